From an optimization exercise on the open Yosys and OpenROAD flow, aimed at small area; shortcuts taken in it are not production practice.
Function was checked by simulation only, so behaviour that the tests miss may differ from the original.
Runs are listed by start time; runs that overlapped did not see each other's results, and the first one shown may already differ from the original design.
The series may have gaps, and a smaller design here may also do less where the tests do not look.
Power is estimated from default activity; no workload was simulated.

`design/flow/config.mk`:
```
export PLATFORM = sky130hd
export DESIGN_NAME = guitar_cpu
export DESIGN_NICKNAME = guitar_cpu
export VERILOG_FILES = /design/flow/design.v
export SDC_FILE = /design/flow/constraint.sdc
export NUM_CORES = 4
export LEC_CHECK = 0
export CAP_MARGIN = 20
export CORE_MARGIN = 2
export CORE_UTILIZATION = 40
export SLEW_MARGIN = 20
```
`design/flow/constraint.sdc`:
```
create_clock -name core_clock -period 12.0 [get_ports {clock}]
set_input_delay 2.4000 -clock core_clock [delete_from_list [all_inputs] [get_ports {clock}]]
set_output_delay 2.4000 -clock core_clock [all_outputs]
set_load 0.01 [all_outputs]
```
`design/flow/design.v`:
```
module dffe_ref (q, d, clk, en, clr);
   input d, clk, en, clr;
   wire clr;
   output q;
   reg q;
   always @(posedge clk or posedge clr) begin
       if (clr) begin
           q <= 1'b0;
       end else if (en) begin
           q <= d;
       end
   end
endmodule
module dffe_neg (q, d, clk, en, clr);
   input d, clk, en, clr;
   wire clr;
   output q;
   reg q;
   always @(negedge clk or posedge clr) begin
       if (clr) begin
           q <= 1'b0;
       end else if (en) begin
           q <= d;
       end
   end
endmodule
module register (clock, input_enable, output_enable, clear, data, data_out);
	input clock, input_enable, output_enable, clear;
	input [31:0] data;
	output [31:0] data_out;
	genvar i;
	generate
		for (i = 0; i <= 31; i = i + 1) begin: loop1
			dffe_ref dff(.q(data_out[i]), .d(data[i]), .clk(clock), .en(input_enable), .clr(clear));
		end
	endgenerate
endmodule
module register_neg (clock, input_enable, output_enable, clear, data, data_out);
	input clock, input_enable, output_enable, clear;
	input [31:0] data;
	output [31:0] data_out;
	genvar i;
	generate
		for (i = 0; i <= 31; i = i + 1) begin: loop1
			dffe_neg dff(.q(data_out[i]), .d(data[i]), .clk(clock), .en(input_enable), .clr(clear));
		end
	endgenerate
endmodule
module decoder(select, enable, out);
	input [4:0] select;
    input enable;
    output [31:0] out;
	assign out = enable << select;
endmodule
module regfile (
	clock,
	ctrl_writeEnable, ctrl_reset, ctrl_writeReg,
	ctrl_readRegA, ctrl_readRegB, data_writeReg,
	data_readRegA, data_readRegB
);
	input clock, ctrl_writeEnable, ctrl_reset;
	input [4:0] ctrl_writeReg, ctrl_readRegA, ctrl_readRegB;
	input [31:0] data_writeReg;
	output [31:0] data_readRegA, data_readRegB;
	wire [31:0] ie;
	decoder write_decoder(.select(ctrl_writeReg), .enable(1'b1), .out(ie));
	wire [1023:0] r;
	assign r[31:0] = 32'b0;
	genvar i;
	generate
		for (i = 1; i <= 31; i = i + 1) begin: loop1
			wire [31:0] out;
			wire write_enable;
			and we(write_enable, ie[i], ctrl_writeEnable);
			register a_reg(.clock(clock), .input_enable(write_enable), .output_enable(1'b1),
				.clear(ctrl_reset), .data(data_writeReg), .data_out(out));
			assign r[32*i +: 32] = out;
		end
	endgenerate
	assign data_readRegA = r[32*ctrl_readRegA +: 32];
	assign data_readRegB = r[32*ctrl_readRegB +: 32];
endmodule
module mux_2(out, select, in0, in1);
	input select;
	input[31:0] in0, in1;
	output[31:0] out;
	assign out = select ? in1 : in0;
endmodule
module mux_4(out, select, in0, in1, in2, in3);
	input [1:0] select;
	input [31:0] in0, in1, in2, in3;
	output [31:0] out;
	wire [31:0] w1, w2;
	mux_2 top(w1, select[0], in0, in1);
	mux_2 bottom(w2, select[0], in2, in3);
	mux_2 final_mux(out, select[1], w1, w2);
endmodule
module mux_8(out, select, in0, in1, in2, in3, in4, in5, in6, in7);
	input [2:0] select;
	input [31:0] in0, in1, in2, in3, in4, in5, in6, in7;
	output [31:0] out;
	wire [31:0] w1, w2;
	mux_4 top(w1, select[1:0], in0, in1, in2, in3);
	mux_4 bottom(w2, select[1:0], in4, in5, in6, in7);
	mux_2 final_mux(out, select[2], w1, w2);
endmodule
module not_2(result, in);
	input[1:0] in;
	output[1:0] result;
	not(result[0], in[0]);
	not(result[1], in[1]);
endmodule
module not_4(result, in);
	input[3:0] in;
	output[3:0] result;
	not_2 first(result[1:0], in[1:0]);
	not_2 second(result[3:2], in[3:2]);
endmodule
module not_8(result, in);
	input[7:0] in;
	output[7:0] result;
	not_4 first(result[3:0], in[3:0]);
	not_4 second(result[7:4], in[7:4]);
endmodule
module not_32(result, in);
	input[31:0] in;
	output[31:0] result;
	not_8 first(result[7:0], in[7:0]);
	not_8 second(result[15:8], in[15:8]);
	not_8 third(result[23:16], in[23:16]);
	not_8 fourth(result[31:24], in[31:24]);
endmodule
module or_2(result, in);
	input[1:0] in;
	output result;
	or(result, in[0], in[1]);
endmodule
module or_4(result, in);
	input[3:0] in;
	output result;
	wire w1, w2;
	or_2 first(w1, in[1:0]);
	or_2 second(w2, in[3:2]);
	or(result, w1, w2);
endmodule
module or_8(result, in);
	input[7:0] in;
	output result;
	wire w1, w2;
	or_4 first(w1, in[3:0]);
	or_4 second(w2, in[7:4]);
	or(result, w1, w2);
endmodule
module or_32(result, in);
	input[31:0] in;
	output result;
	wire w1, w2, w3, w4;
	or_8 first(w1, in[7:0]);
	or_8 second(w2, in[15:8]);
	or_8 third(w3, in[23:16]);
	or_8 fourth(w4, in[31:24]);
	or(result, w1, w2, w3, w4);
endmodule
module sll_1(out, in);
	input[31:0] in;
	output[31:0] out;
	assign out[0] = 0;
	assign out[31:1] = in[30:0];
endmodule
module sll_2(out, in);
	input[31:0] in;
	output[31:0] out;
	assign out[1:0] = 0;
	assign out[31:2] = in[29:0];
endmodule
module sll_4(out, in);
	input[31:0] in;
	output[31:0] out;
	assign out[3:0] = 0;
	assign out[31:4] = in[27:0];
endmodule
module sll_8(out, in);
	input[31:0] in;
	output[31:0] out;
	assign out[7:0] = 0;
	assign out[31:8] = in[23:0];
endmodule
module sll_16(out, in);
	input[31:0] in;
	output[31:0] out;
	assign out[15:0] = 0;
	assign out[31:16] = in[15:0];
endmodule
module sra_1(out, in);
	input[31:0] in;
	output[31:0] out;
	assign out[31] = in[31];
	assign out[30:0] = in[31:1];
endmodule
module sra_2(out, in);
	input[31:0] in;
	output[31:0] out;
	assign out[31] = in[31];
	assign out[30] = in[31];
	assign out[29:0] = in[31:2];
endmodule
module sra_4(out, in);
	input[31:0] in;
	output[31:0] out;
	assign out[31] = in[31];
	assign out[30] = in[31];
	assign out[29] = in[31];
	assign out[28] = in[31];
	assign out[27:0] = in[31:4];
endmodule
module sra_8(out, in);
	input[31:0] in;
	output[31:0] out;
	assign out[31] = in[31];
	assign out[30] = in[31];
	assign out[29] = in[31];
	assign out[28] = in[31];
	assign out[27] = in[31];
	assign out[26] = in[31];
	assign out[25] = in[31];
	assign out[24] = in[31];
	assign out[23:0] = in[31:8];
endmodule
module sra_16(out, in);
	input[31:0] in;
	output[31:0] out;
	assign out[31] = in[31];
	assign out[30] = in[31];
	assign out[29] = in[31];
	assign out[28] = in[31];
	assign out[27] = in[31];
	assign out[26] = in[31];
	assign out[25] = in[31];
	assign out[24] = in[31];
	assign out[23] = in[31];
	assign out[22] = in[31];
	assign out[21] = in[31];
	assign out[20] = in[31];
	assign out[19] = in[31];
	assign out[18] = in[31];
	assign out[17] = in[31];
	assign out[16] = in[31];
	assign out[15:0] = in[31:16];
endmodule
module cla_8(A, B, Cin, S, G, P, Gout, Pout);
    input [7:0] A, B;
    input Cin;
    output [7:0] S, G, P;
    output Gout, Pout;
    wire [7:0] C;
    and g0(G[0], A[0], B[0]);
    and g1(G[1], A[1], B[1]);
    and g2(G[2], A[2], B[2]);
    and g3(G[3], A[3], B[3]);
    and g4(G[4], A[4], B[4]);
    and g5(G[5], A[5], B[5]);
    and g6(G[6], A[6], B[6]);
    and g7(G[7], A[7], B[7]);
    or p0(P[0], A[0], B[0]);
    or p1(P[1], A[1], B[1]);
    or p2(P[2], A[2], B[2]);
    or p3(P[3], A[3], B[3]);
    or p4(P[4], A[4], B[4]);
    or p5(P[5], A[5], B[5]);
    or p6(P[6], A[6], B[6]);
    or p7(P[7], A[7], B[7]);
    assign C[0] = Cin;
    xor s0(S[0], A[0], B[0], C[0]);
    wire w1;
    and w_1(w1, P[0], C[0]);
    or c1(C[1], w1, G[0]);
    xor s1(S[1], A[1], B[1], C[1]);
    wire w2, w3;
    and w_2(w2, P[1], G[0]);
    and w_3(w3, P[1], P[0], C[0]);
    or c2(C[2], w2, w3, G[1]);
    xor s2(S[2], A[2], B[2], C[2]);
    wire w4, w5, w6;
    and w_4(w4, P[2], G[1]);
    and w_5(w5, P[2], P[1], G[0]);
    and w_6(w6, P[2], P[1], P[0], C[0]);
    or c3(C[3], w4, w5, w6, G[2]);
    xor s3(S[3], A[3], B[3], C[3]);
    wire w7, w8, w9, w10;
    and w_7(w7, P[3], G[2]);
    and w_8(w8, P[3], P[2], G[1]);
    and w_9(w9, P[3], P[2], P[1], G[0]);
    and w_10(w10, P[3], P[2], P[1], P[0], C[0]);
    or c4(C[4], w7, w8, w9, w10, G[3]);
    xor s4(S[4], A[4], B[4], C[4]);
    wire w11, w12, w13, w14, w15;
    and w_11(w11, P[4], G[3]);
    and w_12(w12, P[4], P[3], G[2]);
    and w_13(w13, P[4], P[3], P[2], G[1]);
    and w_14(w14, P[4], P[3], P[2], P[1], G[0]);
    and w_15(w15, P[4], P[3], P[2], P[1], P[0], C[0]);
    or c5(C[5], w11, w12, w13, w14, w15, G[4]);
    xor s5(S[5], A[5], B[5], C[5]);
    wire w16, w17, w18, w19, w20, w21;
    and w_16(w16, P[5], G[4]);
    and w_17(w17, P[5], P[4], G[3]);
    and w_18(w18, P[5], P[4], P[3], G[2]);
    and w_19(w19, P[5], P[4], P[3], P[2], G[1]);
    and w_20(w20, P[5], P[4], P[3], P[2], P[1], G[0]);
    and w_21(w21, P[5], P[4], P[3], P[2], P[1], P[0], C[0]);
    or c6(C[6], w16, w17, w18, w19, w20, w21, G[5]);
    xor s6(S[6], A[6], B[6], C[6]);
    wire w22, w23, w24, w25, w26, w27, w28;
    and w_22(w22, P[6], G[5]);
    and w_23(w23, P[6], P[5], G[4]);
    and w_24(w24, P[6], P[5], P[4], G[3]);
    and w_25(w25, P[6], P[5], P[4], P[3], G[2]);
    and w_26(w26, P[6], P[5], P[4], P[3], P[2], G[1]);
    and w_27(w27, P[6], P[5], P[4], P[3], P[2], P[1], G[0]);
    and w_28(w28, P[6], P[5], P[4], P[3], P[2], P[1], P[0], C[0]);
    or c7(C[7], w22, w23, w24, w25, w26, w27, w28, G[6]);
    xor s7(S[7], A[7], B[7], C[7]);
    wire w29, w30, w31, w32, w33, w34, w35;
    and w_29(w29, P[7], G[6]);
    and w_30(w30, P[7], P[6], G[5]);
    and w_31(w31, P[7], P[6], P[5], G[4]);
    and w_32(w32, P[7], P[6], P[5], P[4], G[3]);
    and w_33(w33, P[7], P[6], P[5], P[4], P[3], G[2]);
    and w_34(w34, P[7], P[6], P[5], P[4], P[3], P[2], G[1]);
    and w_35(w35, P[7], P[6], P[5], P[4], P[3], P[2], P[1], G[0]);
    or g_out(Gout, w29, w30, w31, w32, w33, w34, w35, G[7]);
    and p_out(Pout, P[7], P[6], P[5], P[4], P[3], P[2], P[1], P[0]);
endmodule
module cla_32(A, B, Cin, S, Cout, And, Or);
    input [31:0] A, B;
    input Cin;
    output [31:0] S, And, Or;
    output Cout;
    wire [31:0] test;
    wire P0, P1, P2, P3, G0, G1, G2, G3, C8, C16, C24, C32;
    cla_8 block0(.A(A[7:0]), .B(B[7:0]), .Cin(Cin),
                 .S(S[7:0]), .G(And[7:0]), .P(Or[7:0]), .Gout(G0), .Pout(P0));
    wire w1;
    and w_1(w1, P0, Cin);
    or c8(C8, w1, G0);
    cla_8 block1(.A(A[15:8]), .B(B[15:8]), .Cin(C8),
                 .S(S[15:8]), .G(And[15:8]), .P(Or[15:8]), .Gout(G1), .Pout(P1));
    wire w2, w3;
    and w_2(w2, P1, G0);
    and w_3(w3, P1, P0, Cin);
    or c16(C16, w2, w3, G1);
    cla_8 block2(.A(A[23:16]), .B(B[23:16]), .Cin(C16),
                 .S(S[23:16]), .G(And[23:16]), .P(Or[23:16]), .Gout(G2), .Pout(P2));
    wire w4, w5, w6;
    and w_4(w4, P2, G1);
    and w_5(w5, P2, P1, G0);
    and w_6(w6, P2, P1, P0, Cin);
    or c24(C24, w4, w5, w6, G2);
    cla_8 block3(.A(A[31:24]), .B(B[31:24]), .Cin(C24),
                 .S(S[31:24]), .G(And[31:24]), .P(Or[31:24]), .Gout(G3), .Pout(P3));
    wire w7, w8, w9, w10;
    and w_7(w7, P3, G2);
    and w_8(w8, P3, P2, G1);
    and w_9(w9, P3, P2, P1, G0);
    and w_10(w10, P3, P2, P1, P0, Cin);
    or c32(C32, w7, w8, w9, w10, G3);
    assign Cout = C32;
endmodule
module barrel_shifter_sll(A, shift, res);
	input [31:0] A;
    input [4:0] shift;
    output [31:0] res;
    wire [31:0] sli2, sli3, sli4, sli5;
    wire [31:0] slo1, slo2, slo3, slo4, slo5;
    sll_16 block1(.in(A), .out(slo1));
    mux_2 mux1(sli2, shift[4], A, slo1);
    sll_8 block2(.in(sli2), .out(slo2));
    mux_2 mux2(sli3, shift[3], sli2, slo2);
    sll_4 block3(.in(sli3), .out(slo3));
    mux_2 mux3(sli4, shift[2], sli3, slo3);
    sll_2 block4(.in(sli4), .out(slo4));
    mux_2 mux4(sli5, shift[1], sli4, slo4);
    sll_1 block5(.in(sli5), .out(slo5));
    mux_2 mux5(res, shift[0], sli5, slo5);
endmodule
module barrel_shifter_sra(A, shift, res);
	input [31:0] A;
    input [4:0] shift;
    output [31:0] res;
    wire [31:0] sri2, sri3, sri4, sri5;
    wire [31:0] sro1, sro2, sro3, sro4, sro5;
    sra_16 block1(.in(A), .out(sro1));
    mux_2 mux1(sri2, shift[4], A, sro1);
    sra_8 block2(.in(sri2), .out(sro2));
    mux_2 mux2(sri3, shift[3], sri2, sro2);
    sra_4 block3(.in(sri3), .out(sro3));
    mux_2 mux3(sri4, shift[2], sri3, sro3);
    sra_2 block4(.in(sri4), .out(sro4));
    mux_2 mux4(sri5, shift[1], sri4, sro4);
    sra_1 block5(.in(sri5), .out(sro5));
    mux_2 mux5(res, shift[0], sri5, sro5);
endmodule
module alu(data_operandA, data_operandB, ctrl_ALUopcode, ctrl_shiftamt, data_result, isNotEqual, isLessThan, overflow);
    input [31:0] data_operandA, data_operandB;
    input [4:0] ctrl_ALUopcode, ctrl_shiftamt;
    output [31:0] data_result;
    output isNotEqual, isLessThan, overflow;
    wire [31:0] cla_result, and_result, or_result, sll_result, sra_result, cla_b, not_b;
    wire cout, notA31, notB31, notResult31, subtract, w1;
    wire pos_over, neg_over, nnn, np, ppn, eq;
    not_32 negate_b(.result(not_b), .in(data_operandB));
    not temp(w1, ctrl_ALUopcode[1]);
    and sub(subtract, ctrl_ALUopcode[0], w1);
    mux_2 arithmetic(.out(cla_b), .select(subtract), .in0(data_operandB), .in1(not_b));
    cla_32 cla(.A(data_operandA), .B(cla_b), .Cin(ctrl_ALUopcode[0]),
    		   .S(cla_result), .Cout(cout), .And(and_result), .Or(or_result));
    not(notA31, data_operandA[31]);
    not(notB31, cla_b[31]);
    not(notResult31, cla_result[31]);
    and add_overflow_pos(pos_over, notA31, notB31, cla_result[31]);
    and add_overflow_neg(neg_over, data_operandA[31], cla_b[31], notResult31);
    or add_overflow_result(overflow, pos_over, neg_over);
    and(nnn, data_operandA[31], notB31, cla_result[31]);
    and(np, data_operandA[31], cla_b[31]);
    and(ppn, notA31, cla_b[31], cla_result[31]);
    or(isLessThan, nnn, np, ppn);
    or_32 neq(isNotEqual, cla_result);
    barrel_shifter_sll sll(.A(data_operandA), .shift(ctrl_shiftamt), .res(sll_result));
    barrel_shifter_sra sra(.A(data_operandA), .shift(ctrl_shiftamt), .res(sra_result));
    mux_8 mux(data_result, ctrl_ALUopcode[2:0], cla_result, cla_result, and_result, or_result, sll_result, sra_result, 0, 0);
endmodule
module bypass(dx_ir, xm_ir, mw_ir, alu_in_a, alu_in_b, dmem_in);
	input [31:0] dx_ir, xm_ir, mw_ir;
	output [1:0] alu_in_a, alu_in_b;  
	output dmem_in;
	wire [4:0] dx_rs, dx_rt, xm_rd, mw_rd;
	wire [4:0] dx_op = dx_ir[31:27];
	wire [4:0] xm_op = xm_ir[31:27];
	wire [4:0] mw_op = mw_ir[31:27];
	wire dx_rtype = (~dx_op[4] & ~dx_op[3] & ~dx_op[2] & ~dx_op[1] & ~dx_op[0]);
	wire dx_addi = (~dx_op[4] & ~dx_op[3] & dx_op[2] & ~dx_op[1] & dx_op[0]);
	wire dx_lw = (~dx_op[4] & dx_op[3] & ~dx_op[2] & ~dx_op[1] & ~dx_op[0]);
	wire dx_sw = (~dx_op[4] & ~dx_op[3] & dx_op[2] & dx_op[1] & dx_op[0]);
	wire dx_bne = (~dx_op[4] & ~dx_op[3] & ~dx_op[2] & dx_op[1] & ~dx_op[0]);
	wire dx_blt = (~dx_op[4] & ~dx_op[3] & dx_op[2] & dx_op[1] & ~dx_op[0]);
	wire dx_itype_nonbranch = dx_addi | dx_lw | dx_sw;
	wire dx_itype_branch = dx_bne | dx_blt;
	wire dx_jr = (~dx_op[4] & ~dx_op[3] & dx_op[2] & ~dx_op[1] & ~dx_op[0]);
	wire dx_bex = (dx_op[4] & ~dx_op[3] & dx_op[2] & dx_op[1] & ~dx_op[0]);
	wire xm_sw = (~xm_op[4] & ~xm_op[3] & xm_op[2] & xm_op[1] & xm_op[0]);
	wire xm_bne = (~xm_op[4] & ~xm_op[3] & ~xm_op[2] & xm_op[1] & ~xm_op[0]);
	wire xm_blt = (~xm_op[4] & ~xm_op[3] & xm_op[2] & xm_op[1] & ~xm_op[0]);
	wire mw_sw = (~mw_op[4] & ~mw_op[3] & mw_op[2] & mw_op[1] & mw_op[0]);
	wire mw_lw = (~mw_op[4] & mw_op[3] & ~mw_op[2] & ~mw_op[1] & ~mw_op[0]);
	wire mw_bne = (~mw_op[4] & ~mw_op[3] & ~mw_op[2] & mw_op[1] & ~mw_op[0]);
	wire mw_blt = (~mw_op[4] & ~mw_op[3] & mw_op[2] & mw_op[1] & ~mw_op[0]);
	assign mw_rd = mw_ir[26:22];
	assign xm_rd = xm_ir[26:22];
	assign dx_rs = (dx_rtype | dx_itype_nonbranch) ? dx_ir[21:17] :
	               (dx_itype_branch) ? dx_ir[26:22] :
	               dx_jr ? dx_ir[26:22] :
	               dx_bex ? 5'b11110 : 5'b0;
	assign alu_in_a[0] = (xm_rd == dx_rs & ~(xm_sw | xm_bne | xm_blt) & (xm_rd != 5'b0));
	assign alu_in_a[1] = mw_rd == dx_rs & ~(mw_sw | mw_bne | mw_blt) & (mw_rd != 5'b0) & ~alu_in_a[0];
	assign dx_rt = (dx_rtype) ? dx_ir[16:12] :
	               (dx_itype_nonbranch) ? dx_ir[26:22] :
	               (dx_itype_branch) ? dx_ir[21:17] : 5'b0;
	assign alu_in_b[0] = (xm_rd == dx_rt & ~(xm_sw | xm_bne | xm_blt) & (xm_rd != 5'b0));
	assign alu_in_b[1] = mw_rd == dx_rt & ~(mw_sw | mw_bne | mw_blt) & (mw_rd != 5'b0) & ~alu_in_b[0];
	assign dmem_in = (xm_sw & mw_lw & (mw_rd == xm_rd)) ? 1'b1 : 1'b0;
endmodule
module datapath(fd_ir, dx_ir, xm_ir, mw_ir, mul_ir, ne, lt, reg_we, reg_a, reg_b, 
	wreg, im, im_en, alu_op, mwren, wb, branch, mul_rdy, jbranch, jr_im, setx, bex);
	input [31:0] fd_ir, dx_ir, xm_ir, mw_ir, mul_ir;
	input ne, lt, mul_rdy;
	output reg_we, im_en, mwren, branch, jbranch, jr_im, setx, bex;
	output [1:0] wb;
	output [4:0] reg_a, reg_b, wreg, alu_op;
	output [31:0] im;
	wire [4:0] fd_op = fd_ir[31:27];
	wire [4:0] dx_op = dx_ir[31:27];
	wire [4:0] xm_op = xm_ir[31:27];
	wire [4:0] mw_op = mw_ir[31:27];
	wire [4:0] mul_op = mul_ir[31:27];
	wire [4:0] mul_alu_op = mul_ir[6:2];
	wire fd_rtype = (~fd_op[4] & ~fd_op[3] & ~fd_op[2] & ~fd_op[1] & ~fd_op[0]);
	wire fd_addi = (~fd_op[4] & ~fd_op[3] & fd_op[2] & ~fd_op[1] & fd_op[0]);
	wire fd_lw = (~fd_op[4] & fd_op[3] & ~fd_op[2] & ~fd_op[1] & ~fd_op[0]);
	wire fd_sw = (~fd_op[4] & ~fd_op[3] & fd_op[2] & fd_op[1] & fd_op[0]);
	wire fd_bne = (~fd_op[4] & ~fd_op[3] & ~fd_op[2] & fd_op[1] & ~fd_op[0]);
	wire fd_blt = (~fd_op[4] & ~fd_op[3] & fd_op[2] & fd_op[1] & ~fd_op[0]);
	wire fd_jr = (~fd_op[4] & ~fd_op[3] & fd_op[2] & ~fd_op[1] & ~fd_op[0]);
	wire fd_setx = (fd_op[4] & ~fd_op[3] & fd_op[2] & ~fd_op[1] & fd_op[0]);
	wire fd_bex = (fd_op[4] & ~fd_op[3] & fd_op[2] & fd_op[1] & ~fd_op[0]);
	wire dx_rtype = (~dx_op[4] & ~dx_op[3] & ~dx_op[2] & ~dx_op[1] & ~dx_op[0]);
	wire dx_addi = (~dx_op[4] & ~dx_op[3] & dx_op[2] & ~dx_op[1] & dx_op[0]);
	wire dx_lw = (~dx_op[4] & dx_op[3] & ~dx_op[2] & ~dx_op[1] & ~dx_op[0]);
	wire dx_sw = (~dx_op[4] & ~dx_op[3] & dx_op[2] & dx_op[1] & dx_op[0]);
	wire dx_bne = (~dx_op[4] & ~dx_op[3] & ~dx_op[2] & dx_op[1] & ~dx_op[0]);
	wire dx_blt = (~dx_op[4] & ~dx_op[3] & dx_op[2] & dx_op[1] & ~dx_op[0]);
	wire dx_jal = (~dx_op[4] & ~dx_op[3] & ~dx_op[2] & dx_op[1] & dx_op[0]);
	wire dx_j = (~dx_op[4] & ~dx_op[3] & ~dx_op[2] & ~dx_op[1] & dx_op[0]);
	wire dx_jr = (~dx_op[4] & ~dx_op[3] & dx_op[2] & ~dx_op[1] & ~dx_op[0]);
	wire dx_setx = (dx_op[4] & ~dx_op[3] & dx_op[2] & ~dx_op[1] & dx_op[0]);
	wire dx_bex = (dx_op[4] & ~dx_op[3] & dx_op[2] & dx_op[1] & ~dx_op[0]);
	wire xm_sw = (~xm_op[4] & ~xm_op[3] & xm_op[2] & xm_op[1] & xm_op[0]);
	wire mw_rtype = (~mw_op[4] & ~mw_op[3] & ~mw_op[2] & ~mw_op[1] & ~mw_op[0]);
	wire mw_addi = (~mw_op[4] & ~mw_op[3] & mw_op[2] & ~mw_op[1] & mw_op[0]);
	wire mw_lw = (~mw_op[4] & mw_op[3] & ~mw_op[2] & ~mw_op[1] & ~mw_op[0]);
	wire mw_jal = (~mw_op[4] & ~mw_op[3] & ~mw_op[2] & mw_op[1] & mw_op[0]);
	wire mw_setx = (mw_op[4] & ~mw_op[3] & mw_op[2] & ~mw_op[1] & mw_op[0]);
	wire mul_rtype = (~mul_op[4] & ~mul_op[3] & ~mul_op[2] & ~mul_op[1] & ~mul_op[0]);
	wire mul_mul = mul_rtype & (~mul_alu_op[4] & ~mul_alu_op[3] & mul_alu_op[2] & mul_alu_op[1] & ~mul_alu_op[0]);
	wire mul_div = mul_rtype & (~mul_alu_op[4] & ~mul_alu_op[3] & mul_alu_op[2] & mul_alu_op[1] & mul_alu_op[0]);
	wire mul_div_wb = mul_rdy & (mul_mul | mul_div);
	assign reg_we = mul_div_wb | mw_rtype | mw_addi | mw_lw | mw_jal;
	assign wreg = mul_div_wb ? mul_ir[26:22] :
	              (mw_rtype | mw_addi | mw_lw) ? mw_ir[26:22] :
	              mw_jal ? 5'b11111 : 5'b0;
	assign reg_a = (fd_rtype | fd_addi) ? fd_ir[21:17] :
	               (fd_bne | fd_blt | fd_jr) ? fd_ir[26:22] :
	               (fd_sw | fd_lw) ? fd_ir[21:17] :
	               (fd_bex) ? 5'b11110 : 5'b0;
	assign reg_b = (fd_rtype | fd_addi) ? fd_ir[16:12] :
	               (fd_bne | fd_blt) ? fd_ir[21:17] :
	               (fd_sw | fd_lw) ? fd_ir[26:22] : 5'b0;
	assign im = (dx_addi | dx_lw | dx_sw | dx_bne | dx_blt) ? {{15{dx_ir[16]}}, dx_ir[16:0]} :
	            (dx_j | dx_jal | dx_bex | dx_setx) ? {5'b0, dx_ir[26:0]} : 32'b0;
	assign im_en = dx_addi | dx_sw | dx_lw | dx_setx |dx_bex;
	assign jr_im = dx_jr;
	assign setx = dx_setx;
	assign bex = dx_bex;
	assign alu_op = dx_rtype ? dx_ir[6:2] :
	                (dx_bne | dx_blt | dx_bex) ? {4'b0, 1'b1} : 5'b0;
	assign branch = (dx_blt & lt) | (dx_bne & ne) | dx_jal | dx_j | dx_jr | (dx_bex & ne);
	assign jbranch = dx_jal | dx_j | dx_jr;
	assign mwren = xm_sw;
	assign wb[0] = mw_lw | mw_jal;
	assign wb[1] = mul_div_wb | mw_jal;
endmodule
module stall(fd_ir, dx_ir, xm_ir, stall, mul_stall);
	input [31:0] fd_ir, dx_ir, xm_ir;
	input mul_stall;
	output stall;
	wire [4:0] fd_op = fd_ir[31:27];
	wire [4:0] dx_op = dx_ir[31:27];
	wire [4:0] xm_op = xm_ir[31:27];
	wire fd_sw = (~fd_op[4] & ~fd_op[3] & fd_op[2] & fd_op[1] & fd_op[0]);
	wire dx_lw = (~dx_op[4] & dx_op[3] & ~dx_op[2] & ~dx_op[1] & ~dx_op[0]);
	wire [4:0] fd_rs = fd_ir[21:17];
	wire [4:0] fd_rt = fd_ir[16:12];
	wire [4:0] dx_rd = dx_ir[26:22];
	assign stall = mul_stall | (dx_lw & ((fd_rs == dx_rd) | (fd_rt == dx_rd & ~fd_sw)));
endmodule
module guitar(mw_ir, old_strum, new_strum, buttons, intersections, update, inc, score_out);
	input [31:0] mw_ir;
	input old_strum, new_strum;
	input [3:0] buttons, intersections;
	output update;
	output inc;
	output score_out;
	assign c0 = (buttons[0] ~^ intersections[0]);
	assign c1 = (buttons[1] ~^ intersections[1]);
	assign c2 = (buttons[2] ~^ intersections[2]);
	assign c3 = (buttons[3] ~^ intersections[3]);
	assign inc = c0 & c1 & c2 & c3;  
	assign update = new_strum & (~old_strum);  
	assign score_out = mw_ir[26] & mw_ir[25] & mw_ir[24] & ~mw_ir[23] & ~mw_ir[22];
endmodule
module processor(
    clock,                           
    reset,                           
    address_imem,                    
    q_imem,                          
    address_dmem,                    
    data,                            
    wren,                            
    q_dmem,                          
    ctrl_writeEnable,                
    ctrl_writeReg,                   
    ctrl_readRegA,                   
    ctrl_readRegB,                   
    data_writeReg,                   
    data_readRegA,                   
    data_readRegB,                   
    buttons,
    intersections,
    strum,
    score
    );
    input clock, reset;
    output [31:0] address_imem;
    input [31:0] q_imem;
    output [31:0] address_dmem, data;
    output wren;
    input [31:0] q_dmem;
    output ctrl_writeEnable;
    output [4:0] ctrl_writeReg, ctrl_readRegA, ctrl_readRegB;
    output [31:0] data_writeReg;
    input [31:0] data_readRegA, data_readRegB;
    input [3:0] buttons;
    input [3:0] intersections;
    input strum;
    output [31:0] score;
    wire [31:0] pci, pco;  
    wire [31:0] fd_pci, fd_pco, fd_ir, fd_ir_in;  
    wire [31:0] dx_pco, dx_ir_in, dx_ir, dx_a, dx_b;  
    wire [31:0] xm_ir_i, overflow_ir, xm_ir, xm_o, xm_b, mul_ir, mul_p, xm_pco, xm_o_i;  
    wire [31:0] mw_ir, mw_o, mw_d, mw_pco;  
    wire [31:0] pc_inc;  
    wire [31:0] alu_a, alu_b, bypass_a, bypass_b, pcx_res, alu_result, mult_res, im_in_alu_b;  
    wire ne, lt, overflow;  
    wire mul_ctrl_div, mul_ctrl_mul, mul_stall, mul_ready;  
    wire [31:0] wb_data;  
    wire dp_branch;  
    wire dp_reg_we;  
    wire [4:0] dp_reg_a, dp_reg_b, dp_wreg;  
    wire [31:0] dp_immediate, cla_in_a, cla_in_b;  
    wire dp_im_en, dp_jbranch, dp_jr_im, dp_setx, dp_bex;  
    wire [4:0] dp_alu_op;  
    wire dp_mwren;  
    wire [1:0] dp_wb;  
    wire [1:0] bypass_alu_a, bypass_alu_b;
    wire bypass_dmem_in;
    wire stall_ctrl;
    wire [1:0] guitar_sel;
    datapath dp_ctrl(.fd_ir(fd_ir), .dx_ir(dx_ir), .xm_ir(xm_ir), .mw_ir(mw_ir), .mul_ir(mul_ir), 
        .reg_we(dp_reg_we), .ne(ne), .lt(lt),
        .reg_a(dp_reg_a), .reg_b(dp_reg_b), .wreg(dp_wreg), .im(dp_immediate),
        .im_en(dp_im_en), .alu_op(dp_alu_op), .mwren(dp_mwren), .wb(dp_wb), .branch(dp_branch),
        .mul_rdy(mul_ready), .jbranch(dp_jbranch), .jr_im(dp_jr_im), .setx(dp_setx), .bex(dp_bex));
    bypass bp_ctrl(.dx_ir(dx_ir), .xm_ir(xm_ir), .mw_ir(mw_ir), 
        .alu_in_a(bypass_alu_a), .alu_in_b(bypass_alu_b), .dmem_in(bypass_dmem_in));
    stall s_ctrl(.fd_ir(fd_ir), .dx_ir(dx_ir), .xm_ir(xm_ir), .stall(stall_ctrl), .mul_stall(mul_stall));
    register_neg pc_reg(.clock(clock), .input_enable(~stall_ctrl & ~guitar_sel[0] & ~guitar_sel[1]), .output_enable(1'b1), 
        .clear(reset), .data(fd_pci), .data_out(pco));
    wire old_strum, new_strum, guitar_update, guitar_inc, guitar_score;
    guitar guitar_ctrl(.mw_ir(mw_ir), .old_strum(old_strum), .new_strum(new_strum), 
        .buttons(buttons), .intersections(intersections), 
        .update(guitar_update), .inc(guitar_inc), .score_out(guitar_score));
    dffe_neg new_s(.q(new_strum), .d(strum), .clk(clock), .en(1'b1), .clr(reset));
    dffe_neg old_s(.q(old_strum), .d(new_strum), .clk(clock), .en(1'b1), .clr(reset));
    wire inc;
    wire [31:0] guitar_fd_ir, inc_or_dec_ir;
    assign inc_or_dec_ir = inc ? 32'b00101000100000000000000000000010 : 32'b00101000100000000000000000000000;
    mux_4 guitar_inst(.out(guitar_fd_ir), .select(guitar_sel), 
        .in0(fd_ir_in),  
        .in1(inc_or_dec_ir),  
        .in2(32'b00101000010000000000000000000001),  
        .in3(32'b0));
    wire out2, out1, out0;
    wire in0 = (~out2 & ~out1 & ~out0 & guitar_update) | (~out2 & out1 & ~out0) | (out2 & ~out1 & ~out0);
    wire in1 = (~out2 & ~out1 & out0) | (~out2 & out1 & ~out0);
    wire in2 = (out2 & ~out1 & ~out0) | (~out2 & out1 & out0);
    assign guitar_sel[1] = out2 | out1;
    assign guitar_sel[0] = (~out2 & out0) | out2;
    dffe_neg y0(.q(out0), .d(in0), .clk(clock), .en(1'b1), .clr(reset));
    dffe_neg y1(.q(out1), .d(in1), .clk(clock), .en(1'b1), .clr(reset));
    dffe_neg y2(.q(out2), .d(in2), .clk(clock), .en(1'b1), .clr(reset));
    dffe_neg iord(.q(inc), .d(guitar_inc), .clk(clock), .en(1'b1), .clr(reset));
    assign address_imem = pco;
    cla_32 pc_incrementor(.A(pco), .B({31'b0, 1'b1}), .Cin(1'b0),
               .S(pc_inc), .Cout(), .And(), .Or());
    assign fd_pci = dp_branch ? pcx_res : pc_inc;
    assign fd_ir_in = dp_branch ? 32'b0 : q_imem;
    register_neg fd_pc_reg(.clock(clock), .input_enable(~stall_ctrl & ~guitar_sel[0] & ~guitar_sel[1]), .output_enable(1'b1), 
        .clear(reset), .data(fd_pci), .data_out(fd_pco));
    register_neg fd_ir_reg(.clock(clock), .input_enable(~stall_ctrl), .output_enable(1'b1), 
        .clear(reset), .data(guitar_fd_ir), .data_out(fd_ir));
    assign ctrl_writeReg = dp_wreg;
    assign ctrl_writeEnable = dp_reg_we;
    assign ctrl_readRegA = dp_reg_a;
    assign ctrl_readRegB = dp_reg_b;
    assign data_writeReg = wb_data;
    assign dx_ir_in = stall_ctrl | dp_branch ? 32'b0 : fd_ir; 
    register_neg dx_pc_reg(.clock(clock), .input_enable(1'b1), .output_enable(1'b1), 
        .clear(reset), .data(fd_pco), .data_out(dx_pco));
    register_neg dx_ir_reg(.clock(clock), .input_enable(1'b1), .output_enable(1'b1), 
        .clear(reset), .data(dx_ir_in), .data_out(dx_ir));
    register_neg dx_a_reg(.clock(clock), .input_enable(1'b1), .output_enable(1'b1), 
        .clear(reset), .data(data_readRegA), .data_out(dx_a));
    register_neg dx_b_reg(.clock(clock), .input_enable(1'b1), .output_enable(1'b1), 
        .clear(reset), .data(data_readRegB), .data_out(dx_b));
    mux_4 alu_a_bypass(.out(bypass_a), .select(bypass_alu_a), .in0(dx_a), .in1(xm_o), .in2(wb_data), .in3());
    mux_4 alu_b_bypass(.out(bypass_b), .select(bypass_alu_b), .in0(dx_b), .in1(xm_o), .in2(wb_data), .in3());
    assign im_in_alu_b = dp_bex ? 32'b0 : dp_immediate;
    assign alu_a = dp_setx ? 32'b0 : bypass_a;
    assign alu_b = dp_im_en ? im_in_alu_b : bypass_b;
    assign cla_in_a = dp_jbranch | dp_bex ? 32'b0 : dx_pco;
    assign cla_in_b = dp_jr_im ? bypass_a : dp_immediate;
    cla_32 pcx_cla(.A(cla_in_a), .B(cla_in_b), .Cin(1'b0),
               .S(pcx_res), .Cout(), .And(), .Or());
    alu x_alu(.data_operandA(alu_a), .data_operandB(alu_b), 
        .ctrl_ALUopcode(dp_alu_op), .ctrl_shiftamt(dx_ir[11:7]),
        .data_result(alu_result), .isNotEqual(ne), .isLessThan(lt), .overflow(overflow));
    assign mult_res = 32'b0;
    assign mul_ready = 1'b0;
    assign mul_ctrl_mul = 1'b0;
    assign mul_ctrl_div = 1'b0;
    assign mul_stall = 1'b0;
    assign overflow_ir[31:27] = 5'b0;
    assign overflow_ir[26:22] = 5'b11110;
    assign overflow_ir[21:0] = 22'b0;
    assign xm_ir_i = (overflow | dp_setx) ? overflow_ir : dx_ir;
    assign xm_o_i = overflow ? 32'b1 : alu_result;
    register_neg xm_pc_reg(.clock(clock), .input_enable(1'b1), .output_enable(1'b1), 
        .clear(reset), .data(dx_pco), .data_out(xm_pco));
    register_neg xm_ir_reg(.clock(clock), .input_enable(1'b1), .output_enable(1'b1), 
        .clear(reset), .data(xm_ir_i), .data_out(xm_ir));
    register_neg xm_o_reg(.clock(clock), .input_enable(1'b1), .output_enable(1'b1), 
        .clear(reset), .data(xm_o_i), .data_out(xm_o));
    register_neg xm_b_reg(.clock(clock), .input_enable(1'b1), .output_enable(1'b1), 
        .clear(reset), .data(bypass_b), .data_out(xm_b));
    assign mul_ir = 32'b0;
    assign address_dmem = xm_o;
    assign data = bypass_dmem_in ? wb_data : xm_b;
    assign wren = dp_mwren;
    register_neg mw_pc_reg(.clock(clock), .input_enable(1'b1), .output_enable(1'b1), 
        .clear(reset), .data(xm_pco), .data_out(mw_pco));
    register_neg mw_ir_reg(.clock(clock), .input_enable(1'b1), .output_enable(1'b1), 
        .clear(reset), .data(xm_ir), .data_out(mw_ir));
    register_neg mw_o_reg(.clock(clock), .input_enable(1'b1), .output_enable(1'b1), 
        .clear(reset), .data(xm_o), .data_out(mw_o));
    register_neg mw_d_reg(.clock(clock), .input_enable(1'b1), .output_enable(1'b1), 
        .clear(reset), .data(q_dmem), .data_out(mw_d));
    mux_4 writeback(.out(wb_data), .select(dp_wb), .in0(mw_o), .in1(mw_d), .in2(mult_res), .in3(mw_pco));
    assign score = guitar_score ? wb_data : 32'b1;
endmodule
module guitar_cpu (clock, reset, strum, buttons, intersections,
	imem_addr, imem_data, dmem_addr, dmem_wdata, dmem_we, dmem_rdata, score);
	input clock, reset, strum;
	input [3:0] buttons, intersections;
	output [11:0] imem_addr;
	input [31:0] imem_data;
	output [11:0] dmem_addr;
	output [31:0] dmem_wdata;
	output dmem_we;
	input [31:0] dmem_rdata;
	output reg [31:0] score;
	wire rwe, mwe;
	wire[4:0] rd, rs1, rs2;
	wire[31:0] instAddr, instData, 
		rData, regA, regB,
		memAddr, memDataIn, memDataOut, procscore;
	assign imem_addr = instAddr[11:0];
	assign instData = imem_data;
	assign dmem_addr = memAddr[11:0];
	assign dmem_wdata = memDataIn;
	assign dmem_we = mwe;
	assign memDataOut = dmem_rdata;
	processor CPU(.clock(clock), .reset(reset), 
		.address_imem(instAddr), .q_imem(instData),
		.ctrl_writeEnable(rwe),     .ctrl_writeReg(rd),
		.ctrl_readRegA(rs1),     .ctrl_readRegB(rs2), 
		.data_writeReg(rData), .data_readRegA(regA), .data_readRegB(regB),
		.wren(mwe), .address_dmem(memAddr), 
		.data(memDataIn), .q_dmem(memDataOut),
		.buttons(buttons),
		.intersections(intersections),
		.strum(strum),
		.score(procscore)); 
	regfile RegisterFile(.clock(clock), 
		.ctrl_writeEnable(rwe), .ctrl_reset(reset), 
		.ctrl_writeReg(rd),
		.ctrl_readRegA(rs1), .ctrl_readRegB(rs2), 
		.data_writeReg(rData), .data_readRegA(regA), .data_readRegB(regB));
	always @(posedge clock or posedge reset) begin
		if (reset)
		  score <= 32'b0;
		else if(procscore != 32'b1)
		  score <= procscore;
	end
endmodule
```
`design/flow/run.sh`:
```
#!/bin/bash
# synth_recipe.tcl (not shown) runs the flow's synth.tcl, then flattens the netlist and writes it again
# the make line also repeats each setting of config.mk as NAME=value (left out here)
make -C /OpenROAD-flow-scripts/flow DESIGN_CONFIG=/design/flow/config.mk WORK_HOME=/design/flow/orfs CLKGATE_MAP_FILE= SYNTH_SCRIPT=/design/flow/synth_recipe.tcl finish
```
==> run notes, run 1 <==
Routing:
- The routed wire length is 376,000 um.
- The post-detailed-route via-to-cell ratio is 6.23.
- The number of detailed-routing iterations run before antenna repair is 8.
- The detailed router finished its first iteration with 9,857 violations.
- The via count is 79,400.
- In this run the remaining antenna-violating nets after routing total 0.
- In the routed design, unresolved DRC markers number 0.
- In the final routed layout, each cell accounts on average for around 29 um.

Clock network:
- The CTS sink count is 1,434.
- At the later pin of the worst-skew pair, clock insertion delay measures 0.86 ns.
- Clock tree synthesis inserted a total of 165 buffers.
- For this design, the CTS-stage hold fixing added 0 buffers.
- The H-tree was split into 4 levels.
- The largest buffer count on any clock path is 3.
- The clock tree from TritonCTS is built.
- The buffer cell driving the clock tree root is clkbuf_16.
- Clock-pin slew was measured on the worst setup and hold paths at 0.05 ns.

Die:
- After floorplanning, the core was sized to cover ~200,000 um2.
- The vertical die dimension is 455 um.
- The floorplan has roughly 170 rows.
- The number of ports placed on the die boundary is 164.
- The floorplan step defined a die boundary enclosing 207,000 um2.
- The starting density of the core is 0.402.
- The die span in x is 455 um.

Synthesis:
- The distinct cell type count of the synthesized netlist is just over 100.
- Synthesis handed over a netlist of roughly 10,000 instances.
- The area of the mapped netlist is 81,300 um2.
- The post-synthesis async set-or-reset flop share is 1.00.
- The prevailing post-synth register cell is dfrtp_1.
- The most common cell in the synthesized netlist is nand2_1.
- The largest area contributor in the netlist is dfrtp_1.
- By area the synthesized netlist is led by dfrtp_1 32%, nand2_1 13%, dfrtn_1 13%.
- Counting instances in the post-synthesis netlist gives the leading cell types as 2,896 x nand2_1, 1,384 x o21ai_0, 1,024 x dfrtp_1, 811 x clkbuf_1, 415 x a21oi_1.
- The synthesized area per cell is 7.96 um2.
- The share of synthesized area in the top cell type comes to 0.315.
- In this run, synthesis inferred 0 flip-flops with an integrated enable.
- Counting flops and latches in the post-synthesis netlist gives ~1,400.
- The sequential element share of the synthesized area is 0.441.
- The Yosys warning count is 71.

Final layout:
- The number of nets in the layout is 10,100.
- For this run, the share of the core covered by cells in the final layout is 0.454.
- Counting the fill cells in the layout gives ~20,000.
- The signed area change from the synthesized netlist to the final layout is 12.8%.
- The share of cells above drive strength 1 is 0.0791.

Min path:
- The number of cells on the worst hold path is 0.
- The class of the most critical hold timing path is reg2reg.

Worst setup path:
- STA puts the critical path data required time at around 9.6 ns.
- Measured in cells, the most critical reg-to-reg path has a length of 38.
- The critical path contains buffers and inverters numbering 2 combined.
- The delay of the slowest cell on the worst path is between 0.6 and 0.7 ns.
- Along the worst path, the maximum fanout reaches 64.
- The critical path depth is 6.
- STA classifies the critical path endpoint as a primary output.
- The cell family contributing the most delay on the critical path is buffers and inverters.
- STA puts the critical path data arrival time at 9.56 ns.
- The kind of critical path is reg2out.
- The worst setup path is launched from a flop.
- The signal on the critical path passes through xor2_1, nor3_2, nand4_1, buf_4, o21ai_0, clkdlybuf4s50_1.
- The cell with the largest stage delay on the worst path is clkdlybuf4s50_1.

Timing:
- The largest clock skew in the final design is 0.120 ns.
- The final number of hold-violating endpoints is 0.
- The number of pins with negative max-slew slack in the final report is 0.
- Setup repair after global routing could not meet its margin everywhere.
- At the pin with the least slew margin, the transition time is 1.27 ns.
- The count of final setup violators is 0.
- The remaining max-slew budget at the tightest pin is 0.153.

Global routing:
- Summed over all layers, the global routing overflow is 0.
- The first global-routing pass estimated 539,000 um of wire.
- The total routing usage reported by global routing is 0.357.
- Entering global routing, the biggest net connects 156 pins.
- The via count of the first global-routing pass is 74,200.
- The number of antenna violations at the first check in global routing is 28.

Status:
- The flow ran to the end and the layout has no timing, DRC or antenna violations.

Place:
- The routability congestion estimate from global placement is 1.09.
- Buffers placed on the I/O ports in this run total about 160.
- Detailed placement ended at an HPWL of 245,000 um.

Job:
- The number of maximum-capacitance constraint violations is 0.
-- area by class of cell --
cell class | count | area (um2) | share of cell area
clock buffer | 236 | 4830 | 0.0527
clock inverter | 74 | 923 | 0.0101
inverter | 212 | 800 | 0.00872
multi-input combinational | 7642 | 41600 | 0.454
sequential | 1434 | 35900 | 0.391
tap | 2672 | 3340 | 0.0365
antenna | 24 | 60.1 | 0.000655
timing repair buffer | 456 | 4230 | 0.0461
-- path summary, 6_finish.rpt --
kind,start,end,slack [ns]
min,CPU.xm_pc_reg.loop1[16].dff.q$_DFF_NP0_,CPU.mw_pc_reg.loop1[16].dff.q$_DFF_NP0_,0.29
max in group asynchronous,reset,CPU.xm_pc_reg.loop1[3].dff.q$_DFF_NP0_,2.68
min in group asynchronous,reset,RegisterFile.loop1[14].a_reg.loop1[8].dff.q$_DFFE_PP0P_,2.66
max,CPU.mw_ir_reg.loop1[25].dff.q$_DFF_NP0_,dmem_wdata[19],0.04
min reg2reg,CPU.xm_pc_reg.loop1[16].dff.q$_DFF_NP0_,CPU.mw_pc_reg.loop1[16].dff.q$_DFF_NP0_,0.29
max reg2reg,CPU.dx_ir_reg.loop1[30].dff.q$_DFF_NP0_,CPU.pc_reg.loop1[23].dff.q$_DFFE_NP0P_,0.77
-- per-layer routing --
| metal | up-vias | GRT usage | share of wire |
|---|---|---|---|
| met4 | 8 | 0.204 | 0.064 |
| met5 | - | 0 | 0.00014 |
| met1 | 38800 | 0.486 | 0.41 |
| met2 | 4765 | 0.514 | 0.42 |
| met3 | 972 | 0.0908 | 0.11 |
| li1 | 34800 | - | - |
-- flip-flops by register name (all words and copies together) (netlist names) --
signal,cells
CPU.xm_b_reg.loop1.dff.q,32
CPU.mw_o_reg.loop1.dff.q,32
CPU.pc_reg.loop1.dff.q,32
RegisterFile.loop1.a_reg.loop1.dff.q,992
CPU.dx_b_reg.loop1.dff.q,32
CPU.dx_a_reg.loop1.dff.q,32
CPU.old_s.q,1
CPU.y2.q,1
score,32
CPU.xm_ir_reg.loop1.dff.q,10
CPU.mw_pc_reg.loop1.dff.q,32
CPU.dx_ir_reg.loop1.dff.q,32
CPU.mw_d_reg.loop1.dff.q,32
CPU.new_s.q,1
CPU.y1.q,1
CPU.fd_ir_reg.loop1.dff.q,32
CPU.mw_ir_reg.loop1.dff.q,10
CPU.iord.q,1
CPU.xm_pc_reg.loop1.dff.q,32
CPU.y0.q,1
CPU.dx_pc_reg.loop1.dff.q,32
CPU.xm_o_reg.loop1.dff.q,32
-- what timing repair did --
| item | in CTS | in global routing |
|---|---|---|
| pin swaps | 0 | 2 |
| setup buffers | 0 | 4 |
| endpoints found under the setup margin | 28 | 20 |
| gates resized for setup | 7 | 13 |
| gates cloned | 0 | 0 |
-- metrics by stage --
step	TNS, ns	area [um2]	hold slack (ns)	worst slack, ns	std cells
final	0	91700	0.291	0.0446	12800
after global routing	-0.162	91700	0.298	-0.0460	12700
after CTS	0	91500	0.295	0.0147	12700
after detailed placement	0	85800	0.295	0.553	12400
after global placement	0	85800	0.293	0.567	12400
after floorplan	-	81300	0.292	-15.75	10200
-- layout by cell type (no fill, tap or decap), types with 45 or more instances in the layout --
cell             netlist  routed
clkbuf_16              0     169
a211oi_1             232     232
o21ai_0             1384    1364
dfrtn_1              410     410
xnor2_1               68      68
a221oi_1              45      45
a311oi_1             241     241
mux2i_1               87      87
clkdlybuf4s50_1        0     163
buf_4                 28     262
inv_1                200     199
a22oi_1               53      53
a31oi_1              160     156
and2_1               251     249
xor2_1                49      49
nor3_1                84      83
nand2_1             2896    2863
o311ai_0              70      69
mux2_2                55      55
a21oi_1              415     399
nor2_1               330     324
ha_1                 129     129
and3_1               146     146
o21ai_1               40      58
dfrtp_1             1024    1024
nand3_1              393     391
-- kinds of logic (layout without fill, tap and decap cells) --
group,Yosys count,in the layout,synth area share
DFF,1434,1434,0.441
adders and majority gates,138,138,0.0221
other,0,24,0
xor gates and xnor gates,117,117,0.0126
AOI/OAI and AO/OA,2955,2955,0.225
muxes,148,148,0.0199
and+or+nand+nor,4284,4284,0.224
buffers and inverters,1142,978,0.0548
Power of run 1 is not shown: the default activity estimate is doubtful for this run.
==> run 2, diff against run 1 <==
==> design/flow/design.v (replaced) <==
module guitar_cpu (clock, reset, strum, buttons, intersections,
	imem_addr, imem_data, dmem_addr, dmem_wdata, dmem_we, dmem_rdata, score);
	input clock, reset, strum;
	input [3:0] buttons, intersections;
	output [11:0] imem_addr;
	input [31:0] imem_data;
	output [11:0] dmem_addr;
	output [31:0] dmem_wdata;
	output dmem_we;
	input [31:0] dmem_rdata;
	output reg [31:0] score;
	reg [31:0] pc;
	reg [31:0] fd_ir;
	reg [31:0] dx_ir, dx_pc, dx_a, dx_b;
	reg [31:0] xm_o, xm_b;
	reg [4:0]  xm_rd;
	reg        xm_w, xm_lw, xm_jal, xm_nb, xm_sw;
	reg [31:0] mw_o;
	reg [4:0]  mw_rd;
	reg        mw_w, mw_lw, mw_jal;
	reg        new_s, old_s, g0, g1, g2, inc;
	wire [4:0] fo = fd_ir[31:27];
	wire f_rtype = fo == 5'b00000;
	wire f_addi  = fo == 5'b00101;
	wire f_lw    = fo == 5'b01000;
	wire f_sw    = fo == 5'b00111;
	wire f_bne   = fo == 5'b00010;
	wire f_blt   = fo == 5'b00110;
	wire f_jr    = fo == 5'b00100;
	wire f_bex   = fo == 5'b10110;
	wire [4:0] reg_a = (f_rtype | f_addi | f_sw | f_lw) ? fd_ir[21:17] :
	                   (f_bne | f_blt | f_jr) ? fd_ir[26:22] :
	                   f_bex ? 5'd30 : 5'd0;
	wire [4:0] reg_b = (f_rtype | f_addi) ? fd_ir[16:12] :
	                   (f_bne | f_blt) ? fd_ir[21:17] :
	                   (f_sw | f_lw) ? fd_ir[26:22] : 5'd0;
	wire [4:0] f_rt  = f_rtype ? fd_ir[16:12] :
	                   (f_addi | f_lw | f_sw) ? fd_ir[26:22] :
	                   (f_bne | f_blt) ? fd_ir[21:17] : 5'd0;
	wire [4:0] xo = dx_ir[31:27];
	wire x_rtype = xo == 5'b00000;
	wire x_addi  = xo == 5'b00101;
	wire x_lw    = xo == 5'b01000;
	wire x_sw    = xo == 5'b00111;
	wire x_bne   = xo == 5'b00010;
	wire x_blt   = xo == 5'b00110;
	wire x_jal   = xo == 5'b00011;
	wire x_j     = xo == 5'b00001;
	wire x_jr    = xo == 5'b00100;
	wire x_setx  = xo == 5'b10101;
	wire x_bex   = xo == 5'b10110;
	wire [4:0] x_rs = (x_rtype | x_addi | x_sw | x_lw) ? dx_ir[21:17] :
	                  (x_bne | x_blt | x_jr) ? dx_ir[26:22] :
	                  x_bex ? 5'd30 : 5'd0;
	wire [4:0] x_rt = x_rtype ? dx_ir[16:12] :
	                  (x_addi | x_lw | x_sw) ? dx_ir[26:22] :
	                  (x_bne | x_blt) ? dx_ir[21:17] : 5'd0;
	wire stall = x_lw & ((fd_ir[21:17] == dx_ir[26:22]) |
	                     ((fd_ir[16:12] == dx_ir[26:22]) & ~f_sw));
	wire gsel1 = g2 | g1;
	wire gsel0 = (~g2 & g0) | g2;
	wire inject = gsel1 | gsel0;
	wire [31:0] xm_oe = xm_jal ? 32'b0 : xm_o;    
	wire mx_a = (xm_rd == x_rs) & ~xm_nb & (xm_rd != 5'd0);
	wire mx_b = (xm_rd == x_rt) & ~xm_nb & (xm_rd != 5'd0);
	wire [31:0] byp_a = mx_a ? xm_oe : dx_a;
	wire [31:0] byp_b = mx_b ? xm_oe : dx_b;
	wire [31:0] imm_s = {{15{dx_ir[16]}}, dx_ir[16:0]};
	wire [31:0] imm_t = {5'b0, dx_ir[26:0]};
	wire [31:0] alu_a = x_setx ? 32'b0 : byp_a;
	wire [31:0] alu_b = (x_addi | x_sw | x_lw) ? imm_s :
	                    x_setx ? imm_t :
	                    x_bex ? 32'b0 : byp_b;
	wire [2:0] aop = x_rtype ? dx_ir[4:2] : {2'b0, x_bne | x_blt | x_bex};
	wire [4:0] shamt = dx_ir[11:7];
	wire sub = aop[0] & ~aop[1];
	wire [31:0] cb = sub ? ~alu_b : alu_b;
	wire [31:0] sum = alu_a + cb + {31'b0, aop[0]};
	wire ovf = (~alu_a[31] & ~cb[31] & sum[31]) | (alu_a[31] & cb[31] & ~sum[31]);
	wire lt = (alu_a[31] & ~cb[31] & sum[31]) | (alu_a[31] & cb[31]) |
	          (~alu_a[31] & cb[31] & sum[31]);
	wire ne = |sum;
	function [31:0] rev(input [31:0] x);
		integer j;
		begin
			for (j = 0; j < 32; j = j + 1) rev[j] = x[31-j];
		end
	endfunction
	wire sh_left = ~aop[0];
	wire [31:0] sh_in = sh_left ? rev(alu_a) : alu_a;
	wire sh_fill = ~sh_left & alu_a[31];
	wire [63:0] sh_ext = {{32{sh_fill}}, sh_in};
	wire [63:0] sh_out = sh_ext >> shamt;
	wire [31:0] shr = sh_out[31:0];
	wire [31:0] shl = rev(shr);
	reg [31:0] res;
	always @* begin
		case (aop)
			3'd0, 3'd1: res = sum;
			3'd2: res = alu_a & alu_b;
			3'd3: res = alu_a | alu_b;
			3'd4: res = shl;
			3'd5: res = shr;
			default: res = 32'b0;
		endcase
	end
	wire branch = (x_blt & lt) | (x_bne & ne) | x_jal | x_j | x_jr | (x_bex & ne);
	wire [31:0] target = x_jr ? byp_a :
	                     (x_j | x_jal | x_bex) ? imm_t :
	                     dx_pc + imm_s;
	wire to_r30 = ovf | x_setx;
	assign imem_addr = pc[11:0];
	wire [31:0] pc_next = branch ? target : pc + 32'd1;
	wire [31:0] fetched = branch ? 32'b0 : imem_data;
	wire [31:0] fd_in = ~inject ? fetched :
	                    ~gsel1 ? (inc ? 32'h28800002 : 32'h28800000) :
	                    ~gsel0 ? 32'h28400001 : 32'b0;
	wire flush = stall | branch;
	wire [31:0] wb_data = mw_lw ? dmem_rdata : mw_o;
	wire rf_we = mw_w | mw_jal;
	wire [4:0] rf_wa = mw_w ? mw_rd : 5'd31;
	reg [31:0] rf [1:31];
	reg [31:1] valid;
	reg [31:0] rb_hold;
	reg ph_p, ph_n;
	wire ph = ph_p ^ ph_n;
	always @(posedge clock)
		if (rf_we && rf_wa != 5'd0) rf[rf_wa] <= wb_data;
	always @(posedge clock or posedge reset)
		if (reset) valid <= 31'b0;
		else if (rf_we && rf_wa != 5'd0) valid[rf_wa] <= 1'b1;
	always @(posedge clock or posedge reset)
		if (reset) ph_p <= 1'b1;
		else ph_p <= ~ph_p;
	wire [4:0] rp_addr = ph ? reg_a : reg_b;
	wire [31:0] rp_sel = {valid, 1'b0} & (32'd1 << rp_addr);
	reg [31:0] rp;
	integer k;
	always @* begin
		rp = 32'b0;
		for (k = 1; k < 32; k = k + 1)
			rp = rp | ({32{rp_sel[k]}} & rf[k]);
	end
	wire wt_b = rf_we & (rf_wa == reg_b) & (rf_wa != 5'd0);
	always @(posedge clock)
		rb_hold <= wt_b ? wb_data : rp;
	wire [31:0] rd_a = rp;
	wire [31:0] rd_b = rb_hold;
	wire [31:0] xm_wb = xm_lw ? dmem_rdata : xm_o;
	wire wx_a = (xm_rd == reg_a) & ~xm_nb & (xm_rd != 5'd0) & ~flush;
	wire wx_b = (xm_rd == f_rt) & ~xm_nb & (xm_rd != 5'd0) & ~flush;
	assign dmem_addr = xm_oe[11:0];
	assign dmem_we = xm_sw;
	assign dmem_wdata = (mw_lw & (mw_rd == xm_rd)) ? dmem_rdata : xm_b;
	always @(negedge clock or posedge reset) begin
		if (reset) begin
			pc <= 32'b0; fd_ir <= 32'b0;
			dx_ir <= 32'b0; dx_pc <= 32'b0; dx_a <= 32'b0; dx_b <= 32'b0;
			xm_o <= 32'b0; xm_b <= 32'b0; xm_rd <= 5'b0;
			xm_w <= 1'b0; xm_lw <= 1'b0; xm_jal <= 1'b0; xm_nb <= 1'b0; xm_sw <= 1'b0;
			mw_o <= 32'b0; mw_rd <= 5'b0; mw_w <= 1'b0; mw_lw <= 1'b0; mw_jal <= 1'b0;
			ph_n <= 1'b0; new_s <= 1'b0; old_s <= 1'b0; g0 <= 1'b0; g1 <= 1'b0; g2 <= 1'b0; inc <= 1'b0;
		end else begin
			if (~stall & ~inject) pc <= pc_next;
			if (~stall) fd_ir <= fd_in;
			dx_ir <= flush ? 32'b0 : fd_ir;
			dx_pc <= pc;
			dx_a <= wx_a ? xm_wb : rd_a;
			dx_b <= wx_b ? xm_wb : rd_b;
			xm_o <= x_jal ? dx_pc : (ovf ? 32'd1 : res);
			xm_b <= byp_b;
			xm_rd <= to_r30 ? 5'd30 : dx_ir[26:22];
			xm_w <= to_r30 | x_rtype | x_addi | x_lw;
			xm_lw <= ~to_r30 & x_lw;
			xm_jal <= ~to_r30 & x_jal;
			xm_nb <= ~to_r30 & (x_sw | x_bne | x_blt);
			xm_sw <= ~to_r30 & x_sw;
			mw_o <= xm_o; mw_rd <= xm_rd;
			mw_w <= xm_w; mw_lw <= xm_lw; mw_jal <= xm_jal;
			new_s <= strum; old_s <= new_s;
			ph_n <= ph_p;
			inc <= buttons == intersections;
			g0 <= (~g2 & ~g1 & ~g0 & new_s & ~old_s) | (~g2 & g1 & ~g0) | (g2 & ~g1 & ~g0);
			g1 <= (~g2 & ~g1 & g0) | (~g2 & g1 & ~g0);
			g2 <= (g2 & ~g1 & ~g0) | (~g2 & g1 & g0);
		end
	end
	always @(posedge clock or posedge reset)
		if (reset) score <= 32'b0;
		else if (mw_rd == 5'd28 && wb_data != 32'd1) score <= wb_data;
endmodule
==> run 2 against run 1 <==
- still clean on timing, DRC and antenna
- global-route usage decreased by 4.9 points
- synthesized cell count is 54% lower
- routed wire length decreased by 32%
- non-clock buffer count down 49
- sequential cell count shrank 33
- setup slack better by 0.18 ns
- via count down 41%
- count of clock-buffer cells in the layout down 34
- die area is 22% lower
- core utilization rose by 1.3 points
- clock skew is 0.012 ns higher
- hold slack improved by 0.032 ns
- critical path type unchanged
==> run notes, run 2 <==
Pwr:
- The total leakage power is 26.8 nW.
- Power spread over the standard cell area amounts to 297 nW/um2.
- Across the VDD grid, the largest voltage drop is 187 uV.
- The combinational power share is 0.469.
- The fraction of power consumed by sequential logic is 0.326.
- The internal power is 12.2 mW.
- The power spent charging and discharging nets is 9.44 mW.
- The share of total power dissipated in the clock network is 0.205.
- Of the total power, the share spent switching nets is 0.437.
- The overall power consumption is 21.6 mW.

Min path:
- The worst hold path belongs to the class reg2reg.

Final layout:
- The number of flip-flops under the largest register name is 992 (unchanged).
- The top cell types in the final layout, fill and taps aside, are 992 x edfxtp_1, 313 x dfrtn_1, 312 x a22oi_1.
- The number of nets in the layout came to 5,131 (-49%).
- The library cell used most frequently in the layout, excluding fill and tap cells, is edfxtp_1.
- The number of non-filler instances in the completed layout is 7,163 (-44%).
- More flip-flops sit in one register than any other, and that register is rf.
- The signed area change from the synthesized netlist to the final layout is 15.6%.
- The share of cells above drive strength 1 is 0.159 (+0.0797).

Status:
- The flow ran to the end and the layout has no timing, DRC or antenna violations.

Global routing:
- The global-route wire length before repair was 351,000 um (-35%).
- The number of antenna violations at the first check in global routing is 15 (-46%).
- The largest net degree at the start of global routing came to 94 (-40%).
- The via count of the first global-routing pass is 44,100 (-41%).
- The total routing usage reported by global routing was 0.309 (-0.0486).
- The total grt overflow was 0 (unchanged).

Clock network:
- The number of levels in the clock H-tree is 4 (unchanged).
- CTS placed an instance of clkbuf_16 at the clock tree root.
- The number of CTS-inserted buffers is 144 (-13%).
- The later-pin clock latency in the skew report came to 0.82 ns (-0.04 ns).
- TritonCTS built the clock tree.
- The clock-pin slew on the worst setup and hold paths is 0.05 ns (about the same).
- The largest buffer count on any clock path is 3 (unchanged).
- The CTS sink count came to 1,401 (-2.3%).

Routing:
- The number of detailed-routing iterations run before antenna repair is 9 (+1).
- The post-detailed-route count of antenna-violating nets is 0 (unchanged).
- The via count came to 46,800 (-41%).
- The final routed DRC violation total is 0 (unchanged).
- The routed wire length was 254,000 um (-32%).
- The number of DRC markers after the initial detailed-route iteration is 8,148 (-17%).
- The average wire length per cell after detail routing is 35.5 um (+20%).
- The post-detailed-route via-to-cell ratio is 6.54 (+5.0%).

Synthesis:
- The most used flip-flop cell after synthesis is edfxtp_1.
- The sequential element share of the synthesized area came to 0.632 (+0.191).
- The register bit count reported by yosys came to 1,401 (-2.3%).
- The synthesized area per cell was 13.3 um2 (+67%).
- The post-synthesis async set-or-reset flop share is 0.269 (-0.731).
- The number of standard cells after synthesis is 4,750 (-54%).
- The share of the synthesized area in the top cell type is 0.472 (+0.157).
- The area of the mapped netlist is 63,100 um2 (-22%).
- The most instantiated library cell after synthesis is edfxtp_1.
- The largest area contributor in the netlist is edfxtp_1.
- The commonest cells after synthesis are 992 x edfxtp_1, 313 x dfrtn_1, 312 x a22oi_1, 232 x nand2_1, 222 x clkbuf_1.
- The Yosys warning count is 1 (-99%).
- The number of synthesized flops with an enable pin was 992 (+992).
- The distinct cell type count of the synthesized netlist is 113 (+11%).
- By area the synthesized netlist is led by edfxtp_1 47%, dfrtn_1 12%, mux2_2 3.8%.

Timing:
- The count of final setup violators was 0 (unchanged).
- The remaining max-slew budget at the tightest pin came to 0.214 (+0.0615).
- The final sum of negative setup slack is 0 ns (unchanged).
- The setup slack after layout is 0.229 ns (+0.184 ns).
- Setup repair after global routing left no endpoint under its margin.
- The slew at the pin with the worst max-slew slack is 1.18 ns (-0.0875 ns).
- The largest clock skew in the final design is 0.133 ns (+0.0123 ns).
- The minimum hold slack is 0.323 ns (+0.0316 ns).
- The final number of hold-violating endpoints came to 0 (unchanged).
- The number of pins with negative max-slew slack in the final report came to 0 (unchanged).

Place:
- The placed cell count came to 6,886 (-45%).
- The routability congestion estimate from global placement is 1.03 (-5.9%).
- The estimated wirelength of the detail-placed design is 170,000 um (-31%).
- The placement-stage worst setup slack came to 0.832 ns (+0.279 ns).
- The total of buffers placed on input and output ports is 163 (unchanged).

Die:
- The core outline area came to 156,000 um2 (-23%).
- The vertical die dimension was 401 um (-12%).
- The total die area came to 161,000 um2 (-22%).
- The row count is 145 (-12%).
- The die span in x is 401 um (-12%).
- The number of ports placed on the die boundary came to 164 (unchanged).
- The starting density of the core is 0.403 (+0.00108).

Job:
- The number of maximum-capacitance constraint violations is 0 (unchanged).

Worst setup path:
- The data arrival time of the worst path is 9.37 ns (-0.19 ns).
- The worst setup path is launched from a flop.
- The largest fanout on the critical path is 32 (-50%).
- The kind of critical path is reg2out.
- STA classifies the critical path endpoint as a primary output.
- The worst path required time was 9.60 ns (about the same).
-- run 2: through the flow --
step,util,area [um2]
5_1_grt,0.466,72900
2_1_floorplan,-,63100
3_3_place_gp,0.436,68200
4_1_cts,0.466,72900
6_report,0.466,72900
3_5_place_dp,0.436,68200
-- run 2: critical path: stages, from the launching register on --
cell and delay (ns):
dfrtn_1 0.65, xor2_1 0.12, nor4_1 0.40, and3_2 0.26
buf_6 0.33, mux2_2 0.39, clkdlybuf4s50_1 0.48
-- run 2: power by group through the flow --
stage          combinational, mW  sequential, mW  clock, mW
2_1_floorplan               5.87            6.80          0
3_3_place_gp                9.76            7.12          0
6_report                    10.1            7.06       4.42
4_1_cts                     9.82            7.05       4.44
3_5_place_dp                9.77            7.14          0
5_1_grt                     10.6            7.12       4.64
-- run 2: path summary, 6_finish.rpt --
kind                                      from               endpoint  slack (ns)  cells after the start
hold / removal                 new_s$_DFF_NP0_        old_s$_DFF_NP0_        0.32                      0
setup reg to reg           dx_ir[28]$_DFF_NP0_     dx_a[18]$_DFF_NP0_        0.57                     40
min in group asynchronous                reset  score[17]$_DFFE_PP0P_        2.09                      2
setup / recovery            mw_rd[2]$_DFF_NP0_         dmem_wdata[20]        0.23                      6
max in group asynchronous                reset     dx_a[11]$_DFF_NP0_        2.82                      3
hold reg to reg                new_s$_DFF_NP0_        old_s$_DFF_NP0_        0.32                      0
-- run 2: logic make-up (layout without fill, tap and decap cells) --
| logic type | Yosys count | in the layout | synth area share |
|---|---|---|---|
| other cells | 0 | 9 | 0 |
| flops | 1401 | 1401 | 0.632 |
| fa+ha+maj | 107 | 107 | 0.0207 |
| buf+inv | 402 | 748 | 0.0273 |
| xor+xnor | 135 | 135 | 0.0187 |
| compound gates | 1334 | 1334 | 0.156 |
| mux | 342 | 342 | 0.0616 |
| simple gates | 1029 | 1029 | 0.0839 |
-- run 2: final cells by class --
cell class	instances	area [um2]
tap	2058	2570
antenna	9	22.5
inverter	74	282
timing repair buffer	407	3680
sequential	1401	39900
fill	13800	83500
clock inverter	65	702
clock buffer	202	3930
multi-input combinational	2947	21900
-- run 2: what timing repair did --
item,CTS,global route
endpoints found under the setup margin,0,5
buffers inserted,0,0
hold buffers,0,0
resized for setup,0,1
-- run 2: layer usage --
layer	global-route usage	vias to the layer above	wire length, um
li1	-	19200	-
met1	0.417	23700	98400
met2	0.461	3306	111000
met3	0.0872	589	31700
met4	0.139	6	12800
met5	0	-	50
==> run 3, diff against run 2 <==
--- a/design/flow/design.v
+++ b/design/flow/design.v
@@ -18,6 +18,7 @@
 	reg [31:0] mw_o;
 	reg [4:0]  mw_rd;
 	reg        mw_w, mw_lw, mw_jal;
+	reg        wm_sel;   
 	reg        new_s, old_s, g0, g1, g2, inc;
 	wire [4:0] fo = fd_ir[31:27];
 	wire f_rtype = fo == 5'b00000;
@@ -151,14 +152,14 @@
 	wire wx_b = (xm_rd == f_rt) & ~xm_nb & (xm_rd != 5'd0) & ~flush;
 	assign dmem_addr = xm_oe[11:0];
 	assign dmem_we = xm_sw;
-	assign dmem_wdata = (mw_lw & (mw_rd == xm_rd)) ? dmem_rdata : xm_b;
+	assign dmem_wdata = wm_sel ? dmem_rdata : xm_b;
 	always @(negedge clock or posedge reset) begin
 		if (reset) begin
 			pc <= 32'b0; fd_ir <= 32'b0;
 			dx_ir <= 32'b0; dx_pc <= 32'b0; dx_a <= 32'b0; dx_b <= 32'b0;
 			xm_o <= 32'b0; xm_b <= 32'b0; xm_rd <= 5'b0;
 			xm_w <= 1'b0; xm_lw <= 1'b0; xm_jal <= 1'b0; xm_nb <= 1'b0; xm_sw <= 1'b0;
-			mw_o <= 32'b0; mw_rd <= 5'b0; mw_w <= 1'b0; mw_lw <= 1'b0; mw_jal <= 1'b0;
+			wm_sel <= 1'b0; mw_o <= 32'b0; mw_rd <= 5'b0; mw_w <= 1'b0; mw_lw <= 1'b0; mw_jal <= 1'b0;
 			ph_n <= 1'b0; new_s <= 1'b0; old_s <= 1'b0; g0 <= 1'b0; g1 <= 1'b0; g2 <= 1'b0; inc <= 1'b0;
 		end else begin
 			if (~stall & ~inject) pc <= pc_next;
@@ -175,6 +176,7 @@
 			xm_jal <= ~to_r30 & x_jal;
 			xm_nb <= ~to_r30 & (x_sw | x_bne | x_blt);
 			xm_sw <= ~to_r30 & x_sw;
+			wm_sel <= xm_lw & (xm_rd == dx_ir[26:22]);
 			mw_o <= xm_o; mw_rd <= xm_rd;
 			mw_w <= xm_w; mw_lw <= xm_lw; mw_jal <= xm_jal;
 			new_s <= strum; old_s <= new_s;
--- a/design/flow/config.mk
+++ b/design/flow/config.mk
@@ -7,5 +7,6 @@
 export LEC_CHECK = 0
 export CAP_MARGIN = 20
 export CORE_MARGIN = 2
-export CORE_UTILIZATION = 40
+export CORE_UTILIZATION = 55
+export CTS_BUF_LIST = sky130_fd_sc_hd__clkbuf_4 sky130_fd_sc_hd__clkbuf_8
 export SLEW_MARGIN = 20
==> run 3 against run 2 <==
- sequential power is 0.6% higher
- clock power is 3% lower
- count of clock-buffer cells in the layout is 135 higher
- cell area is 1.5% lower
- sequential cell count is 1 higher
- routed wire length is 2.9% lower
- final cell count is 7.0% lower
- core utilization is 17 points higher
- global-route usage is 11 points higher
- still clean
- setup slack better by 0.47 ns
==> run notes, run 3 <==
Status:
- The run finished with no timing, DRC or antenna violations.

Routing:
- The post-detailed-route via-to-cell ratio is 7.06 (+7.9%).
- The average wire length per cell after detail routing is 37.1 um (+4.4%).
- The post-detailed-route count of antenna-violating nets is 0 (unchanged).
- The via count is 47,000 (+0.33%).
- The number of DRC markers after the initial detailed-route iteration is 7,506 (-7.9%).
- The number of detailed-routing iterations run before antenna repair is 8 (-1).
- The routed wire length is 247,000 um (-2.9%).
- The final routed DRC violation total is 0 (unchanged).

Timing:
- Setup repair after global routing left no endpoint under its margin.
- The final number of hold-violating endpoints came to 0 (unchanged).
- The slew at the pin with the worst max-slew slack is 1.20 ns (+0.0175 ns).
- The count of final setup violators is 0 (unchanged).
- The largest clock skew in the final design was 0.199 ns (+0.0667 ns).
- The remaining max-slew budget at the tightest pin is 0.180 (-0.0345).
- The number of pins with negative max-slew slack in the final report came to 0 (unchanged).

Pwr:
- The total leakage power is 26.8 nW (about the same).
- The power spent charging and discharging nets is 9.36 mW (-0.89%).
- The highest ir drop seen on vdd is 174 uV (-6.8%).
- The fraction of power consumed by sequential logic is 0.333 (+0.007).
- The internal power is 12.0 mW (-1.9%).
- The combinational power share is 0.465 (-0.004).
- The power density relative to cell area is 297 nW/um2 (about the same).
- The overall power consumption came to 21.3 mW (-1.5%).
- The proportion of power drawn by the clock network was 0.201 (-0.004).
- The switching portion of total power was 0.439 (+0.00259).

Die:
- The starting density of the core is 0.557 (+0.153).
- The vertical die dimension is 342 um (-15%).
- The number of ports placed on the die boundary came to 164 (unchanged).
- The row count is 123 (-15%).
- The die span in x was 342 um (-15%).
- The core outline area is 113,000 um2 (-28%).
- The total die area is 117,000 um2 (-27%).

Global routing:
- The total routing usage reported by global routing came to 0.419 (+0.111).
- The via count of the first global-routing pass is 44,500 (+0.79%).
- The total grt overflow is 0 (unchanged).
- The global-route wire length before repair is 343,000 um (-2.5%).
- The largest net degree at the start of global routing came to 65 (-31%).
- The number of antenna violations at the first check in global routing is 13 (-2).

Final layout:
- From synthesis to final layout, the design area changed by 14.4%.
- In the layout the commonest cells are 992 x edfxtp_1, 314 x dfrtn_1, 297 x a22oi_1.
- The design area is 71,800 um2 (-1.5%).
- The number of non-filler instances in the completed layout was 6,659 (-7.0%).
- The number of flip-flops under the largest register name is 992 (unchanged).
- The most common cell after layout, fill and taps aside is edfxtp_1.
- The share of cells above drive strength 1 is 0.178 (+0.0192).
- Ranked by flip-flop count, first place goes to rf.
- The number of nets in the layout is 5,120 (-0.21%).

Synthesis:
- The prevailing post-synth register cell is edfxtp_1.
- The sequential element share of the synthesized area came to 0.635 (+0.00338).
- The most instantiated library cell after synthesis is edfxtp_1.
- The area of the mapped netlist is 62,800 um2 (-0.47%).
- The largest area contributor in the netlist is edfxtp_1.
- The number of standard cells after synthesis is 4,722 (-0.59%).
- The synthesized area per cell is 13.3 um2 (+0.12%).
- The register bit count reported by yosys is 1,402 (+0.071%).
- The post-synthesis async set-or-reset flop share came to 0.270 (+0.000521).
- Sorting the synthesized cells by how often they occur yields 992 x edfxtp_1, 314 x dfrtn_1, 297 x a22oi_1, 266 x clkbuf_1, 239 x nand2_1.
- Sorting the synthesized cells by area gives the leading types as edfxtp_1 47%, dfrtn_1 13%, mux2_2 3.6%.
- The number of synthesized flops with an enable pin was 992 (unchanged).
- The Yosys warning count is 1 (unchanged).
- The distinct cell type count of the synthesized netlist was 96 (-15%).
- The share of the synthesized area in the top cell type came to 0.474 (+0.00223).

Clock network:
- The clock tree from TritonCTS is built.
- The setup fix buffers added after clock tree synthesis is 0 (unchanged).
- The clock-pin slew on the worst setup and hold paths is 0.05 ns (about the same).
- The number of levels in the clock H-tree is 4 (unchanged).
- The largest buffer count on any clock path is 3 (unchanged).
- The CTS sink count came to 1,402 (+0.071%).
- The buffer cell driving the clock tree root is clkbuf_8.
- The number of CTS-inserted buffers was 215 (+49%).
- The hold buffer count at cts was 0 (unchanged).
- The later-pin clock latency in the skew report is 0.94 ns (+0.12 ns).
- The number of instances resized during post-cts repair was 0 (unchanged).

Worst setup path:
- The data arrival time of the worst path is 8.90 ns (-0.47 ns).
- The largest fanout on the critical path is 23 (-28%).
- The critical path launch point type is a flop.
- The worst path required time came to 9.60 ns (about the same).
- The logic depth of the worst register-to-register path is 13 (-68%).
- The critical path endpoint category is a primary output.
- The kind of critical path is reg2out.

Place:
- The total cell area at the placement stage is 67,000 um2 (-1.8%).
- The routability congestion estimate from global placement is 1.05 (+2.3%).
- The estimated wirelength of the detail-placed design was 162,000 um (-5.1%).
- The total of buffers placed on input and output ports is 163 (unchanged).
- The placed cell count is 6,246 (-9.3%).

Min path:
- In this run the worst hold path is classified as reg2reg.
- The number of cells on the worst hold path is 0 (unchanged).

Job:
- The number of maximum-capacitance constraint violations is 0 (unchanged).
[run 3: power groups by stage]
stage / Sequential, mW / Clock [mW] / Combinational, mW
floorplan: 6.77 / 0 / 5.94
global placement: 7.15 / 0 / 9.48
detailed placement: 7.16 / 0 / 9.50
CTS: 7.07 / 4.30 / 9.55
global route: 7.14 / 4.52 / 10.3
finish: 7.10 / 4.29 / 9.92
[run 3: layout make-up]
class                           instances  area, um2
Clock buffer                          337       4180
Clock inverter                         68        601
Inverter                               64        244
Antenna cell                            7       17.5
Multi-Input combinational cell       2935      21800
Fill cell                            8430      41000
Sequential cell                      1402      39900
Timing Repair Buffer                  346       3210
Tap cell                             1500       1880
[run 3: layer usage]
metal  GRT usage  vias up  share of wire
met5    0.000817        -        0.00011
met4       0.265        4          0.076
met3      0.0769      783           0.11
met2       0.653     3537           0.46
met1       0.546    23500           0.36
li1            -    19200              -
[run 3: cell families after synthesis]
group	Yosys count	share of synthesized area
flip-flops	1402	0.635
AND/OR/NAND/NOR	1052	0.0847
XOR/XNOR	132	0.0184
AO/OA/AOI/OAI	1311	0.155
adder cells (fa/ha/maj)	110	0.0212
buffers and inverters	385	0.0243
multiplexers	330	0.0611
[run 3: worst max-delay path, cell delays in order, from the launching register on]
cell             delay, ns
dfrtn_1               1.04
nand2b_1              0.49
inv_1                 0.08
clkdlybuf4s50_1       0.49
[run 3: stage by stage]
stage	worst slack, ns	utilization	hold slack (ns)	setup TNS, ns
2_1_floorplan	-1.29	-	0.292	-405.92
3_3_place_gp	1.05	0.594	0.299	0
3_5_place_dp	0.945	0.594	0.309	0
4_1_cts	0.703	0.637	0.305	0
5_1_grt	0.648	0.637	0.320	0
6_report	0.697	0.637	0.300	0
[run 3: path summary, 6_finish.rpt]
path,end,slack (ns),from
max,dmem_addr[4],0.70,xm_jal$_DFF_NP0_
min,mw_w$_DFF_NP0_,0.30,xm_w$_DFF_NP0_
max reg2reg,rb_hold[8]$_DFF_P_,0.97,fd_ir[27]$_DFFE_NP0N_
min reg2reg,mw_w$_DFF_NP0_,0.30,xm_w$_DFF_NP0_
max in group asynchronous,dx_b[4]$_DFF_NP0_,2.98,reset
min in group asynchronous,score[12]$_DFFE_PP0P_,2.49,reset
==> run 4, diff against run 3 <==
--- a/design/flow/design.v
+++ b/design/flow/design.v
@@ -176,7 +176,7 @@
 			xm_jal <= ~to_r30 & x_jal;
 			xm_nb <= ~to_r30 & (x_sw | x_bne | x_blt);
 			xm_sw <= ~to_r30 & x_sw;
-			wm_sel <= xm_lw & (xm_rd == dx_ir[26:22]);
+			wm_sel <= xm_lw & (xm_rd == dx_ir[26:22]) & x_sw & ~to_r30;
 			mw_o <= xm_o; mw_rd <= xm_rd;
 			mw_w <= xm_w; mw_lw <= xm_lw; mw_jal <= xm_jal;
 			new_s <= strum; old_s <= new_s;
==> design/flow/flow/run.sh (new file) <==
#!/bin/bash
# The standard layout (standard.sh: standard synthesis, floorplan,
# power grid, placement, CTS, routing), with two arguments changed:
#  - CTS without dummy loads, using clkbuf_4/clkbuf_8 buffers;
#  - port buffers use the smallest buffer cell (every port still gets one).
set -euo pipefail
export CTS_ARGS="-sink_clustering_enable -repair_clock_nets -dont_use_dummy_load -buf_list {sky130_fd_sc_hd__clkbuf_4 sky130_fd_sc_hd__clkbuf_8}"
export BUFFER_PORTS_ARGS="-buffer_cell sky130_fd_sc_hd__buf_1"
bash standard.sh > standard_flow.log 2>&1
==> design/flow/standard.sh (new file) <==
#!/bin/bash
# synth_recipe.tcl (not shown) runs the flow's synth.tcl, then flattens the netlist and writes it again
# the make line also repeats each setting of config.mk as NAME=value (left out here)
make -C /OpenROAD-flow-scripts/flow DESIGN_CONFIG=/design/flow/config.mk WORK_HOME=/design/flow/orfs CLKGATE_MAP_FILE= SYNTH_SCRIPT=/design/flow/synth_recipe.tcl "${@:-finish}"
removed: design/flow/run.sh
==> run 4 against run 3 <==
- register-to-register slack got worse by 0.25 ns
- critical path type is now reg2reg
- core utilization down 2.7 points
- routed wire length up 1.1%
- sequential share of layout area up 1.9 points
- via count down 0.37%
- count of clock-buffer cells in the layout decreased by 122
- final cell count down 0.90%
==> run notes, run 4 <==
Min path:
- The number of cells on the worst hold path is 0 (unchanged).
- In this run the worst hold path is classified as reg2reg.

Global routing:
- The total grt overflow is 0 (unchanged).
- The total routing usage reported by global routing is 0.425 (+0.00559).
- The global-route wire length before repair came to 346,000 um (+0.99%).
- The largest net degree at the start of global routing was 100 (+54%).
- The via count of the first global-routing pass was 44,600 (+0.33%).
- The number of antenna violations at the first check in global routing is 16 (+3).

Routing:
- The number of DRC markers after the initial detailed-route iteration was 6,995 (-6.8%).
- The final routed DRC violation total is 0 (unchanged).
- The routed metal-1 wirelength is 87,500 um (-1.7%).
- The uppermost layer routed is met5.
- The via count was 46,800 (-0.37%).
- The met3 routed wirelength was 24,800 um (-7.0%).
- The number of detailed-routing iterations run before antenna repair is 10 (+2).
- The post-detailed-route via-to-cell ratio is 7.09 (+0.53%).
- The average wire length per cell after detail routing is 37.8 um (+2.0%).
- The total length of routed met2 wires is 115,000 um (+2.4%).
- The post-detailed-route count of antenna-violating nets was 0 (unchanged).
- The routed wire length was 250,000 um (+1.1%).

Final layout:
- In the layout the commonest cells are 992 x edfxtp_1, 314 x dfrtn_1, 242 x nor2_1.
- More flip-flops sit in one register than any other, and that register is rf.
- The area growth from synthesis to layout is 10.4%.
- The number of nets in the layout came to 5,232 (+2.2%).
- The most common cell after layout, fill and taps aside is edfxtp_1.
- The number of flip-flops under the largest register name is 992 (unchanged).
- The sequential cell area came to 39,900 um2 (unchanged).
- The number of fill cells came to 9,025 (+7.1%).
- The area of the multi-input gates is 21,700 um2 (-0.56%).
- The share of cells above drive strength 1 came to 0.152 (-0.0264).

Synthesis:
- The share of synthesized cell area in full adder, half adder and majority cells is 0.0204 (-0.000838).
- The post-synthesis async set-or-reset flop share came to 0.270 (unchanged).
- After synthesis, the most frequently instantiated cells are 992 x edfxtp_1, 314 x dfrtn_1, 279 x nor2_1, 255 x clkbuf_1, 238 x a22oi_1.
- The area fraction in compound gates after synthesis is 0.163 (+0.00786).
- The Yosys warning count is 1 (unchanged).
- The XOR/XNOR share of the synthesized area is 0.0181 (-0.000315).
- By area, the combinational part of the netlist is dominated by compound AO/OA/AOI/OAI gates.
- The area of the mapped netlist is 62,900 um2 (+0.20%).
- Ranked by total cell area, the synthesized netlist is headed by edfxtp_1 47%, dfrtn_1 12%, mux2_2 3.0%.
- The largest area contributor in the netlist is edfxtp_1.
- The synthesized area per cell was 13.1 um2 (-1.5%).
- The distinct cell type count of the synthesized netlist came to 102 (+6.3%).
- The simple-gate share of the synthesized area is 0.0861 (+0.00142).
- The sequential element share of the synthesized area is 0.634 (-0.00128).
- The share of the synthesized area in the top cell type is 0.474 (-0.000953).
- The number of standard cells after synthesis is 4,804 (+1.7%).
- Among all flip-flop cells after synthesis, the most frequent one is edfxtp_1.
- The number of synthesized flops with an enable pin is 992 (unchanged).
- The register bit count reported by yosys is 1,402 (unchanged).
- The multiplexer fraction of the synthesized cell area is 0.0508 (-0.0103).
- Among all cell types in the netlist, the one instantiated most often is edfxtp_1.

Clock network:
- The number of CTS-inserted buffers is 215 (unchanged).
- The number of levels in the clock H-tree is 4 (unchanged).
- The clock-pin slew on the worst setup and hold paths is 0.06 ns (about the same).
- The largest buffer count on any clock path is 3 (unchanged).
- The number of instances resized during post-cts repair is 0 (unchanged).
- The CTS sink count came to 1,402 (unchanged).
- CTS placed an instance of clkbuf_8 at the clock tree root.
- The later-pin clock latency in the skew report was 0.91 ns (-0.03 ns).
- The hold buffer count at cts is 0 (unchanged).
- TritonCTS built the clock tree.
- The setup fix buffers added after clock tree synthesis is 0 (unchanged).

Timing:
- The count of final setup violators is 0 (unchanged).
- The remaining max-slew budget at the tightest pin is 0.147 (-0.0324).
- The largest clock skew in the final design is 0.236 ns (+0.0367 ns).
- The final sum of negative setup slack is 0 ns (unchanged).
- The final number of hold-violating endpoints is 0 (unchanged).
- The number of pins with negative max-slew slack in the final report came to 0 (unchanged).
- The slew at the pin with the worst max-slew slack is 1.24 ns (+0.0473 ns).
- Setup repair after global routing left no endpoint under its margin.

Die:
- The core outline area is 114,000 um2 (+0.95%).
- The vertical die dimension came to 342 um (about the same).
- The die span in x is 342 um (about the same).
- The starting density of the core is 0.552 (-0.00413).
- The total die area was 117,000 um2 (+0.20%).
- The row count is 124 (+0.81%).
- The number of ports placed on the die boundary was 164 (unchanged).

Job:
- The number of maximum-capacitance constraint violations is 0 (unchanged).

Worst setup path:
- The largest fanout on the critical path came to 21 (-8.7%).
- The logic depth of the worst register-to-register path is 12 (-1).
- The critical path is of the reg2reg type.
- The worst path required time is 12.71 ns (+3.11 ns).
- The data arrival time of the worst path is 11.99 ns (+3.09 ns).
- The critical path endpoint category is a flop.
- STA classifies the critical path startpoint as a flop.

Place:
- The estimated wirelength of the detail-placed design was 172,000 um (+6.8%).
- The total of buffers placed on input and output ports came to 163 (unchanged).
- The routability congestion estimate from global placement is 1.06 (+1.2%).

Status:
- The run finished with no timing, DRC or antenna violations.
==> run 4: area by class of cell <==
type                    instances  share of cell area
well taps                    1512              0.0272
diodes                         13            0.000468
clock buffers                 215              0.0426
repair buffers                390              0.0373
multi-input cells            2970               0.313
inverters                      97             0.00530
flip-flops and latches       1402               0.574
==> run 4: routing by layer <==
| metal | track usage | vias to the layer above |
|---|---|---|
| met5 | 0 | - |
| met4 | 0.313 | 12 |
| li1 | - | 19300 |
| met1 | 0.522 | 23500 |
| met2 | 0.663 | 3199 |
| met3 | 0.0951 | 813 |
==> run 4: through the flow <==
step	worst slack (ns)	hold WS [ns]	util	instance area (um2)	std cells
after floorplan	-1.29	0.292	-	62900	4804
after global placement	0.913	0.309	0.583	66300	6366
after detailed placement	0.772	0.301	0.583	66400	6368
after CTS	0.898	0.280	0.609	69300	6583
after global routing	0.524	0.295	0.610	69400	6589
final	0.715	0.286	0.610	69400	6599
==> run 4: cell families (layout without fill, tap and decap cells) <==
group                    after synthesis  after routing
XOR/XNOR                             130            130
AND/OR/NAND/NOR                     1074           1074
other                                  0             13
flip-flops                          1402           1402
AO/OA/AOI/OAI                       1389           1389
adder cells (fa/ha/maj)              105            105
multiplexers                         272            272
buffers and inverters                432            702
==> run 4: critical path, cell delays in order (launching register included) <==
cell and delay (ns):
dfrtn_1 0.56, or3_1 0.50, a21oi_1 0.33, nand2b_1 0.13, a31oi_1 0.83, a21oi_1 0.27
and3_2 0.61, a222oi_1 0.98, nand4_1 0.18, nor2_1 0.25, nand4_1 0.21, nor2_1 0.33
a21oi_1 0.09
==> run 4: worst paths after layout <==
check | startpoint | endpoint | slack [ns]
max reg2reg | fd_ir[27]$_DFFE_NP0N_ | rb_hold[10]$_DFF_P_ | 0.72
max | fd_ir[27]$_DFFE_NP0N_ | rb_hold[10]$_DFF_P_ | 0.72
min reg2reg | new_s$_DFF_NP0_ | old_s$_DFF_NP0_ | 0.29
min | new_s$_DFF_NP0_ | old_s$_DFF_NP0_ | 0.29
max in group asynchronous | reset | dx_ir[17]$_DFF_NP0_ | 3.26
min in group asynchronous | reset | score[17]$_DFFE_PP0P_ | 1.87
Power of run 4 is not shown: the default activity estimate is doubtful for this run.
==> run 5, diff against run 4 <==
--- a/design/flow/design.v
+++ b/design/flow/design.v
@@ -11,7 +11,8 @@
 	output reg [31:0] score;
 	reg [31:0] pc;
 	reg [31:0] fd_ir;
-	reg [31:0] dx_ir, dx_pc, dx_a, dx_b;
+	reg [31:0] dx_ir, dx_a, dx_b;
+	reg        adv;    
 	reg [31:0] xm_o, xm_b;
 	reg [4:0]  xm_rd;
 	reg        xm_w, xm_lw, xm_jal, xm_nb, xm_sw;
@@ -61,11 +62,10 @@
 	wire gsel1 = g2 | g1;
 	wire gsel0 = (~g2 & g0) | g2;
 	wire inject = gsel1 | gsel0;
-	wire [31:0] xm_oe = xm_jal ? 32'b0 : xm_o;    
 	wire mx_a = (xm_rd == x_rs) & ~xm_nb & (xm_rd != 5'd0);
 	wire mx_b = (xm_rd == x_rt) & ~xm_nb & (xm_rd != 5'd0);
-	wire [31:0] byp_a = mx_a ? xm_oe : dx_a;
-	wire [31:0] byp_b = mx_b ? xm_oe : dx_b;
+	wire [31:0] byp_a = mx_a ? xm_o : dx_a;
+	wire [31:0] byp_b = mx_b ? xm_o : dx_b;
 	wire [31:0] imm_s = {{15{dx_ir[16]}}, dx_ir[16:0]};
 	wire [31:0] imm_t = {5'b0, dx_ir[26:0]};
 	wire [31:0] alu_a = x_setx ? 32'b0 : byp_a;
@@ -88,8 +88,8 @@
 		end
 	endfunction
 	wire sh_left = ~aop[0];
-	wire [31:0] sh_in = sh_left ? rev(alu_a) : alu_a;
-	wire sh_fill = ~sh_left & alu_a[31];
+	wire [31:0] sh_in = sh_left ? rev(byp_a) : byp_a;
+	wire sh_fill = ~sh_left & byp_a[31];
 	wire [63:0] sh_ext = {{32{sh_fill}}, sh_in};
 	wire [63:0] sh_out = sh_ext >> shamt;
 	wire [31:0] shr = sh_out[31:0];
@@ -98,17 +98,19 @@
 	always @* begin
 		case (aop)
 			3'd0, 3'd1: res = sum;
-			3'd2: res = alu_a & alu_b;
-			3'd3: res = alu_a | alu_b;
+			3'd2: res = byp_a & byp_b;
+			3'd3: res = byp_a | byp_b;
 			3'd4: res = shl;
 			3'd5: res = shr;
 			default: res = 32'b0;
 		endcase
 	end
 	wire branch = (x_blt & lt) | (x_bne & ne) | x_jal | x_j | x_jr | (x_bex & ne);
+	wire [17:0] imm_m1 = {dx_ir[16], dx_ir[16:0]} - 18'd1;
+	wire [31:0] pcx_b = x_jal ? 32'hffffffff : {{14{imm_m1[17]}}, imm_m1};
+	wire [31:0] pcx = pc + pcx_b + {31'b0, ~adv};
 	wire [31:0] target = x_jr ? byp_a :
-	                     (x_j | x_jal | x_bex) ? imm_t :
-	                     dx_pc + imm_s;
+	                     (x_j | x_jal | x_bex) ? imm_t : pcx;
 	wire to_r30 = ovf | x_setx;
 	assign imem_addr = pc[11:0];
 	wire [31:0] pc_next = branch ? target : pc + 32'd1;
@@ -147,29 +149,29 @@
 		rb_hold <= wt_b ? wb_data : rp;
 	wire [31:0] rd_a = rp;
 	wire [31:0] rd_b = rb_hold;
-	wire [31:0] xm_wb = xm_lw ? dmem_rdata : xm_o;
+	wire [31:0] xm_wb = xm_lw ? dmem_rdata : xm_jal ? xm_b : xm_o;
 	wire wx_a = (xm_rd == reg_a) & ~xm_nb & (xm_rd != 5'd0) & ~flush;
 	wire wx_b = (xm_rd == f_rt) & ~xm_nb & (xm_rd != 5'd0) & ~flush;
-	assign dmem_addr = xm_oe[11:0];
+	assign dmem_addr = xm_o[11:0];
 	assign dmem_we = xm_sw;
 	assign dmem_wdata = wm_sel ? dmem_rdata : xm_b;
 	always @(negedge clock or posedge reset) begin
 		if (reset) begin
 			pc <= 32'b0; fd_ir <= 32'b0;
-			dx_ir <= 32'b0; dx_pc <= 32'b0; dx_a <= 32'b0; dx_b <= 32'b0;
+			dx_ir <= 32'b0; adv <= 1'b0; dx_a <= 32'b0; dx_b <= 32'b0;
 			xm_o <= 32'b0; xm_b <= 32'b0; xm_rd <= 5'b0;
 			xm_w <= 1'b0; xm_lw <= 1'b0; xm_jal <= 1'b0; xm_nb <= 1'b0; xm_sw <= 1'b0;
-			wm_sel <= 1'b0; mw_o <= 32'b0; mw_rd <= 5'b0; mw_w <= 1'b0; mw_lw <= 1'b0; mw_jal <= 1'b0;
+			wm_sel <= 1'b0;
 			ph_n <= 1'b0; new_s <= 1'b0; old_s <= 1'b0; g0 <= 1'b0; g1 <= 1'b0; g2 <= 1'b0; inc <= 1'b0;
 		end else begin
 			if (~stall & ~inject) pc <= pc_next;
 			if (~stall) fd_ir <= fd_in;
 			dx_ir <= flush ? 32'b0 : fd_ir;
-			dx_pc <= pc;
+			adv <= ~inject;
 			dx_a <= wx_a ? xm_wb : rd_a;
 			dx_b <= wx_b ? xm_wb : rd_b;
-			xm_o <= x_jal ? dx_pc : (ovf ? 32'd1 : res);
-			xm_b <= byp_b;
+			xm_o <= ovf ? 32'd1 : res;
+			xm_b <= x_jal ? pcx : byp_b;    
 			xm_rd <= to_r30 ? 5'd30 : dx_ir[26:22];
 			xm_w <= to_r30 | x_rtype | x_addi | x_lw;
 			xm_lw <= ~to_r30 & x_lw;
@@ -177,8 +179,6 @@
 			xm_nb <= ~to_r30 & (x_sw | x_bne | x_blt);
 			xm_sw <= ~to_r30 & x_sw;
 			wm_sel <= xm_lw & (xm_rd == dx_ir[26:22]) & x_sw & ~to_r30;
-			mw_o <= xm_o; mw_rd <= xm_rd;
-			mw_w <= xm_w; mw_lw <= xm_lw; mw_jal <= xm_jal;
 			new_s <= strum; old_s <= new_s;
 			ph_n <= ph_p;
 			inc <= buttons == intersections;
@@ -187,6 +187,10 @@
 			g2 <= (g2 & ~g1 & ~g0) | (~g2 & g1 & g0);
 		end
 	end
+	always @(posedge clock) begin
+		mw_o <= xm_jal ? xm_b : xm_o; mw_rd <= xm_rd;
+		mw_w <= xm_w; mw_lw <= xm_lw; mw_jal <= xm_jal;
+	end
 	always @(posedge clock or posedge reset)
 		if (reset) score <= 32'b0;
 		else if (mw_rd == 5'd28 && wb_data != 32'd1) score <= wb_data;
==> design/flow/flow/run.sh (replaced) <==
#!/bin/bash
# The standard layout (standard.sh: standard synthesis, floorplan,
# power grid, placement, CTS, routing), with two arguments changed:
#  - CTS: clkbuf_8 buffers on clusters of at most 12 sinks (50 um), and no
#    dummy loads; this keeps flip-flop clock-pin slews near 100 ps;
#  - port buffers use the smallest buffer cell (every port still gets one).
set -euo pipefail
export CTS_ARGS="-sink_clustering_enable -repair_clock_nets -dont_use_dummy_load -buf_list {sky130_fd_sc_hd__clkbuf_8} -sink_clustering_size 12 -sink_clustering_max_diameter 50"
export BUFFER_PORTS_ARGS="-buffer_cell sky130_fd_sc_hd__buf_1"
bash standard.sh > standard_flow.log 2>&1
--- a/design/flow/config.mk
+++ b/design/flow/config.mk
@@ -8,5 +8,4 @@
 export CAP_MARGIN = 20
 export CORE_MARGIN = 2
 export CORE_UTILIZATION = 55
-export CTS_BUF_LIST = sky130_fd_sc_hd__clkbuf_4 sky130_fd_sc_hd__clkbuf_8
 export SLEW_MARGIN = 20
==> run 5 against run 4 <==
- hold slack better by 0.027 ns
- via count is 2.9% lower
- non-clock buffer count decreased by 9
- setup slack better by 0.060 ns
==> run notes, run 5 <==
Status:
- The flow ran to the end and the layout has no timing, DRC or antenna violations.

Synthesis:
- The distinct cell type count of the synthesized netlist is 107 (+4.9%).
- The share of synthesized cell area in full adder, half adder and majority cells is 0.0217 (+0.00134).
- The share of the synthesized area in the top cell type came to 0.479 (+0.00498).
- Ranked by total cell area, the synthesized netlist is headed by edfxtp_1 48%, dfrtn_1 9.8%, mux2i_1 2.8%.
- In the post-synthesis netlist, the cell with the most instances is edfxtp_1.
- edfxtp_1 takes more of the synthesized area than any other cell.
- The number of synthesized flops with an enable pin is 992 (unchanged).
- The Yosys warning count came to 1 (unchanged).
- The sequential element share of the synthesized area is 0.625 (-0.00901).
- The most used flip-flop cell after synthesis is edfxtp_1.
- The post-synthesis async set-or-reset flop share is 0.224 (-0.0457).
- The multiplexer fraction of the synthesized cell area is 0.0759 (+0.0251).
- The synthesized area per cell is 13.2 um2 (+1.1%).
- The simple-gate share of the synthesized area came to 0.0830 (-0.00313).
- The register bit count reported by yosys came to 1,371 (-2.2%).
- The number of standard cells after synthesis is 4,702 (-2.1%).
- The XOR/XNOR share of the synthesized area is 0.0203 (+0.00216).
- The area fraction in compound gates after synthesis is 0.144 (-0.0187).
- By area, the combinational part of the netlist is dominated by compound AO/OA/AOI/OAI gates.
- The area of the mapped netlist came to 62,300 um2 (-1.0%).
- By count the netlist is led by 992 x edfxtp_1, 286 x nor2_1, 243 x dfrtn_1, 237 x clkbuf_1, 230 x a21oi_1.

Die:
- The core outline area is 112,000 um2 (-1.3%).
- The row count came to 123 (-0.81%).
- The die span in x came to 340 um (-0.52%).
- The number of ports placed on the die boundary is 164 (unchanged).
- The vertical die dimension was 340 um (-0.52%).
- The total die area was 116,000 um2 (-1.0%).
- The starting density of the core is 0.554 (+0.00172).

Final layout:
- The sequential cell area is 38,900 um2 (-2.4%).
- The number of fill cells came to 8,927 (-1.1%).
- Counting flops per register, the top entry is rf.
- The top cell types in the final layout, fill and taps aside, are 992 x edfxtp_1, 254 x nor2_1, 243 x dfrtn_1.
- The number of non-filler instances in the completed layout is 6,404 (-3.0%).
- The most common cell after layout, fill and taps aside is edfxtp_1.
- The area of the multi-input gates is 21,900 um2 (+0.71%).
- The share of cells above drive strength 1 came to 0.141 (-0.0109).
- The signed area change from the synthesized netlist to the final layout is 8.42%.
- The number of nets in the layout is 5,052 (-3.4%).
- The number of flip-flops under the largest register name is 992 (unchanged).

Clock network:
- The number of instances resized during post-cts repair is 0 (unchanged).
- CTS placed an instance of clkbuf_8 at the clock tree root.
- TritonCTS built the clock tree.
- The largest buffer count on any clock path came to 3 (unchanged).
- The number of levels in the clock H-tree came to 4 (unchanged).
- The number of CTS-inserted buffers was 147 (-32%).
- The hold buffer count at cts was 0 (unchanged).
- The CTS sink count is 1,371 (-2.2%).
- The setup fix buffers added after clock tree synthesis came to 0 (unchanged).
- The later-pin clock latency in the skew report is 0.89 ns (-0.02 ns).
- The clock-pin slew on the worst setup and hold paths is 0.05 ns (about the same).

Timing:
- The remaining max-slew budget at the tightest pin is 0.226 (+0.0787).
- The final number of hold-violating endpoints was 0 (unchanged).
- The number of pins with negative max-slew slack in the final report came to 0 (unchanged).
- The largest clock skew in the final design was 0.208 ns (-0.0283 ns).
- The count of final setup violators is 0 (unchanged).
- Setup repair after global routing left no endpoint under its margin.
- The slew at the pin with the worst max-slew slack is 1.13 ns (-0.115 ns).

Place:
- The total of buffers placed on input and output ports is 163 (unchanged).
- The estimated wirelength of the detail-placed design is 157,000 um (-8.9%).
- The placed cell count is 6,245 (-1.9%).
- The routability congestion estimate from global placement is 1.06 (about the same).

Global routing:
- The via count of the first global-routing pass is 43,200 (-3.1%).
- The largest net degree at the start of global routing is 100 (unchanged).
- The total routing usage reported by global routing is 0.410 (-0.0145).
- The global-route wire length before repair is 335,000 um (-3.3%).
- The number of antenna violations at the first check in global routing is 8 (-8).
- The total grt overflow came to 0 (unchanged).

Worst setup path:
- The cell with the largest stage delay on the worst path is dfrtn_1.
- The data arrival time of the worst path is 8.82 ns (-3.17 ns).
- The critical path endpoint category is a primary output.
- The critical path goes through buf_4, mux2_2, buf_1.
- The flop-to-flop setup slack is 1.00 ns (+0.28 ns).
- The kind of critical path is reg2out.
- The worst path required time was 9.60 ns (-3.11 ns).
- The delay of the slowest cell on the worst path is 1.14 ns (+0.16 ns).
- The critical path launch point type is a flop.
- The largest fanout on the critical path was 20 (-4.8%).

Routing:
- The number of detailed-routing iterations run before antenna repair is 9 (-1).
- The post-detailed-route via-to-cell ratio is 7.09 (about the same).
- The routed wire length is 240,000 um (-3.8%).
- The average wire length per cell after detail routing is 37.5 um (-0.91%).
- The via count is 45,400 (-2.9%).
- The post-detailed-route count of antenna-violating nets is 0 (unchanged).
- The final routed DRC violation total came to 0 (unchanged).
- The number of DRC markers after the initial detailed-route iteration is 7,393 (+5.7%).

Job:
- The number of maximum-capacitance constraint violations is 0 (unchanged).

Min path:
- The class of the most critical hold timing path is reg2reg.
==> run 5: cell count changes after synthesis, moves of 28 or more <==
cell and delta:
nand2_1 -36, dfrtn_1 -71, dfxtp_1 +40, mux2_2 -38, mux2_1 +28, o21ai_0 -28, nand4_1 -29, mux2i_1 +93
xnor2_1 +28, mux2_4 +30, a22oi_1 -46, or3_1 +31, nor2b_1 -28
==> run 5: kinds of logic after synthesis <==
family                   Yosys count
flip-flops                      1371
AO/OA/AOI/OAI                   1218
AND/OR/NAND/NOR                 1021
buffers and inverters            440
multiplexers                     397
XOR/XNOR                         144
adder cells (fa/ha/maj)          111
==> run 5: final timing paths <==
| path | endpoint | cells after the start | startpoint |
|---|---|---|---|
| worst max-delay path | dmem_wdata[18] | 3 | wm_sel$_DFF_NP0_ |
| worst min-delay path | old_s$_DFF_NP0_ | 0 | new_s$_DFF_NP0_ |
| worst max register to register | rb_hold[22]$_DFF_P_ | 13 | fd_ir[29]$_DFFE_NP0N_ |
| worst min register to register | old_s$_DFF_NP0_ | 0 | new_s$_DFF_NP0_ |
| max in group asynchronous | xm_o[1]$_DFF_NP0_ | 4 | reset |
| min in group asynchronous | score[26]$_DFFE_PP0P_ | 4 | reset |
==> run 5: metal layers <==
metal  GRT usage  vias up  part of all wire
met5           0        -          0.000096
met4       0.222        4             0.065
met3      0.0744      689              0.11
met2       0.646     3197              0.46
met1       0.544    22900              0.37
li1            -    18700                 -
==> run 5: worst max-delay path, delay by kind of cell (launching register included) <==
family | cells | cell delay (ns)
DFF | 1 | 1.14
buffers and inverters | 2 | 0.57
muxes | 1 | 0.41
==> run 5: area by class of cell <==
cell class                      count  area share
Clock buffer                      147      0.0300
Tap cell                         1500      0.0278
Timing Repair Buffer              381      0.0355
Antenna cell                       11    0.000408
Multi-Input combinational cell   2891       0.324
Inverter                          103     0.00578
Sequential cell                  1371       0.577
==> run 5: through the flow <==
stage	setup TNS [ns]	hold slack (ns)	instance area [um2]	util	setup slack (ns)
final	0	0.313	67500	0.601	0.775
after global placement	0	0.314	65400	0.582	1.14
after global routing	0	0.327	67500	0.601	0.771
after detailed placement	0	0.317	65400	0.582	1.11
after floorplan	-78.21	0.307	62300	-	-0.322
after CTS	0	0.317	67400	0.600	0.831
Power of run 5 is not shown: default switching activity piles up to over one toggle a cycle in this logic, so the estimate is an artifact.
==> run 6, diff against run 5 <==
==> design/flow/flow/run.sh (replaced) <==
#!/bin/bash
# The standard layout (standard.sh: standard synthesis, floorplan,
# power grid, placement, CTS, routing), with two arguments changed:
#  - CTS: clkbuf_4 buffers on clusters of at most 8 sinks (40 um), and no
#    dummy loads; this keeps flip-flop clock-pin slews near 115 ps;
#  - port buffers use the smallest buffer cell (every port still gets one).
set -euo pipefail
export CTS_ARGS="-sink_clustering_enable -repair_clock_nets -dont_use_dummy_load -buf_list {sky130_fd_sc_hd__clkbuf_4} -sink_clustering_size 8 -sink_clustering_max_diameter 40"
export BUFFER_PORTS_ARGS="-buffer_cell sky130_fd_sc_hd__buf_1"
bash standard.sh > standard_flow.log 2>&1
==> run 6 against run 5 <==
- global-route usage about the same
- highest routed layer unchanged
- still clean
- critical path depth unchanged
- first-iteration DRC count down 11%
- final cell count rose by 0.91%
- largest cell class unchanged
- count of clock-buffer cells in the layout rose by 56
- synthesized cell count unchanged
- hold slack barely moved
- cell area decreased by 0.74%
==> run notes, run 6 <==
Place:
- The routability congestion estimate from global placement is 1.06 (unchanged).
- The total of buffers placed on input and output ports is 163 (unchanged).
- The estimated wirelength of the detail-placed design is 157,000 um (unchanged).

Die:
- The number of ports placed on the die boundary is 164 (unchanged).
- The starting density of the core is 0.554 (unchanged).
- The vertical die dimension is 340 um (unchanged).
- The row count is 123 (unchanged).
- The total die area is 116,000 um2 (unchanged).
- The core outline area is 112,000 um2 (unchanged).
- The die span in x is 340 um (unchanged).

Final layout:
- In the layout the commonest cells are 992 x edfxtp_1, 254 x nor2_1, 243 x dfrtn_1.
- The register name with the most flops is rf.
- The area of the multi-input gates is 21,900 um2 (about the same).
- The number of nets in the layout is 5,108 (+1.1%).
- The share of cells above drive strength 1 is 0.150 (+0.00952).
- The sequential cell area is 38,900 um2 (unchanged).
- The number of fill cells is 9,094 (+1.9%).
- The number of flip-flops under the largest register name is 992 (unchanged).
- The library cell used most frequently in the layout, excluding fill and tap cells, is edfxtp_1.
- The signed area change from the synthesized netlist to the final layout is 7.62%.

Synthesis:
- The synthesized area per cell is 13.2 um2 (unchanged).
- The number of standard cells after synthesis was 4,702 (unchanged).
- The share of the synthesized area in the top cell type came to 0.479 (unchanged).
- The distinct cell type count of the synthesized netlist is 107 (unchanged).
- The register bit count reported by yosys came to 1,371 (unchanged).
- The post-synthesis async set-or-reset flop share is 0.224 (unchanged).
- The area of the mapped netlist was 62,300 um2 (unchanged).
- In the post-synthesis netlist, the cell with the most instances is edfxtp_1.
- The largest area contributor in the netlist is edfxtp_1.
- The prevailing post-synth register cell is edfxtp_1.
- By area the synthesized netlist is led by edfxtp_1 48%, dfrtn_1 9.8%, mux2i_1 2.8%.
- The sequential element share of the synthesized area is 0.625 (unchanged).
- The commonest cells after synthesis are 992 x edfxtp_1, 286 x nor2_1, 243 x dfrtn_1, 237 x clkbuf_1, 230 x a21oi_1.
- The Yosys warning count was 1 (unchanged).
- The number of synthesized flops with an enable pin was 992 (unchanged).

Clock network:
- The root buffer cell chosen for the clock tree is clkbuf_4.
- TritonCTS built the clock tree.
- The later-pin clock latency in the skew report was 1.18 ns (+0.29 ns).
- The CTS sink count came to 1,371 (unchanged).
- The hold buffer count at cts came to 0 (unchanged).
- The number of CTS-inserted buffers is 203 (+38%).
- The number of instances resized during post-cts repair is 0 (unchanged).
- The clock-pin slew on the worst setup and hold paths is 0.06 ns (about the same).
- The number of levels in the clock H-tree is 4 (unchanged).
- The largest buffer count on any clock path is 3 (unchanged).
- The setup fix buffers added after clock tree synthesis is 0 (unchanged).

Timing:
- The minimum hold slack was 0.313 ns (-0.0000400 ns).
- The number of pins with negative max-slew slack in the final report is 0 (unchanged).
- The remaining max-slew budget at the tightest pin is 0.181 (-0.0455).
- The final number of hold-violating endpoints was 0 (unchanged).
- The largest clock skew in the final design is 0.274 ns (+0.0664 ns).
- Setup repair after global routing left no endpoint under its margin.
- The count of final setup violators came to 0 (unchanged).
- The slew at the pin with the worst max-slew slack was 1.19 ns (+0.0663 ns).

Routing:
- The post-detailed-route count of antenna-violating nets is 0 (unchanged).
- The number of detailed-routing iterations run before antenna repair is 8 (-1).
- The routed wire length is 240,000 um (about the same).
- The number of DRC markers after the initial detailed-route iteration is 6,606 (-11%).
- The post-detailed-route via-to-cell ratio is 7.06 (-0.44%).
- The average wire length per cell after detail routing is 37.1 um (-0.92%).
- The final routed DRC violation total is 0 (unchanged).
- The via count is 45,600 (+0.46%).

Worst setup path:
- The worst path required time is 9.60 ns (about the same).
- STA classifies the critical path startpoint as a flop.
- The data arrival time of the worst path is 9.10 ns (+0.28 ns).
- The largest fanout on the critical path is 20 (unchanged).
- The critical path endpoint category is a primary output.
- The kind of critical path is reg2out.

Min path:
- In this run the worst hold path is classified as reg2reg.

Global routing:
- The largest net degree at the start of global routing is 100 (unchanged).
- The total grt overflow is 0 (unchanged).
- The global-route wire length before repair is 335,000 um (+0.14%).
- The total routing usage reported by global routing is 0.410 (about the same).
- The number of antenna violations at the first check in global routing is 14 (+6).
- The via count of the first global-routing pass came to 43,600 (+0.85%).

Status:
- The run finished with no timing, DRC or antenna violations.

Job:
- The number of maximum-capacitance constraint violations came to 0 (unchanged).
## run 6: cells by family (layout without fill, tap and decap cells)
logic type | count (synthesis) | after routing | share of synthesized area
and+or+nand+nor | 1021 | 1021 | 0.0830
buffers and inverters | 440 | 687 | 0.0299
AOI/OAI and AO/OA | 1218 | 1218 | 0.144
adders and majority gates | 111 | 111 | 0.0217
other | 0 | 13 | 0
xor gates and xnor gates | 144 | 144 | 0.0203
DFF | 1371 | 1371 | 0.625
muxes | 397 | 397 | 0.0759
## run 6: stage by stage
| step | TNS (ns) | worst slack, ns | instances | cell area (um2) | utilization |
|---|---|---|---|---|---|
| after floorplan | -78.21 | -0.322 | 4702 | 62300 | - |
| after global placement | 0 | 1.14 | 6245 | 65400 | 0.582 |
| after detailed placement | 0 | 1.11 | 6245 | 65400 | 0.582 |
| after CTS | 0 | 0.518 | 6448 | 66900 | 0.596 |
| after global routing | 0 | 0.489 | 6453 | 67000 | 0.596 |
| final | 0 | 0.501 | 6462 | 67000 | 0.596 |
## run 6: worst paths after layout
check	start	to	slack [ns]	depth (start not counted)
min in group asynchronous	reset	score[20]$_DFFE_PP0P_	1.81	4
worst max register to register	fd_ir[29]$_DFFE_NP0N_	rb_hold[22]$_DFF_P_	1.01	13
worst max-delay path	wm_sel$_DFF_NP0_	dmem_wdata[15]	0.50	3
worst min-delay path	new_s$_DFF_NP0_	old_s$_DFF_NP0_	0.31	0
worst min register to register	new_s$_DFF_NP0_	old_s$_DFF_NP0_	0.31	0
max in group asynchronous	reset	xm_o[2]$_DFF_NP0_	3.50	4
## run 6: critical path, stage by stage (launching register included)
cell and delay (ns):
dfrtn_1 1.14, buf_4 0.43, mux2_2 0.40, buf_1 0.15
## run 6: per-layer routing
| metal | GRT usage | wire (um) | part of all wire |
|---|---|---|---|
| met2 | 0.634 | 109000 | 0.45 |
| met4 | 0.246 | 17200 | 0.072 |
| met1 | 0.538 | 88300 | 0.37 |
| met3 | 0.0841 | 25700 | 0.11 |
| met5 | 0 | 33 | 0.00014 |
## run 6: cell type report
class / count / area share
antenna: 13 / 0.000486
multi-input combinational: 2891 / 0.326
sequential: 1371 / 0.581
timing repair buffer: 381 / 0.0358
inverter: 103 / 0.00583
clock buffer: 203 / 0.0227
tap: 1500 / 0.0280
Power of run 6 is left out for the same reason.
==> run 7, diff against run 6 <==
--- a/design/flow/config.mk
+++ b/design/flow/config.mk
@@ -7,5 +7,5 @@
 export LEC_CHECK = 0
 export CAP_MARGIN = 20
 export CORE_MARGIN = 2
-export CORE_UTILIZATION = 55
+export CORE_UTILIZATION = 65
 export SLEW_MARGIN = 20
==> run 7 against run 6 <==
- die area shrank 15%
- sequential share of layout area up 0.59 points
- area after synthesis unchanged
- routed wire length is 5.2% lower
- highest routed layer unchanged
==> run notes, run 7 <==
Synthesis:
- The sequential element share of the synthesized area is 0.625 (unchanged).
- The prevailing post-synth register cell is edfxtp_1.
- The biggest area contributor in the post-synthesis netlist is edfxtp_1.
- The share of the synthesized area in the top cell type is 0.479 (unchanged).
- The simple-gate share of the synthesized area was 0.0830 (unchanged).
- The dominant combinational cell family by area after synthesis is compound AO/OA/AOI/OAI gates.
- The number of standard cells after synthesis is 4,702 (unchanged).
- The Yosys warning count was 1 (unchanged).
- The distinct cell type count of the synthesized netlist is 107 (unchanged).
- The area fraction in compound gates after synthesis is 0.144 (unchanged).
- The number of synthesized flops with an enable pin came to 992 (unchanged).
- By area the synthesized netlist is led by edfxtp_1 48%, dfrtn_1 9.8%, mux2i_1 2.8%.
- By count the netlist is led by 992 x edfxtp_1, 286 x nor2_1, 243 x dfrtn_1, 237 x clkbuf_1, 230 x a21oi_1.
- The area of the mapped netlist is 62,300 um2 (unchanged).
- The post-synthesis async set-or-reset flop share is 0.224 (unchanged).
- The XOR/XNOR share of the synthesized area is 0.0203 (unchanged).
- The synthesized area per cell is 13.2 um2 (unchanged).
- The most common cell in the synthesized netlist is edfxtp_1.
- The register bit count reported by yosys is 1,371 (unchanged).
- The multiplexer fraction of the synthesized cell area was 0.0759 (unchanged).
- The share of synthesized cell area in full adder, half adder and majority cells is 0.0217 (unchanged).

Routing:
- The post-detailed-route count of antenna-violating nets came to 0 (unchanged).
- The final routed DRC violation total came to 0 (unchanged).
- The post-detailed-route via-to-cell ratio came to 7.45 (+5.5%).
- The number of DRC markers after the initial detailed-route iteration is 7,768 (+18%).
- The routed wire length is 228,000 um (-5.2%).
- The via count came to 46,100 (+1.0%).
- The number of detailed-routing iterations run before antenna repair is 8 (unchanged).
- The average wire length per cell after detail routing is 36.8 um (-0.90%).

Worst setup path:
- The kind of critical path is reg2reg.
- The worst path required time is 18.74 ns (+9.14 ns).
- The delay of the slowest cell on the worst path is 0.77 ns (-0.37 ns).
- The worst setup path is captured at a flop.
- The cell with the largest stage delay on the worst path is or4b_2.
- The largest fanout on the critical path is 32 (+60%).
- The data arrival time of the worst path is 18.10 ns (+9.00 ns).
- The logic depth of the worst register-to-register path is 36 (+23).
- The endpoint of the worst-slack reg-to-reg timing path is dx_a[11]$_DFF_NP0_.
- Counting stages on the worst path, the most repeated cell is a21oi_1.
- The flop-to-flop setup slack is 0.64 ns (-0.37 ns).
- The worst setup path is launched from a flop.
- The startpoint identified for the worst register-to-register timing path is dx_ir[28]$_DFF_NP0_.

Min path:
- The path class of the tightest hold or removal check is reg2reg.
- The capture endpoint of the worst hold path is old_s$_DFF_NP0_.
- The worst min-delay path startpoint is new_s$_DFF_NP0_.
- The number of cells on the worst hold path was 0 (unchanged).

Timing:
- The final number of hold-violating endpoints is 0 (unchanged).
- The count of final setup violators is 0 (unchanged).
- The largest clock skew in the final design is 0.292 ns (+0.0182 ns).
- For the finished layout, the period the worst path requires is about 11 ns.
- The number of pins with negative max-slew slack in the final report came to 0 (unchanged).
- The setup slack after layout is 0.641 ns (+0.140 ns).
- Timing would allow up to 88.0 MHz.
- The slew at the pin with the worst max-slew slack is 1.17 ns (-0.0300 ns).
- The final sum of negative setup slack was 0 ns (unchanged).
- Of the available clock period, the critical path in the final layout requires 0.947.
- The remaining max-slew budget at the tightest pin came to 0.201 (+0.0206).
- Setup repair after global routing left no endpoint under its margin.

Die:
- The core outline area was 95,000 um2 (-15%).
- The number of ports placed on the die boundary is 164 (unchanged).
- The die span in x is 313 um (-7.9%).
- The vertical die dimension is 313 um (-7.9%).
- The row count is 113 (-8.1%).
- The total die area is 98,300 um2 (-15%).
- The starting density of the core was 0.655 (+0.101).

Global routing:
- The total routing usage reported by global routing came to 0.460 (+0.0498).
- The via count of the first global-routing pass is 44,500 (+2.0%).
- The largest net degree at the start of global routing is 104 (+4.0%).
- The number of antenna violations at the first check in global routing is 11 (-3).
- The global-route wire length before repair was 320,000 um (-4.6%).
- The met2 demand-to-capacity share in global routing is 0.700 (+0.0658).
- The global routing's busiest layer is met2.
- The global routing usage on met1 is 0.572 (+0.0335).
- The met3 routing resource usage after global routing is 0.131 (+0.0468).
- The total grt overflow came to 0 (unchanged).

Place:
- The placement-stage worst setup slack is 1.00 ns (-0.107 ns).
- The total of buffers placed on input and output ports is 163 (unchanged).
- The routability congestion estimate from global placement came to 1.11 (+4.4%).
- The estimated wirelength of the detail-placed design is 148,000 um (-6.0%).

Final layout:
- Leaving out fill and tap cells, the most frequent cell in the layout is edfxtp_1.
- The sequential cell area is 38,900 um2 (unchanged).
- The number of nets in the layout was 5,067 (-0.80%).
- The share of cells above drive strength 1 is 0.143 (-0.00730).
- The number of flip-flops under the largest register name was 992 (unchanged).
- The signed area change from the synthesized netlist to the final layout is 6.54%.
- The core occupancy in the finished layout is 0.698 (+0.102).
- The area of the multi-input gates is 21,900 um2 (about the same).
- In the layout the commonest cells are 992 x edfxtp_1, 254 x nor2_1, 243 x dfrtn_1.
- The number of fill cells is 6,698 (-26%).
- The register name with the most flops is rf.

Clock network:
- The later-pin clock latency in the skew report is 1.20 ns (+0.02 ns).
- The number of CTS-inserted buffers came to 207 (+2.0%).
- The number of instances resized during post-cts repair came to 0 (unchanged).
- The CTS sink count is 1,371 (unchanged).
- The clock-pin slew on the worst setup and hold paths is 0.06 ns (about the same).
- The number of levels in the clock H-tree is 4 (unchanged).
- The setup fix buffers added after clock tree synthesis came to 0 (unchanged).
- The largest buffer count on any clock path is 3 (unchanged).
- The hold buffer count at cts came to 0 (unchanged).
- The clock tree from TritonCTS is built.
- The buffer cell driving the clock tree root is clkbuf_4.

Status:
- The run finished with no timing, DRC or antenna violations.

Job:
- The number of maximum-capacitance constraint violations came to 0 (unchanged).
[run 7: changes by cell type in the layout (fill, tap and decap cells not counted), moves of 2 or more]
| cell | before | now |
|---|---|---|
| buf_12 | 12 | 7 |
| buf_4 | 206 | 166 |
| clkbuf_4 | 203 | 207 |
| diode_2 | 13 | 11 |
[run 7: cell type report]
| cell class | count | area share |
|---|---|---|
| diodes | 11 | 0.000415 |
| clock buffers | 207 | 0.0234 |
| inverters | 103 | 0.00589 |
| multi-input cells | 2891 | 0.330 |
| flip-flops and latches | 1371 | 0.587 |
| well taps | 1265 | 0.0239 |
| repair buffers | 336 | 0.0301 |
[run 7: per-stage QoR]
step / instance area (um2) / hold slack [ns] / std cells
2_1_floorplan: 62300 / 0.307 / 4702
3_3_place_gp: 64700 / 0.314 / 5966
3_5_place_dp: 64700 / 0.320 / 5966
4_1_cts: 66300 / 0.321 / 6173
5_1_grt: 66300 / 0.343 / 6179
6_report: 66300 / 0.320 / 6184
[run 7: cell families (layout without fill, tap and decap cells)]
family                     count (synthesis)  in the layout
DFF                                     1371           1371
AOI/OAI and AO/OA                       1218           1218
and+or+nand+nor                         1021           1021
buffers and inverters                    440            646
muxes                                    397            397
xor gates and xnor gates                 144            144
adders and majority gates                111            111
other                                      0             11
[run 7: worst max-delay path, delay by kind of cell (launching register included)]
kind | cells | cell delay, ns
flops | 1 | 0.61
xor+xnor | 2 | 0.49
simple gates | 13 | 4.13
mux | 2 | 0.75
buf+inv | 4 | 1.27
compound gates | 13 | 2.86
fa+ha+maj | 2 | 0.97
[run 7: worst max path at each step]
stage	start	to	slack, ns	cells past startpoint
5_1_grt	dx_ir[28]$_DFF_NP0_	dx_a[9]$_DFF_NP0_	0.06	36
2_1_floorplan	reset	adv$_DFF_NP0_	-0.32	1
4_1_cts	dx_ir[28]$_DFF_NP0_	dx_a[11]$_DFF_NP0_	0.93	33
3_5_place_dp	dx_ir[28]$_DFF_NP0_	dx_a[11]$_DFF_NP0_	1.00	33
3_3_place_gp	dx_ir[30]$_DFF_NP0_	dx_a[30]$_DFF_NP0_	1.05	33
6_report	dx_ir[28]$_DFF_NP0_	dx_a[11]$_DFF_NP0_	0.64	36
[run 7: metal layers]
layer | share of wire | routed length (um)
met1 | 0.33 | 75700
met2 | 0.45 | 101000
met3 | 0.14 | 31200
met4 | 0.084 | 19100
met5 | 0.00010 | 23
Power of run 7 is left out for the same reason.
==> run 8, diff against run 7 <==
--- a/design/flow/design.v
+++ b/design/flow/design.v
@@ -137,13 +137,21 @@
 		else ph_p <= ~ph_p;
 	wire [4:0] rp_addr = ph ? reg_a : reg_b;
 	wire [31:0] rp_sel = {valid, 1'b0} & (32'd1 << rp_addr);
-	reg [31:0] rp;
-	integer k;
-	always @* begin
-		rp = 32'b0;
-		for (k = 1; k < 32; k = k + 1)
-			rp = rp | ({32{rp_sel[k]}} & rf[k]);
-	end
+	wire [31:0] rp;
+	genvar gb, gj;
+	generate
+		for (gb = 0; gb < 32; gb = gb + 1) begin: rpb
+			wire [10:0] g;
+			for (gj = 0; gj < 10; gj = gj + 1) begin: rpt
+				rf_aoi3 u_aoi(.s0(rp_sel[3*gj+1]), .d0(rf[3*gj+1][gb]),
+				              .s1(rp_sel[3*gj+2]), .d1(rf[3*gj+2][gb]),
+				              .s2(rp_sel[3*gj+3]), .d2(rf[3*gj+3][gb]),
+				              .y(g[gj]));
+			end
+			assign g[10] = ~(rp_sel[31] & rf[31][gb]);
+			rf_nand11 u_or(.g(g), .y(rp[gb]));
+		end
+	endgenerate
 	wire wt_b = rf_we & (rf_wa == reg_b) & (rf_wa != 5'd0);
 	always @(posedge clock)
 		rb_hold <= wt_b ? wb_data : rp;
@@ -195,3 +203,13 @@
 		if (reset) score <= 32'b0;
 		else if (mw_rd == 5'd28 && wb_data != 32'd1) score <= wb_data;
 endmodule
+module rf_aoi3 (s0, d0, s1, d1, s2, d2, y);
+	input s0, d0, s1, d1, s2, d2;
+	output y;
+	assign y = ~((s0 & d0) | (s1 & d1) | (s2 & d2));
+endmodule
+module rf_nand11 (g, y);
+	input [10:0] g;
+	output y;
+	assign y = ~&g;
+endmodule
--- a/design/flow/config.mk
+++ b/design/flow/config.mk
@@ -7,5 +7,6 @@
 export LEC_CHECK = 0
 export CAP_MARGIN = 20
 export CORE_MARGIN = 2
-export CORE_UTILIZATION = 65
+export CORE_UTILIZATION = 55
 export SLEW_MARGIN = 20
+export SYNTH_HIERARCHICAL = 1
==> run 8 against run 7 <==
- sequential share of layout area grew 0.38 points
- critical path type unchanged
- highest routed layer is now met4
- setup slack better by 0.46 ns
- sequential cell count unchanged
- largest cell class unchanged
- cell area shrank 0.64%
==> run notes, run 8 <==
Status:
- The run finished with no timing, DRC or antenna violations.

Final layout:
- The number of fill cells is 8,946 (+34%).
- The number of flip-flops under the largest register name is 992 (unchanged).
- The core occupancy in the finished layout was 0.597 (-0.101).
- In the layout the commonest cells are 992 x edfxtp_1, 325 x a222oi_1, 258 x nand2_1.
- The share of cells above drive strength 1 is 0.138 (-0.00511).
- rf holds more flip-flops than any other register.
- Compared with the post-synthesis result, the final layout area differs by 8.07%.
- The most common cell after layout, fill and taps aside is edfxtp_1.
- The number of nets in the layout is 4,967 (-2.0%).

Place:
- The placement-stage worst setup slack is 1.10 ns (+0.0915 ns).
- The routability congestion estimate from global placement is 1.05 (-5.8%).
- The estimated wirelength of the detail-placed design is 148,000 um (about the same).
- The total of buffers placed on input and output ports is 163 (unchanged).

Synthesis:
- The register bit count reported by yosys is 1,371 (unchanged).
- The largest area contributor in the netlist is edfxtp_1.
- The XOR/XNOR share of the synthesized area is 0.0210 (+0.000709).
- The number of standard cells after synthesis is 4,477 (-4.8%).
- The post-synthesis async set-or-reset flop share was 0.224 (unchanged).
- The share of the synthesized area in the top cell type came to 0.488 (+0.00996).
- The number of synthesized flops with an enable pin is 992 (unchanged).
- The share of synthesized cell area in full adder, half adder and majority cells came to 0.0224 (+0.000658).
- The area fraction in compound gates after synthesis is 0.131 (-0.0134).
- The Yosys warning count is 7 (+6).
- Ranked by total cell area, the synthesized netlist is headed by edfxtp_1 49%, dfrtn_1 10%, a222oi_1 5.3%.
- The dominant combinational cell family by area after synthesis is compound AO/OA/AOI/OAI gates.
- The most common cell in the synthesized netlist is edfxtp_1.
- The area of the mapped netlist came to 61,000 um2 (-2.0%).
- The sequential element share of the synthesized area is 0.638 (+0.0130).
- The prevailing post-synth register cell is edfxtp_1.
- The synthesized area per cell is 13.6 um2 (+2.9%).
- The distinct cell type count of the synthesized netlist is 92 (-14%).
- By count the netlist is led by 992 x edfxtp_1, 325 x a222oi_1, 283 x nor2_1, 258 x nand2_1, 243 x dfrtn_1.
- The simple-gate share of the synthesized area is 0.0873 (+0.00433).
- The multiplexer fraction of the synthesized cell area is 0.0786 (+0.00265).

Worst setup path:
- The launch instance of the worst register-to-register path is ph_p$_DFF_PP1_.
- Walking the worst path, the cells encountered are xnor2_1, mux2i_1, nand2b_1, nor2b_1, and3_1, buf_4, a222oi_1, nand4_1, or3_1, mux2_2.
- The flop-to-flop setup slack is 1.10 ns (+0.46 ns).
- The kind of cell with the highest combined delay along the critical path is simple AND/OR/NAND/NOR gates.
- The data arrival time of the worst path is 5.65 ns (-12.45 ns).
- The cell with the largest stage delay on the worst path is or3_1.
- The logic depth of the worst register-to-register path is 10 (-72%).
- The critical path is of the reg2reg type.
- The buffering stage count on the worst path with inverters included is 1 (-3).
- The worst path required time is 6.75 ns (-11.99 ns).
- The largest fanout on the critical path is 16 (-50%).
- The critical path launch point type is a flop.
- The endpoint of the worst-slack reg-to-reg timing path is dx_a[2]$_DFF_NP0_.
- The critical path endpoint category is a flop.
- The delay of the slowest cell on the worst path was 0.69 ns (-0.08 ns).

Timing:
- The final number of hold-violating endpoints is 0 (unchanged).
- Setup repair after global routing left no endpoint under its margin.
- The setup slack after layout is 1.10 ns (+0.456 ns).
- The largest clock skew in the final design was 0.311 ns (+0.0189 ns).
- The number of pins with negative max-slew slack in the final report was 0 (unchanged).
- The slew at the pin with the worst max-slew slack is 1.17 ns (+0.00316 ns).
- The remaining max-slew budget at the tightest pin is 0.201 (about the same).
- The count of final setup violators came to 0 (unchanged).

Die:
- The starting density of the core is 0.553 (-0.103).
- The die span in x is 337 um (+7.5%).
- The vertical die dimension is 337 um (+7.5%).
- The total die area came to 114,000 um2 (+16%).
- The row count is 122 (+8.0%).
- The number of ports placed on the die boundary is 164 (unchanged).
- The core outline area is 110,000 um2 (+16%).

Clock network:
- In this run the clock root is driven by a clkbuf_4.
- The number of instances resized during post-cts repair was 0 (unchanged).
- The number of levels in the clock H-tree was 4 (unchanged).
- The later-pin clock latency in the skew report is 1.15 ns (-0.05 ns).
- The hold buffer count at cts was 0 (unchanged).
- The CTS sink count is 1,371 (unchanged).
- The number of CTS-inserted buffers is 205 (-0.97%).
- TritonCTS built the clock tree.
- The setup fix buffers added after clock tree synthesis is 0 (unchanged).
- The clock-pin slew on the worst setup and hold paths was 0.08 ns (+0.02 ns).
- The largest buffer count on any clock path is 3 (unchanged).

Routing:
- The post-detailed-route via-to-cell ratio is 6.95 (-6.7%).
- The routed wire length is 219,000 um (-3.9%).
- The average wire length per cell after detail routing is 34.7 um (-5.8%).
- The number of detailed-routing iterations run before antenna repair is 9 (+1).
- The final routed DRC violation total was 0 (unchanged).
- The via count is 43,900 (-4.9%).
- The number of DRC markers after the initial detailed-route iteration is 7,363 (-5.2%).
- The post-detailed-route count of antenna-violating nets is 0 (unchanged).

Global routing:
- The via count of the first global-routing pass is 41,500 (-6.7%).
- The number of antenna violations at the first check in global routing is 7 (-4).
- The global-route wire length before repair is 307,000 um (-4.0%).
- The total grt overflow was 0 (unchanged).
- The largest net degree at the start of global routing was 90 (-13%).
- The total routing usage reported by global routing is 0.383 (-0.0773).

Min path:
- The class of the most critical hold timing path is reg2reg.
- The worst hold path terminates at old_s$_DFF_NP0_.
- The worst hold path begins at new_s$_DFF_NP0_.
- The number of cells on the worst hold path is 0 (unchanged).

Job:
- The number of maximum-capacitance constraint violations is 0 (unchanged).
run 8: cell types whose count changed in the layout (fill, tap and decap cells not counted), sizes merged, moves of 44 or more:
cell	change
a22o	-128
mux2i	+44
a22oi	-177
a222oi	+279
nand2	+65
a221oi	-126
run 8: worst max-delay path by stage:
| stage | from | to | slack (ns) | depth (start not counted) |
|---|---|---|---|---|
| final | ph_p$_DFF_PP1_ | dx_a[2]$_DFF_NP0_ | 1.10 | 10 |
| after global routing | fd_ir[31]$_DFFE_NP0N_ | rb_hold[29]$_DFF_P_ | 0.92 | 14 |
| after CTS | wm_sel$_DFF_NP0_ | dmem_wdata[1] | 1.21 | 3 |
| after detailed placement | fd_ir[28]$_DFFE_NP0N_ | rb_hold[18]$_DFF_P_ | 1.10 | 16 |
| after global placement | fd_ir[28]$_DFFE_NP0N_ | rb_hold[10]$_DFF_P_ | 1.20 | 16 |
| after floorplan | reset | adv$_DFF_NP0_ | -0.32 | 1 |
run 8: cell families after synthesis:
family / after synthesis
adders and majority gates: 112
AOI/OAI and AO/OA: 1043
muxes: 425
DFF: 1371
xor gates and xnor gates: 146
and+or+nand+nor: 1078
buffers and inverters: 302
run 8: stage by stage:
stage	TNS [ns]	hold slack [ns]	cells	instance area, um2
floorplan	-78.21	0.315	4477	61000
finish	0	0.343	6309	65900
detailed placement	0	0.345	6086	64200
global route	0	0.360	6305	65900
global placement	0	0.342	6082	64200
CTS	0	0.344	6291	65800
run 8: modules after synthesis, one instance, submodules excluded:
module      flops+latches  cells inside
guitar_cpu           1371          4029
rf_nand11               0             4
rf_aoi3                 0             1
run 8: layout make-up:
class                   instances  area (um2)  share of cell area
flip-flops and latches       1371       38900               0.590
multi-input cells            2804       21100               0.319
repair buffers                351        2210              0.0335
well taps                    1488        1860              0.0283
clock buffers                 205        1540              0.0234
inverters                      76         289             0.00439
diodes                         14        35.0            0.000532
run 8: metal layers:
metal | up-vias | wire [um] | global-route usage
met2 | 2842 | 98400 | 0.587
met5 | - | 0 | 0
met3 | 621 | 21400 | 0.0693
li1 | 18500 | - | -
met4 | 0 | 16100 | 0.240
met1 | 21900 | 82800 | 0.508
Power of run 8 is left out for the same reason.
==> run 9, diff against run 8 <==
--- a/design/flow/design.v
+++ b/design/flow/design.v
@@ -68,43 +68,11 @@
 	wire [31:0] byp_b = mx_b ? xm_o : dx_b;
 	wire [31:0] imm_s = {{15{dx_ir[16]}}, dx_ir[16:0]};
 	wire [31:0] imm_t = {5'b0, dx_ir[26:0]};
-	wire [31:0] alu_a = x_setx ? 32'b0 : byp_a;
-	wire [31:0] alu_b = (x_addi | x_sw | x_lw) ? imm_s :
-	                    x_setx ? imm_t :
-	                    x_bex ? 32'b0 : byp_b;
-	wire [2:0] aop = x_rtype ? dx_ir[4:2] : {2'b0, x_bne | x_blt | x_bex};
-	wire [4:0] shamt = dx_ir[11:7];
-	wire sub = aop[0] & ~aop[1];
-	wire [31:0] cb = sub ? ~alu_b : alu_b;
-	wire [31:0] sum = alu_a + cb + {31'b0, aop[0]};
-	wire ovf = (~alu_a[31] & ~cb[31] & sum[31]) | (alu_a[31] & cb[31] & ~sum[31]);
-	wire lt = (alu_a[31] & ~cb[31] & sum[31]) | (alu_a[31] & cb[31]) |
-	          (~alu_a[31] & cb[31] & sum[31]);
-	wire ne = |sum;
-	function [31:0] rev(input [31:0] x);
-		integer j;
-		begin
-			for (j = 0; j < 32; j = j + 1) rev[j] = x[31-j];
-		end
-	endfunction
-	wire sh_left = ~aop[0];
-	wire [31:0] sh_in = sh_left ? rev(byp_a) : byp_a;
-	wire sh_fill = ~sh_left & byp_a[31];
-	wire [63:0] sh_ext = {{32{sh_fill}}, sh_in};
-	wire [63:0] sh_out = sh_ext >> shamt;
-	wire [31:0] shr = sh_out[31:0];
-	wire [31:0] shl = rev(shr);
-	reg [31:0] res;
-	always @* begin
-		case (aop)
-			3'd0, 3'd1: res = sum;
-			3'd2: res = byp_a & byp_b;
-			3'd3: res = byp_a | byp_b;
-			3'd4: res = shl;
-			3'd5: res = shr;
-			default: res = 32'b0;
-		endcase
-	end
+	wire [31:0] res;
+	wire ovf, lt, ne;
+	alu_blk u_alu(.byp_a(byp_a), .byp_b(byp_b), .imm_s(imm_s), .imm_t(imm_t), .dx_ir(dx_ir),
+		.x_setx(x_setx), .x_addi(x_addi), .x_sw(x_sw), .x_lw(x_lw), .x_bex(x_bex),
+		.x_rtype(x_rtype), .x_bne(x_bne), .x_blt(x_blt), .res(res), .ovf(ovf), .lt(lt), .ne(ne));
 	wire branch = (x_blt & lt) | (x_bne & ne) | x_jal | x_j | x_jr | (x_bex & ne);
 	wire [17:0] imm_m1 = {dx_ir[16], dx_ir[16:0]} - 18'd1;
 	wire [31:0] pcx_b = x_jal ? 32'hffffffff : {{14{imm_m1[17]}}, imm_m1};
@@ -213,3 +181,45 @@
 	output y;
 	assign y = ~&g;
 endmodule
+module alu_blk(byp_a, byp_b, imm_s, imm_t, dx_ir, x_setx, x_addi, x_sw, x_lw, x_bex, x_rtype, x_bne, x_blt, res, ovf, lt, ne);
+	input [31:0] byp_a, byp_b, imm_s, imm_t, dx_ir;
+	input x_setx, x_addi, x_sw, x_lw, x_bex, x_rtype, x_bne, x_blt;
+	output reg [31:0] res;
+	output ovf, lt, ne;
+	wire [31:0] alu_a = x_setx ? 32'b0 : byp_a;
+	wire [31:0] alu_b = (x_addi | x_sw | x_lw) ? imm_s :
+	                    x_setx ? imm_t :
+	                    x_bex ? 32'b0 : byp_b;
+	wire [2:0] aop = x_rtype ? dx_ir[4:2] : {2'b0, x_bne | x_blt | x_bex};
+	wire [4:0] shamt = dx_ir[11:7];
+	wire sub = aop[0] & ~aop[1];
+	wire [31:0] cb = sub ? ~alu_b : alu_b;
+	wire [31:0] sum = alu_a + cb + {31'b0, aop[0]};
+	assign ovf = (~alu_a[31] & ~cb[31] & sum[31]) | (alu_a[31] & cb[31] & ~sum[31]);
+	assign lt = (alu_a[31] & ~cb[31] & sum[31]) | (alu_a[31] & cb[31]) |
+	          (~alu_a[31] & cb[31] & sum[31]);
+	assign ne = |sum;
+	function [31:0] rev(input [31:0] x);
+		integer j;
+		begin
+			for (j = 0; j < 32; j = j + 1) rev[j] = x[31-j];
+		end
+	endfunction
+	wire sh_left = ~aop[0];
+	wire [31:0] sh_in = sh_left ? rev(byp_a) : byp_a;
+	wire sh_fill = ~sh_left & byp_a[31];
+	wire [63:0] sh_ext = {{32{sh_fill}}, sh_in};
+	wire [63:0] sh_out = sh_ext >> shamt;
+	wire [31:0] shr = sh_out[31:0];
+	wire [31:0] shl = rev(shr);
+	always @* begin
+		case (aop)
+			3'd0, 3'd1: res = sum;
+			3'd2: res = byp_a & byp_b;
+			3'd3: res = byp_a | byp_b;
+			3'd4: res = shl;
+			3'd5: res = shr;
+			default: res = 32'b0;
+		endcase
+	end
+endmodule
==> run 9 against run 8 <==
- register-to-register slack improved by 0.28 ns
- largest cell class unchanged
- area after synthesis is 0.21% lower
- global-route usage decreased by 2.8 points
- still clean on timing, DRC and antenna
- highest routed layer is now met5
- setup slack got worse by 0.43 ns
- critical endpoint is now dmem_wdata[31]
- sequential share of layout area rose by 0.61 points
==> run notes, run 9 <==
Clock network:
- The clock-pin slew on the worst setup and hold paths is 0.06 ns (-0.02 ns).
- The number of CTS-inserted buffers is 210 (+2.4%).
- The hold buffer count at cts is 0 (unchanged).
- The setup fix buffers added after clock tree synthesis is 0 (unchanged).
- TritonCTS built the clock tree.
- The later-pin clock latency in the skew report was 1.13 ns (-0.02 ns).
- The number of levels in the clock H-tree is 4 (unchanged).
- The largest buffer count on any clock path is 3 (unchanged).
- The CTS sink count is 1,371 (unchanged).
- The cell sitting at the root of the clock tree is a clkbuf_4.
- The number of instances resized during post-cts repair is 0 (unchanged).

Final layout:
- The number of non-filler instances in the completed layout is 6,068 (-3.8%).
- The register name with the most flops is rf.
- Compared with the post-synthesis result, the final layout area differs by 7.20%.
- The sequential cell area is 38,900 um2 (unchanged).
- The area of the multi-input gates is 21,100 um2 (+0.21%).
- The number of flip-flops under the largest register name is 992 (unchanged).
- The number of fill cells is 8,904 (-0.47%).
- The most common cell after layout, fill and taps aside is edfxtp_1.
- In the layout the commonest cells are 992 x edfxtp_1, 342 x a222oi_1, 306 x mux2_2.
- The number of nets in the layout is 4,722 (-4.9%).
- The core occupancy in the finished layout is 0.592 (-0.00525).
- The share of cells above drive strength 1 came to 0.173 (+0.0352).

Timing:
- The remaining max-slew budget at the tightest pin is 0.224 (+0.0224).
- The final number of hold-violating endpoints is 0 (unchanged).
- The count of final setup violators is 0 (unchanged).
- The number of pins with negative max-slew slack in the final report is 0 (unchanged).
- The largest clock skew in the final design is 0.254 ns (-0.0573 ns).
- The slew at the pin with the worst max-slew slack was 1.16 ns (-0.00344 ns).
- Setup repair after global routing left no endpoint under its margin.

Min path:
- In this run the most critical hold path is launched from new_s$_DFF_NP0_.
- The number of cells on the worst hold path is 0 (unchanged).
- The class of the most critical hold timing path is reg2reg.
- For hold timing, the worst endpoint is old_s$_DFF_NP0_.

Routing:
- The post-detailed-route via-to-cell ratio is 6.95 (about the same).
- The final routed DRC violation total came to 0 (unchanged).
- The number of DRC markers after the initial detailed-route iteration is 6,824 (-7.3%).
- The via count is 42,200 (-3.8%).
- The routed wire length was 203,000 um (-7.4%).
- The average wire length per cell after detail routing is 33.4 um (-3.7%).
- The post-detailed-route count of antenna-violating nets came to 0 (unchanged).
- The number of detailed-routing iterations run before antenna repair is 9 (unchanged).

Worst setup path:
- The worst setup path is of the reg2out kind.
- The flop-to-flop setup slack came to 1.38 ns (+0.28 ns).
- The worst path required time came to 9.60 ns (+2.85 ns).
- For this design, the slowest cell found on the critical path is dfrtn_1.
- STA classifies the critical path endpoint as a primary output.
- The worst register-to-register path ends at rb_hold[14]$_DFF_P_.
- The dominant delay contributor by cell family on the critical path is flip-flops.
- The buffering stage count on the worst path with inverters included is 2 (+1).
- The worst setup path is launched from a flop.
- The launch instance of the worst register-to-register path is fd_ir[31]$_DFFE_NP0N_.
- The data arrival time of the worst path is 8.94 ns (+3.29 ns).
- The delay of the slowest cell on the worst path is 1.17 ns (+0.48 ns).
- The signal on the critical path passes through buf_4, mux2_2, buf_1.
- The largest fanout on the critical path is 13 (-3).
- The logic depth of the worst register-to-register path was 12 (+2).

Synthesis:
- The share of the synthesized area in the top cell type was 0.490 (+0.00103).
- The synthesized area per cell is 14.2 um2 (+4.3%).
- The Yosys warning count is 8 (+1).
- The sequential element share of the synthesized area came to 0.639 (+0.00135).
- By area the synthesized netlist is led by edfxtp_1 49%, dfrtn_1 10%, mux2_2 5.7%.
- The distinct cell type count of the synthesized netlist is 103 (+12%).
- The post-synthesis async set-or-reset flop share is 0.224 (unchanged).
- The number of synthesized flops with an enable pin came to 992 (unchanged).
- The number of standard cells after synthesis is 4,285 (-4.3%).
- The commonest cells after synthesis are 992 x edfxtp_1, 342 x a222oi_1, 306 x mux2_2, 243 x dfrtn_1, 231 x nand2_1.
- The register bit count reported by yosys is 1,371 (unchanged).
- The most instantiated library cell after synthesis is edfxtp_1.
- edfxtp_1 takes more of the synthesized area than any other cell.
- The area of the mapped netlist is 60,900 um2 (-0.21%).
- In the synthesized netlist the dominant register cell turns out to be edfxtp_1.

Status:
- The run finished with no timing, DRC or antenna violations.

Die:
- The starting density of the core was 0.552 (about the same).
- The number of ports placed on the die boundary was 164 (unchanged).
- The total die area came to 113,000 um2 (-0.21%).
- The vertical die dimension is 337 um (-0.10%).
- The row count is 122 (unchanged).
- The die span in x is 337 um (-0.10%).
- The core outline area came to 110,000 um2 (-0.14%).

Global routing:
- The total grt overflow was 0 (unchanged).
- The via count of the first global-routing pass is 39,900 (-3.7%).
- The global-route wire length before repair was 289,000 um (-5.9%).
- The number of antenna violations at the first check in global routing was 12 (+5).
- The total routing usage reported by global routing is 0.355 (-0.0278).
- The largest net degree at the start of global routing is 148 (+64%).

Place:
- The routability congestion estimate from global placement came to 1.05 (+0.51%).
- The total of buffers placed on input and output ports is 163 (unchanged).
- The placed cell count is 5,847 (-3.9%).
- The estimated wirelength of the detail-placed design came to 135,000 um (-8.4%).

Job:
- The number of maximum-capacitance constraint violations came to 0 (unchanged).
## run 9: cell types whose count changed after synthesis, sizes merged, moves of 23 or more
cell,delta
and2,+29
nand2,-27
a21oi,-74
nor2,-99
nor2b,+60
and3,-39
o21bai,-35
o22ai,-23
mux2,+170
mux2i,-153
a22oi,+28
## run 9: how the worst max path moves through the flow
| stage | slack [ns] | end | start | cells past startpoint |
|---|---|---|---|---|
| floorplan | -0.32 | adv$_DFF_NP0_ | reset | 1 |
| global placement | 1.51 | rb_hold[31]$_DFF_P_ | fd_ir[31]$_DFFE_NP0N_ | 12 |
| detailed placement | 1.49 | rb_hold[31]$_DFF_P_ | fd_ir[31]$_DFFE_NP0N_ | 12 |
| CTS | 0.54 | dmem_wdata[31] | wm_sel$_DFF_NP0_ | 3 |
| global route | 0.54 | dmem_wdata[20] | wm_sel$_DFF_NP0_ | 3 |
| finish | 0.66 | dmem_wdata[31] | wm_sel$_DFF_NP0_ | 3 |
## run 9: cell type report
| class | instances | share of cell area |
|---|---|---|
| well taps | 1488 | 0.0285 |
| repair buffers | 280 | 0.0237 |
| inverters | 55 | 0.00322 |
| flip-flops and latches | 1371 | 0.597 |
| multi-input cells | 2653 | 0.323 |
| diodes | 11 | 0.000422 |
| clock buffers | 210 | 0.0242 |
## run 9: metrics by stage
stage | setup TNS [ns] | setup WS [ns] | hold WS [ns] | cell area (um2)
after global placement | 0 | 1.51 | 0.336 | 63600
after detailed placement | 0 | 1.49 | 0.323 | 63600
after CTS | 0 | 0.537 | 0.339 | 65200
after global routing | 0 | 0.539 | 0.344 | 65200
final | 0 | 0.664 | 0.333 | 65200
after floorplan | -78.21 | -0.322 | 0.315 | 60900
## run 9: cells by family after synthesis
| family | synth area share |
|---|---|
| AOI/OAI and AO/OA | 0.127 |
| and+or+nand+nor | 0.0823 |
| DFF | 0.639 |
| xor gates and xnor gates | 0.0193 |
| other | 0.0000616 |
| buffers and inverters | 0.0198 |
| adders and majority gates | 0.0213 |
| muxes | 0.0910 |
## run 9: worst register-to-register path: cells and delay by family (launching register included)
family,cells,cell delay [ns]
simple gates,6,2.22
flops,1,0.45
buf+inv,1,0.35
mux,2,0.64
compound gates,3,0.92
## run 9: per-layer routing
metal  vias to the layer above  routed length, um  GRT usage
met4                         8              10700      0.172
met5                         -                 85    0.00298
met1                     21200              81600      0.497
li1                      17900                  -          -
met2                      2608              90800      0.536
met3                       515              19400     0.0687
## run 9: per-module statistics from Yosys, one instance, submodules excluded
| module | cells | cell area (um2) | flip-flops and latches |
|---|---|---|---|
| guitar_cpu | 3008 | 50800 | 1371 |
| rf_nand11 | 4 | 23.8 | 0 |
| rf_aoi3 | 1 | 10.0 | 0 |
| alu_blk | 829 | 6140 | 0 |
Power of run 9 is not shown: the default activity estimate is doubtful for this run.
==> run 10, diff against run 9 <==
--- a/design/flow/design.v
+++ b/design/flow/design.v
@@ -81,7 +81,9 @@
 	                     (x_j | x_jal | x_bex) ? imm_t : pcx;
 	wire to_r30 = ovf | x_setx;
 	assign imem_addr = pc[11:0];
-	wire [31:0] pc_next = branch ? target : pc + 32'd1;
+	wire [31:0] pc_inc;
+	pc_incr u_inc(.a(pc), .y(pc_inc));
+	wire [31:0] pc_next = branch ? target : pc_inc;
 	wire [31:0] fetched = branch ? 32'b0 : imem_data;
 	wire [31:0] fd_in = ~inject ? fetched :
 	                    ~gsel1 ? (inc ? 32'h28800002 : 32'h28800000) :
@@ -223,3 +225,16 @@
 		endcase
 	end
 endmodule
+module pc_incr(a, y);
+	input [31:0] a;
+	output [31:0] y;
+	wire [32:0] c;
+	assign c[0] = 1'b1;
+	genvar i;
+	generate
+		for (i = 0; i < 32; i = i + 1) begin: ha
+			assign y[i] = a[i] ^ c[i];
+			assign c[i+1] = a[i] & c[i];
+		end
+	endgenerate
+endmodule
--- a/design/flow/config.mk
+++ b/design/flow/config.mk
@@ -7,6 +7,6 @@
 export LEC_CHECK = 0
 export CAP_MARGIN = 20
 export CORE_MARGIN = 2
-export CORE_UTILIZATION = 55
+export CORE_UTILIZATION = 65
 export SLEW_MARGIN = 20
 export SYNTH_HIERARCHICAL = 1
==> run 10 against run 9 <==
- setup slack improved by 0.27 ns
- global-route usage rose by 5.9 points
- sequential share of layout area rose by 0.62 points
- routed wire length fell by 2.5%
- non-clock buffer count fell by 2
- first-iteration DRC count rose by 21%
- clock skew rose by 0.019 ns
- still clean on timing, DRC and antenna
- sequential cell count did not move
==> run notes, run 10 <==
Synthesis:
- The register bit count reported by yosys is 1,371 (unchanged).
- The most instantiated library cell after synthesis is edfxtp_1.
- The synthesized area per cell is 14.2 um2 (+0.31%).
- The post-synthesis async set-or-reset flop share came to 0.224 (unchanged).
- The number of standard cells after synthesis is 4,253 (-0.75%).
- By count the netlist is led by 992 x edfxtp_1, 335 x a222oi_1, 324 x mux2_2, 243 x dfrtn_1, 240 x nor2_1.
- The sequential element share of the synthesized area is 0.642 (+0.00283).
- The largest area contributor in the netlist is edfxtp_1.
- The share of the synthesized area in the top cell type is 0.492 (+0.00216).
- The most used flip-flop cell after synthesis is edfxtp_1.
- The number of synthesized flops with an enable pin is 992 (unchanged).
- The distinct cell type count of the synthesized netlist was 94 (-8.7%).
- The Yosys warning count is 8 (unchanged).
- The area of the mapped netlist was 60,600 um2 (-0.44%).
- Yosys attributes the largest share of cell area to edfxtp_1 49%, dfrtn_1 10%, mux2_2 6.0%.

Routing:
- The final routed DRC violation total is 0 (unchanged).
- The average wire length per cell after detail routing is 34.2 um (+2.4%).
- The number of DRC markers after the initial detailed-route iteration is 8,267 (+21%).
- The post-detailed-route count of antenna-violating nets came to 0 (unchanged).
- The number of detailed-routing iterations run before antenna repair is 12 (+3).
- The via count is 42,600 (+0.93%).
- The routed wire length is 198,000 um (-2.5%).
- The post-detailed-route via-to-cell ratio came to 7.37 (+6.0%).

Die:
- The total die area is 95,700 um2 (-16%).
- The vertical die dimension is 309 um (-8.1%).
- The starting density of the core is 0.658 (+0.106).
- The number of ports placed on the die boundary came to 164 (unchanged).
- The die span in x is 309 um (-8.1%).
- The row count is 111 (-9.0%).
- The core outline area came to 92,100 um2 (-16%).

Clock network:
- The number of CTS-inserted buffers was 199 (-5.2%).
- The number of levels in the clock H-tree was 4 (unchanged).
- The clock-pin slew on the worst setup and hold paths is 0.06 ns (about the same).
- TritonCTS built the clock tree.
- The setup fix buffers added after clock tree synthesis is 0 (unchanged).
- The number of instances resized during post-cts repair is 0 (unchanged).
- The hold buffer count at cts is 0 (unchanged).
- The later-pin clock latency in the skew report is 1.18 ns (+0.05 ns).
- The CTS sink count is 1,371 (unchanged).
- The largest buffer count on any clock path came to 3 (unchanged).
- The buffer cell driving the clock tree root is clkbuf_4.

Timing:
- The minimum hold slack is 0.324 ns (-0.00962 ns).
- Setup repair after global routing left no endpoint under its margin.
- The largest clock skew in the final design was 0.273 ns (+0.0189 ns).
- The slew at the pin with the worst max-slew slack is 1.29 ns (+0.126 ns).
- The remaining max-slew budget at the tightest pin is 0.139 (-0.0843).
- The number of pins with negative max-slew slack in the final report was 0 (unchanged).
- The final number of hold-violating endpoints came to 0 (unchanged).
- The count of final setup violators came to 0 (unchanged).

Global routing:
- The total grt overflow is 0 (unchanged).
- The largest net degree at the start of global routing is 109 (-26%).
- The via count of the first global-routing pass was 40,300 (+1.0%).
- The number of antenna violations at the first check in global routing is 27 (+15).
- The global-route wire length before repair was 280,000 um (-2.9%).
- The total routing usage reported by global routing is 0.414 (+0.0587).

Worst setup path:
- The logic depth of the worst register-to-register path is 13 (+1).
- STA classifies the critical path endpoint as a primary output.
- The flop-to-flop setup slack came to 1.31 ns (-0.07 ns).
- The worst setup path startpoint is wm_sel$_DFF_NP0_.
- The kind of critical path is reg2out.
- The startpoint identified for the worst register-to-register timing path is fd_ir[31]$_DFFE_NP0N_.
- STA classifies the critical path startpoint as a flop.
- In this run the critical register-to-register path is captured at rb_hold[12]$_DFF_P_.
- The largest fanout on the critical path is 28 (+15).
- The data arrival time of the worst path is 8.67 ns (-0.27 ns).
- The worst path required time is 9.60 ns (about the same).

Min path:
- The worst min-delay path startpoint is new_s$_DFF_NP0_.
- The capture endpoint of the worst hold path is old_s$_DFF_NP0_.
- The class of the most critical hold timing path is reg2reg.
- The number of cells on the worst hold path is 0 (unchanged).

Job:
- The number of maximum-capacitance constraint violations is 0 (unchanged).

Final layout:
- The number of fill cells is 6,420 (-28%).
- The share of cells above drive strength 1 is 0.167 (-0.00624).
- The top cell types in the final layout, fill and taps aside, are 992 x edfxtp_1, 335 x a222oi_1, 324 x mux2_2.
- The library cell used most frequently in the layout, excluding fill and tap cells, is edfxtp_1.
- The number of nets in the layout is 4,706 (-0.34%).
- rf holds more flip-flops than any other register.
- The area of the multi-input gates came to 20,900 um2 (-1.1%).
- The sequential cell area is 38,900 um2 (unchanged).
- The number of flip-flops under the largest register name came to 992 (unchanged).
- The signed area change from the synthesized netlist to the final layout is 6.57%.

Place:
- The total of buffers placed on input and output ports is 163 (unchanged).
- The routability congestion estimate from global placement was 1.05 (-0.35%).
- The estimated wirelength of the detail-placed design is 130,000 um (-3.7%).

Status:
- The run finished with no timing, DRC or antenna violations.
## run 10: Yosys stat by module, one instance, submodules excluded
| module | cell area, um2 | cells |
|---|---|---|
| rf_nand11 | 23.8 | 4 |
| alu_blk | 6070 | 808 |
| pc_incr | 388 | 32 |
| rf_aoi3 | 10.0 | 1 |
| guitar_cpu | 50200 | 2965 |
## run 10: per-stage QoR
step / instance area (um2) / util / worst slack (ns) / cells / TNS (ns)
floorplan: 60600 / - / -0.322 / 4257 / -78.21
global placement: 63100 / 0.685 / 1.53 / 5568 / 0
detailed placement: 63100 / 0.685 / 1.33 / 5568 / 0
CTS: 64500 / 0.701 / 0.892 / 5767 / 0
global route: 64600 / 0.701 / 0.878 / 5771 / 0
finish: 64600 / 0.701 / 0.932 / 5775 / 0
## run 10: cell type report
| cell class | count | share of cell area |
|---|---|---|
| Antenna cell | 8 | 0.000310 |
| Sequential cell | 1371 | 0.603 |
| Inverter | 39 | 0.00240 |
| Clock buffer | 199 | 0.0231 |
| Multi-Input combinational cell | 2637 | 0.323 |
| Timing Repair Buffer | 278 | 0.0242 |
| Tap cell | 1243 | 0.0241 |
## run 10: worst max path at each step
stage / endpoint / cells after the start
CTS: dmem_wdata[27] / 3
global route: dx_a[0]$_DFF_NP0_ / 37
global placement: rb_hold[12]$_DFF_P_ / 13
detailed placement: rb_hold[12]$_DFF_P_ / 13
finish: dmem_wdata[27] / 3
floorplan: adv$_DFF_NP0_ / 1
## run 10: logic make-up (layout without fill, tap and decap cells)
kind of cell,Yosys count,count (layout),synth area share
xor gates and xnor gates,132,132,0.0191
muxes,427,427,0.0856
buffers and inverters,249,516,0.0186
adders and majority gates,137,137,0.0276
and+or+nand+nor,973,973,0.0820
other,1,13,0.0000619
AOI/OAI and AO/OA,963,963,0.125
DFF,1371,1371,0.642
## run 10: per-layer routing
layer / vias up / track usage / wire, um
li1: 17700 / - / -
met2: 3354 / 0.602 / 85100
met5: - / 0.00506 / 227
met1: 20900 / 0.569 / 72600
met3: 628 / 0.126 / 28300
met4: 26 / 0.209 / 11300
## run 10: worst max-delay path, stage by stage (launching register included)
cell and delay, ns:
dfrtn_1 0.59, buf_4 0.47, mux2_2 0.47, buf_1 0.17
Power of run 10 is left out: the tool's default activity adds up to more than one toggle a clock period on the data nets, which glitch-free logic cannot reach.
==> run 11, diff against run 10 <==
--- a/design/flow/design.v
+++ b/design/flow/design.v
@@ -214,16 +214,14 @@
 	wire [63:0] sh_out = sh_ext >> shamt;
 	wire [31:0] shr = sh_out[31:0];
 	wire [31:0] shl = rev(shr);
-	always @* begin
-		case (aop)
-			3'd0, 3'd1: res = sum;
-			3'd2: res = byp_a & byp_b;
-			3'd3: res = byp_a | byp_b;
-			3'd4: res = shl;
-			3'd5: res = shr;
-			default: res = 32'b0;
-		endcase
-	end
+	wire r_sum = ~aop[2] & ~aop[1];
+	wire r_and = ~aop[2] & aop[1] & ~aop[0];
+	wire r_or  = ~aop[2] & aop[1] & aop[0];
+	wire r_shl = aop[2] & ~aop[1] & ~aop[0];
+	wire r_shr = aop[2] & ~aop[1] & aop[0];
+	always @*
+		res = ({32{r_sum}} & sum) | ({32{r_and}} & byp_a & byp_b) | ({32{r_or}} & (byp_a | byp_b)) |
+		      ({32{r_shl}} & shl) | ({32{r_shr}} & shr);
 endmodule
 module pc_incr(a, y);
 	input [31:0] a;
==> run 11 against run 10 <==
- core utilization fell by 0.062 points
- count of clock-buffer cells in the layout rose by 1
- routed wire length rose by 4.9%
- hold slack got worse by 0.0071 ns
- setup slack got worse by 0.24 ns
- via count rose by 3.3%
- non-clock buffer count rose by 5
- clock skew fell by 0.016 ns
- area after synthesis fell by 0.18%
- critical endpoint is now dmem_wdata[24]
- highest routed layer unchanged
==> run notes, run 11 <==
Status:
- The flow ran to the end and the layout has no timing, DRC or antenna violations.

Global routing:
- The total routing usage reported by global routing was 0.435 (+0.0213).
- The via count of the first global-routing pass is 41,800 (+3.7%).
- The total grt overflow is 0 (unchanged).
- The global-route wire length before repair is 294,000 um (+4.8%).
- The largest net degree at the start of global routing was 105 (-3.7%).
- The number of antenna violations at the first check in global routing was 9 (-67%).

Synthesis:
- The share of the synthesized area in the top cell type is 0.493 (+0.000895).
- The area of the mapped netlist came to 60,500 um2 (-0.18%).
- The number of synthesized flops with an enable pin is 992 (unchanged).
- The number of standard cells after synthesis was 4,423 (+4.0%).
- The Yosys warning count is 8 (unchanged).
- The synthesized area per cell is 13.7 um2 (-4.0%).
- By count the netlist is led by 992 x edfxtp_1, 341 x a222oi_1, 311 x nand2_1, 243 x dfrtn_1, 217 x o21ai_0.
- The prevailing post-synth register cell is edfxtp_1.
- After synthesis, the cell types taking the most area are edfxtp_1 49%, dfrtn_1 10%, a222oi_1 5.6%.
- The post-synthesis async set-or-reset flop share came to 0.224 (unchanged).
- The sequential element share of the synthesized area was 0.643 (+0.00117).
- The register bit count reported by yosys was 1,371 (unchanged).
- Among all cell types in the netlist, the one instantiated most often is edfxtp_1.
- The largest area contributor in the netlist is edfxtp_1.
- The distinct cell type count of the synthesized netlist is 97 (+3.2%).

Clock network:
- TritonCTS built the clock tree.
- The hold buffer count at cts came to 0 (unchanged).
- The setup fix buffers added after clock tree synthesis is 0 (unchanged).
- The largest buffer count on any clock path is 3 (unchanged).
- The CTS sink count was 1,371 (unchanged).
- The later-pin clock latency in the skew report is 1.13 ns (-0.05 ns).
- The clock-pin slew on the worst setup and hold paths is 0.06 ns (about the same).
- The number of instances resized during post-cts repair is 0 (unchanged).
- The number of levels in the clock H-tree was 4 (unchanged).
- The number of CTS-inserted buffers was 200 (+0.50%).
- The tree is rooted in a clkbuf_4.

Routing:
- The routed wire length was 207,000 um (+4.9%).
- The number of detailed-routing iterations run before antenna repair is 13 (+1).
- The final routed DRC violation total is 0 (unchanged).
- The number of DRC markers after the initial detailed-route iteration was 8,833 (+6.8%).
- The post-detailed-route via-to-cell ratio was 7.40 (+0.40%).
- The via count was 44,000 (+3.3%).
- The average wire length per cell after detail routing was 34.9 um (+2.0%).
- The post-detailed-route count of antenna-violating nets came to 0 (unchanged).

Final layout:
- The number of fill cells is 6,420 (unchanged).
- The design area is 64,400 um2 (-0.24%).
- The share of cells above drive strength 1 is 0.128 (-0.0384).
- The number of nets in the layout is 4,869 (+3.5%).
- The sequential cell area is 38,900 um2 (unchanged).
- The area of the multi-input gates is 20,600 um2 (-1.4%).
- In the layout the commonest cells are 992 x edfxtp_1, 341 x a222oi_1, 310 x nand2_1.
- The signed area change from the synthesized netlist to the final layout is 6.51% (about the same).
- The number of non-filler instances in the completed layout is 5,940 (+2.9%).
- The number of flip-flops under the largest register name came to 992 (unchanged).
- Leaving out fill and tap cells, the most frequent cell in the layout is edfxtp_1.
- rf holds more flip-flops than any other register.

Die:
- The core outline area was 91,900 um2 (-0.15%).
- The starting density of the core is 0.658 (about the same).
- The total die area is 95,500 um2 (-0.18%).
- The row count was 111 (unchanged).
- The vertical die dimension is 309 um (about the same).
- The die span in x is 309 um (about the same).
- The number of ports placed on the die boundary is 164 (unchanged).

Place:
- The estimated wirelength of the detail-placed design is 134,000 um (+3.1%).
- The routability congestion estimate from global placement is 1.08 (+2.8%).
- The total cell area at the placement stage is 62,900 um2 (-0.26%).
- The total of buffers placed on input and output ports is 163 (unchanged).
- The placement-stage worst setup slack is 1.28 ns (-0.0495 ns).
- The placed cell count was 5,730 (+2.9%).

Timing:
- The number of pins with negative max-slew slack in the final report was 0 (unchanged).
- The largest clock skew in the final design is 0.257 ns (-0.0159 ns).
- Setup repair after global routing left no endpoint under its margin.
- The remaining max-slew budget at the tightest pin is 0.145 (+0.00580).
- The final number of hold-violating endpoints came to 0 (unchanged).
- The minimum hold slack came to 0.317 ns (-0.00712 ns).
- The setup slack after layout is 0.696 ns (-0.235 ns).
- The count of final setup violators was 0 (unchanged).
- The slew at the pin with the worst max-slew slack came to 1.28 ns (-0.00869 ns).

Worst setup path:
- The data arrival time of the worst path is 8.90 ns (+0.23 ns).
- STA classifies the critical path startpoint as a flop.
- The critical path endpoint category is a primary output.
- The worst path required time is 9.60 ns (about the same).
- The setup path with the least slack is of type reg2out.
- The largest fanout on the critical path is 17 (-39%).

Job:
- The number of maximum-capacitance constraint violations was 0 (unchanged).

Min path:
- The worst hold path belongs to the class reg2reg.
==> run 11: changes by cell type after synthesis, moves of 26 or more <==
| cell | delta |
|---|---|
| o21ai_0 | +102 |
| mux2_2 | -167 |
| inv_1 | +45 |
| mux2i_1 | +71 |
| nor2_1 | -26 |
| clkbuf_1 | +28 |
| nand2_1 | +119 |
==> run 11: modules after synthesis (local to each module, per instance) <==
module / copies in the design / flops+latches / cell area [um2]
guitar_cpu: 1 / 1371 / 49800
alu_blk: 1 / 0 / 6270
pc_incr: 1 / 0 / 388
rf_nand11: 32 / 0 / 23.8
rf_aoi3: 320 / 0 / 10.0
==> run 11: final timing paths <==
kind | startpoint | to | slack (ns) | cells after the start
worst max-delay path | wm_sel$_DFF_NP0_ | dmem_wdata[24] | 0.70 | 3
worst min-delay path | new_s$_DFF_NP0_ | old_s$_DFF_NP0_ | 0.32 | 0
worst max register to register | fd_ir[27]$_DFFE_NP0N_ | rb_hold[14]$_DFF_P_ | 1.18 | 13
worst min register to register | new_s$_DFF_NP0_ | old_s$_DFF_NP0_ | 0.32 | 0
max in group asynchronous | reset | ph_n$_DFF_NP0_ | 3.44 | 3
min in group asynchronous | reset | score[25]$_DFFE_PP0P_ | 1.84 | 3
==> run 11: metal layers <==
layer	GRT usage	share of wire	vias up	wire length, um
met5	0.00455	0.00067	-	139
met2	0.645	0.44	3776	92100
met3	0.121	0.14	737	28900
met4	0.279	0.071	12	14700
li1	-	-	18100	-
met1	0.570	0.34	21300	71300
==> run 11: worst max-delay path, stage by stage, from the launching register on <==
cell and delay, ns:
dfrtn_1 1.01, buf_4 0.43, mux2_2 0.41, buf_1 0.14
==> run 11: cells by family after synthesis <==
| kind of cell | share of synthesized area |
|---|---|
| other | 0.0000620 |
| buffers and inverters | 0.0215 |
| adders and majority gates | 0.0276 |
| AOI/OAI and AO/OA | 0.136 |
| and+or+nand+nor | 0.0892 |
| DFF | 0.643 |
| muxes | 0.0627 |
| xor gates and xnor gates | 0.0193 |
==> run 11: metrics by stage <==
stage | setup TNS, ns | util
after floorplan | -78.21 | -
after global placement | 0 | 0.684
after detailed placement | 0 | 0.684
after CTS | 0 | 0.700
after global routing | 0 | 0.700
final | 0 | 0.701
==> run 11: layout make-up <==
type	instances	share of cell area
Clock buffer	200	0.0233
Inverter	81	0.00486
Multi-Input combinational cell	2752	0.319
Tap cell	1243	0.0241
Sequential cell	1371	0.604
Antenna cell	10	0.000388
Timing Repair Buffer	283	0.0239
Power of run 11 is left out for the same reason.
==> run 12, diff against run 11 <==
--- a/design/flow/config.mk
+++ b/design/flow/config.mk
@@ -7,6 +7,6 @@
 export LEC_CHECK = 0
 export CAP_MARGIN = 20
 export CORE_MARGIN = 2
-export CORE_UTILIZATION = 65
+export CORE_UTILIZATION = 75
 export SLEW_MARGIN = 20
 export SYNTH_HIERARCHICAL = 1
==> run 12 against run 11 <==
- sequential share of layout area up 0.31 points
- core utilization is 9.9 points higher
- routed wire length is 1.6% higher
- die area decreased by 13%
- count of clock-buffer cells in the layout decreased by 1
- area after synthesis did not move
- largest cell class unchanged
==> run notes, run 12 <==
Final layout:
- Counting flops per register, the top entry is rf.
- The number of fill cells is 4,437 (-31%).
- The number of flip-flops under the largest register name is 992 (unchanged).
- The library cell used most frequently in the layout, excluding fill and tap cells, is edfxtp_1.
- The share of cells above drive strength 1 is 0.126 (-0.00240).
- The number of nets in the layout is 4,855 (-0.29%).
- The signed area change from the synthesized netlist to the final layout is 5.96%.
- The design area is 64,100 um2 (-0.51%).
- The library cells used most frequently in the layout, excluding fill and tap cells, are 992 x edfxtp_1, 341 x a222oi_1, 310 x nand2_1.

Worst setup path:
- The delay of the slowest cell on the worst path was 1.07 ns (+0.06 ns).
- The critical path launch point type is a flop.
- The largest fanout on the critical path was 18 (+1).
- The buffering stage count on the worst path with inverters included is 2 (unchanged).
- The dominant delay contributor by cell family on the critical path is flip-flops.
- The worst path required time came to 9.60 ns (about the same).
- STA classifies the critical path endpoint as a primary output.
- The data arrival time of the worst path is 8.89 ns (about the same).
- Walking the worst path, the cells encountered are buf_4, mux2_2, buf_1.
- Among all stages on the critical path, the largest delay is contributed by dfrtn_1.
- The kind of critical path is reg2out.

Synthesis:
- The XOR/XNOR share of the synthesized area is 0.0193 (unchanged).
- The register bit count reported by yosys is 1,371 (unchanged).
- By area the synthesized netlist is led by edfxtp_1 49%, dfrtn_1 10%, a222oi_1 5.6%.
- By count the netlist is led by 992 x edfxtp_1, 341 x a222oi_1, 311 x nand2_1, 243 x dfrtn_1, 217 x o21ai_0.
- The distinct cell type count of the synthesized netlist was 97 (unchanged).
- The most instantiated library cell after synthesis is edfxtp_1.
- The sequential element share of the synthesized area came to 0.643 (unchanged).
- The number of standard cells after synthesis is 4,423 (unchanged).
- After synthesis, the largest family of logic cells by area is compound AO/OA/AOI/OAI gates.
- The multiplexer fraction of the synthesized cell area is 0.0627 (unchanged).
- The area fraction in compound gates after synthesis is 0.136 (unchanged).
- The area of the mapped netlist is 60,500 um2 (unchanged).
- The prevailing post-synth register cell is edfxtp_1.
- The largest total area in the synthesized netlist belongs to edfxtp_1.
- The share of synthesized cell area in full adder, half adder and majority cells is 0.0276 (unchanged).
- The number of synthesized flops with an enable pin came to 992 (unchanged).
- The post-synthesis async set-or-reset flop share is 0.224 (unchanged).
- The share of the synthesized area in the top cell type is 0.493 (unchanged).
- The Yosys warning count was 8 (unchanged).
- The simple-gate share of the synthesized area is 0.0892 (unchanged).
- The synthesized area per cell is 13.7 um2 (unchanged).

Timing:
- The slew at the pin with the worst max-slew slack is 1.32 ns (+0.0384 ns).
- The setup slack after layout is 0.710 ns (+0.0139 ns).
- The largest clock skew in the final design is 0.298 ns (+0.0409 ns).
- The remaining max-slew budget at the tightest pin is 0.119 (-0.0256).
- The minimum hold slack is 0.318 ns (+0.00123 ns).
- The final number of hold-violating endpoints came to 0 (unchanged).
- The number of pins with negative max-slew slack in the final report is 0 (unchanged).
- The final sum of negative setup slack is 0 ns (unchanged).
- Setup repair after global routing left no endpoint under its margin.
- The count of final setup violators came to 0 (unchanged).

Die:
- The core outline area came to 80,200 um2 (-13%).
- The starting density of the core is 0.754 (+0.0967).
- The row count came to 104 (-6.3%).
- The number of ports placed on the die boundary was 164 (unchanged).
- The total die area came to 82,900 um2 (-13%).
- The vertical die dimension came to 288 um (-6.8%).
- The die span in x is 288 um (-6.8%).

Min path:
- The min-delay analysis places its worst path in the category reg2reg.

Global routing:
- The total grt overflow is 0 (unchanged).
- The global-route wire length before repair is 302,000 um (+2.7%).
- The largest net degree at the start of global routing came to 109 (+3.8%).
- The via count of the first global-routing pass came to 44,600 (+6.7%).
- The total routing usage reported by global routing is 0.512 (+0.0770).
- The number of antenna violations at the first check in global routing is 17 (+8).

Place:
- The placement-stage worst setup slack is 1.53 ns (+0.244 ns).
- The total cell area at the placement stage was 62,600 um2 (-0.51%).
- The routability congestion estimate from global placement is 1.11 (+2.7%).
- The estimated wirelength of the detail-placed design is 130,000 um (-3.4%).
- The total of buffers placed on input and output ports came to 163 (unchanged).

Routing:
- The final routed DRC violation total is 0 (unchanged).
- The via count came to 46,000 (+4.6%).
- The number of detailed-routing iterations run before antenna repair is 13 (unchanged).
- The average wire length per cell after detail routing is 36.7 um (+5.1%).
- The post-detailed-route via-to-cell ratio was 8.01 (+8.2%).
- The routed wire length is 211,000 um (+1.6%).
- The number of DRC markers after the initial detailed-route iteration was 10,900 (+24%).
- The post-detailed-route count of antenna-violating nets is 0 (unchanged).

Clock network:
- The clock tree from TritonCTS is built.
- The largest buffer count on any clock path came to 3 (unchanged).
- The number of levels in the clock H-tree is 4 (unchanged).
- The number of CTS-inserted buffers is 199 (-0.50%).
- The setup fix buffers added after clock tree synthesis came to 0 (unchanged).
- The tree is rooted in a clkbuf_4.
- The clock-pin slew on the worst setup and hold paths is 0.06 ns (about the same).
- The hold buffer count at cts is 0 (unchanged).
- The later-pin clock latency in the skew report is 1.17 ns (+0.04 ns).
- The CTS sink count is 1,371 (unchanged).
- The number of instances resized during post-cts repair is 0 (unchanged).

Job:
- The number of maximum-capacitance constraint violations was 0 (unchanged).

Status:
- The flow ran to the end and the layout has no timing, DRC or antenna violations.
run 12: cell types whose count changed in the layout (fill, tap and decap cells not counted):
cell      previous run  this run
buf_4              118       105
diode_2             10         8
and3_2              10         9
and3_4               0         1
clkbuf_4           200       199
o21ai_1              5         4
o21ai_2              1         2
run 12: path summary, 6_finish.rpt:
kind,start,endpoint,slack (ns),depth (start not counted)
max,wm_sel$_DFF_NP0_,dmem_wdata[17],0.71,3
min,new_s$_DFF_NP0_,old_s$_DFF_NP0_,0.32,0
max reg2reg,dx_ir[31]$_DFF_NP0_,dx_a[31]$_DFF_NP0_,1.12,38
min reg2reg,new_s$_DFF_NP0_,old_s$_DFF_NP0_,0.32,0
max in group asynchronous,reset,xm_o[1]$_DFF_NP0_,3.21,3
min in group asynchronous,reset,score[27]$_DFFE_PP0P_,2.11,3
run 12: layer usage:
layer	up-vias	routed length (um)	global-route usage
li1	18100	-	-
met1	21400	64400	0.634
met2	5274	90500	0.741
met3	1190	37300	0.205
met4	16	18200	0.358
met5	-	180	0
run 12: modules after synthesis (local to each module, per instance):
module / area, um2 / copies in the design / cells / flops+latches
alu_blk: 6270 / 1 / 864 / 0
rf_aoi3: 10.0 / 320 / 1 / 0
pc_incr: 388 / 1 / 32 / 0
guitar_cpu: 49800 / 1 / 3079 / 1371
rf_nand11: 23.8 / 32 / 4 / 0
run 12: through the flow:
stage	instances	util
6_report	5741	0.799
5_1_grt	5735	0.799
4_1_cts	5733	0.799
3_5_place_dp	5534	0.781
3_3_place_gp	5534	0.781
2_1_floorplan	4427	-
run 12: logic make-up (layout without fill, tap and decap cells):
kind of cell	after synthesis	after routing
flops	1371	1371
compound gates	1090	1090
simple gates	1071	1071
mux	316	316
buf+inv	304	550
fa+ha+maj	137	137
xor+xnor	133	133
other cells	1	13
run 12: layout make-up:
class | instances | area, um2 | share of cell area
Tap cell | 1060 | 1330 | 0.0207
Inverter | 81 | 313 | 0.00488
Antenna cell | 8 | 20.0 | 0.000312
Clock buffer | 199 | 1490 | 0.0233
Timing Repair Buffer | 270 | 1440 | 0.0225
Multi-Input combinational cell | 2752 | 20600 | 0.321
Sequential cell | 1371 | 38900 | 0.607
run 12: worst reg2reg max path: cells and delay by family (launching register included):
family,cells,cell delay (ns)
compound gates,12,2.73
simple gates,18,4.28
fa+ha+maj,2,0.99
buf+inv,3,1.15
flops,1,0.72
xor+xnor,2,0.35
mux,1,0.46
Power of run 12 is not shown: the default activity estimate is doubtful for this run.
==> run 13, diff against run 12 <==
--- a/design/flow/config.mk
+++ b/design/flow/config.mk
@@ -7,6 +7,6 @@
 export LEC_CHECK = 0
 export CAP_MARGIN = 20
 export CORE_MARGIN = 2
-export CORE_UTILIZATION = 75
+export CORE_UTILIZATION = 85
 export SLEW_MARGIN = 20
 export SYNTH_HIERARCHICAL = 1
==> run 13 against run 12 <==
- the run now fails in 5_1_grt
- synthesized cell count did not move
- area after synthesis did not move
==> run notes, run 13 <==
Synthesis:
- The prevailing post-synth register cell is edfxtp_1.
- The synthesized area per cell came to 13.7 um2 (unchanged).
- The distinct cell type count of the synthesized netlist was 97 (unchanged).
- The Yosys warning count is 8 (unchanged).
- The area of the mapped netlist is 60,500 um2 (unchanged).
- The sequential element share of the synthesized area is 0.643 (unchanged).
- The share of the synthesized area in the top cell type is 0.493 (unchanged).
- Counting instances in the post-synthesis netlist gives the leading cell types as 992 x edfxtp_1, 341 x a222oi_1, 311 x nand2_1, 243 x dfrtn_1, 217 x o21ai_0.
- The largest area contributor in the netlist is edfxtp_1.
- The post-synthesis async set-or-reset flop share is 0.224 (unchanged).
- The number of standard cells after synthesis is 4,423 (unchanged).
- The register bit count reported by yosys is 1,371 (unchanged).
- The number of synthesized flops with an enable pin is 992 (unchanged).
- The most instantiated library cell after synthesis is edfxtp_1.
- Yosys attributes the largest share of cell area to edfxtp_1 49%, dfrtn_1 10%, a222oi_1 5.6%.

Die:
- The starting density of the core came to 0.861 (+0.106).
- The vertical die dimension came to 271 um (-6.0%).
- The die span in x was 271 um (-6.0%).
- The row count is 97 (-6.7%).
- The number of ports placed on the die boundary is 164 (unchanged).

Clock network:
- The largest buffer count on any clock path came to 3 (unchanged).
- The CTS sink count is 1,371 (unchanged).
- The number of CTS-inserted buffers is 197 (-1.0%).
- The number of levels in the clock H-tree is 4 (unchanged).
- The root buffer cell chosen for the clock tree is clkbuf_4.
- The number of instances resized during post-cts repair was 0 (unchanged).
- The setup fix buffers added after clock tree synthesis is 0 (unchanged).
- The hold buffer count at cts is 0 (unchanged).

Global routing:
- The total grt overflow is 70.
- The largest net degree at the start of global routing is around 120.
- Across every metal layer, demand over resource in global routing totals 0.820.

Place:
- The total of buffers placed on input and output ports is 163 (unchanged).
- The estimated wirelength of the detail-placed design is 140,000 um (+7.6%).
- The routability congestion estimate from global placement is 1.18 (+6.6%).

Status:
- The last stage reached is 5_1_grt.
- The run stopped with a tool error.
- The tool reported: "[ERROR GRT-0232] Routing congestion too high. Check the congestion heatmap in the GUI".
[run 13: cells by family after synthesis]
logic type / count (synthesis) / synth area share
other: 1 / 0.0000620
DFF: 1371 / 0.643
xor gates and xnor gates: 133 / 0.0193
adders and majority gates: 137 / 0.0276
buffers and inverters: 304 / 0.0215
muxes: 316 / 0.0627
and+or+nand+nor: 1071 / 0.0892
AOI/OAI and AO/OA: 1090 / 0.136
[run 13: Yosys stat by module, one instance, submodules excluded]
module | cells inside | flip-flops and latches | area, um2
pc_incr | 32 | 0 | 388
rf_aoi3 | 1 | 0 | 10.0
rf_nand11 | 4 | 0 | 23.8
alu_blk | 864 | 0 | 6270
guitar_cpu | 3079 | 1371 | 49800
[run 13: layer usage]
layer | overflow | global-route usage
met1 | 0 | 0.830
met5 | 0 | 0.451
met3 | 1 | 0.724
met2 | 31 | 0.934
met4 | 38 | 0.788
[run 13: worst min-delay path by stage]
stage | cells after the start | end | from
after floorplan | 0 | old_s$_DFF_NP0_ | new_s$_DFF_NP0_
after global placement | 0 | old_s$_DFF_NP0_ | new_s$_DFF_NP0_
after detailed placement | 0 | old_s$_DFF_NP0_ | new_s$_DFF_NP0_
after CTS | 0 | old_s$_DFF_NP0_ | new_s$_DFF_NP0_
[run 13: through the flow]
| step | worst slack [ns] | util | setup TNS, ns | instance area (um2) | instances |
|---|---|---|---|---|---|
| 2_1_floorplan | -0.322 | - | -78.21 | 60500 | 4427 |
| 3_3_place_gp | 1.64 | 0.889 | 0 | 62500 | 5425 |
| 3_5_place_dp | 1.27 | 0.889 | 0 | 62500 | 5425 |
| 4_1_cts | 0.772 | 0.910 | 0 | 64000 | 5622 |
